Background: an optimization exercise with open tools, aiming at small area. Do not read the settings as production practice. Only simulation tests tie the RTL to the original design; equivalence was not proved. The runs stand in the order in which they began. Some may have run side by side, so a run need not build on the results above it, and the first need not be the original design. The series may have gaps, and a smaller design here may also do less where the tests do not look.

`run.sh`:
```
#!/bin/bash
# synth_recipe.tcl (not shown) runs the flow's synth.tcl, then flattens the netlist and writes it again
# the make line also repeats each setting of config.mk as NAME=value (left out here)
make -C /OpenROAD-flow-scripts/flow DESIGN_CONFIG=/design/flow/config.mk WORK_HOME=/design/flow/orfs CLKGATE_MAP_FILE= SYNTH_SCRIPT=/design/flow/synth_recipe.tcl finish
```
`constraint.sdc`:
```
create_clock -name core_clock -period 190.0 [get_ports {CLK}]
set_input_delay 38.0000 -clock core_clock [delete_from_list [all_inputs] [get_ports {CLK}]]
set_output_delay 38.0000 -clock core_clock [all_outputs]
set_load 0.01 [all_outputs]
```
`config.mk`:
```
export PLATFORM = sky130hd
export DESIGN_NAME = selevy_core
export DESIGN_NICKNAME = selevy_core
export VERILOG_FILES = /design/flow/design.v
export SDC_FILE = /design/flow/constraint.sdc
export NUM_CORES = 4
export LEC_CHECK = 0
export ABC_AREA = 1
export CAP_MARGIN = 20
export CORE_MARGIN = 2
export CORE_UTILIZATION = 40
export SLEW_MARGIN = 20
```
`design.v`:
```
module sc_mdarr (
    input  wire        dv,    
    input  wire [31:0] a,     
    input  wire [31:0] z,     
    input  wire [31:0] e,     
    input  wire [31:0] hz,    
    output wire [31:0] q,     
    output wire [31:0] r      
);
wire x0_0 = dv & a[31];
wire [0:0] y0 = z[0:0] & {1{e[31]}};
wire [0:0] r0;
wire [0:0] p0;
assign p0[0] = x0_0 ^ y0[0];
wire q0 = ((x0_0 & y0[0]) | (p0[0] & dv)) & hz[1];
wire s0 = q0 | ~dv;
assign r0[0] = s0 ? (p0[0] ^ dv) : x0_0;
assign q[31] = q0;
wire x1_0 = dv & a[30];
wire [1:0] y1 = z[1:0] & {2{e[30]}};
wire [1:0] r1;
wire [1:0] p1;
assign p1[0] = x1_0 ^ y1[0];
assign p1[1] = r0[0] ^ y1[1];
wire c1_g1 = (r0[0] & y1[1]) | (p1[1] & ((x1_0 & y1[0]) | (p1[0] & dv)));
wire q1 = c1_g1 & hz[2];
wire s1 = q1 | ~dv;
assign r1[0] = s1 ? (p1[0] ^ dv) : x1_0;
assign r1[1] = s1 ? (p1[1] ^ ((x1_0 & y1[0]) | (p1[0] & dv))) : r0[0];
assign q[30] = q1;
wire x2_0 = dv & a[29];
wire [2:0] y2 = z[2:0] & {3{e[29]}};
wire [2:0] r2;
wire [2:0] p2;
assign p2[0] = x2_0 ^ y2[0];
assign p2[1] = r1[0] ^ y2[1];
assign p2[2] = r1[1] ^ y2[2];
wire c2_g1 = (r1[0] & y2[1]) | (p2[1] & ((x2_0 & y2[0]) | (p2[0] & dv)));
wire c2_g2 = (r1[1] & y2[2]) | (p2[2] & c2_g1);
wire q2 = c2_g2 & hz[3];
wire s2 = q2 | ~dv;
assign r2[0] = s2 ? (p2[0] ^ dv) : x2_0;
assign r2[1] = s2 ? (p2[1] ^ ((x2_0 & y2[0]) | (p2[0] & dv))) : r1[0];
assign r2[2] = s2 ? (p2[2] ^ c2_g1) : r1[1];
assign q[29] = q2;
wire x3_0 = dv & a[28];
wire [3:0] y3 = z[3:0] & {4{e[28]}};
wire [3:0] r3;
wire [3:0] p3;
assign p3[0] = x3_0 ^ y3[0];
assign p3[1] = r2[0] ^ y3[1];
assign p3[2] = r2[1] ^ y3[2];
assign p3[3] = r2[2] ^ y3[3];
wire c3_g1 = (r2[0] & y3[1]) | (p3[1] & ((x3_0 & y3[0]) | (p3[0] & dv)));
wire c3_g2 = (r2[2] & y3[3]) | (p3[3] & (r2[1] & y3[2]));
wire c3_p3 = p3[3] & p3[2];
wire c3_g4 = (r2[1] & y3[2]) | (p3[2] & c3_g1);
wire c3_g5 = c3_g2 | (c3_p3 & c3_g1);
wire q3 = c3_g5 & hz[4];
wire s3 = q3 | ~dv;
assign r3[0] = s3 ? (p3[0] ^ dv) : x3_0;
assign r3[1] = s3 ? (p3[1] ^ ((x3_0 & y3[0]) | (p3[0] & dv))) : r2[0];
assign r3[2] = s3 ? (p3[2] ^ c3_g1) : r2[1];
assign r3[3] = s3 ? (p3[3] ^ c3_g4) : r2[2];
assign q[28] = q3;
wire x4_0 = dv & a[27];
wire [4:0] y4 = z[4:0] & {5{e[27]}};
wire [4:0] r4;
wire [4:0] p4;
assign p4[0] = x4_0 ^ y4[0];
assign p4[1] = r3[0] ^ y4[1];
assign p4[2] = r3[1] ^ y4[2];
assign p4[3] = r3[2] ^ y4[3];
assign p4[4] = r3[3] ^ y4[4];
wire c4_g1 = (r3[0] & y4[1]) | (p4[1] & ((x4_0 & y4[0]) | (p4[0] & dv)));
wire c4_g2 = (r3[2] & y4[3]) | (p4[3] & (r3[1] & y4[2]));
wire c4_p3 = p4[3] & p4[2];
wire c4_g4 = (r3[1] & y4[2]) | (p4[2] & c4_g1);
wire c4_g5 = c4_g2 | (c4_p3 & c4_g1);
wire c4_g6 = (r3[3] & y4[4]) | (p4[4] & c4_g5);
wire q4 = c4_g6 & hz[5];
wire s4 = q4 | ~dv;
assign r4[0] = s4 ? (p4[0] ^ dv) : x4_0;
assign r4[1] = s4 ? (p4[1] ^ ((x4_0 & y4[0]) | (p4[0] & dv))) : r3[0];
assign r4[2] = s4 ? (p4[2] ^ c4_g1) : r3[1];
assign r4[3] = s4 ? (p4[3] ^ c4_g4) : r3[2];
assign r4[4] = s4 ? (p4[4] ^ c4_g5) : r3[3];
assign q[27] = q4;
wire x5_0 = dv & a[26];
wire [5:0] y5 = z[5:0] & {6{e[26]}};
wire [5:0] r5;
wire [5:0] p5;
assign p5[0] = x5_0 ^ y5[0];
assign p5[1] = r4[0] ^ y5[1];
assign p5[2] = r4[1] ^ y5[2];
assign p5[3] = r4[2] ^ y5[3];
assign p5[4] = r4[3] ^ y5[4];
assign p5[5] = r4[4] ^ y5[5];
wire c5_g1 = (r4[0] & y5[1]) | (p5[1] & ((x5_0 & y5[0]) | (p5[0] & dv)));
wire c5_g2 = (r4[2] & y5[3]) | (p5[3] & (r4[1] & y5[2]));
wire c5_p3 = p5[3] & p5[2];
wire c5_g4 = (r4[4] & y5[5]) | (p5[5] & (r4[3] & y5[4]));
wire c5_p5 = p5[5] & p5[4];
wire c5_g6 = (r4[1] & y5[2]) | (p5[2] & c5_g1);
wire c5_g7 = c5_g2 | (c5_p3 & c5_g1);
wire c5_g8 = (r4[3] & y5[4]) | (p5[4] & c5_g7);
wire c5_g9 = c5_g4 | (c5_p5 & c5_g7);
wire q5 = c5_g9 & hz[6];
wire s5 = q5 | ~dv;
assign r5[0] = s5 ? (p5[0] ^ dv) : x5_0;
assign r5[1] = s5 ? (p5[1] ^ ((x5_0 & y5[0]) | (p5[0] & dv))) : r4[0];
assign r5[2] = s5 ? (p5[2] ^ c5_g1) : r4[1];
assign r5[3] = s5 ? (p5[3] ^ c5_g6) : r4[2];
assign r5[4] = s5 ? (p5[4] ^ c5_g7) : r4[3];
assign r5[5] = s5 ? (p5[5] ^ c5_g8) : r4[4];
assign q[26] = q5;
wire x6_0 = dv & a[25];
wire [6:0] y6 = z[6:0] & {7{e[25]}};
wire [6:0] r6;
wire [6:0] p6;
assign p6[0] = x6_0 ^ y6[0];
assign p6[1] = r5[0] ^ y6[1];
assign p6[2] = r5[1] ^ y6[2];
assign p6[3] = r5[2] ^ y6[3];
assign p6[4] = r5[3] ^ y6[4];
assign p6[5] = r5[4] ^ y6[5];
assign p6[6] = r5[5] ^ y6[6];
wire c6_g1 = (r5[0] & y6[1]) | (p6[1] & ((x6_0 & y6[0]) | (p6[0] & dv)));
wire c6_g2 = (r5[2] & y6[3]) | (p6[3] & (r5[1] & y6[2]));
wire c6_p3 = p6[3] & p6[2];
wire c6_g4 = (r5[4] & y6[5]) | (p6[5] & (r5[3] & y6[4]));
wire c6_p5 = p6[5] & p6[4];
wire c6_g6 = (r5[1] & y6[2]) | (p6[2] & c6_g1);
wire c6_g7 = c6_g2 | (c6_p3 & c6_g1);
wire c6_g8 = (r5[5] & y6[6]) | (p6[6] & c6_g4);
wire c6_p9 = p6[6] & c6_p5;
wire c6_g10 = (r5[3] & y6[4]) | (p6[4] & c6_g7);
wire c6_g11 = c6_g4 | (c6_p5 & c6_g7);
wire c6_g12 = c6_g8 | (c6_p9 & c6_g7);
wire q6 = c6_g12 & hz[7];
wire s6 = q6 | ~dv;
assign r6[0] = s6 ? (p6[0] ^ dv) : x6_0;
assign r6[1] = s6 ? (p6[1] ^ ((x6_0 & y6[0]) | (p6[0] & dv))) : r5[0];
assign r6[2] = s6 ? (p6[2] ^ c6_g1) : r5[1];
assign r6[3] = s6 ? (p6[3] ^ c6_g6) : r5[2];
assign r6[4] = s6 ? (p6[4] ^ c6_g7) : r5[3];
assign r6[5] = s6 ? (p6[5] ^ c6_g10) : r5[4];
assign r6[6] = s6 ? (p6[6] ^ c6_g11) : r5[5];
assign q[25] = q6;
wire x7_0 = dv & a[24];
wire [7:0] y7 = z[7:0] & {8{e[24]}};
wire [7:0] r7;
wire [7:0] p7;
assign p7[0] = x7_0 ^ y7[0];
assign p7[1] = r6[0] ^ y7[1];
assign p7[2] = r6[1] ^ y7[2];
assign p7[3] = r6[2] ^ y7[3];
assign p7[4] = r6[3] ^ y7[4];
assign p7[5] = r6[4] ^ y7[5];
assign p7[6] = r6[5] ^ y7[6];
assign p7[7] = r6[6] ^ y7[7];
wire c7_g1 = (r6[0] & y7[1]) | (p7[1] & ((x7_0 & y7[0]) | (p7[0] & dv)));
wire c7_g2 = (r6[2] & y7[3]) | (p7[3] & (r6[1] & y7[2]));
wire c7_p3 = p7[3] & p7[2];
wire c7_g4 = (r6[4] & y7[5]) | (p7[5] & (r6[3] & y7[4]));
wire c7_p5 = p7[5] & p7[4];
wire c7_g6 = (r6[6] & y7[7]) | (p7[7] & (r6[5] & y7[6]));
wire c7_p7 = p7[7] & p7[6];
wire c7_g8 = (r6[1] & y7[2]) | (p7[2] & c7_g1);
wire c7_g9 = c7_g2 | (c7_p3 & c7_g1);
wire c7_g10 = (r6[5] & y7[6]) | (p7[6] & c7_g4);
wire c7_p11 = p7[6] & c7_p5;
wire c7_g12 = c7_g6 | (c7_p7 & c7_g4);
wire c7_p13 = c7_p7 & c7_p5;
wire c7_g14 = (r6[3] & y7[4]) | (p7[4] & c7_g9);
wire c7_g15 = c7_g4 | (c7_p5 & c7_g9);
wire c7_g16 = c7_g10 | (c7_p11 & c7_g9);
wire c7_g17 = c7_g12 | (c7_p13 & c7_g9);
wire q7 = c7_g17 & hz[8];
wire s7 = q7 | ~dv;
assign r7[0] = s7 ? (p7[0] ^ dv) : x7_0;
assign r7[1] = s7 ? (p7[1] ^ ((x7_0 & y7[0]) | (p7[0] & dv))) : r6[0];
assign r7[2] = s7 ? (p7[2] ^ c7_g1) : r6[1];
assign r7[3] = s7 ? (p7[3] ^ c7_g8) : r6[2];
assign r7[4] = s7 ? (p7[4] ^ c7_g9) : r6[3];
assign r7[5] = s7 ? (p7[5] ^ c7_g14) : r6[4];
assign r7[6] = s7 ? (p7[6] ^ c7_g15) : r6[5];
assign r7[7] = s7 ? (p7[7] ^ c7_g16) : r6[6];
assign q[24] = q7;
wire x8_0 = dv & a[23];
wire [8:0] y8 = z[8:0] & {9{e[23]}};
wire [8:0] r8;
wire [8:0] p8;
assign p8[0] = x8_0 ^ y8[0];
assign p8[1] = r7[0] ^ y8[1];
assign p8[2] = r7[1] ^ y8[2];
assign p8[3] = r7[2] ^ y8[3];
assign p8[4] = r7[3] ^ y8[4];
assign p8[5] = r7[4] ^ y8[5];
assign p8[6] = r7[5] ^ y8[6];
assign p8[7] = r7[6] ^ y8[7];
assign p8[8] = r7[7] ^ y8[8];
wire c8_g1 = (r7[0] & y8[1]) | (p8[1] & ((x8_0 & y8[0]) | (p8[0] & dv)));
wire c8_g2 = (r7[2] & y8[3]) | (p8[3] & (r7[1] & y8[2]));
wire c8_p3 = p8[3] & p8[2];
wire c8_g4 = (r7[4] & y8[5]) | (p8[5] & (r7[3] & y8[4]));
wire c8_p5 = p8[5] & p8[4];
wire c8_g6 = (r7[6] & y8[7]) | (p8[7] & (r7[5] & y8[6]));
wire c8_p7 = p8[7] & p8[6];
wire c8_g8 = (r7[1] & y8[2]) | (p8[2] & c8_g1);
wire c8_g9 = c8_g2 | (c8_p3 & c8_g1);
wire c8_g10 = (r7[5] & y8[6]) | (p8[6] & c8_g4);
wire c8_p11 = p8[6] & c8_p5;
wire c8_g12 = c8_g6 | (c8_p7 & c8_g4);
wire c8_p13 = c8_p7 & c8_p5;
wire c8_g14 = (r7[3] & y8[4]) | (p8[4] & c8_g9);
wire c8_g15 = c8_g4 | (c8_p5 & c8_g9);
wire c8_g16 = c8_g10 | (c8_p11 & c8_g9);
wire c8_g17 = c8_g12 | (c8_p13 & c8_g9);
wire c8_g18 = (r7[7] & y8[8]) | (p8[8] & c8_g17);
wire q8 = c8_g18 & hz[9];
wire s8 = q8 | ~dv;
assign r8[0] = s8 ? (p8[0] ^ dv) : x8_0;
assign r8[1] = s8 ? (p8[1] ^ ((x8_0 & y8[0]) | (p8[0] & dv))) : r7[0];
assign r8[2] = s8 ? (p8[2] ^ c8_g1) : r7[1];
assign r8[3] = s8 ? (p8[3] ^ c8_g8) : r7[2];
assign r8[4] = s8 ? (p8[4] ^ c8_g9) : r7[3];
assign r8[5] = s8 ? (p8[5] ^ c8_g14) : r7[4];
assign r8[6] = s8 ? (p8[6] ^ c8_g15) : r7[5];
assign r8[7] = s8 ? (p8[7] ^ c8_g16) : r7[6];
assign r8[8] = s8 ? (p8[8] ^ c8_g17) : r7[7];
assign q[23] = q8;
wire x9_0 = dv & a[22];
wire [9:0] y9 = z[9:0] & {10{e[22]}};
wire [9:0] r9;
wire [9:0] p9;
assign p9[0] = x9_0 ^ y9[0];
assign p9[1] = r8[0] ^ y9[1];
assign p9[2] = r8[1] ^ y9[2];
assign p9[3] = r8[2] ^ y9[3];
assign p9[4] = r8[3] ^ y9[4];
assign p9[5] = r8[4] ^ y9[5];
assign p9[6] = r8[5] ^ y9[6];
assign p9[7] = r8[6] ^ y9[7];
assign p9[8] = r8[7] ^ y9[8];
assign p9[9] = r8[8] ^ y9[9];
wire c9_g1 = (r8[0] & y9[1]) | (p9[1] & ((x9_0 & y9[0]) | (p9[0] & dv)));
wire c9_g2 = (r8[2] & y9[3]) | (p9[3] & (r8[1] & y9[2]));
wire c9_p3 = p9[3] & p9[2];
wire c9_g4 = (r8[4] & y9[5]) | (p9[5] & (r8[3] & y9[4]));
wire c9_p5 = p9[5] & p9[4];
wire c9_g6 = (r8[6] & y9[7]) | (p9[7] & (r8[5] & y9[6]));
wire c9_p7 = p9[7] & p9[6];
wire c9_g8 = (r8[8] & y9[9]) | (p9[9] & (r8[7] & y9[8]));
wire c9_p9 = p9[9] & p9[8];
wire c9_g10 = (r8[1] & y9[2]) | (p9[2] & c9_g1);
wire c9_g11 = c9_g2 | (c9_p3 & c9_g1);
wire c9_g12 = (r8[5] & y9[6]) | (p9[6] & c9_g4);
wire c9_p13 = p9[6] & c9_p5;
wire c9_g14 = c9_g6 | (c9_p7 & c9_g4);
wire c9_p15 = c9_p7 & c9_p5;
wire c9_g16 = (r8[3] & y9[4]) | (p9[4] & c9_g11);
wire c9_g17 = c9_g4 | (c9_p5 & c9_g11);
wire c9_g18 = c9_g12 | (c9_p13 & c9_g11);
wire c9_g19 = c9_g14 | (c9_p15 & c9_g11);
wire c9_g20 = (r8[7] & y9[8]) | (p9[8] & c9_g19);
wire c9_g21 = c9_g8 | (c9_p9 & c9_g19);
wire q9 = c9_g21 & hz[10];
wire s9 = q9 | ~dv;
assign r9[0] = s9 ? (p9[0] ^ dv) : x9_0;
assign r9[1] = s9 ? (p9[1] ^ ((x9_0 & y9[0]) | (p9[0] & dv))) : r8[0];
assign r9[2] = s9 ? (p9[2] ^ c9_g1) : r8[1];
assign r9[3] = s9 ? (p9[3] ^ c9_g10) : r8[2];
assign r9[4] = s9 ? (p9[4] ^ c9_g11) : r8[3];
assign r9[5] = s9 ? (p9[5] ^ c9_g16) : r8[4];
assign r9[6] = s9 ? (p9[6] ^ c9_g17) : r8[5];
assign r9[7] = s9 ? (p9[7] ^ c9_g18) : r8[6];
assign r9[8] = s9 ? (p9[8] ^ c9_g19) : r8[7];
assign r9[9] = s9 ? (p9[9] ^ c9_g20) : r8[8];
assign q[22] = q9;
wire x10_0 = dv & a[21];
wire [10:0] y10 = z[10:0] & {11{e[21]}};
wire [10:0] r10;
wire [10:0] p10;
assign p10[0] = x10_0 ^ y10[0];
assign p10[1] = r9[0] ^ y10[1];
assign p10[2] = r9[1] ^ y10[2];
assign p10[3] = r9[2] ^ y10[3];
assign p10[4] = r9[3] ^ y10[4];
assign p10[5] = r9[4] ^ y10[5];
assign p10[6] = r9[5] ^ y10[6];
assign p10[7] = r9[6] ^ y10[7];
assign p10[8] = r9[7] ^ y10[8];
assign p10[9] = r9[8] ^ y10[9];
assign p10[10] = r9[9] ^ y10[10];
wire c10_g1 = (r9[0] & y10[1]) | (p10[1] & ((x10_0 & y10[0]) | (p10[0] & dv)));
wire c10_g2 = (r9[2] & y10[3]) | (p10[3] & (r9[1] & y10[2]));
wire c10_p3 = p10[3] & p10[2];
wire c10_g4 = (r9[4] & y10[5]) | (p10[5] & (r9[3] & y10[4]));
wire c10_p5 = p10[5] & p10[4];
wire c10_g6 = (r9[6] & y10[7]) | (p10[7] & (r9[5] & y10[6]));
wire c10_p7 = p10[7] & p10[6];
wire c10_g8 = (r9[8] & y10[9]) | (p10[9] & (r9[7] & y10[8]));
wire c10_p9 = p10[9] & p10[8];
wire c10_g10 = (r9[1] & y10[2]) | (p10[2] & c10_g1);
wire c10_g11 = c10_g2 | (c10_p3 & c10_g1);
wire c10_g12 = (r9[5] & y10[6]) | (p10[6] & c10_g4);
wire c10_p13 = p10[6] & c10_p5;
wire c10_g14 = c10_g6 | (c10_p7 & c10_g4);
wire c10_p15 = c10_p7 & c10_p5;
wire c10_g16 = (r9[9] & y10[10]) | (p10[10] & c10_g8);
wire c10_p17 = p10[10] & c10_p9;
wire c10_g18 = (r9[3] & y10[4]) | (p10[4] & c10_g11);
wire c10_g19 = c10_g4 | (c10_p5 & c10_g11);
wire c10_g20 = c10_g12 | (c10_p13 & c10_g11);
wire c10_g21 = c10_g14 | (c10_p15 & c10_g11);
wire c10_g22 = (r9[7] & y10[8]) | (p10[8] & c10_g21);
wire c10_g23 = c10_g8 | (c10_p9 & c10_g21);
wire c10_g24 = c10_g16 | (c10_p17 & c10_g21);
wire q10 = c10_g24 & hz[11];
wire s10 = q10 | ~dv;
assign r10[0] = s10 ? (p10[0] ^ dv) : x10_0;
assign r10[1] = s10 ? (p10[1] ^ ((x10_0 & y10[0]) | (p10[0] & dv))) : r9[0];
assign r10[2] = s10 ? (p10[2] ^ c10_g1) : r9[1];
assign r10[3] = s10 ? (p10[3] ^ c10_g10) : r9[2];
assign r10[4] = s10 ? (p10[4] ^ c10_g11) : r9[3];
assign r10[5] = s10 ? (p10[5] ^ c10_g18) : r9[4];
assign r10[6] = s10 ? (p10[6] ^ c10_g19) : r9[5];
assign r10[7] = s10 ? (p10[7] ^ c10_g20) : r9[6];
assign r10[8] = s10 ? (p10[8] ^ c10_g21) : r9[7];
assign r10[9] = s10 ? (p10[9] ^ c10_g22) : r9[8];
assign r10[10] = s10 ? (p10[10] ^ c10_g23) : r9[9];
assign q[21] = q10;
wire x11_0 = dv & a[20];
wire [11:0] y11 = z[11:0] & {12{e[20]}};
wire [11:0] r11;
wire [11:0] p11;
assign p11[0] = x11_0 ^ y11[0];
assign p11[1] = r10[0] ^ y11[1];
assign p11[2] = r10[1] ^ y11[2];
assign p11[3] = r10[2] ^ y11[3];
assign p11[4] = r10[3] ^ y11[4];
assign p11[5] = r10[4] ^ y11[5];
assign p11[6] = r10[5] ^ y11[6];
assign p11[7] = r10[6] ^ y11[7];
assign p11[8] = r10[7] ^ y11[8];
assign p11[9] = r10[8] ^ y11[9];
assign p11[10] = r10[9] ^ y11[10];
assign p11[11] = r10[10] ^ y11[11];
wire c11_g1 = (r10[0] & y11[1]) | (p11[1] & ((x11_0 & y11[0]) | (p11[0] & dv)));
wire c11_g2 = (r10[2] & y11[3]) | (p11[3] & (r10[1] & y11[2]));
wire c11_p3 = p11[3] & p11[2];
wire c11_g4 = (r10[4] & y11[5]) | (p11[5] & (r10[3] & y11[4]));
wire c11_p5 = p11[5] & p11[4];
wire c11_g6 = (r10[6] & y11[7]) | (p11[7] & (r10[5] & y11[6]));
wire c11_p7 = p11[7] & p11[6];
wire c11_g8 = (r10[8] & y11[9]) | (p11[9] & (r10[7] & y11[8]));
wire c11_p9 = p11[9] & p11[8];
wire c11_g10 = (r10[10] & y11[11]) | (p11[11] & (r10[9] & y11[10]));
wire c11_p11 = p11[11] & p11[10];
wire c11_g12 = (r10[1] & y11[2]) | (p11[2] & c11_g1);
wire c11_g13 = c11_g2 | (c11_p3 & c11_g1);
wire c11_g14 = (r10[5] & y11[6]) | (p11[6] & c11_g4);
wire c11_p15 = p11[6] & c11_p5;
wire c11_g16 = c11_g6 | (c11_p7 & c11_g4);
wire c11_p17 = c11_p7 & c11_p5;
wire c11_g18 = (r10[9] & y11[10]) | (p11[10] & c11_g8);
wire c11_p19 = p11[10] & c11_p9;
wire c11_g20 = c11_g10 | (c11_p11 & c11_g8);
wire c11_p21 = c11_p11 & c11_p9;
wire c11_g22 = (r10[3] & y11[4]) | (p11[4] & c11_g13);
wire c11_g23 = c11_g4 | (c11_p5 & c11_g13);
wire c11_g24 = c11_g14 | (c11_p15 & c11_g13);
wire c11_g25 = c11_g16 | (c11_p17 & c11_g13);
wire c11_g26 = (r10[7] & y11[8]) | (p11[8] & c11_g25);
wire c11_g27 = c11_g8 | (c11_p9 & c11_g25);
wire c11_g28 = c11_g18 | (c11_p19 & c11_g25);
wire c11_g29 = c11_g20 | (c11_p21 & c11_g25);
wire q11 = c11_g29 & hz[12];
wire s11 = q11 | ~dv;
assign r11[0] = s11 ? (p11[0] ^ dv) : x11_0;
assign r11[1] = s11 ? (p11[1] ^ ((x11_0 & y11[0]) | (p11[0] & dv))) : r10[0];
assign r11[2] = s11 ? (p11[2] ^ c11_g1) : r10[1];
assign r11[3] = s11 ? (p11[3] ^ c11_g12) : r10[2];
assign r11[4] = s11 ? (p11[4] ^ c11_g13) : r10[3];
assign r11[5] = s11 ? (p11[5] ^ c11_g22) : r10[4];
assign r11[6] = s11 ? (p11[6] ^ c11_g23) : r10[5];
assign r11[7] = s11 ? (p11[7] ^ c11_g24) : r10[6];
assign r11[8] = s11 ? (p11[8] ^ c11_g25) : r10[7];
assign r11[9] = s11 ? (p11[9] ^ c11_g26) : r10[8];
assign r11[10] = s11 ? (p11[10] ^ c11_g27) : r10[9];
assign r11[11] = s11 ? (p11[11] ^ c11_g28) : r10[10];
assign q[20] = q11;
wire x12_0 = dv & a[19];
wire [12:0] y12 = z[12:0] & {13{e[19]}};
wire [12:0] r12;
wire [12:0] p12;
assign p12[0] = x12_0 ^ y12[0];
assign p12[1] = r11[0] ^ y12[1];
assign p12[2] = r11[1] ^ y12[2];
assign p12[3] = r11[2] ^ y12[3];
assign p12[4] = r11[3] ^ y12[4];
assign p12[5] = r11[4] ^ y12[5];
assign p12[6] = r11[5] ^ y12[6];
assign p12[7] = r11[6] ^ y12[7];
assign p12[8] = r11[7] ^ y12[8];
assign p12[9] = r11[8] ^ y12[9];
assign p12[10] = r11[9] ^ y12[10];
assign p12[11] = r11[10] ^ y12[11];
assign p12[12] = r11[11] ^ y12[12];
wire c12_g1 = (r11[0] & y12[1]) | (p12[1] & ((x12_0 & y12[0]) | (p12[0] & dv)));
wire c12_g2 = (r11[2] & y12[3]) | (p12[3] & (r11[1] & y12[2]));
wire c12_p3 = p12[3] & p12[2];
wire c12_g4 = (r11[4] & y12[5]) | (p12[5] & (r11[3] & y12[4]));
wire c12_p5 = p12[5] & p12[4];
wire c12_g6 = (r11[6] & y12[7]) | (p12[7] & (r11[5] & y12[6]));
wire c12_p7 = p12[7] & p12[6];
wire c12_g8 = (r11[8] & y12[9]) | (p12[9] & (r11[7] & y12[8]));
wire c12_p9 = p12[9] & p12[8];
wire c12_g10 = (r11[10] & y12[11]) | (p12[11] & (r11[9] & y12[10]));
wire c12_p11 = p12[11] & p12[10];
wire c12_g12 = (r11[1] & y12[2]) | (p12[2] & c12_g1);
wire c12_g13 = c12_g2 | (c12_p3 & c12_g1);
wire c12_g14 = (r11[5] & y12[6]) | (p12[6] & c12_g4);
wire c12_p15 = p12[6] & c12_p5;
wire c12_g16 = c12_g6 | (c12_p7 & c12_g4);
wire c12_p17 = c12_p7 & c12_p5;
wire c12_g18 = (r11[9] & y12[10]) | (p12[10] & c12_g8);
wire c12_p19 = p12[10] & c12_p9;
wire c12_g20 = c12_g10 | (c12_p11 & c12_g8);
wire c12_p21 = c12_p11 & c12_p9;
wire c12_g22 = (r11[3] & y12[4]) | (p12[4] & c12_g13);
wire c12_g23 = c12_g4 | (c12_p5 & c12_g13);
wire c12_g24 = c12_g14 | (c12_p15 & c12_g13);
wire c12_g25 = c12_g16 | (c12_p17 & c12_g13);
wire c12_g26 = (r11[11] & y12[12]) | (p12[12] & c12_g20);
wire c12_p27 = p12[12] & c12_p21;
wire c12_g28 = (r11[7] & y12[8]) | (p12[8] & c12_g25);
wire c12_g29 = c12_g8 | (c12_p9 & c12_g25);
wire c12_g30 = c12_g18 | (c12_p19 & c12_g25);
wire c12_g31 = c12_g20 | (c12_p21 & c12_g25);
wire c12_g32 = c12_g26 | (c12_p27 & c12_g25);
wire q12 = c12_g32 & hz[13];
wire s12 = q12 | ~dv;
assign r12[0] = s12 ? (p12[0] ^ dv) : x12_0;
assign r12[1] = s12 ? (p12[1] ^ ((x12_0 & y12[0]) | (p12[0] & dv))) : r11[0];
assign r12[2] = s12 ? (p12[2] ^ c12_g1) : r11[1];
assign r12[3] = s12 ? (p12[3] ^ c12_g12) : r11[2];
assign r12[4] = s12 ? (p12[4] ^ c12_g13) : r11[3];
assign r12[5] = s12 ? (p12[5] ^ c12_g22) : r11[4];
assign r12[6] = s12 ? (p12[6] ^ c12_g23) : r11[5];
assign r12[7] = s12 ? (p12[7] ^ c12_g24) : r11[6];
assign r12[8] = s12 ? (p12[8] ^ c12_g25) : r11[7];
assign r12[9] = s12 ? (p12[9] ^ c12_g28) : r11[8];
assign r12[10] = s12 ? (p12[10] ^ c12_g29) : r11[9];
assign r12[11] = s12 ? (p12[11] ^ c12_g30) : r11[10];
assign r12[12] = s12 ? (p12[12] ^ c12_g31) : r11[11];
assign q[19] = q12;
wire x13_0 = dv & a[18];
wire [13:0] y13 = z[13:0] & {14{e[18]}};
wire [13:0] r13;
wire [13:0] p13;
assign p13[0] = x13_0 ^ y13[0];
assign p13[1] = r12[0] ^ y13[1];
assign p13[2] = r12[1] ^ y13[2];
assign p13[3] = r12[2] ^ y13[3];
assign p13[4] = r12[3] ^ y13[4];
assign p13[5] = r12[4] ^ y13[5];
assign p13[6] = r12[5] ^ y13[6];
assign p13[7] = r12[6] ^ y13[7];
assign p13[8] = r12[7] ^ y13[8];
assign p13[9] = r12[8] ^ y13[9];
assign p13[10] = r12[9] ^ y13[10];
assign p13[11] = r12[10] ^ y13[11];
assign p13[12] = r12[11] ^ y13[12];
assign p13[13] = r12[12] ^ y13[13];
wire c13_g1 = (r12[0] & y13[1]) | (p13[1] & ((x13_0 & y13[0]) | (p13[0] & dv)));
wire c13_g2 = (r12[2] & y13[3]) | (p13[3] & (r12[1] & y13[2]));
wire c13_p3 = p13[3] & p13[2];
wire c13_g4 = (r12[4] & y13[5]) | (p13[5] & (r12[3] & y13[4]));
wire c13_p5 = p13[5] & p13[4];
wire c13_g6 = (r12[6] & y13[7]) | (p13[7] & (r12[5] & y13[6]));
wire c13_p7 = p13[7] & p13[6];
wire c13_g8 = (r12[8] & y13[9]) | (p13[9] & (r12[7] & y13[8]));
wire c13_p9 = p13[9] & p13[8];
wire c13_g10 = (r12[10] & y13[11]) | (p13[11] & (r12[9] & y13[10]));
wire c13_p11 = p13[11] & p13[10];
wire c13_g12 = (r12[12] & y13[13]) | (p13[13] & (r12[11] & y13[12]));
wire c13_p13 = p13[13] & p13[12];
wire c13_g14 = (r12[1] & y13[2]) | (p13[2] & c13_g1);
wire c13_g15 = c13_g2 | (c13_p3 & c13_g1);
wire c13_g16 = (r12[5] & y13[6]) | (p13[6] & c13_g4);
wire c13_p17 = p13[6] & c13_p5;
wire c13_g18 = c13_g6 | (c13_p7 & c13_g4);
wire c13_p19 = c13_p7 & c13_p5;
wire c13_g20 = (r12[9] & y13[10]) | (p13[10] & c13_g8);
wire c13_p21 = p13[10] & c13_p9;
wire c13_g22 = c13_g10 | (c13_p11 & c13_g8);
wire c13_p23 = c13_p11 & c13_p9;
wire c13_g24 = (r12[3] & y13[4]) | (p13[4] & c13_g15);
wire c13_g25 = c13_g4 | (c13_p5 & c13_g15);
wire c13_g26 = c13_g16 | (c13_p17 & c13_g15);
wire c13_g27 = c13_g18 | (c13_p19 & c13_g15);
wire c13_g28 = (r12[11] & y13[12]) | (p13[12] & c13_g22);
wire c13_p29 = p13[12] & c13_p23;
wire c13_g30 = c13_g12 | (c13_p13 & c13_g22);
wire c13_p31 = c13_p13 & c13_p23;
wire c13_g32 = (r12[7] & y13[8]) | (p13[8] & c13_g27);
wire c13_g33 = c13_g8 | (c13_p9 & c13_g27);
wire c13_g34 = c13_g20 | (c13_p21 & c13_g27);
wire c13_g35 = c13_g22 | (c13_p23 & c13_g27);
wire c13_g36 = c13_g28 | (c13_p29 & c13_g27);
wire c13_g37 = c13_g30 | (c13_p31 & c13_g27);
wire q13 = c13_g37 & hz[14];
wire s13 = q13 | ~dv;
assign r13[0] = s13 ? (p13[0] ^ dv) : x13_0;
assign r13[1] = s13 ? (p13[1] ^ ((x13_0 & y13[0]) | (p13[0] & dv))) : r12[0];
assign r13[2] = s13 ? (p13[2] ^ c13_g1) : r12[1];
assign r13[3] = s13 ? (p13[3] ^ c13_g14) : r12[2];
assign r13[4] = s13 ? (p13[4] ^ c13_g15) : r12[3];
assign r13[5] = s13 ? (p13[5] ^ c13_g24) : r12[4];
assign r13[6] = s13 ? (p13[6] ^ c13_g25) : r12[5];
assign r13[7] = s13 ? (p13[7] ^ c13_g26) : r12[6];
assign r13[8] = s13 ? (p13[8] ^ c13_g27) : r12[7];
assign r13[9] = s13 ? (p13[9] ^ c13_g32) : r12[8];
assign r13[10] = s13 ? (p13[10] ^ c13_g33) : r12[9];
assign r13[11] = s13 ? (p13[11] ^ c13_g34) : r12[10];
assign r13[12] = s13 ? (p13[12] ^ c13_g35) : r12[11];
assign r13[13] = s13 ? (p13[13] ^ c13_g36) : r12[12];
assign q[18] = q13;
wire x14_0 = dv & a[17];
wire [14:0] y14 = z[14:0] & {15{e[17]}};
wire [14:0] r14;
wire [14:0] p14;
assign p14[0] = x14_0 ^ y14[0];
assign p14[1] = r13[0] ^ y14[1];
assign p14[2] = r13[1] ^ y14[2];
assign p14[3] = r13[2] ^ y14[3];
assign p14[4] = r13[3] ^ y14[4];
assign p14[5] = r13[4] ^ y14[5];
assign p14[6] = r13[5] ^ y14[6];
assign p14[7] = r13[6] ^ y14[7];
assign p14[8] = r13[7] ^ y14[8];
assign p14[9] = r13[8] ^ y14[9];
assign p14[10] = r13[9] ^ y14[10];
assign p14[11] = r13[10] ^ y14[11];
assign p14[12] = r13[11] ^ y14[12];
assign p14[13] = r13[12] ^ y14[13];
assign p14[14] = r13[13] ^ y14[14];
wire c14_g1 = (r13[0] & y14[1]) | (p14[1] & ((x14_0 & y14[0]) | (p14[0] & dv)));
wire c14_g2 = (r13[2] & y14[3]) | (p14[3] & (r13[1] & y14[2]));
wire c14_p3 = p14[3] & p14[2];
wire c14_g4 = (r13[4] & y14[5]) | (p14[5] & (r13[3] & y14[4]));
wire c14_p5 = p14[5] & p14[4];
wire c14_g6 = (r13[6] & y14[7]) | (p14[7] & (r13[5] & y14[6]));
wire c14_p7 = p14[7] & p14[6];
wire c14_g8 = (r13[8] & y14[9]) | (p14[9] & (r13[7] & y14[8]));
wire c14_p9 = p14[9] & p14[8];
wire c14_g10 = (r13[10] & y14[11]) | (p14[11] & (r13[9] & y14[10]));
wire c14_p11 = p14[11] & p14[10];
wire c14_g12 = (r13[12] & y14[13]) | (p14[13] & (r13[11] & y14[12]));
wire c14_p13 = p14[13] & p14[12];
wire c14_g14 = (r13[1] & y14[2]) | (p14[2] & c14_g1);
wire c14_g15 = c14_g2 | (c14_p3 & c14_g1);
wire c14_g16 = (r13[5] & y14[6]) | (p14[6] & c14_g4);
wire c14_p17 = p14[6] & c14_p5;
wire c14_g18 = c14_g6 | (c14_p7 & c14_g4);
wire c14_p19 = c14_p7 & c14_p5;
wire c14_g20 = (r13[9] & y14[10]) | (p14[10] & c14_g8);
wire c14_p21 = p14[10] & c14_p9;
wire c14_g22 = c14_g10 | (c14_p11 & c14_g8);
wire c14_p23 = c14_p11 & c14_p9;
wire c14_g24 = (r13[13] & y14[14]) | (p14[14] & c14_g12);
wire c14_p25 = p14[14] & c14_p13;
wire c14_g26 = (r13[3] & y14[4]) | (p14[4] & c14_g15);
wire c14_g27 = c14_g4 | (c14_p5 & c14_g15);
wire c14_g28 = c14_g16 | (c14_p17 & c14_g15);
wire c14_g29 = c14_g18 | (c14_p19 & c14_g15);
wire c14_g30 = (r13[11] & y14[12]) | (p14[12] & c14_g22);
wire c14_p31 = p14[12] & c14_p23;
wire c14_g32 = c14_g12 | (c14_p13 & c14_g22);
wire c14_p33 = c14_p13 & c14_p23;
wire c14_g34 = c14_g24 | (c14_p25 & c14_g22);
wire c14_p35 = c14_p25 & c14_p23;
wire c14_g36 = (r13[7] & y14[8]) | (p14[8] & c14_g29);
wire c14_g37 = c14_g8 | (c14_p9 & c14_g29);
wire c14_g38 = c14_g20 | (c14_p21 & c14_g29);
wire c14_g39 = c14_g22 | (c14_p23 & c14_g29);
wire c14_g40 = c14_g30 | (c14_p31 & c14_g29);
wire c14_g41 = c14_g32 | (c14_p33 & c14_g29);
wire c14_g42 = c14_g34 | (c14_p35 & c14_g29);
wire q14 = c14_g42 & hz[15];
wire s14 = q14 | ~dv;
assign r14[0] = s14 ? (p14[0] ^ dv) : x14_0;
assign r14[1] = s14 ? (p14[1] ^ ((x14_0 & y14[0]) | (p14[0] & dv))) : r13[0];
assign r14[2] = s14 ? (p14[2] ^ c14_g1) : r13[1];
assign r14[3] = s14 ? (p14[3] ^ c14_g14) : r13[2];
assign r14[4] = s14 ? (p14[4] ^ c14_g15) : r13[3];
assign r14[5] = s14 ? (p14[5] ^ c14_g26) : r13[4];
assign r14[6] = s14 ? (p14[6] ^ c14_g27) : r13[5];
assign r14[7] = s14 ? (p14[7] ^ c14_g28) : r13[6];
assign r14[8] = s14 ? (p14[8] ^ c14_g29) : r13[7];
assign r14[9] = s14 ? (p14[9] ^ c14_g36) : r13[8];
assign r14[10] = s14 ? (p14[10] ^ c14_g37) : r13[9];
assign r14[11] = s14 ? (p14[11] ^ c14_g38) : r13[10];
assign r14[12] = s14 ? (p14[12] ^ c14_g39) : r13[11];
assign r14[13] = s14 ? (p14[13] ^ c14_g40) : r13[12];
assign r14[14] = s14 ? (p14[14] ^ c14_g41) : r13[13];
assign q[17] = q14;
wire x15_0 = dv & a[16];
wire [15:0] y15 = z[15:0] & {16{e[16]}};
wire [15:0] r15;
wire [15:0] p15;
assign p15[0] = x15_0 ^ y15[0];
assign p15[1] = r14[0] ^ y15[1];
assign p15[2] = r14[1] ^ y15[2];
assign p15[3] = r14[2] ^ y15[3];
assign p15[4] = r14[3] ^ y15[4];
assign p15[5] = r14[4] ^ y15[5];
assign p15[6] = r14[5] ^ y15[6];
assign p15[7] = r14[6] ^ y15[7];
assign p15[8] = r14[7] ^ y15[8];
assign p15[9] = r14[8] ^ y15[9];
assign p15[10] = r14[9] ^ y15[10];
assign p15[11] = r14[10] ^ y15[11];
assign p15[12] = r14[11] ^ y15[12];
assign p15[13] = r14[12] ^ y15[13];
assign p15[14] = r14[13] ^ y15[14];
assign p15[15] = r14[14] ^ y15[15];
wire c15_g1 = (r14[0] & y15[1]) | (p15[1] & ((x15_0 & y15[0]) | (p15[0] & dv)));
wire c15_g2 = (r14[2] & y15[3]) | (p15[3] & (r14[1] & y15[2]));
wire c15_p3 = p15[3] & p15[2];
wire c15_g4 = (r14[4] & y15[5]) | (p15[5] & (r14[3] & y15[4]));
wire c15_p5 = p15[5] & p15[4];
wire c15_g6 = (r14[6] & y15[7]) | (p15[7] & (r14[5] & y15[6]));
wire c15_p7 = p15[7] & p15[6];
wire c15_g8 = (r14[8] & y15[9]) | (p15[9] & (r14[7] & y15[8]));
wire c15_p9 = p15[9] & p15[8];
wire c15_g10 = (r14[10] & y15[11]) | (p15[11] & (r14[9] & y15[10]));
wire c15_p11 = p15[11] & p15[10];
wire c15_g12 = (r14[12] & y15[13]) | (p15[13] & (r14[11] & y15[12]));
wire c15_p13 = p15[13] & p15[12];
wire c15_g14 = (r14[14] & y15[15]) | (p15[15] & (r14[13] & y15[14]));
wire c15_p15 = p15[15] & p15[14];
wire c15_g16 = (r14[1] & y15[2]) | (p15[2] & c15_g1);
wire c15_g17 = c15_g2 | (c15_p3 & c15_g1);
wire c15_g18 = (r14[5] & y15[6]) | (p15[6] & c15_g4);
wire c15_p19 = p15[6] & c15_p5;
wire c15_g20 = c15_g6 | (c15_p7 & c15_g4);
wire c15_p21 = c15_p7 & c15_p5;
wire c15_g22 = (r14[9] & y15[10]) | (p15[10] & c15_g8);
wire c15_p23 = p15[10] & c15_p9;
wire c15_g24 = c15_g10 | (c15_p11 & c15_g8);
wire c15_p25 = c15_p11 & c15_p9;
wire c15_g26 = (r14[13] & y15[14]) | (p15[14] & c15_g12);
wire c15_p27 = p15[14] & c15_p13;
wire c15_g28 = c15_g14 | (c15_p15 & c15_g12);
wire c15_p29 = c15_p15 & c15_p13;
wire c15_g30 = (r14[3] & y15[4]) | (p15[4] & c15_g17);
wire c15_g31 = c15_g4 | (c15_p5 & c15_g17);
wire c15_g32 = c15_g18 | (c15_p19 & c15_g17);
wire c15_g33 = c15_g20 | (c15_p21 & c15_g17);
wire c15_g34 = (r14[11] & y15[12]) | (p15[12] & c15_g24);
wire c15_p35 = p15[12] & c15_p25;
wire c15_g36 = c15_g12 | (c15_p13 & c15_g24);
wire c15_p37 = c15_p13 & c15_p25;
wire c15_g38 = c15_g26 | (c15_p27 & c15_g24);
wire c15_p39 = c15_p27 & c15_p25;
wire c15_g40 = c15_g28 | (c15_p29 & c15_g24);
wire c15_p41 = c15_p29 & c15_p25;
wire c15_g42 = (r14[7] & y15[8]) | (p15[8] & c15_g33);
wire c15_g43 = c15_g8 | (c15_p9 & c15_g33);
wire c15_g44 = c15_g22 | (c15_p23 & c15_g33);
wire c15_g45 = c15_g24 | (c15_p25 & c15_g33);
wire c15_g46 = c15_g34 | (c15_p35 & c15_g33);
wire c15_g47 = c15_g36 | (c15_p37 & c15_g33);
wire c15_g48 = c15_g38 | (c15_p39 & c15_g33);
wire c15_g49 = c15_g40 | (c15_p41 & c15_g33);
wire q15 = c15_g49 & hz[16];
wire s15 = q15 | ~dv;
assign r15[0] = s15 ? (p15[0] ^ dv) : x15_0;
assign r15[1] = s15 ? (p15[1] ^ ((x15_0 & y15[0]) | (p15[0] & dv))) : r14[0];
assign r15[2] = s15 ? (p15[2] ^ c15_g1) : r14[1];
assign r15[3] = s15 ? (p15[3] ^ c15_g16) : r14[2];
assign r15[4] = s15 ? (p15[4] ^ c15_g17) : r14[3];
assign r15[5] = s15 ? (p15[5] ^ c15_g30) : r14[4];
assign r15[6] = s15 ? (p15[6] ^ c15_g31) : r14[5];
assign r15[7] = s15 ? (p15[7] ^ c15_g32) : r14[6];
assign r15[8] = s15 ? (p15[8] ^ c15_g33) : r14[7];
assign r15[9] = s15 ? (p15[9] ^ c15_g42) : r14[8];
assign r15[10] = s15 ? (p15[10] ^ c15_g43) : r14[9];
assign r15[11] = s15 ? (p15[11] ^ c15_g44) : r14[10];
assign r15[12] = s15 ? (p15[12] ^ c15_g45) : r14[11];
assign r15[13] = s15 ? (p15[13] ^ c15_g46) : r14[12];
assign r15[14] = s15 ? (p15[14] ^ c15_g47) : r14[13];
assign r15[15] = s15 ? (p15[15] ^ c15_g48) : r14[14];
assign q[16] = q15;
wire x16_0 = dv & a[15];
wire [16:0] y16 = z[16:0] & {17{e[15]}};
wire [16:0] r16;
wire [16:0] p16;
assign p16[0] = x16_0 ^ y16[0];
assign p16[1] = r15[0] ^ y16[1];
assign p16[2] = r15[1] ^ y16[2];
assign p16[3] = r15[2] ^ y16[3];
assign p16[4] = r15[3] ^ y16[4];
assign p16[5] = r15[4] ^ y16[5];
assign p16[6] = r15[5] ^ y16[6];
assign p16[7] = r15[6] ^ y16[7];
assign p16[8] = r15[7] ^ y16[8];
assign p16[9] = r15[8] ^ y16[9];
assign p16[10] = r15[9] ^ y16[10];
assign p16[11] = r15[10] ^ y16[11];
assign p16[12] = r15[11] ^ y16[12];
assign p16[13] = r15[12] ^ y16[13];
assign p16[14] = r15[13] ^ y16[14];
assign p16[15] = r15[14] ^ y16[15];
assign p16[16] = r15[15] ^ y16[16];
wire c16_g1 = (r15[0] & y16[1]) | (p16[1] & ((x16_0 & y16[0]) | (p16[0] & dv)));
wire c16_g2 = (r15[2] & y16[3]) | (p16[3] & (r15[1] & y16[2]));
wire c16_p3 = p16[3] & p16[2];
wire c16_g4 = (r15[4] & y16[5]) | (p16[5] & (r15[3] & y16[4]));
wire c16_p5 = p16[5] & p16[4];
wire c16_g6 = (r15[6] & y16[7]) | (p16[7] & (r15[5] & y16[6]));
wire c16_p7 = p16[7] & p16[6];
wire c16_g8 = (r15[8] & y16[9]) | (p16[9] & (r15[7] & y16[8]));
wire c16_p9 = p16[9] & p16[8];
wire c16_g10 = (r15[10] & y16[11]) | (p16[11] & (r15[9] & y16[10]));
wire c16_p11 = p16[11] & p16[10];
wire c16_g12 = (r15[12] & y16[13]) | (p16[13] & (r15[11] & y16[12]));
wire c16_p13 = p16[13] & p16[12];
wire c16_g14 = (r15[14] & y16[15]) | (p16[15] & (r15[13] & y16[14]));
wire c16_p15 = p16[15] & p16[14];
wire c16_g16 = (r15[1] & y16[2]) | (p16[2] & c16_g1);
wire c16_g17 = c16_g2 | (c16_p3 & c16_g1);
wire c16_g18 = (r15[5] & y16[6]) | (p16[6] & c16_g4);
wire c16_p19 = p16[6] & c16_p5;
wire c16_g20 = c16_g6 | (c16_p7 & c16_g4);
wire c16_p21 = c16_p7 & c16_p5;
wire c16_g22 = (r15[9] & y16[10]) | (p16[10] & c16_g8);
wire c16_p23 = p16[10] & c16_p9;
wire c16_g24 = c16_g10 | (c16_p11 & c16_g8);
wire c16_p25 = c16_p11 & c16_p9;
wire c16_g26 = (r15[13] & y16[14]) | (p16[14] & c16_g12);
wire c16_p27 = p16[14] & c16_p13;
wire c16_g28 = c16_g14 | (c16_p15 & c16_g12);
wire c16_p29 = c16_p15 & c16_p13;
wire c16_g30 = (r15[3] & y16[4]) | (p16[4] & c16_g17);
wire c16_g31 = c16_g4 | (c16_p5 & c16_g17);
wire c16_g32 = c16_g18 | (c16_p19 & c16_g17);
wire c16_g33 = c16_g20 | (c16_p21 & c16_g17);
wire c16_g34 = (r15[11] & y16[12]) | (p16[12] & c16_g24);
wire c16_p35 = p16[12] & c16_p25;
wire c16_g36 = c16_g12 | (c16_p13 & c16_g24);
wire c16_p37 = c16_p13 & c16_p25;
wire c16_g38 = c16_g26 | (c16_p27 & c16_g24);
wire c16_p39 = c16_p27 & c16_p25;
wire c16_g40 = c16_g28 | (c16_p29 & c16_g24);
wire c16_p41 = c16_p29 & c16_p25;
wire c16_g42 = (r15[7] & y16[8]) | (p16[8] & c16_g33);
wire c16_g43 = c16_g8 | (c16_p9 & c16_g33);
wire c16_g44 = c16_g22 | (c16_p23 & c16_g33);
wire c16_g45 = c16_g24 | (c16_p25 & c16_g33);
wire c16_g46 = c16_g34 | (c16_p35 & c16_g33);
wire c16_g47 = c16_g36 | (c16_p37 & c16_g33);
wire c16_g48 = c16_g38 | (c16_p39 & c16_g33);
wire c16_g49 = c16_g40 | (c16_p41 & c16_g33);
wire c16_g50 = (r15[15] & y16[16]) | (p16[16] & c16_g49);
wire q16 = c16_g50 & hz[17];
wire s16 = q16 | ~dv;
assign r16[0] = s16 ? (p16[0] ^ dv) : x16_0;
assign r16[1] = s16 ? (p16[1] ^ ((x16_0 & y16[0]) | (p16[0] & dv))) : r15[0];
assign r16[2] = s16 ? (p16[2] ^ c16_g1) : r15[1];
assign r16[3] = s16 ? (p16[3] ^ c16_g16) : r15[2];
assign r16[4] = s16 ? (p16[4] ^ c16_g17) : r15[3];
assign r16[5] = s16 ? (p16[5] ^ c16_g30) : r15[4];
assign r16[6] = s16 ? (p16[6] ^ c16_g31) : r15[5];
assign r16[7] = s16 ? (p16[7] ^ c16_g32) : r15[6];
assign r16[8] = s16 ? (p16[8] ^ c16_g33) : r15[7];
assign r16[9] = s16 ? (p16[9] ^ c16_g42) : r15[8];
assign r16[10] = s16 ? (p16[10] ^ c16_g43) : r15[9];
assign r16[11] = s16 ? (p16[11] ^ c16_g44) : r15[10];
assign r16[12] = s16 ? (p16[12] ^ c16_g45) : r15[11];
assign r16[13] = s16 ? (p16[13] ^ c16_g46) : r15[12];
assign r16[14] = s16 ? (p16[14] ^ c16_g47) : r15[13];
assign r16[15] = s16 ? (p16[15] ^ c16_g48) : r15[14];
assign r16[16] = s16 ? (p16[16] ^ c16_g49) : r15[15];
assign q[15] = q16;
wire x17_0 = dv & a[14];
wire [17:0] y17 = z[17:0] & {18{e[14]}};
wire [17:0] r17;
wire [17:0] p17;
assign p17[0] = x17_0 ^ y17[0];
assign p17[1] = r16[0] ^ y17[1];
assign p17[2] = r16[1] ^ y17[2];
assign p17[3] = r16[2] ^ y17[3];
assign p17[4] = r16[3] ^ y17[4];
assign p17[5] = r16[4] ^ y17[5];
assign p17[6] = r16[5] ^ y17[6];
assign p17[7] = r16[6] ^ y17[7];
assign p17[8] = r16[7] ^ y17[8];
assign p17[9] = r16[8] ^ y17[9];
assign p17[10] = r16[9] ^ y17[10];
assign p17[11] = r16[10] ^ y17[11];
assign p17[12] = r16[11] ^ y17[12];
assign p17[13] = r16[12] ^ y17[13];
assign p17[14] = r16[13] ^ y17[14];
assign p17[15] = r16[14] ^ y17[15];
assign p17[16] = r16[15] ^ y17[16];
assign p17[17] = r16[16] ^ y17[17];
wire c17_g1 = (r16[0] & y17[1]) | (p17[1] & ((x17_0 & y17[0]) | (p17[0] & dv)));
wire c17_g2 = (r16[2] & y17[3]) | (p17[3] & (r16[1] & y17[2]));
wire c17_p3 = p17[3] & p17[2];
wire c17_g4 = (r16[4] & y17[5]) | (p17[5] & (r16[3] & y17[4]));
wire c17_p5 = p17[5] & p17[4];
wire c17_g6 = (r16[6] & y17[7]) | (p17[7] & (r16[5] & y17[6]));
wire c17_p7 = p17[7] & p17[6];
wire c17_g8 = (r16[8] & y17[9]) | (p17[9] & (r16[7] & y17[8]));
wire c17_p9 = p17[9] & p17[8];
wire c17_g10 = (r16[10] & y17[11]) | (p17[11] & (r16[9] & y17[10]));
wire c17_p11 = p17[11] & p17[10];
wire c17_g12 = (r16[12] & y17[13]) | (p17[13] & (r16[11] & y17[12]));
wire c17_p13 = p17[13] & p17[12];
wire c17_g14 = (r16[14] & y17[15]) | (p17[15] & (r16[13] & y17[14]));
wire c17_p15 = p17[15] & p17[14];
wire c17_g16 = (r16[16] & y17[17]) | (p17[17] & (r16[15] & y17[16]));
wire c17_p17 = p17[17] & p17[16];
wire c17_g18 = (r16[1] & y17[2]) | (p17[2] & c17_g1);
wire c17_g19 = c17_g2 | (c17_p3 & c17_g1);
wire c17_g20 = (r16[5] & y17[6]) | (p17[6] & c17_g4);
wire c17_p21 = p17[6] & c17_p5;
wire c17_g22 = c17_g6 | (c17_p7 & c17_g4);
wire c17_p23 = c17_p7 & c17_p5;
wire c17_g24 = (r16[9] & y17[10]) | (p17[10] & c17_g8);
wire c17_p25 = p17[10] & c17_p9;
wire c17_g26 = c17_g10 | (c17_p11 & c17_g8);
wire c17_p27 = c17_p11 & c17_p9;
wire c17_g28 = (r16[13] & y17[14]) | (p17[14] & c17_g12);
wire c17_p29 = p17[14] & c17_p13;
wire c17_g30 = c17_g14 | (c17_p15 & c17_g12);
wire c17_p31 = c17_p15 & c17_p13;
wire c17_g32 = (r16[3] & y17[4]) | (p17[4] & c17_g19);
wire c17_g33 = c17_g4 | (c17_p5 & c17_g19);
wire c17_g34 = c17_g20 | (c17_p21 & c17_g19);
wire c17_g35 = c17_g22 | (c17_p23 & c17_g19);
wire c17_g36 = (r16[11] & y17[12]) | (p17[12] & c17_g26);
wire c17_p37 = p17[12] & c17_p27;
wire c17_g38 = c17_g12 | (c17_p13 & c17_g26);
wire c17_p39 = c17_p13 & c17_p27;
wire c17_g40 = c17_g28 | (c17_p29 & c17_g26);
wire c17_p41 = c17_p29 & c17_p27;
wire c17_g42 = c17_g30 | (c17_p31 & c17_g26);
wire c17_p43 = c17_p31 & c17_p27;
wire c17_g44 = (r16[7] & y17[8]) | (p17[8] & c17_g35);
wire c17_g45 = c17_g8 | (c17_p9 & c17_g35);
wire c17_g46 = c17_g24 | (c17_p25 & c17_g35);
wire c17_g47 = c17_g26 | (c17_p27 & c17_g35);
wire c17_g48 = c17_g36 | (c17_p37 & c17_g35);
wire c17_g49 = c17_g38 | (c17_p39 & c17_g35);
wire c17_g50 = c17_g40 | (c17_p41 & c17_g35);
wire c17_g51 = c17_g42 | (c17_p43 & c17_g35);
wire c17_g52 = (r16[15] & y17[16]) | (p17[16] & c17_g51);
wire c17_g53 = c17_g16 | (c17_p17 & c17_g51);
wire q17 = c17_g53 & hz[18];
wire s17 = q17 | ~dv;
assign r17[0] = s17 ? (p17[0] ^ dv) : x17_0;
assign r17[1] = s17 ? (p17[1] ^ ((x17_0 & y17[0]) | (p17[0] & dv))) : r16[0];
assign r17[2] = s17 ? (p17[2] ^ c17_g1) : r16[1];
assign r17[3] = s17 ? (p17[3] ^ c17_g18) : r16[2];
assign r17[4] = s17 ? (p17[4] ^ c17_g19) : r16[3];
assign r17[5] = s17 ? (p17[5] ^ c17_g32) : r16[4];
assign r17[6] = s17 ? (p17[6] ^ c17_g33) : r16[5];
assign r17[7] = s17 ? (p17[7] ^ c17_g34) : r16[6];
assign r17[8] = s17 ? (p17[8] ^ c17_g35) : r16[7];
assign r17[9] = s17 ? (p17[9] ^ c17_g44) : r16[8];
assign r17[10] = s17 ? (p17[10] ^ c17_g45) : r16[9];
assign r17[11] = s17 ? (p17[11] ^ c17_g46) : r16[10];
assign r17[12] = s17 ? (p17[12] ^ c17_g47) : r16[11];
assign r17[13] = s17 ? (p17[13] ^ c17_g48) : r16[12];
assign r17[14] = s17 ? (p17[14] ^ c17_g49) : r16[13];
assign r17[15] = s17 ? (p17[15] ^ c17_g50) : r16[14];
assign r17[16] = s17 ? (p17[16] ^ c17_g51) : r16[15];
assign r17[17] = s17 ? (p17[17] ^ c17_g52) : r16[16];
assign q[14] = q17;
wire x18_0 = dv & a[13];
wire [18:0] y18 = z[18:0] & {19{e[13]}};
wire [18:0] r18;
wire [18:0] p18;
assign p18[0] = x18_0 ^ y18[0];
assign p18[1] = r17[0] ^ y18[1];
assign p18[2] = r17[1] ^ y18[2];
assign p18[3] = r17[2] ^ y18[3];
assign p18[4] = r17[3] ^ y18[4];
assign p18[5] = r17[4] ^ y18[5];
assign p18[6] = r17[5] ^ y18[6];
assign p18[7] = r17[6] ^ y18[7];
assign p18[8] = r17[7] ^ y18[8];
assign p18[9] = r17[8] ^ y18[9];
assign p18[10] = r17[9] ^ y18[10];
assign p18[11] = r17[10] ^ y18[11];
assign p18[12] = r17[11] ^ y18[12];
assign p18[13] = r17[12] ^ y18[13];
assign p18[14] = r17[13] ^ y18[14];
assign p18[15] = r17[14] ^ y18[15];
assign p18[16] = r17[15] ^ y18[16];
assign p18[17] = r17[16] ^ y18[17];
assign p18[18] = r17[17] ^ y18[18];
wire c18_g1 = (r17[0] & y18[1]) | (p18[1] & ((x18_0 & y18[0]) | (p18[0] & dv)));
wire c18_g2 = (r17[2] & y18[3]) | (p18[3] & (r17[1] & y18[2]));
wire c18_p3 = p18[3] & p18[2];
wire c18_g4 = (r17[4] & y18[5]) | (p18[5] & (r17[3] & y18[4]));
wire c18_p5 = p18[5] & p18[4];
wire c18_g6 = (r17[6] & y18[7]) | (p18[7] & (r17[5] & y18[6]));
wire c18_p7 = p18[7] & p18[6];
wire c18_g8 = (r17[8] & y18[9]) | (p18[9] & (r17[7] & y18[8]));
wire c18_p9 = p18[9] & p18[8];
wire c18_g10 = (r17[10] & y18[11]) | (p18[11] & (r17[9] & y18[10]));
wire c18_p11 = p18[11] & p18[10];
wire c18_g12 = (r17[12] & y18[13]) | (p18[13] & (r17[11] & y18[12]));
wire c18_p13 = p18[13] & p18[12];
wire c18_g14 = (r17[14] & y18[15]) | (p18[15] & (r17[13] & y18[14]));
wire c18_p15 = p18[15] & p18[14];
wire c18_g16 = (r17[16] & y18[17]) | (p18[17] & (r17[15] & y18[16]));
wire c18_p17 = p18[17] & p18[16];
wire c18_g18 = (r17[1] & y18[2]) | (p18[2] & c18_g1);
wire c18_g19 = c18_g2 | (c18_p3 & c18_g1);
wire c18_g20 = (r17[5] & y18[6]) | (p18[6] & c18_g4);
wire c18_p21 = p18[6] & c18_p5;
wire c18_g22 = c18_g6 | (c18_p7 & c18_g4);
wire c18_p23 = c18_p7 & c18_p5;
wire c18_g24 = (r17[9] & y18[10]) | (p18[10] & c18_g8);
wire c18_p25 = p18[10] & c18_p9;
wire c18_g26 = c18_g10 | (c18_p11 & c18_g8);
wire c18_p27 = c18_p11 & c18_p9;
wire c18_g28 = (r17[13] & y18[14]) | (p18[14] & c18_g12);
wire c18_p29 = p18[14] & c18_p13;
wire c18_g30 = c18_g14 | (c18_p15 & c18_g12);
wire c18_p31 = c18_p15 & c18_p13;
wire c18_g32 = (r17[17] & y18[18]) | (p18[18] & c18_g16);
wire c18_p33 = p18[18] & c18_p17;
wire c18_g34 = (r17[3] & y18[4]) | (p18[4] & c18_g19);
wire c18_g35 = c18_g4 | (c18_p5 & c18_g19);
wire c18_g36 = c18_g20 | (c18_p21 & c18_g19);
wire c18_g37 = c18_g22 | (c18_p23 & c18_g19);
wire c18_g38 = (r17[11] & y18[12]) | (p18[12] & c18_g26);
wire c18_p39 = p18[12] & c18_p27;
wire c18_g40 = c18_g12 | (c18_p13 & c18_g26);
wire c18_p41 = c18_p13 & c18_p27;
wire c18_g42 = c18_g28 | (c18_p29 & c18_g26);
wire c18_p43 = c18_p29 & c18_p27;
wire c18_g44 = c18_g30 | (c18_p31 & c18_g26);
wire c18_p45 = c18_p31 & c18_p27;
wire c18_g46 = (r17[7] & y18[8]) | (p18[8] & c18_g37);
wire c18_g47 = c18_g8 | (c18_p9 & c18_g37);
wire c18_g48 = c18_g24 | (c18_p25 & c18_g37);
wire c18_g49 = c18_g26 | (c18_p27 & c18_g37);
wire c18_g50 = c18_g38 | (c18_p39 & c18_g37);
wire c18_g51 = c18_g40 | (c18_p41 & c18_g37);
wire c18_g52 = c18_g42 | (c18_p43 & c18_g37);
wire c18_g53 = c18_g44 | (c18_p45 & c18_g37);
wire c18_g54 = (r17[15] & y18[16]) | (p18[16] & c18_g53);
wire c18_g55 = c18_g16 | (c18_p17 & c18_g53);
wire c18_g56 = c18_g32 | (c18_p33 & c18_g53);
wire q18 = c18_g56 & hz[19];
wire s18 = q18 | ~dv;
assign r18[0] = s18 ? (p18[0] ^ dv) : x18_0;
assign r18[1] = s18 ? (p18[1] ^ ((x18_0 & y18[0]) | (p18[0] & dv))) : r17[0];
assign r18[2] = s18 ? (p18[2] ^ c18_g1) : r17[1];
assign r18[3] = s18 ? (p18[3] ^ c18_g18) : r17[2];
assign r18[4] = s18 ? (p18[4] ^ c18_g19) : r17[3];
assign r18[5] = s18 ? (p18[5] ^ c18_g34) : r17[4];
assign r18[6] = s18 ? (p18[6] ^ c18_g35) : r17[5];
assign r18[7] = s18 ? (p18[7] ^ c18_g36) : r17[6];
assign r18[8] = s18 ? (p18[8] ^ c18_g37) : r17[7];
assign r18[9] = s18 ? (p18[9] ^ c18_g46) : r17[8];
assign r18[10] = s18 ? (p18[10] ^ c18_g47) : r17[9];
assign r18[11] = s18 ? (p18[11] ^ c18_g48) : r17[10];
assign r18[12] = s18 ? (p18[12] ^ c18_g49) : r17[11];
assign r18[13] = s18 ? (p18[13] ^ c18_g50) : r17[12];
assign r18[14] = s18 ? (p18[14] ^ c18_g51) : r17[13];
assign r18[15] = s18 ? (p18[15] ^ c18_g52) : r17[14];
assign r18[16] = s18 ? (p18[16] ^ c18_g53) : r17[15];
assign r18[17] = s18 ? (p18[17] ^ c18_g54) : r17[16];
assign r18[18] = s18 ? (p18[18] ^ c18_g55) : r17[17];
assign q[13] = q18;
wire x19_0 = dv & a[12];
wire [19:0] y19 = z[19:0] & {20{e[12]}};
wire [19:0] r19;
wire [19:0] p19;
assign p19[0] = x19_0 ^ y19[0];
assign p19[1] = r18[0] ^ y19[1];
assign p19[2] = r18[1] ^ y19[2];
assign p19[3] = r18[2] ^ y19[3];
assign p19[4] = r18[3] ^ y19[4];
assign p19[5] = r18[4] ^ y19[5];
assign p19[6] = r18[5] ^ y19[6];
assign p19[7] = r18[6] ^ y19[7];
assign p19[8] = r18[7] ^ y19[8];
assign p19[9] = r18[8] ^ y19[9];
assign p19[10] = r18[9] ^ y19[10];
assign p19[11] = r18[10] ^ y19[11];
assign p19[12] = r18[11] ^ y19[12];
assign p19[13] = r18[12] ^ y19[13];
assign p19[14] = r18[13] ^ y19[14];
assign p19[15] = r18[14] ^ y19[15];
assign p19[16] = r18[15] ^ y19[16];
assign p19[17] = r18[16] ^ y19[17];
assign p19[18] = r18[17] ^ y19[18];
assign p19[19] = r18[18] ^ y19[19];
wire c19_g1 = (r18[0] & y19[1]) | (p19[1] & ((x19_0 & y19[0]) | (p19[0] & dv)));
wire c19_g2 = (r18[2] & y19[3]) | (p19[3] & (r18[1] & y19[2]));
wire c19_p3 = p19[3] & p19[2];
wire c19_g4 = (r18[4] & y19[5]) | (p19[5] & (r18[3] & y19[4]));
wire c19_p5 = p19[5] & p19[4];
wire c19_g6 = (r18[6] & y19[7]) | (p19[7] & (r18[5] & y19[6]));
wire c19_p7 = p19[7] & p19[6];
wire c19_g8 = (r18[8] & y19[9]) | (p19[9] & (r18[7] & y19[8]));
wire c19_p9 = p19[9] & p19[8];
wire c19_g10 = (r18[10] & y19[11]) | (p19[11] & (r18[9] & y19[10]));
wire c19_p11 = p19[11] & p19[10];
wire c19_g12 = (r18[12] & y19[13]) | (p19[13] & (r18[11] & y19[12]));
wire c19_p13 = p19[13] & p19[12];
wire c19_g14 = (r18[14] & y19[15]) | (p19[15] & (r18[13] & y19[14]));
wire c19_p15 = p19[15] & p19[14];
wire c19_g16 = (r18[16] & y19[17]) | (p19[17] & (r18[15] & y19[16]));
wire c19_p17 = p19[17] & p19[16];
wire c19_g18 = (r18[18] & y19[19]) | (p19[19] & (r18[17] & y19[18]));
wire c19_p19 = p19[19] & p19[18];
wire c19_g20 = (r18[1] & y19[2]) | (p19[2] & c19_g1);
wire c19_g21 = c19_g2 | (c19_p3 & c19_g1);
wire c19_g22 = (r18[5] & y19[6]) | (p19[6] & c19_g4);
wire c19_p23 = p19[6] & c19_p5;
wire c19_g24 = c19_g6 | (c19_p7 & c19_g4);
wire c19_p25 = c19_p7 & c19_p5;
wire c19_g26 = (r18[9] & y19[10]) | (p19[10] & c19_g8);
wire c19_p27 = p19[10] & c19_p9;
wire c19_g28 = c19_g10 | (c19_p11 & c19_g8);
wire c19_p29 = c19_p11 & c19_p9;
wire c19_g30 = (r18[13] & y19[14]) | (p19[14] & c19_g12);
wire c19_p31 = p19[14] & c19_p13;
wire c19_g32 = c19_g14 | (c19_p15 & c19_g12);
wire c19_p33 = c19_p15 & c19_p13;
wire c19_g34 = (r18[17] & y19[18]) | (p19[18] & c19_g16);
wire c19_p35 = p19[18] & c19_p17;
wire c19_g36 = c19_g18 | (c19_p19 & c19_g16);
wire c19_p37 = c19_p19 & c19_p17;
wire c19_g38 = (r18[3] & y19[4]) | (p19[4] & c19_g21);
wire c19_g39 = c19_g4 | (c19_p5 & c19_g21);
wire c19_g40 = c19_g22 | (c19_p23 & c19_g21);
wire c19_g41 = c19_g24 | (c19_p25 & c19_g21);
wire c19_g42 = (r18[11] & y19[12]) | (p19[12] & c19_g28);
wire c19_p43 = p19[12] & c19_p29;
wire c19_g44 = c19_g12 | (c19_p13 & c19_g28);
wire c19_p45 = c19_p13 & c19_p29;
wire c19_g46 = c19_g30 | (c19_p31 & c19_g28);
wire c19_p47 = c19_p31 & c19_p29;
wire c19_g48 = c19_g32 | (c19_p33 & c19_g28);
wire c19_p49 = c19_p33 & c19_p29;
wire c19_g50 = (r18[7] & y19[8]) | (p19[8] & c19_g41);
wire c19_g51 = c19_g8 | (c19_p9 & c19_g41);
wire c19_g52 = c19_g26 | (c19_p27 & c19_g41);
wire c19_g53 = c19_g28 | (c19_p29 & c19_g41);
wire c19_g54 = c19_g42 | (c19_p43 & c19_g41);
wire c19_g55 = c19_g44 | (c19_p45 & c19_g41);
wire c19_g56 = c19_g46 | (c19_p47 & c19_g41);
wire c19_g57 = c19_g48 | (c19_p49 & c19_g41);
wire c19_g58 = (r18[15] & y19[16]) | (p19[16] & c19_g57);
wire c19_g59 = c19_g16 | (c19_p17 & c19_g57);
wire c19_g60 = c19_g34 | (c19_p35 & c19_g57);
wire c19_g61 = c19_g36 | (c19_p37 & c19_g57);
wire q19 = c19_g61 & hz[20];
wire s19 = q19 | ~dv;
assign r19[0] = s19 ? (p19[0] ^ dv) : x19_0;
assign r19[1] = s19 ? (p19[1] ^ ((x19_0 & y19[0]) | (p19[0] & dv))) : r18[0];
assign r19[2] = s19 ? (p19[2] ^ c19_g1) : r18[1];
assign r19[3] = s19 ? (p19[3] ^ c19_g20) : r18[2];
assign r19[4] = s19 ? (p19[4] ^ c19_g21) : r18[3];
assign r19[5] = s19 ? (p19[5] ^ c19_g38) : r18[4];
assign r19[6] = s19 ? (p19[6] ^ c19_g39) : r18[5];
assign r19[7] = s19 ? (p19[7] ^ c19_g40) : r18[6];
assign r19[8] = s19 ? (p19[8] ^ c19_g41) : r18[7];
assign r19[9] = s19 ? (p19[9] ^ c19_g50) : r18[8];
assign r19[10] = s19 ? (p19[10] ^ c19_g51) : r18[9];
assign r19[11] = s19 ? (p19[11] ^ c19_g52) : r18[10];
assign r19[12] = s19 ? (p19[12] ^ c19_g53) : r18[11];
assign r19[13] = s19 ? (p19[13] ^ c19_g54) : r18[12];
assign r19[14] = s19 ? (p19[14] ^ c19_g55) : r18[13];
assign r19[15] = s19 ? (p19[15] ^ c19_g56) : r18[14];
assign r19[16] = s19 ? (p19[16] ^ c19_g57) : r18[15];
assign r19[17] = s19 ? (p19[17] ^ c19_g58) : r18[16];
assign r19[18] = s19 ? (p19[18] ^ c19_g59) : r18[17];
assign r19[19] = s19 ? (p19[19] ^ c19_g60) : r18[18];
assign q[12] = q19;
wire x20_0 = dv & a[11];
wire [20:0] y20 = z[20:0] & {21{e[11]}};
wire [20:0] r20;
wire [20:0] p20;
assign p20[0] = x20_0 ^ y20[0];
assign p20[1] = r19[0] ^ y20[1];
assign p20[2] = r19[1] ^ y20[2];
assign p20[3] = r19[2] ^ y20[3];
assign p20[4] = r19[3] ^ y20[4];
assign p20[5] = r19[4] ^ y20[5];
assign p20[6] = r19[5] ^ y20[6];
assign p20[7] = r19[6] ^ y20[7];
assign p20[8] = r19[7] ^ y20[8];
assign p20[9] = r19[8] ^ y20[9];
assign p20[10] = r19[9] ^ y20[10];
assign p20[11] = r19[10] ^ y20[11];
assign p20[12] = r19[11] ^ y20[12];
assign p20[13] = r19[12] ^ y20[13];
assign p20[14] = r19[13] ^ y20[14];
assign p20[15] = r19[14] ^ y20[15];
assign p20[16] = r19[15] ^ y20[16];
assign p20[17] = r19[16] ^ y20[17];
assign p20[18] = r19[17] ^ y20[18];
assign p20[19] = r19[18] ^ y20[19];
assign p20[20] = r19[19] ^ y20[20];
wire c20_g1 = (r19[0] & y20[1]) | (p20[1] & ((x20_0 & y20[0]) | (p20[0] & dv)));
wire c20_g2 = (r19[2] & y20[3]) | (p20[3] & (r19[1] & y20[2]));
wire c20_p3 = p20[3] & p20[2];
wire c20_g4 = (r19[4] & y20[5]) | (p20[5] & (r19[3] & y20[4]));
wire c20_p5 = p20[5] & p20[4];
wire c20_g6 = (r19[6] & y20[7]) | (p20[7] & (r19[5] & y20[6]));
wire c20_p7 = p20[7] & p20[6];
wire c20_g8 = (r19[8] & y20[9]) | (p20[9] & (r19[7] & y20[8]));
wire c20_p9 = p20[9] & p20[8];
wire c20_g10 = (r19[10] & y20[11]) | (p20[11] & (r19[9] & y20[10]));
wire c20_p11 = p20[11] & p20[10];
wire c20_g12 = (r19[12] & y20[13]) | (p20[13] & (r19[11] & y20[12]));
wire c20_p13 = p20[13] & p20[12];
wire c20_g14 = (r19[14] & y20[15]) | (p20[15] & (r19[13] & y20[14]));
wire c20_p15 = p20[15] & p20[14];
wire c20_g16 = (r19[16] & y20[17]) | (p20[17] & (r19[15] & y20[16]));
wire c20_p17 = p20[17] & p20[16];
wire c20_g18 = (r19[18] & y20[19]) | (p20[19] & (r19[17] & y20[18]));
wire c20_p19 = p20[19] & p20[18];
wire c20_g20 = (r19[1] & y20[2]) | (p20[2] & c20_g1);
wire c20_g21 = c20_g2 | (c20_p3 & c20_g1);
wire c20_g22 = (r19[5] & y20[6]) | (p20[6] & c20_g4);
wire c20_p23 = p20[6] & c20_p5;
wire c20_g24 = c20_g6 | (c20_p7 & c20_g4);
wire c20_p25 = c20_p7 & c20_p5;
wire c20_g26 = (r19[9] & y20[10]) | (p20[10] & c20_g8);
wire c20_p27 = p20[10] & c20_p9;
wire c20_g28 = c20_g10 | (c20_p11 & c20_g8);
wire c20_p29 = c20_p11 & c20_p9;
wire c20_g30 = (r19[13] & y20[14]) | (p20[14] & c20_g12);
wire c20_p31 = p20[14] & c20_p13;
wire c20_g32 = c20_g14 | (c20_p15 & c20_g12);
wire c20_p33 = c20_p15 & c20_p13;
wire c20_g34 = (r19[17] & y20[18]) | (p20[18] & c20_g16);
wire c20_p35 = p20[18] & c20_p17;
wire c20_g36 = c20_g18 | (c20_p19 & c20_g16);
wire c20_p37 = c20_p19 & c20_p17;
wire c20_g38 = (r19[3] & y20[4]) | (p20[4] & c20_g21);
wire c20_g39 = c20_g4 | (c20_p5 & c20_g21);
wire c20_g40 = c20_g22 | (c20_p23 & c20_g21);
wire c20_g41 = c20_g24 | (c20_p25 & c20_g21);
wire c20_g42 = (r19[11] & y20[12]) | (p20[12] & c20_g28);
wire c20_p43 = p20[12] & c20_p29;
wire c20_g44 = c20_g12 | (c20_p13 & c20_g28);
wire c20_p45 = c20_p13 & c20_p29;
wire c20_g46 = c20_g30 | (c20_p31 & c20_g28);
wire c20_p47 = c20_p31 & c20_p29;
wire c20_g48 = c20_g32 | (c20_p33 & c20_g28);
wire c20_p49 = c20_p33 & c20_p29;
wire c20_g50 = (r19[19] & y20[20]) | (p20[20] & c20_g36);
wire c20_p51 = p20[20] & c20_p37;
wire c20_g52 = (r19[7] & y20[8]) | (p20[8] & c20_g41);
wire c20_g53 = c20_g8 | (c20_p9 & c20_g41);
wire c20_g54 = c20_g26 | (c20_p27 & c20_g41);
wire c20_g55 = c20_g28 | (c20_p29 & c20_g41);
wire c20_g56 = c20_g42 | (c20_p43 & c20_g41);
wire c20_g57 = c20_g44 | (c20_p45 & c20_g41);
wire c20_g58 = c20_g46 | (c20_p47 & c20_g41);
wire c20_g59 = c20_g48 | (c20_p49 & c20_g41);
wire c20_g60 = (r19[15] & y20[16]) | (p20[16] & c20_g59);
wire c20_g61 = c20_g16 | (c20_p17 & c20_g59);
wire c20_g62 = c20_g34 | (c20_p35 & c20_g59);
wire c20_g63 = c20_g36 | (c20_p37 & c20_g59);
wire c20_g64 = c20_g50 | (c20_p51 & c20_g59);
wire q20 = c20_g64 & hz[21];
wire s20 = q20 | ~dv;
assign r20[0] = s20 ? (p20[0] ^ dv) : x20_0;
assign r20[1] = s20 ? (p20[1] ^ ((x20_0 & y20[0]) | (p20[0] & dv))) : r19[0];
assign r20[2] = s20 ? (p20[2] ^ c20_g1) : r19[1];
assign r20[3] = s20 ? (p20[3] ^ c20_g20) : r19[2];
assign r20[4] = s20 ? (p20[4] ^ c20_g21) : r19[3];
assign r20[5] = s20 ? (p20[5] ^ c20_g38) : r19[4];
assign r20[6] = s20 ? (p20[6] ^ c20_g39) : r19[5];
assign r20[7] = s20 ? (p20[7] ^ c20_g40) : r19[6];
assign r20[8] = s20 ? (p20[8] ^ c20_g41) : r19[7];
assign r20[9] = s20 ? (p20[9] ^ c20_g52) : r19[8];
assign r20[10] = s20 ? (p20[10] ^ c20_g53) : r19[9];
assign r20[11] = s20 ? (p20[11] ^ c20_g54) : r19[10];
assign r20[12] = s20 ? (p20[12] ^ c20_g55) : r19[11];
assign r20[13] = s20 ? (p20[13] ^ c20_g56) : r19[12];
assign r20[14] = s20 ? (p20[14] ^ c20_g57) : r19[13];
assign r20[15] = s20 ? (p20[15] ^ c20_g58) : r19[14];
assign r20[16] = s20 ? (p20[16] ^ c20_g59) : r19[15];
assign r20[17] = s20 ? (p20[17] ^ c20_g60) : r19[16];
assign r20[18] = s20 ? (p20[18] ^ c20_g61) : r19[17];
assign r20[19] = s20 ? (p20[19] ^ c20_g62) : r19[18];
assign r20[20] = s20 ? (p20[20] ^ c20_g63) : r19[19];
assign q[11] = q20;
wire x21_0 = dv & a[10];
wire [21:0] y21 = z[21:0] & {22{e[10]}};
wire [21:0] r21;
wire [21:0] p21;
assign p21[0] = x21_0 ^ y21[0];
assign p21[1] = r20[0] ^ y21[1];
assign p21[2] = r20[1] ^ y21[2];
assign p21[3] = r20[2] ^ y21[3];
assign p21[4] = r20[3] ^ y21[4];
assign p21[5] = r20[4] ^ y21[5];
assign p21[6] = r20[5] ^ y21[6];
assign p21[7] = r20[6] ^ y21[7];
assign p21[8] = r20[7] ^ y21[8];
assign p21[9] = r20[8] ^ y21[9];
assign p21[10] = r20[9] ^ y21[10];
assign p21[11] = r20[10] ^ y21[11];
assign p21[12] = r20[11] ^ y21[12];
assign p21[13] = r20[12] ^ y21[13];
assign p21[14] = r20[13] ^ y21[14];
assign p21[15] = r20[14] ^ y21[15];
assign p21[16] = r20[15] ^ y21[16];
assign p21[17] = r20[16] ^ y21[17];
assign p21[18] = r20[17] ^ y21[18];
assign p21[19] = r20[18] ^ y21[19];
assign p21[20] = r20[19] ^ y21[20];
assign p21[21] = r20[20] ^ y21[21];
wire c21_g1 = (r20[0] & y21[1]) | (p21[1] & ((x21_0 & y21[0]) | (p21[0] & dv)));
wire c21_g2 = (r20[2] & y21[3]) | (p21[3] & (r20[1] & y21[2]));
wire c21_p3 = p21[3] & p21[2];
wire c21_g4 = (r20[4] & y21[5]) | (p21[5] & (r20[3] & y21[4]));
wire c21_p5 = p21[5] & p21[4];
wire c21_g6 = (r20[6] & y21[7]) | (p21[7] & (r20[5] & y21[6]));
wire c21_p7 = p21[7] & p21[6];
wire c21_g8 = (r20[8] & y21[9]) | (p21[9] & (r20[7] & y21[8]));
wire c21_p9 = p21[9] & p21[8];
wire c21_g10 = (r20[10] & y21[11]) | (p21[11] & (r20[9] & y21[10]));
wire c21_p11 = p21[11] & p21[10];
wire c21_g12 = (r20[12] & y21[13]) | (p21[13] & (r20[11] & y21[12]));
wire c21_p13 = p21[13] & p21[12];
wire c21_g14 = (r20[14] & y21[15]) | (p21[15] & (r20[13] & y21[14]));
wire c21_p15 = p21[15] & p21[14];
wire c21_g16 = (r20[16] & y21[17]) | (p21[17] & (r20[15] & y21[16]));
wire c21_p17 = p21[17] & p21[16];
wire c21_g18 = (r20[18] & y21[19]) | (p21[19] & (r20[17] & y21[18]));
wire c21_p19 = p21[19] & p21[18];
wire c21_g20 = (r20[20] & y21[21]) | (p21[21] & (r20[19] & y21[20]));
wire c21_p21 = p21[21] & p21[20];
wire c21_g22 = (r20[1] & y21[2]) | (p21[2] & c21_g1);
wire c21_g23 = c21_g2 | (c21_p3 & c21_g1);
wire c21_g24 = (r20[5] & y21[6]) | (p21[6] & c21_g4);
wire c21_p25 = p21[6] & c21_p5;
wire c21_g26 = c21_g6 | (c21_p7 & c21_g4);
wire c21_p27 = c21_p7 & c21_p5;
wire c21_g28 = (r20[9] & y21[10]) | (p21[10] & c21_g8);
wire c21_p29 = p21[10] & c21_p9;
wire c21_g30 = c21_g10 | (c21_p11 & c21_g8);
wire c21_p31 = c21_p11 & c21_p9;
wire c21_g32 = (r20[13] & y21[14]) | (p21[14] & c21_g12);
wire c21_p33 = p21[14] & c21_p13;
wire c21_g34 = c21_g14 | (c21_p15 & c21_g12);
wire c21_p35 = c21_p15 & c21_p13;
wire c21_g36 = (r20[17] & y21[18]) | (p21[18] & c21_g16);
wire c21_p37 = p21[18] & c21_p17;
wire c21_g38 = c21_g18 | (c21_p19 & c21_g16);
wire c21_p39 = c21_p19 & c21_p17;
wire c21_g40 = (r20[3] & y21[4]) | (p21[4] & c21_g23);
wire c21_g41 = c21_g4 | (c21_p5 & c21_g23);
wire c21_g42 = c21_g24 | (c21_p25 & c21_g23);
wire c21_g43 = c21_g26 | (c21_p27 & c21_g23);
wire c21_g44 = (r20[11] & y21[12]) | (p21[12] & c21_g30);
wire c21_p45 = p21[12] & c21_p31;
wire c21_g46 = c21_g12 | (c21_p13 & c21_g30);
wire c21_p47 = c21_p13 & c21_p31;
wire c21_g48 = c21_g32 | (c21_p33 & c21_g30);
wire c21_p49 = c21_p33 & c21_p31;
wire c21_g50 = c21_g34 | (c21_p35 & c21_g30);
wire c21_p51 = c21_p35 & c21_p31;
wire c21_g52 = (r20[19] & y21[20]) | (p21[20] & c21_g38);
wire c21_p53 = p21[20] & c21_p39;
wire c21_g54 = c21_g20 | (c21_p21 & c21_g38);
wire c21_p55 = c21_p21 & c21_p39;
wire c21_g56 = (r20[7] & y21[8]) | (p21[8] & c21_g43);
wire c21_g57 = c21_g8 | (c21_p9 & c21_g43);
wire c21_g58 = c21_g28 | (c21_p29 & c21_g43);
wire c21_g59 = c21_g30 | (c21_p31 & c21_g43);
wire c21_g60 = c21_g44 | (c21_p45 & c21_g43);
wire c21_g61 = c21_g46 | (c21_p47 & c21_g43);
wire c21_g62 = c21_g48 | (c21_p49 & c21_g43);
wire c21_g63 = c21_g50 | (c21_p51 & c21_g43);
wire c21_g64 = (r20[15] & y21[16]) | (p21[16] & c21_g63);
wire c21_g65 = c21_g16 | (c21_p17 & c21_g63);
wire c21_g66 = c21_g36 | (c21_p37 & c21_g63);
wire c21_g67 = c21_g38 | (c21_p39 & c21_g63);
wire c21_g68 = c21_g52 | (c21_p53 & c21_g63);
wire c21_g69 = c21_g54 | (c21_p55 & c21_g63);
wire q21 = c21_g69 & hz[22];
wire s21 = q21 | ~dv;
assign r21[0] = s21 ? (p21[0] ^ dv) : x21_0;
assign r21[1] = s21 ? (p21[1] ^ ((x21_0 & y21[0]) | (p21[0] & dv))) : r20[0];
assign r21[2] = s21 ? (p21[2] ^ c21_g1) : r20[1];
assign r21[3] = s21 ? (p21[3] ^ c21_g22) : r20[2];
assign r21[4] = s21 ? (p21[4] ^ c21_g23) : r20[3];
assign r21[5] = s21 ? (p21[5] ^ c21_g40) : r20[4];
assign r21[6] = s21 ? (p21[6] ^ c21_g41) : r20[5];
assign r21[7] = s21 ? (p21[7] ^ c21_g42) : r20[6];
assign r21[8] = s21 ? (p21[8] ^ c21_g43) : r20[7];
assign r21[9] = s21 ? (p21[9] ^ c21_g56) : r20[8];
assign r21[10] = s21 ? (p21[10] ^ c21_g57) : r20[9];
assign r21[11] = s21 ? (p21[11] ^ c21_g58) : r20[10];
assign r21[12] = s21 ? (p21[12] ^ c21_g59) : r20[11];
assign r21[13] = s21 ? (p21[13] ^ c21_g60) : r20[12];
assign r21[14] = s21 ? (p21[14] ^ c21_g61) : r20[13];
assign r21[15] = s21 ? (p21[15] ^ c21_g62) : r20[14];
assign r21[16] = s21 ? (p21[16] ^ c21_g63) : r20[15];
assign r21[17] = s21 ? (p21[17] ^ c21_g64) : r20[16];
assign r21[18] = s21 ? (p21[18] ^ c21_g65) : r20[17];
assign r21[19] = s21 ? (p21[19] ^ c21_g66) : r20[18];
assign r21[20] = s21 ? (p21[20] ^ c21_g67) : r20[19];
assign r21[21] = s21 ? (p21[21] ^ c21_g68) : r20[20];
assign q[10] = q21;
wire x22_0 = dv & a[9];
wire [22:0] y22 = z[22:0] & {23{e[9]}};
wire [22:0] r22;
wire [22:0] p22;
assign p22[0] = x22_0 ^ y22[0];
assign p22[1] = r21[0] ^ y22[1];
assign p22[2] = r21[1] ^ y22[2];
assign p22[3] = r21[2] ^ y22[3];
assign p22[4] = r21[3] ^ y22[4];
assign p22[5] = r21[4] ^ y22[5];
assign p22[6] = r21[5] ^ y22[6];
assign p22[7] = r21[6] ^ y22[7];
assign p22[8] = r21[7] ^ y22[8];
assign p22[9] = r21[8] ^ y22[9];
assign p22[10] = r21[9] ^ y22[10];
assign p22[11] = r21[10] ^ y22[11];
assign p22[12] = r21[11] ^ y22[12];
assign p22[13] = r21[12] ^ y22[13];
assign p22[14] = r21[13] ^ y22[14];
assign p22[15] = r21[14] ^ y22[15];
assign p22[16] = r21[15] ^ y22[16];
assign p22[17] = r21[16] ^ y22[17];
assign p22[18] = r21[17] ^ y22[18];
assign p22[19] = r21[18] ^ y22[19];
assign p22[20] = r21[19] ^ y22[20];
assign p22[21] = r21[20] ^ y22[21];
assign p22[22] = r21[21] ^ y22[22];
wire c22_g1 = (r21[0] & y22[1]) | (p22[1] & ((x22_0 & y22[0]) | (p22[0] & dv)));
wire c22_g2 = (r21[2] & y22[3]) | (p22[3] & (r21[1] & y22[2]));
wire c22_p3 = p22[3] & p22[2];
wire c22_g4 = (r21[4] & y22[5]) | (p22[5] & (r21[3] & y22[4]));
wire c22_p5 = p22[5] & p22[4];
wire c22_g6 = (r21[6] & y22[7]) | (p22[7] & (r21[5] & y22[6]));
wire c22_p7 = p22[7] & p22[6];
wire c22_g8 = (r21[8] & y22[9]) | (p22[9] & (r21[7] & y22[8]));
wire c22_p9 = p22[9] & p22[8];
wire c22_g10 = (r21[10] & y22[11]) | (p22[11] & (r21[9] & y22[10]));
wire c22_p11 = p22[11] & p22[10];
wire c22_g12 = (r21[12] & y22[13]) | (p22[13] & (r21[11] & y22[12]));
wire c22_p13 = p22[13] & p22[12];
wire c22_g14 = (r21[14] & y22[15]) | (p22[15] & (r21[13] & y22[14]));
wire c22_p15 = p22[15] & p22[14];
wire c22_g16 = (r21[16] & y22[17]) | (p22[17] & (r21[15] & y22[16]));
wire c22_p17 = p22[17] & p22[16];
wire c22_g18 = (r21[18] & y22[19]) | (p22[19] & (r21[17] & y22[18]));
wire c22_p19 = p22[19] & p22[18];
wire c22_g20 = (r21[20] & y22[21]) | (p22[21] & (r21[19] & y22[20]));
wire c22_p21 = p22[21] & p22[20];
wire c22_g22 = (r21[1] & y22[2]) | (p22[2] & c22_g1);
wire c22_g23 = c22_g2 | (c22_p3 & c22_g1);
wire c22_g24 = (r21[5] & y22[6]) | (p22[6] & c22_g4);
wire c22_p25 = p22[6] & c22_p5;
wire c22_g26 = c22_g6 | (c22_p7 & c22_g4);
wire c22_p27 = c22_p7 & c22_p5;
wire c22_g28 = (r21[9] & y22[10]) | (p22[10] & c22_g8);
wire c22_p29 = p22[10] & c22_p9;
wire c22_g30 = c22_g10 | (c22_p11 & c22_g8);
wire c22_p31 = c22_p11 & c22_p9;
wire c22_g32 = (r21[13] & y22[14]) | (p22[14] & c22_g12);
wire c22_p33 = p22[14] & c22_p13;
wire c22_g34 = c22_g14 | (c22_p15 & c22_g12);
wire c22_p35 = c22_p15 & c22_p13;
wire c22_g36 = (r21[17] & y22[18]) | (p22[18] & c22_g16);
wire c22_p37 = p22[18] & c22_p17;
wire c22_g38 = c22_g18 | (c22_p19 & c22_g16);
wire c22_p39 = c22_p19 & c22_p17;
wire c22_g40 = (r21[21] & y22[22]) | (p22[22] & c22_g20);
wire c22_p41 = p22[22] & c22_p21;
wire c22_g42 = (r21[3] & y22[4]) | (p22[4] & c22_g23);
wire c22_g43 = c22_g4 | (c22_p5 & c22_g23);
wire c22_g44 = c22_g24 | (c22_p25 & c22_g23);
wire c22_g45 = c22_g26 | (c22_p27 & c22_g23);
wire c22_g46 = (r21[11] & y22[12]) | (p22[12] & c22_g30);
wire c22_p47 = p22[12] & c22_p31;
wire c22_g48 = c22_g12 | (c22_p13 & c22_g30);
wire c22_p49 = c22_p13 & c22_p31;
wire c22_g50 = c22_g32 | (c22_p33 & c22_g30);
wire c22_p51 = c22_p33 & c22_p31;
wire c22_g52 = c22_g34 | (c22_p35 & c22_g30);
wire c22_p53 = c22_p35 & c22_p31;
wire c22_g54 = (r21[19] & y22[20]) | (p22[20] & c22_g38);
wire c22_p55 = p22[20] & c22_p39;
wire c22_g56 = c22_g20 | (c22_p21 & c22_g38);
wire c22_p57 = c22_p21 & c22_p39;
wire c22_g58 = c22_g40 | (c22_p41 & c22_g38);
wire c22_p59 = c22_p41 & c22_p39;
wire c22_g60 = (r21[7] & y22[8]) | (p22[8] & c22_g45);
wire c22_g61 = c22_g8 | (c22_p9 & c22_g45);
wire c22_g62 = c22_g28 | (c22_p29 & c22_g45);
wire c22_g63 = c22_g30 | (c22_p31 & c22_g45);
wire c22_g64 = c22_g46 | (c22_p47 & c22_g45);
wire c22_g65 = c22_g48 | (c22_p49 & c22_g45);
wire c22_g66 = c22_g50 | (c22_p51 & c22_g45);
wire c22_g67 = c22_g52 | (c22_p53 & c22_g45);
wire c22_g68 = (r21[15] & y22[16]) | (p22[16] & c22_g67);
wire c22_g69 = c22_g16 | (c22_p17 & c22_g67);
wire c22_g70 = c22_g36 | (c22_p37 & c22_g67);
wire c22_g71 = c22_g38 | (c22_p39 & c22_g67);
wire c22_g72 = c22_g54 | (c22_p55 & c22_g67);
wire c22_g73 = c22_g56 | (c22_p57 & c22_g67);
wire c22_g74 = c22_g58 | (c22_p59 & c22_g67);
wire q22 = c22_g74 & hz[23];
wire s22 = q22 | ~dv;
assign r22[0] = s22 ? (p22[0] ^ dv) : x22_0;
assign r22[1] = s22 ? (p22[1] ^ ((x22_0 & y22[0]) | (p22[0] & dv))) : r21[0];
assign r22[2] = s22 ? (p22[2] ^ c22_g1) : r21[1];
assign r22[3] = s22 ? (p22[3] ^ c22_g22) : r21[2];
assign r22[4] = s22 ? (p22[4] ^ c22_g23) : r21[3];
assign r22[5] = s22 ? (p22[5] ^ c22_g42) : r21[4];
assign r22[6] = s22 ? (p22[6] ^ c22_g43) : r21[5];
assign r22[7] = s22 ? (p22[7] ^ c22_g44) : r21[6];
assign r22[8] = s22 ? (p22[8] ^ c22_g45) : r21[7];
assign r22[9] = s22 ? (p22[9] ^ c22_g60) : r21[8];
assign r22[10] = s22 ? (p22[10] ^ c22_g61) : r21[9];
assign r22[11] = s22 ? (p22[11] ^ c22_g62) : r21[10];
assign r22[12] = s22 ? (p22[12] ^ c22_g63) : r21[11];
assign r22[13] = s22 ? (p22[13] ^ c22_g64) : r21[12];
assign r22[14] = s22 ? (p22[14] ^ c22_g65) : r21[13];
assign r22[15] = s22 ? (p22[15] ^ c22_g66) : r21[14];
assign r22[16] = s22 ? (p22[16] ^ c22_g67) : r21[15];
assign r22[17] = s22 ? (p22[17] ^ c22_g68) : r21[16];
assign r22[18] = s22 ? (p22[18] ^ c22_g69) : r21[17];
assign r22[19] = s22 ? (p22[19] ^ c22_g70) : r21[18];
assign r22[20] = s22 ? (p22[20] ^ c22_g71) : r21[19];
assign r22[21] = s22 ? (p22[21] ^ c22_g72) : r21[20];
assign r22[22] = s22 ? (p22[22] ^ c22_g73) : r21[21];
assign q[9] = q22;
wire x23_0 = dv & a[8];
wire [23:0] y23 = z[23:0] & {24{e[8]}};
wire [23:0] r23;
wire [23:0] p23;
assign p23[0] = x23_0 ^ y23[0];
assign p23[1] = r22[0] ^ y23[1];
assign p23[2] = r22[1] ^ y23[2];
assign p23[3] = r22[2] ^ y23[3];
assign p23[4] = r22[3] ^ y23[4];
assign p23[5] = r22[4] ^ y23[5];
assign p23[6] = r22[5] ^ y23[6];
assign p23[7] = r22[6] ^ y23[7];
assign p23[8] = r22[7] ^ y23[8];
assign p23[9] = r22[8] ^ y23[9];
assign p23[10] = r22[9] ^ y23[10];
assign p23[11] = r22[10] ^ y23[11];
assign p23[12] = r22[11] ^ y23[12];
assign p23[13] = r22[12] ^ y23[13];
assign p23[14] = r22[13] ^ y23[14];
assign p23[15] = r22[14] ^ y23[15];
assign p23[16] = r22[15] ^ y23[16];
assign p23[17] = r22[16] ^ y23[17];
assign p23[18] = r22[17] ^ y23[18];
assign p23[19] = r22[18] ^ y23[19];
assign p23[20] = r22[19] ^ y23[20];
assign p23[21] = r22[20] ^ y23[21];
assign p23[22] = r22[21] ^ y23[22];
assign p23[23] = r22[22] ^ y23[23];
wire c23_g1 = (r22[0] & y23[1]) | (p23[1] & ((x23_0 & y23[0]) | (p23[0] & dv)));
wire c23_g2 = (r22[2] & y23[3]) | (p23[3] & (r22[1] & y23[2]));
wire c23_p3 = p23[3] & p23[2];
wire c23_g4 = (r22[4] & y23[5]) | (p23[5] & (r22[3] & y23[4]));
wire c23_p5 = p23[5] & p23[4];
wire c23_g6 = (r22[6] & y23[7]) | (p23[7] & (r22[5] & y23[6]));
wire c23_p7 = p23[7] & p23[6];
wire c23_g8 = (r22[8] & y23[9]) | (p23[9] & (r22[7] & y23[8]));
wire c23_p9 = p23[9] & p23[8];
wire c23_g10 = (r22[10] & y23[11]) | (p23[11] & (r22[9] & y23[10]));
wire c23_p11 = p23[11] & p23[10];
wire c23_g12 = (r22[12] & y23[13]) | (p23[13] & (r22[11] & y23[12]));
wire c23_p13 = p23[13] & p23[12];
wire c23_g14 = (r22[14] & y23[15]) | (p23[15] & (r22[13] & y23[14]));
wire c23_p15 = p23[15] & p23[14];
wire c23_g16 = (r22[16] & y23[17]) | (p23[17] & (r22[15] & y23[16]));
wire c23_p17 = p23[17] & p23[16];
wire c23_g18 = (r22[18] & y23[19]) | (p23[19] & (r22[17] & y23[18]));
wire c23_p19 = p23[19] & p23[18];
wire c23_g20 = (r22[20] & y23[21]) | (p23[21] & (r22[19] & y23[20]));
wire c23_p21 = p23[21] & p23[20];
wire c23_g22 = (r22[22] & y23[23]) | (p23[23] & (r22[21] & y23[22]));
wire c23_p23 = p23[23] & p23[22];
wire c23_g24 = (r22[1] & y23[2]) | (p23[2] & c23_g1);
wire c23_g25 = c23_g2 | (c23_p3 & c23_g1);
wire c23_g26 = (r22[5] & y23[6]) | (p23[6] & c23_g4);
wire c23_p27 = p23[6] & c23_p5;
wire c23_g28 = c23_g6 | (c23_p7 & c23_g4);
wire c23_p29 = c23_p7 & c23_p5;
wire c23_g30 = (r22[9] & y23[10]) | (p23[10] & c23_g8);
wire c23_p31 = p23[10] & c23_p9;
wire c23_g32 = c23_g10 | (c23_p11 & c23_g8);
wire c23_p33 = c23_p11 & c23_p9;
wire c23_g34 = (r22[13] & y23[14]) | (p23[14] & c23_g12);
wire c23_p35 = p23[14] & c23_p13;
wire c23_g36 = c23_g14 | (c23_p15 & c23_g12);
wire c23_p37 = c23_p15 & c23_p13;
wire c23_g38 = (r22[17] & y23[18]) | (p23[18] & c23_g16);
wire c23_p39 = p23[18] & c23_p17;
wire c23_g40 = c23_g18 | (c23_p19 & c23_g16);
wire c23_p41 = c23_p19 & c23_p17;
wire c23_g42 = (r22[21] & y23[22]) | (p23[22] & c23_g20);
wire c23_p43 = p23[22] & c23_p21;
wire c23_g44 = c23_g22 | (c23_p23 & c23_g20);
wire c23_p45 = c23_p23 & c23_p21;
wire c23_g46 = (r22[3] & y23[4]) | (p23[4] & c23_g25);
wire c23_g47 = c23_g4 | (c23_p5 & c23_g25);
wire c23_g48 = c23_g26 | (c23_p27 & c23_g25);
wire c23_g49 = c23_g28 | (c23_p29 & c23_g25);
wire c23_g50 = (r22[11] & y23[12]) | (p23[12] & c23_g32);
wire c23_p51 = p23[12] & c23_p33;
wire c23_g52 = c23_g12 | (c23_p13 & c23_g32);
wire c23_p53 = c23_p13 & c23_p33;
wire c23_g54 = c23_g34 | (c23_p35 & c23_g32);
wire c23_p55 = c23_p35 & c23_p33;
wire c23_g56 = c23_g36 | (c23_p37 & c23_g32);
wire c23_p57 = c23_p37 & c23_p33;
wire c23_g58 = (r22[19] & y23[20]) | (p23[20] & c23_g40);
wire c23_p59 = p23[20] & c23_p41;
wire c23_g60 = c23_g20 | (c23_p21 & c23_g40);
wire c23_p61 = c23_p21 & c23_p41;
wire c23_g62 = c23_g42 | (c23_p43 & c23_g40);
wire c23_p63 = c23_p43 & c23_p41;
wire c23_g64 = c23_g44 | (c23_p45 & c23_g40);
wire c23_p65 = c23_p45 & c23_p41;
wire c23_g66 = (r22[7] & y23[8]) | (p23[8] & c23_g49);
wire c23_g67 = c23_g8 | (c23_p9 & c23_g49);
wire c23_g68 = c23_g30 | (c23_p31 & c23_g49);
wire c23_g69 = c23_g32 | (c23_p33 & c23_g49);
wire c23_g70 = c23_g50 | (c23_p51 & c23_g49);
wire c23_g71 = c23_g52 | (c23_p53 & c23_g49);
wire c23_g72 = c23_g54 | (c23_p55 & c23_g49);
wire c23_g73 = c23_g56 | (c23_p57 & c23_g49);
wire c23_g74 = (r22[15] & y23[16]) | (p23[16] & c23_g73);
wire c23_g75 = c23_g16 | (c23_p17 & c23_g73);
wire c23_g76 = c23_g38 | (c23_p39 & c23_g73);
wire c23_g77 = c23_g40 | (c23_p41 & c23_g73);
wire c23_g78 = c23_g58 | (c23_p59 & c23_g73);
wire c23_g79 = c23_g60 | (c23_p61 & c23_g73);
wire c23_g80 = c23_g62 | (c23_p63 & c23_g73);
wire c23_g81 = c23_g64 | (c23_p65 & c23_g73);
wire q23 = c23_g81 & hz[24];
wire s23 = q23 | ~dv;
assign r23[0] = s23 ? (p23[0] ^ dv) : x23_0;
assign r23[1] = s23 ? (p23[1] ^ ((x23_0 & y23[0]) | (p23[0] & dv))) : r22[0];
assign r23[2] = s23 ? (p23[2] ^ c23_g1) : r22[1];
assign r23[3] = s23 ? (p23[3] ^ c23_g24) : r22[2];
assign r23[4] = s23 ? (p23[4] ^ c23_g25) : r22[3];
assign r23[5] = s23 ? (p23[5] ^ c23_g46) : r22[4];
assign r23[6] = s23 ? (p23[6] ^ c23_g47) : r22[5];
assign r23[7] = s23 ? (p23[7] ^ c23_g48) : r22[6];
assign r23[8] = s23 ? (p23[8] ^ c23_g49) : r22[7];
assign r23[9] = s23 ? (p23[9] ^ c23_g66) : r22[8];
assign r23[10] = s23 ? (p23[10] ^ c23_g67) : r22[9];
assign r23[11] = s23 ? (p23[11] ^ c23_g68) : r22[10];
assign r23[12] = s23 ? (p23[12] ^ c23_g69) : r22[11];
assign r23[13] = s23 ? (p23[13] ^ c23_g70) : r22[12];
assign r23[14] = s23 ? (p23[14] ^ c23_g71) : r22[13];
assign r23[15] = s23 ? (p23[15] ^ c23_g72) : r22[14];
assign r23[16] = s23 ? (p23[16] ^ c23_g73) : r22[15];
assign r23[17] = s23 ? (p23[17] ^ c23_g74) : r22[16];
assign r23[18] = s23 ? (p23[18] ^ c23_g75) : r22[17];
assign r23[19] = s23 ? (p23[19] ^ c23_g76) : r22[18];
assign r23[20] = s23 ? (p23[20] ^ c23_g77) : r22[19];
assign r23[21] = s23 ? (p23[21] ^ c23_g78) : r22[20];
assign r23[22] = s23 ? (p23[22] ^ c23_g79) : r22[21];
assign r23[23] = s23 ? (p23[23] ^ c23_g80) : r22[22];
assign q[8] = q23;
wire x24_0 = dv & a[7];
wire [24:0] y24 = z[24:0] & {25{e[7]}};
wire [24:0] r24;
wire [24:0] p24;
assign p24[0] = x24_0 ^ y24[0];
assign p24[1] = r23[0] ^ y24[1];
assign p24[2] = r23[1] ^ y24[2];
assign p24[3] = r23[2] ^ y24[3];
assign p24[4] = r23[3] ^ y24[4];
assign p24[5] = r23[4] ^ y24[5];
assign p24[6] = r23[5] ^ y24[6];
assign p24[7] = r23[6] ^ y24[7];
assign p24[8] = r23[7] ^ y24[8];
assign p24[9] = r23[8] ^ y24[9];
assign p24[10] = r23[9] ^ y24[10];
assign p24[11] = r23[10] ^ y24[11];
assign p24[12] = r23[11] ^ y24[12];
assign p24[13] = r23[12] ^ y24[13];
assign p24[14] = r23[13] ^ y24[14];
assign p24[15] = r23[14] ^ y24[15];
assign p24[16] = r23[15] ^ y24[16];
assign p24[17] = r23[16] ^ y24[17];
assign p24[18] = r23[17] ^ y24[18];
assign p24[19] = r23[18] ^ y24[19];
assign p24[20] = r23[19] ^ y24[20];
assign p24[21] = r23[20] ^ y24[21];
assign p24[22] = r23[21] ^ y24[22];
assign p24[23] = r23[22] ^ y24[23];
assign p24[24] = r23[23] ^ y24[24];
wire c24_g1 = (r23[0] & y24[1]) | (p24[1] & ((x24_0 & y24[0]) | (p24[0] & dv)));
wire c24_g2 = (r23[2] & y24[3]) | (p24[3] & (r23[1] & y24[2]));
wire c24_p3 = p24[3] & p24[2];
wire c24_g4 = (r23[4] & y24[5]) | (p24[5] & (r23[3] & y24[4]));
wire c24_p5 = p24[5] & p24[4];
wire c24_g6 = (r23[6] & y24[7]) | (p24[7] & (r23[5] & y24[6]));
wire c24_p7 = p24[7] & p24[6];
wire c24_g8 = (r23[8] & y24[9]) | (p24[9] & (r23[7] & y24[8]));
wire c24_p9 = p24[9] & p24[8];
wire c24_g10 = (r23[10] & y24[11]) | (p24[11] & (r23[9] & y24[10]));
wire c24_p11 = p24[11] & p24[10];
wire c24_g12 = (r23[12] & y24[13]) | (p24[13] & (r23[11] & y24[12]));
wire c24_p13 = p24[13] & p24[12];
wire c24_g14 = (r23[14] & y24[15]) | (p24[15] & (r23[13] & y24[14]));
wire c24_p15 = p24[15] & p24[14];
wire c24_g16 = (r23[16] & y24[17]) | (p24[17] & (r23[15] & y24[16]));
wire c24_p17 = p24[17] & p24[16];
wire c24_g18 = (r23[18] & y24[19]) | (p24[19] & (r23[17] & y24[18]));
wire c24_p19 = p24[19] & p24[18];
wire c24_g20 = (r23[20] & y24[21]) | (p24[21] & (r23[19] & y24[20]));
wire c24_p21 = p24[21] & p24[20];
wire c24_g22 = (r23[22] & y24[23]) | (p24[23] & (r23[21] & y24[22]));
wire c24_p23 = p24[23] & p24[22];
wire c24_g24 = (r23[1] & y24[2]) | (p24[2] & c24_g1);
wire c24_g25 = c24_g2 | (c24_p3 & c24_g1);
wire c24_g26 = (r23[5] & y24[6]) | (p24[6] & c24_g4);
wire c24_p27 = p24[6] & c24_p5;
wire c24_g28 = c24_g6 | (c24_p7 & c24_g4);
wire c24_p29 = c24_p7 & c24_p5;
wire c24_g30 = (r23[9] & y24[10]) | (p24[10] & c24_g8);
wire c24_p31 = p24[10] & c24_p9;
wire c24_g32 = c24_g10 | (c24_p11 & c24_g8);
wire c24_p33 = c24_p11 & c24_p9;
wire c24_g34 = (r23[13] & y24[14]) | (p24[14] & c24_g12);
wire c24_p35 = p24[14] & c24_p13;
wire c24_g36 = c24_g14 | (c24_p15 & c24_g12);
wire c24_p37 = c24_p15 & c24_p13;
wire c24_g38 = (r23[17] & y24[18]) | (p24[18] & c24_g16);
wire c24_p39 = p24[18] & c24_p17;
wire c24_g40 = c24_g18 | (c24_p19 & c24_g16);
wire c24_p41 = c24_p19 & c24_p17;
wire c24_g42 = (r23[21] & y24[22]) | (p24[22] & c24_g20);
wire c24_p43 = p24[22] & c24_p21;
wire c24_g44 = c24_g22 | (c24_p23 & c24_g20);
wire c24_p45 = c24_p23 & c24_p21;
wire c24_g46 = (r23[3] & y24[4]) | (p24[4] & c24_g25);
wire c24_g47 = c24_g4 | (c24_p5 & c24_g25);
wire c24_g48 = c24_g26 | (c24_p27 & c24_g25);
wire c24_g49 = c24_g28 | (c24_p29 & c24_g25);
wire c24_g50 = (r23[11] & y24[12]) | (p24[12] & c24_g32);
wire c24_p51 = p24[12] & c24_p33;
wire c24_g52 = c24_g12 | (c24_p13 & c24_g32);
wire c24_p53 = c24_p13 & c24_p33;
wire c24_g54 = c24_g34 | (c24_p35 & c24_g32);
wire c24_p55 = c24_p35 & c24_p33;
wire c24_g56 = c24_g36 | (c24_p37 & c24_g32);
wire c24_p57 = c24_p37 & c24_p33;
wire c24_g58 = (r23[19] & y24[20]) | (p24[20] & c24_g40);
wire c24_p59 = p24[20] & c24_p41;
wire c24_g60 = c24_g20 | (c24_p21 & c24_g40);
wire c24_p61 = c24_p21 & c24_p41;
wire c24_g62 = c24_g42 | (c24_p43 & c24_g40);
wire c24_p63 = c24_p43 & c24_p41;
wire c24_g64 = c24_g44 | (c24_p45 & c24_g40);
wire c24_p65 = c24_p45 & c24_p41;
wire c24_g66 = (r23[7] & y24[8]) | (p24[8] & c24_g49);
wire c24_g67 = c24_g8 | (c24_p9 & c24_g49);
wire c24_g68 = c24_g30 | (c24_p31 & c24_g49);
wire c24_g69 = c24_g32 | (c24_p33 & c24_g49);
wire c24_g70 = c24_g50 | (c24_p51 & c24_g49);
wire c24_g71 = c24_g52 | (c24_p53 & c24_g49);
wire c24_g72 = c24_g54 | (c24_p55 & c24_g49);
wire c24_g73 = c24_g56 | (c24_p57 & c24_g49);
wire c24_g74 = (r23[23] & y24[24]) | (p24[24] & c24_g64);
wire c24_p75 = p24[24] & c24_p65;
wire c24_g76 = (r23[15] & y24[16]) | (p24[16] & c24_g73);
wire c24_g77 = c24_g16 | (c24_p17 & c24_g73);
wire c24_g78 = c24_g38 | (c24_p39 & c24_g73);
wire c24_g79 = c24_g40 | (c24_p41 & c24_g73);
wire c24_g80 = c24_g58 | (c24_p59 & c24_g73);
wire c24_g81 = c24_g60 | (c24_p61 & c24_g73);
wire c24_g82 = c24_g62 | (c24_p63 & c24_g73);
wire c24_g83 = c24_g64 | (c24_p65 & c24_g73);
wire c24_g84 = c24_g74 | (c24_p75 & c24_g73);
wire q24 = c24_g84 & hz[25];
wire s24 = q24 | ~dv;
assign r24[0] = s24 ? (p24[0] ^ dv) : x24_0;
assign r24[1] = s24 ? (p24[1] ^ ((x24_0 & y24[0]) | (p24[0] & dv))) : r23[0];
assign r24[2] = s24 ? (p24[2] ^ c24_g1) : r23[1];
assign r24[3] = s24 ? (p24[3] ^ c24_g24) : r23[2];
assign r24[4] = s24 ? (p24[4] ^ c24_g25) : r23[3];
assign r24[5] = s24 ? (p24[5] ^ c24_g46) : r23[4];
assign r24[6] = s24 ? (p24[6] ^ c24_g47) : r23[5];
assign r24[7] = s24 ? (p24[7] ^ c24_g48) : r23[6];
assign r24[8] = s24 ? (p24[8] ^ c24_g49) : r23[7];
assign r24[9] = s24 ? (p24[9] ^ c24_g66) : r23[8];
assign r24[10] = s24 ? (p24[10] ^ c24_g67) : r23[9];
assign r24[11] = s24 ? (p24[11] ^ c24_g68) : r23[10];
assign r24[12] = s24 ? (p24[12] ^ c24_g69) : r23[11];
assign r24[13] = s24 ? (p24[13] ^ c24_g70) : r23[12];
assign r24[14] = s24 ? (p24[14] ^ c24_g71) : r23[13];
assign r24[15] = s24 ? (p24[15] ^ c24_g72) : r23[14];
assign r24[16] = s24 ? (p24[16] ^ c24_g73) : r23[15];
assign r24[17] = s24 ? (p24[17] ^ c24_g76) : r23[16];
assign r24[18] = s24 ? (p24[18] ^ c24_g77) : r23[17];
assign r24[19] = s24 ? (p24[19] ^ c24_g78) : r23[18];
assign r24[20] = s24 ? (p24[20] ^ c24_g79) : r23[19];
assign r24[21] = s24 ? (p24[21] ^ c24_g80) : r23[20];
assign r24[22] = s24 ? (p24[22] ^ c24_g81) : r23[21];
assign r24[23] = s24 ? (p24[23] ^ c24_g82) : r23[22];
assign r24[24] = s24 ? (p24[24] ^ c24_g83) : r23[23];
assign q[7] = q24;
wire x25_0 = dv & a[6];
wire [25:0] y25 = z[25:0] & {26{e[6]}};
wire [25:0] r25;
wire [25:0] p25;
assign p25[0] = x25_0 ^ y25[0];
assign p25[1] = r24[0] ^ y25[1];
assign p25[2] = r24[1] ^ y25[2];
assign p25[3] = r24[2] ^ y25[3];
assign p25[4] = r24[3] ^ y25[4];
assign p25[5] = r24[4] ^ y25[5];
assign p25[6] = r24[5] ^ y25[6];
assign p25[7] = r24[6] ^ y25[7];
assign p25[8] = r24[7] ^ y25[8];
assign p25[9] = r24[8] ^ y25[9];
assign p25[10] = r24[9] ^ y25[10];
assign p25[11] = r24[10] ^ y25[11];
assign p25[12] = r24[11] ^ y25[12];
assign p25[13] = r24[12] ^ y25[13];
assign p25[14] = r24[13] ^ y25[14];
assign p25[15] = r24[14] ^ y25[15];
assign p25[16] = r24[15] ^ y25[16];
assign p25[17] = r24[16] ^ y25[17];
assign p25[18] = r24[17] ^ y25[18];
assign p25[19] = r24[18] ^ y25[19];
assign p25[20] = r24[19] ^ y25[20];
assign p25[21] = r24[20] ^ y25[21];
assign p25[22] = r24[21] ^ y25[22];
assign p25[23] = r24[22] ^ y25[23];
assign p25[24] = r24[23] ^ y25[24];
assign p25[25] = r24[24] ^ y25[25];
wire c25_g1 = (r24[0] & y25[1]) | (p25[1] & ((x25_0 & y25[0]) | (p25[0] & dv)));
wire c25_g2 = (r24[2] & y25[3]) | (p25[3] & (r24[1] & y25[2]));
wire c25_p3 = p25[3] & p25[2];
wire c25_g4 = (r24[4] & y25[5]) | (p25[5] & (r24[3] & y25[4]));
wire c25_p5 = p25[5] & p25[4];
wire c25_g6 = (r24[6] & y25[7]) | (p25[7] & (r24[5] & y25[6]));
wire c25_p7 = p25[7] & p25[6];
wire c25_g8 = (r24[8] & y25[9]) | (p25[9] & (r24[7] & y25[8]));
wire c25_p9 = p25[9] & p25[8];
wire c25_g10 = (r24[10] & y25[11]) | (p25[11] & (r24[9] & y25[10]));
wire c25_p11 = p25[11] & p25[10];
wire c25_g12 = (r24[12] & y25[13]) | (p25[13] & (r24[11] & y25[12]));
wire c25_p13 = p25[13] & p25[12];
wire c25_g14 = (r24[14] & y25[15]) | (p25[15] & (r24[13] & y25[14]));
wire c25_p15 = p25[15] & p25[14];
wire c25_g16 = (r24[16] & y25[17]) | (p25[17] & (r24[15] & y25[16]));
wire c25_p17 = p25[17] & p25[16];
wire c25_g18 = (r24[18] & y25[19]) | (p25[19] & (r24[17] & y25[18]));
wire c25_p19 = p25[19] & p25[18];
wire c25_g20 = (r24[20] & y25[21]) | (p25[21] & (r24[19] & y25[20]));
wire c25_p21 = p25[21] & p25[20];
wire c25_g22 = (r24[22] & y25[23]) | (p25[23] & (r24[21] & y25[22]));
wire c25_p23 = p25[23] & p25[22];
wire c25_g24 = (r24[24] & y25[25]) | (p25[25] & (r24[23] & y25[24]));
wire c25_p25 = p25[25] & p25[24];
wire c25_g26 = (r24[1] & y25[2]) | (p25[2] & c25_g1);
wire c25_g27 = c25_g2 | (c25_p3 & c25_g1);
wire c25_g28 = (r24[5] & y25[6]) | (p25[6] & c25_g4);
wire c25_p29 = p25[6] & c25_p5;
wire c25_g30 = c25_g6 | (c25_p7 & c25_g4);
wire c25_p31 = c25_p7 & c25_p5;
wire c25_g32 = (r24[9] & y25[10]) | (p25[10] & c25_g8);
wire c25_p33 = p25[10] & c25_p9;
wire c25_g34 = c25_g10 | (c25_p11 & c25_g8);
wire c25_p35 = c25_p11 & c25_p9;
wire c25_g36 = (r24[13] & y25[14]) | (p25[14] & c25_g12);
wire c25_p37 = p25[14] & c25_p13;
wire c25_g38 = c25_g14 | (c25_p15 & c25_g12);
wire c25_p39 = c25_p15 & c25_p13;
wire c25_g40 = (r24[17] & y25[18]) | (p25[18] & c25_g16);
wire c25_p41 = p25[18] & c25_p17;
wire c25_g42 = c25_g18 | (c25_p19 & c25_g16);
wire c25_p43 = c25_p19 & c25_p17;
wire c25_g44 = (r24[21] & y25[22]) | (p25[22] & c25_g20);
wire c25_p45 = p25[22] & c25_p21;
wire c25_g46 = c25_g22 | (c25_p23 & c25_g20);
wire c25_p47 = c25_p23 & c25_p21;
wire c25_g48 = (r24[3] & y25[4]) | (p25[4] & c25_g27);
wire c25_g49 = c25_g4 | (c25_p5 & c25_g27);
wire c25_g50 = c25_g28 | (c25_p29 & c25_g27);
wire c25_g51 = c25_g30 | (c25_p31 & c25_g27);
wire c25_g52 = (r24[11] & y25[12]) | (p25[12] & c25_g34);
wire c25_p53 = p25[12] & c25_p35;
wire c25_g54 = c25_g12 | (c25_p13 & c25_g34);
wire c25_p55 = c25_p13 & c25_p35;
wire c25_g56 = c25_g36 | (c25_p37 & c25_g34);
wire c25_p57 = c25_p37 & c25_p35;
wire c25_g58 = c25_g38 | (c25_p39 & c25_g34);
wire c25_p59 = c25_p39 & c25_p35;
wire c25_g60 = (r24[19] & y25[20]) | (p25[20] & c25_g42);
wire c25_p61 = p25[20] & c25_p43;
wire c25_g62 = c25_g20 | (c25_p21 & c25_g42);
wire c25_p63 = c25_p21 & c25_p43;
wire c25_g64 = c25_g44 | (c25_p45 & c25_g42);
wire c25_p65 = c25_p45 & c25_p43;
wire c25_g66 = c25_g46 | (c25_p47 & c25_g42);
wire c25_p67 = c25_p47 & c25_p43;
wire c25_g68 = (r24[7] & y25[8]) | (p25[8] & c25_g51);
wire c25_g69 = c25_g8 | (c25_p9 & c25_g51);
wire c25_g70 = c25_g32 | (c25_p33 & c25_g51);
wire c25_g71 = c25_g34 | (c25_p35 & c25_g51);
wire c25_g72 = c25_g52 | (c25_p53 & c25_g51);
wire c25_g73 = c25_g54 | (c25_p55 & c25_g51);
wire c25_g74 = c25_g56 | (c25_p57 & c25_g51);
wire c25_g75 = c25_g58 | (c25_p59 & c25_g51);
wire c25_g76 = (r24[23] & y25[24]) | (p25[24] & c25_g66);
wire c25_p77 = p25[24] & c25_p67;
wire c25_g78 = c25_g24 | (c25_p25 & c25_g66);
wire c25_p79 = c25_p25 & c25_p67;
wire c25_g80 = (r24[15] & y25[16]) | (p25[16] & c25_g75);
wire c25_g81 = c25_g16 | (c25_p17 & c25_g75);
wire c25_g82 = c25_g40 | (c25_p41 & c25_g75);
wire c25_g83 = c25_g42 | (c25_p43 & c25_g75);
wire c25_g84 = c25_g60 | (c25_p61 & c25_g75);
wire c25_g85 = c25_g62 | (c25_p63 & c25_g75);
wire c25_g86 = c25_g64 | (c25_p65 & c25_g75);
wire c25_g87 = c25_g66 | (c25_p67 & c25_g75);
wire c25_g88 = c25_g76 | (c25_p77 & c25_g75);
wire c25_g89 = c25_g78 | (c25_p79 & c25_g75);
wire q25 = c25_g89 & hz[26];
wire s25 = q25 | ~dv;
assign r25[0] = s25 ? (p25[0] ^ dv) : x25_0;
assign r25[1] = s25 ? (p25[1] ^ ((x25_0 & y25[0]) | (p25[0] & dv))) : r24[0];
assign r25[2] = s25 ? (p25[2] ^ c25_g1) : r24[1];
assign r25[3] = s25 ? (p25[3] ^ c25_g26) : r24[2];
assign r25[4] = s25 ? (p25[4] ^ c25_g27) : r24[3];
assign r25[5] = s25 ? (p25[5] ^ c25_g48) : r24[4];
assign r25[6] = s25 ? (p25[6] ^ c25_g49) : r24[5];
assign r25[7] = s25 ? (p25[7] ^ c25_g50) : r24[6];
assign r25[8] = s25 ? (p25[8] ^ c25_g51) : r24[7];
assign r25[9] = s25 ? (p25[9] ^ c25_g68) : r24[8];
assign r25[10] = s25 ? (p25[10] ^ c25_g69) : r24[9];
assign r25[11] = s25 ? (p25[11] ^ c25_g70) : r24[10];
assign r25[12] = s25 ? (p25[12] ^ c25_g71) : r24[11];
assign r25[13] = s25 ? (p25[13] ^ c25_g72) : r24[12];
assign r25[14] = s25 ? (p25[14] ^ c25_g73) : r24[13];
assign r25[15] = s25 ? (p25[15] ^ c25_g74) : r24[14];
assign r25[16] = s25 ? (p25[16] ^ c25_g75) : r24[15];
assign r25[17] = s25 ? (p25[17] ^ c25_g80) : r24[16];
assign r25[18] = s25 ? (p25[18] ^ c25_g81) : r24[17];
assign r25[19] = s25 ? (p25[19] ^ c25_g82) : r24[18];
assign r25[20] = s25 ? (p25[20] ^ c25_g83) : r24[19];
assign r25[21] = s25 ? (p25[21] ^ c25_g84) : r24[20];
assign r25[22] = s25 ? (p25[22] ^ c25_g85) : r24[21];
assign r25[23] = s25 ? (p25[23] ^ c25_g86) : r24[22];
assign r25[24] = s25 ? (p25[24] ^ c25_g87) : r24[23];
assign r25[25] = s25 ? (p25[25] ^ c25_g88) : r24[24];
assign q[6] = q25;
wire x26_0 = dv & a[5];
wire [26:0] y26 = z[26:0] & {27{e[5]}};
wire [26:0] r26;
wire [26:0] p26;
assign p26[0] = x26_0 ^ y26[0];
assign p26[1] = r25[0] ^ y26[1];
assign p26[2] = r25[1] ^ y26[2];
assign p26[3] = r25[2] ^ y26[3];
assign p26[4] = r25[3] ^ y26[4];
assign p26[5] = r25[4] ^ y26[5];
assign p26[6] = r25[5] ^ y26[6];
assign p26[7] = r25[6] ^ y26[7];
assign p26[8] = r25[7] ^ y26[8];
assign p26[9] = r25[8] ^ y26[9];
assign p26[10] = r25[9] ^ y26[10];
assign p26[11] = r25[10] ^ y26[11];
assign p26[12] = r25[11] ^ y26[12];
assign p26[13] = r25[12] ^ y26[13];
assign p26[14] = r25[13] ^ y26[14];
assign p26[15] = r25[14] ^ y26[15];
assign p26[16] = r25[15] ^ y26[16];
assign p26[17] = r25[16] ^ y26[17];
assign p26[18] = r25[17] ^ y26[18];
assign p26[19] = r25[18] ^ y26[19];
assign p26[20] = r25[19] ^ y26[20];
assign p26[21] = r25[20] ^ y26[21];
assign p26[22] = r25[21] ^ y26[22];
assign p26[23] = r25[22] ^ y26[23];
assign p26[24] = r25[23] ^ y26[24];
assign p26[25] = r25[24] ^ y26[25];
assign p26[26] = r25[25] ^ y26[26];
wire c26_g1 = (r25[0] & y26[1]) | (p26[1] & ((x26_0 & y26[0]) | (p26[0] & dv)));
wire c26_g2 = (r25[2] & y26[3]) | (p26[3] & (r25[1] & y26[2]));
wire c26_p3 = p26[3] & p26[2];
wire c26_g4 = (r25[4] & y26[5]) | (p26[5] & (r25[3] & y26[4]));
wire c26_p5 = p26[5] & p26[4];
wire c26_g6 = (r25[6] & y26[7]) | (p26[7] & (r25[5] & y26[6]));
wire c26_p7 = p26[7] & p26[6];
wire c26_g8 = (r25[8] & y26[9]) | (p26[9] & (r25[7] & y26[8]));
wire c26_p9 = p26[9] & p26[8];
wire c26_g10 = (r25[10] & y26[11]) | (p26[11] & (r25[9] & y26[10]));
wire c26_p11 = p26[11] & p26[10];
wire c26_g12 = (r25[12] & y26[13]) | (p26[13] & (r25[11] & y26[12]));
wire c26_p13 = p26[13] & p26[12];
wire c26_g14 = (r25[14] & y26[15]) | (p26[15] & (r25[13] & y26[14]));
wire c26_p15 = p26[15] & p26[14];
wire c26_g16 = (r25[16] & y26[17]) | (p26[17] & (r25[15] & y26[16]));
wire c26_p17 = p26[17] & p26[16];
wire c26_g18 = (r25[18] & y26[19]) | (p26[19] & (r25[17] & y26[18]));
wire c26_p19 = p26[19] & p26[18];
wire c26_g20 = (r25[20] & y26[21]) | (p26[21] & (r25[19] & y26[20]));
wire c26_p21 = p26[21] & p26[20];
wire c26_g22 = (r25[22] & y26[23]) | (p26[23] & (r25[21] & y26[22]));
wire c26_p23 = p26[23] & p26[22];
wire c26_g24 = (r25[24] & y26[25]) | (p26[25] & (r25[23] & y26[24]));
wire c26_p25 = p26[25] & p26[24];
wire c26_g26 = (r25[1] & y26[2]) | (p26[2] & c26_g1);
wire c26_g27 = c26_g2 | (c26_p3 & c26_g1);
wire c26_g28 = (r25[5] & y26[6]) | (p26[6] & c26_g4);
wire c26_p29 = p26[6] & c26_p5;
wire c26_g30 = c26_g6 | (c26_p7 & c26_g4);
wire c26_p31 = c26_p7 & c26_p5;
wire c26_g32 = (r25[9] & y26[10]) | (p26[10] & c26_g8);
wire c26_p33 = p26[10] & c26_p9;
wire c26_g34 = c26_g10 | (c26_p11 & c26_g8);
wire c26_p35 = c26_p11 & c26_p9;
wire c26_g36 = (r25[13] & y26[14]) | (p26[14] & c26_g12);
wire c26_p37 = p26[14] & c26_p13;
wire c26_g38 = c26_g14 | (c26_p15 & c26_g12);
wire c26_p39 = c26_p15 & c26_p13;
wire c26_g40 = (r25[17] & y26[18]) | (p26[18] & c26_g16);
wire c26_p41 = p26[18] & c26_p17;
wire c26_g42 = c26_g18 | (c26_p19 & c26_g16);
wire c26_p43 = c26_p19 & c26_p17;
wire c26_g44 = (r25[21] & y26[22]) | (p26[22] & c26_g20);
wire c26_p45 = p26[22] & c26_p21;
wire c26_g46 = c26_g22 | (c26_p23 & c26_g20);
wire c26_p47 = c26_p23 & c26_p21;
wire c26_g48 = (r25[25] & y26[26]) | (p26[26] & c26_g24);
wire c26_p49 = p26[26] & c26_p25;
wire c26_g50 = (r25[3] & y26[4]) | (p26[4] & c26_g27);
wire c26_g51 = c26_g4 | (c26_p5 & c26_g27);
wire c26_g52 = c26_g28 | (c26_p29 & c26_g27);
wire c26_g53 = c26_g30 | (c26_p31 & c26_g27);
wire c26_g54 = (r25[11] & y26[12]) | (p26[12] & c26_g34);
wire c26_p55 = p26[12] & c26_p35;
wire c26_g56 = c26_g12 | (c26_p13 & c26_g34);
wire c26_p57 = c26_p13 & c26_p35;
wire c26_g58 = c26_g36 | (c26_p37 & c26_g34);
wire c26_p59 = c26_p37 & c26_p35;
wire c26_g60 = c26_g38 | (c26_p39 & c26_g34);
wire c26_p61 = c26_p39 & c26_p35;
wire c26_g62 = (r25[19] & y26[20]) | (p26[20] & c26_g42);
wire c26_p63 = p26[20] & c26_p43;
wire c26_g64 = c26_g20 | (c26_p21 & c26_g42);
wire c26_p65 = c26_p21 & c26_p43;
wire c26_g66 = c26_g44 | (c26_p45 & c26_g42);
wire c26_p67 = c26_p45 & c26_p43;
wire c26_g68 = c26_g46 | (c26_p47 & c26_g42);
wire c26_p69 = c26_p47 & c26_p43;
wire c26_g70 = (r25[7] & y26[8]) | (p26[8] & c26_g53);
wire c26_g71 = c26_g8 | (c26_p9 & c26_g53);
wire c26_g72 = c26_g32 | (c26_p33 & c26_g53);
wire c26_g73 = c26_g34 | (c26_p35 & c26_g53);
wire c26_g74 = c26_g54 | (c26_p55 & c26_g53);
wire c26_g75 = c26_g56 | (c26_p57 & c26_g53);
wire c26_g76 = c26_g58 | (c26_p59 & c26_g53);
wire c26_g77 = c26_g60 | (c26_p61 & c26_g53);
wire c26_g78 = (r25[23] & y26[24]) | (p26[24] & c26_g68);
wire c26_p79 = p26[24] & c26_p69;
wire c26_g80 = c26_g24 | (c26_p25 & c26_g68);
wire c26_p81 = c26_p25 & c26_p69;
wire c26_g82 = c26_g48 | (c26_p49 & c26_g68);
wire c26_p83 = c26_p49 & c26_p69;
wire c26_g84 = (r25[15] & y26[16]) | (p26[16] & c26_g77);
wire c26_g85 = c26_g16 | (c26_p17 & c26_g77);
wire c26_g86 = c26_g40 | (c26_p41 & c26_g77);
wire c26_g87 = c26_g42 | (c26_p43 & c26_g77);
wire c26_g88 = c26_g62 | (c26_p63 & c26_g77);
wire c26_g89 = c26_g64 | (c26_p65 & c26_g77);
wire c26_g90 = c26_g66 | (c26_p67 & c26_g77);
wire c26_g91 = c26_g68 | (c26_p69 & c26_g77);
wire c26_g92 = c26_g78 | (c26_p79 & c26_g77);
wire c26_g93 = c26_g80 | (c26_p81 & c26_g77);
wire c26_g94 = c26_g82 | (c26_p83 & c26_g77);
wire q26 = c26_g94 & hz[27];
wire s26 = q26 | ~dv;
assign r26[0] = s26 ? (p26[0] ^ dv) : x26_0;
assign r26[1] = s26 ? (p26[1] ^ ((x26_0 & y26[0]) | (p26[0] & dv))) : r25[0];
assign r26[2] = s26 ? (p26[2] ^ c26_g1) : r25[1];
assign r26[3] = s26 ? (p26[3] ^ c26_g26) : r25[2];
assign r26[4] = s26 ? (p26[4] ^ c26_g27) : r25[3];
assign r26[5] = s26 ? (p26[5] ^ c26_g50) : r25[4];
assign r26[6] = s26 ? (p26[6] ^ c26_g51) : r25[5];
assign r26[7] = s26 ? (p26[7] ^ c26_g52) : r25[6];
assign r26[8] = s26 ? (p26[8] ^ c26_g53) : r25[7];
assign r26[9] = s26 ? (p26[9] ^ c26_g70) : r25[8];
assign r26[10] = s26 ? (p26[10] ^ c26_g71) : r25[9];
assign r26[11] = s26 ? (p26[11] ^ c26_g72) : r25[10];
assign r26[12] = s26 ? (p26[12] ^ c26_g73) : r25[11];
assign r26[13] = s26 ? (p26[13] ^ c26_g74) : r25[12];
assign r26[14] = s26 ? (p26[14] ^ c26_g75) : r25[13];
assign r26[15] = s26 ? (p26[15] ^ c26_g76) : r25[14];
assign r26[16] = s26 ? (p26[16] ^ c26_g77) : r25[15];
assign r26[17] = s26 ? (p26[17] ^ c26_g84) : r25[16];
assign r26[18] = s26 ? (p26[18] ^ c26_g85) : r25[17];
assign r26[19] = s26 ? (p26[19] ^ c26_g86) : r25[18];
assign r26[20] = s26 ? (p26[20] ^ c26_g87) : r25[19];
assign r26[21] = s26 ? (p26[21] ^ c26_g88) : r25[20];
assign r26[22] = s26 ? (p26[22] ^ c26_g89) : r25[21];
assign r26[23] = s26 ? (p26[23] ^ c26_g90) : r25[22];
assign r26[24] = s26 ? (p26[24] ^ c26_g91) : r25[23];
assign r26[25] = s26 ? (p26[25] ^ c26_g92) : r25[24];
assign r26[26] = s26 ? (p26[26] ^ c26_g93) : r25[25];
assign q[5] = q26;
wire x27_0 = dv & a[4];
wire [27:0] y27 = z[27:0] & {28{e[4]}};
wire [27:0] r27;
wire [27:0] p27;
assign p27[0] = x27_0 ^ y27[0];
assign p27[1] = r26[0] ^ y27[1];
assign p27[2] = r26[1] ^ y27[2];
assign p27[3] = r26[2] ^ y27[3];
assign p27[4] = r26[3] ^ y27[4];
assign p27[5] = r26[4] ^ y27[5];
assign p27[6] = r26[5] ^ y27[6];
assign p27[7] = r26[6] ^ y27[7];
assign p27[8] = r26[7] ^ y27[8];
assign p27[9] = r26[8] ^ y27[9];
assign p27[10] = r26[9] ^ y27[10];
assign p27[11] = r26[10] ^ y27[11];
assign p27[12] = r26[11] ^ y27[12];
assign p27[13] = r26[12] ^ y27[13];
assign p27[14] = r26[13] ^ y27[14];
assign p27[15] = r26[14] ^ y27[15];
assign p27[16] = r26[15] ^ y27[16];
assign p27[17] = r26[16] ^ y27[17];
assign p27[18] = r26[17] ^ y27[18];
assign p27[19] = r26[18] ^ y27[19];
assign p27[20] = r26[19] ^ y27[20];
assign p27[21] = r26[20] ^ y27[21];
assign p27[22] = r26[21] ^ y27[22];
assign p27[23] = r26[22] ^ y27[23];
assign p27[24] = r26[23] ^ y27[24];
assign p27[25] = r26[24] ^ y27[25];
assign p27[26] = r26[25] ^ y27[26];
assign p27[27] = r26[26] ^ y27[27];
wire c27_g1 = (r26[0] & y27[1]) | (p27[1] & ((x27_0 & y27[0]) | (p27[0] & dv)));
wire c27_g2 = (r26[2] & y27[3]) | (p27[3] & (r26[1] & y27[2]));
wire c27_p3 = p27[3] & p27[2];
wire c27_g4 = (r26[4] & y27[5]) | (p27[5] & (r26[3] & y27[4]));
wire c27_p5 = p27[5] & p27[4];
wire c27_g6 = (r26[6] & y27[7]) | (p27[7] & (r26[5] & y27[6]));
wire c27_p7 = p27[7] & p27[6];
wire c27_g8 = (r26[8] & y27[9]) | (p27[9] & (r26[7] & y27[8]));
wire c27_p9 = p27[9] & p27[8];
wire c27_g10 = (r26[10] & y27[11]) | (p27[11] & (r26[9] & y27[10]));
wire c27_p11 = p27[11] & p27[10];
wire c27_g12 = (r26[12] & y27[13]) | (p27[13] & (r26[11] & y27[12]));
wire c27_p13 = p27[13] & p27[12];
wire c27_g14 = (r26[14] & y27[15]) | (p27[15] & (r26[13] & y27[14]));
wire c27_p15 = p27[15] & p27[14];
wire c27_g16 = (r26[16] & y27[17]) | (p27[17] & (r26[15] & y27[16]));
wire c27_p17 = p27[17] & p27[16];
wire c27_g18 = (r26[18] & y27[19]) | (p27[19] & (r26[17] & y27[18]));
wire c27_p19 = p27[19] & p27[18];
wire c27_g20 = (r26[20] & y27[21]) | (p27[21] & (r26[19] & y27[20]));
wire c27_p21 = p27[21] & p27[20];
wire c27_g22 = (r26[22] & y27[23]) | (p27[23] & (r26[21] & y27[22]));
wire c27_p23 = p27[23] & p27[22];
wire c27_g24 = (r26[24] & y27[25]) | (p27[25] & (r26[23] & y27[24]));
wire c27_p25 = p27[25] & p27[24];
wire c27_g26 = (r26[26] & y27[27]) | (p27[27] & (r26[25] & y27[26]));
wire c27_p27 = p27[27] & p27[26];
wire c27_g28 = (r26[1] & y27[2]) | (p27[2] & c27_g1);
wire c27_g29 = c27_g2 | (c27_p3 & c27_g1);
wire c27_g30 = (r26[5] & y27[6]) | (p27[6] & c27_g4);
wire c27_p31 = p27[6] & c27_p5;
wire c27_g32 = c27_g6 | (c27_p7 & c27_g4);
wire c27_p33 = c27_p7 & c27_p5;
wire c27_g34 = (r26[9] & y27[10]) | (p27[10] & c27_g8);
wire c27_p35 = p27[10] & c27_p9;
wire c27_g36 = c27_g10 | (c27_p11 & c27_g8);
wire c27_p37 = c27_p11 & c27_p9;
wire c27_g38 = (r26[13] & y27[14]) | (p27[14] & c27_g12);
wire c27_p39 = p27[14] & c27_p13;
wire c27_g40 = c27_g14 | (c27_p15 & c27_g12);
wire c27_p41 = c27_p15 & c27_p13;
wire c27_g42 = (r26[17] & y27[18]) | (p27[18] & c27_g16);
wire c27_p43 = p27[18] & c27_p17;
wire c27_g44 = c27_g18 | (c27_p19 & c27_g16);
wire c27_p45 = c27_p19 & c27_p17;
wire c27_g46 = (r26[21] & y27[22]) | (p27[22] & c27_g20);
wire c27_p47 = p27[22] & c27_p21;
wire c27_g48 = c27_g22 | (c27_p23 & c27_g20);
wire c27_p49 = c27_p23 & c27_p21;
wire c27_g50 = (r26[25] & y27[26]) | (p27[26] & c27_g24);
wire c27_p51 = p27[26] & c27_p25;
wire c27_g52 = c27_g26 | (c27_p27 & c27_g24);
wire c27_p53 = c27_p27 & c27_p25;
wire c27_g54 = (r26[3] & y27[4]) | (p27[4] & c27_g29);
wire c27_g55 = c27_g4 | (c27_p5 & c27_g29);
wire c27_g56 = c27_g30 | (c27_p31 & c27_g29);
wire c27_g57 = c27_g32 | (c27_p33 & c27_g29);
wire c27_g58 = (r26[11] & y27[12]) | (p27[12] & c27_g36);
wire c27_p59 = p27[12] & c27_p37;
wire c27_g60 = c27_g12 | (c27_p13 & c27_g36);
wire c27_p61 = c27_p13 & c27_p37;
wire c27_g62 = c27_g38 | (c27_p39 & c27_g36);
wire c27_p63 = c27_p39 & c27_p37;
wire c27_g64 = c27_g40 | (c27_p41 & c27_g36);
wire c27_p65 = c27_p41 & c27_p37;
wire c27_g66 = (r26[19] & y27[20]) | (p27[20] & c27_g44);
wire c27_p67 = p27[20] & c27_p45;
wire c27_g68 = c27_g20 | (c27_p21 & c27_g44);
wire c27_p69 = c27_p21 & c27_p45;
wire c27_g70 = c27_g46 | (c27_p47 & c27_g44);
wire c27_p71 = c27_p47 & c27_p45;
wire c27_g72 = c27_g48 | (c27_p49 & c27_g44);
wire c27_p73 = c27_p49 & c27_p45;
wire c27_g74 = (r26[7] & y27[8]) | (p27[8] & c27_g57);
wire c27_g75 = c27_g8 | (c27_p9 & c27_g57);
wire c27_g76 = c27_g34 | (c27_p35 & c27_g57);
wire c27_g77 = c27_g36 | (c27_p37 & c27_g57);
wire c27_g78 = c27_g58 | (c27_p59 & c27_g57);
wire c27_g79 = c27_g60 | (c27_p61 & c27_g57);
wire c27_g80 = c27_g62 | (c27_p63 & c27_g57);
wire c27_g81 = c27_g64 | (c27_p65 & c27_g57);
wire c27_g82 = (r26[23] & y27[24]) | (p27[24] & c27_g72);
wire c27_p83 = p27[24] & c27_p73;
wire c27_g84 = c27_g24 | (c27_p25 & c27_g72);
wire c27_p85 = c27_p25 & c27_p73;
wire c27_g86 = c27_g50 | (c27_p51 & c27_g72);
wire c27_p87 = c27_p51 & c27_p73;
wire c27_g88 = c27_g52 | (c27_p53 & c27_g72);
wire c27_p89 = c27_p53 & c27_p73;
wire c27_g90 = (r26[15] & y27[16]) | (p27[16] & c27_g81);
wire c27_g91 = c27_g16 | (c27_p17 & c27_g81);
wire c27_g92 = c27_g42 | (c27_p43 & c27_g81);
wire c27_g93 = c27_g44 | (c27_p45 & c27_g81);
wire c27_g94 = c27_g66 | (c27_p67 & c27_g81);
wire c27_g95 = c27_g68 | (c27_p69 & c27_g81);
wire c27_g96 = c27_g70 | (c27_p71 & c27_g81);
wire c27_g97 = c27_g72 | (c27_p73 & c27_g81);
wire c27_g98 = c27_g82 | (c27_p83 & c27_g81);
wire c27_g99 = c27_g84 | (c27_p85 & c27_g81);
wire c27_g100 = c27_g86 | (c27_p87 & c27_g81);
wire c27_g101 = c27_g88 | (c27_p89 & c27_g81);
wire q27 = c27_g101 & hz[28];
wire s27 = q27 | ~dv;
assign r27[0] = s27 ? (p27[0] ^ dv) : x27_0;
assign r27[1] = s27 ? (p27[1] ^ ((x27_0 & y27[0]) | (p27[0] & dv))) : r26[0];
assign r27[2] = s27 ? (p27[2] ^ c27_g1) : r26[1];
assign r27[3] = s27 ? (p27[3] ^ c27_g28) : r26[2];
assign r27[4] = s27 ? (p27[4] ^ c27_g29) : r26[3];
assign r27[5] = s27 ? (p27[5] ^ c27_g54) : r26[4];
assign r27[6] = s27 ? (p27[6] ^ c27_g55) : r26[5];
assign r27[7] = s27 ? (p27[7] ^ c27_g56) : r26[6];
assign r27[8] = s27 ? (p27[8] ^ c27_g57) : r26[7];
assign r27[9] = s27 ? (p27[9] ^ c27_g74) : r26[8];
assign r27[10] = s27 ? (p27[10] ^ c27_g75) : r26[9];
assign r27[11] = s27 ? (p27[11] ^ c27_g76) : r26[10];
assign r27[12] = s27 ? (p27[12] ^ c27_g77) : r26[11];
assign r27[13] = s27 ? (p27[13] ^ c27_g78) : r26[12];
assign r27[14] = s27 ? (p27[14] ^ c27_g79) : r26[13];
assign r27[15] = s27 ? (p27[15] ^ c27_g80) : r26[14];
assign r27[16] = s27 ? (p27[16] ^ c27_g81) : r26[15];
assign r27[17] = s27 ? (p27[17] ^ c27_g90) : r26[16];
assign r27[18] = s27 ? (p27[18] ^ c27_g91) : r26[17];
assign r27[19] = s27 ? (p27[19] ^ c27_g92) : r26[18];
assign r27[20] = s27 ? (p27[20] ^ c27_g93) : r26[19];
assign r27[21] = s27 ? (p27[21] ^ c27_g94) : r26[20];
assign r27[22] = s27 ? (p27[22] ^ c27_g95) : r26[21];
assign r27[23] = s27 ? (p27[23] ^ c27_g96) : r26[22];
assign r27[24] = s27 ? (p27[24] ^ c27_g97) : r26[23];
assign r27[25] = s27 ? (p27[25] ^ c27_g98) : r26[24];
assign r27[26] = s27 ? (p27[26] ^ c27_g99) : r26[25];
assign r27[27] = s27 ? (p27[27] ^ c27_g100) : r26[26];
assign q[4] = q27;
wire x28_0 = dv & a[3];
wire [28:0] y28 = z[28:0] & {29{e[3]}};
wire [28:0] r28;
wire [28:0] p28;
assign p28[0] = x28_0 ^ y28[0];
assign p28[1] = r27[0] ^ y28[1];
assign p28[2] = r27[1] ^ y28[2];
assign p28[3] = r27[2] ^ y28[3];
assign p28[4] = r27[3] ^ y28[4];
assign p28[5] = r27[4] ^ y28[5];
assign p28[6] = r27[5] ^ y28[6];
assign p28[7] = r27[6] ^ y28[7];
assign p28[8] = r27[7] ^ y28[8];
assign p28[9] = r27[8] ^ y28[9];
assign p28[10] = r27[9] ^ y28[10];
assign p28[11] = r27[10] ^ y28[11];
assign p28[12] = r27[11] ^ y28[12];
assign p28[13] = r27[12] ^ y28[13];
assign p28[14] = r27[13] ^ y28[14];
assign p28[15] = r27[14] ^ y28[15];
assign p28[16] = r27[15] ^ y28[16];
assign p28[17] = r27[16] ^ y28[17];
assign p28[18] = r27[17] ^ y28[18];
assign p28[19] = r27[18] ^ y28[19];
assign p28[20] = r27[19] ^ y28[20];
assign p28[21] = r27[20] ^ y28[21];
assign p28[22] = r27[21] ^ y28[22];
assign p28[23] = r27[22] ^ y28[23];
assign p28[24] = r27[23] ^ y28[24];
assign p28[25] = r27[24] ^ y28[25];
assign p28[26] = r27[25] ^ y28[26];
assign p28[27] = r27[26] ^ y28[27];
assign p28[28] = r27[27] ^ y28[28];
wire c28_g1 = (r27[0] & y28[1]) | (p28[1] & ((x28_0 & y28[0]) | (p28[0] & dv)));
wire c28_g2 = (r27[2] & y28[3]) | (p28[3] & (r27[1] & y28[2]));
wire c28_p3 = p28[3] & p28[2];
wire c28_g4 = (r27[4] & y28[5]) | (p28[5] & (r27[3] & y28[4]));
wire c28_p5 = p28[5] & p28[4];
wire c28_g6 = (r27[6] & y28[7]) | (p28[7] & (r27[5] & y28[6]));
wire c28_p7 = p28[7] & p28[6];
wire c28_g8 = (r27[8] & y28[9]) | (p28[9] & (r27[7] & y28[8]));
wire c28_p9 = p28[9] & p28[8];
wire c28_g10 = (r27[10] & y28[11]) | (p28[11] & (r27[9] & y28[10]));
wire c28_p11 = p28[11] & p28[10];
wire c28_g12 = (r27[12] & y28[13]) | (p28[13] & (r27[11] & y28[12]));
wire c28_p13 = p28[13] & p28[12];
wire c28_g14 = (r27[14] & y28[15]) | (p28[15] & (r27[13] & y28[14]));
wire c28_p15 = p28[15] & p28[14];
wire c28_g16 = (r27[16] & y28[17]) | (p28[17] & (r27[15] & y28[16]));
wire c28_p17 = p28[17] & p28[16];
wire c28_g18 = (r27[18] & y28[19]) | (p28[19] & (r27[17] & y28[18]));
wire c28_p19 = p28[19] & p28[18];
wire c28_g20 = (r27[20] & y28[21]) | (p28[21] & (r27[19] & y28[20]));
wire c28_p21 = p28[21] & p28[20];
wire c28_g22 = (r27[22] & y28[23]) | (p28[23] & (r27[21] & y28[22]));
wire c28_p23 = p28[23] & p28[22];
wire c28_g24 = (r27[24] & y28[25]) | (p28[25] & (r27[23] & y28[24]));
wire c28_p25 = p28[25] & p28[24];
wire c28_g26 = (r27[26] & y28[27]) | (p28[27] & (r27[25] & y28[26]));
wire c28_p27 = p28[27] & p28[26];
wire c28_g28 = (r27[1] & y28[2]) | (p28[2] & c28_g1);
wire c28_g29 = c28_g2 | (c28_p3 & c28_g1);
wire c28_g30 = (r27[5] & y28[6]) | (p28[6] & c28_g4);
wire c28_p31 = p28[6] & c28_p5;
wire c28_g32 = c28_g6 | (c28_p7 & c28_g4);
wire c28_p33 = c28_p7 & c28_p5;
wire c28_g34 = (r27[9] & y28[10]) | (p28[10] & c28_g8);
wire c28_p35 = p28[10] & c28_p9;
wire c28_g36 = c28_g10 | (c28_p11 & c28_g8);
wire c28_p37 = c28_p11 & c28_p9;
wire c28_g38 = (r27[13] & y28[14]) | (p28[14] & c28_g12);
wire c28_p39 = p28[14] & c28_p13;
wire c28_g40 = c28_g14 | (c28_p15 & c28_g12);
wire c28_p41 = c28_p15 & c28_p13;
wire c28_g42 = (r27[17] & y28[18]) | (p28[18] & c28_g16);
wire c28_p43 = p28[18] & c28_p17;
wire c28_g44 = c28_g18 | (c28_p19 & c28_g16);
wire c28_p45 = c28_p19 & c28_p17;
wire c28_g46 = (r27[21] & y28[22]) | (p28[22] & c28_g20);
wire c28_p47 = p28[22] & c28_p21;
wire c28_g48 = c28_g22 | (c28_p23 & c28_g20);
wire c28_p49 = c28_p23 & c28_p21;
wire c28_g50 = (r27[25] & y28[26]) | (p28[26] & c28_g24);
wire c28_p51 = p28[26] & c28_p25;
wire c28_g52 = c28_g26 | (c28_p27 & c28_g24);
wire c28_p53 = c28_p27 & c28_p25;
wire c28_g54 = (r27[3] & y28[4]) | (p28[4] & c28_g29);
wire c28_g55 = c28_g4 | (c28_p5 & c28_g29);
wire c28_g56 = c28_g30 | (c28_p31 & c28_g29);
wire c28_g57 = c28_g32 | (c28_p33 & c28_g29);
wire c28_g58 = (r27[11] & y28[12]) | (p28[12] & c28_g36);
wire c28_p59 = p28[12] & c28_p37;
wire c28_g60 = c28_g12 | (c28_p13 & c28_g36);
wire c28_p61 = c28_p13 & c28_p37;
wire c28_g62 = c28_g38 | (c28_p39 & c28_g36);
wire c28_p63 = c28_p39 & c28_p37;
wire c28_g64 = c28_g40 | (c28_p41 & c28_g36);
wire c28_p65 = c28_p41 & c28_p37;
wire c28_g66 = (r27[19] & y28[20]) | (p28[20] & c28_g44);
wire c28_p67 = p28[20] & c28_p45;
wire c28_g68 = c28_g20 | (c28_p21 & c28_g44);
wire c28_p69 = c28_p21 & c28_p45;
wire c28_g70 = c28_g46 | (c28_p47 & c28_g44);
wire c28_p71 = c28_p47 & c28_p45;
wire c28_g72 = c28_g48 | (c28_p49 & c28_g44);
wire c28_p73 = c28_p49 & c28_p45;
wire c28_g74 = (r27[27] & y28[28]) | (p28[28] & c28_g52);
wire c28_p75 = p28[28] & c28_p53;
wire c28_g76 = (r27[7] & y28[8]) | (p28[8] & c28_g57);
wire c28_g77 = c28_g8 | (c28_p9 & c28_g57);
wire c28_g78 = c28_g34 | (c28_p35 & c28_g57);
wire c28_g79 = c28_g36 | (c28_p37 & c28_g57);
wire c28_g80 = c28_g58 | (c28_p59 & c28_g57);
wire c28_g81 = c28_g60 | (c28_p61 & c28_g57);
wire c28_g82 = c28_g62 | (c28_p63 & c28_g57);
wire c28_g83 = c28_g64 | (c28_p65 & c28_g57);
wire c28_g84 = (r27[23] & y28[24]) | (p28[24] & c28_g72);
wire c28_p85 = p28[24] & c28_p73;
wire c28_g86 = c28_g24 | (c28_p25 & c28_g72);
wire c28_p87 = c28_p25 & c28_p73;
wire c28_g88 = c28_g50 | (c28_p51 & c28_g72);
wire c28_p89 = c28_p51 & c28_p73;
wire c28_g90 = c28_g52 | (c28_p53 & c28_g72);
wire c28_p91 = c28_p53 & c28_p73;
wire c28_g92 = c28_g74 | (c28_p75 & c28_g72);
wire c28_p93 = c28_p75 & c28_p73;
wire c28_g94 = (r27[15] & y28[16]) | (p28[16] & c28_g83);
wire c28_g95 = c28_g16 | (c28_p17 & c28_g83);
wire c28_g96 = c28_g42 | (c28_p43 & c28_g83);
wire c28_g97 = c28_g44 | (c28_p45 & c28_g83);
wire c28_g98 = c28_g66 | (c28_p67 & c28_g83);
wire c28_g99 = c28_g68 | (c28_p69 & c28_g83);
wire c28_g100 = c28_g70 | (c28_p71 & c28_g83);
wire c28_g101 = c28_g72 | (c28_p73 & c28_g83);
wire c28_g102 = c28_g84 | (c28_p85 & c28_g83);
wire c28_g103 = c28_g86 | (c28_p87 & c28_g83);
wire c28_g104 = c28_g88 | (c28_p89 & c28_g83);
wire c28_g105 = c28_g90 | (c28_p91 & c28_g83);
wire c28_g106 = c28_g92 | (c28_p93 & c28_g83);
wire q28 = c28_g106 & hz[29];
wire s28 = q28 | ~dv;
assign r28[0] = s28 ? (p28[0] ^ dv) : x28_0;
assign r28[1] = s28 ? (p28[1] ^ ((x28_0 & y28[0]) | (p28[0] & dv))) : r27[0];
assign r28[2] = s28 ? (p28[2] ^ c28_g1) : r27[1];
assign r28[3] = s28 ? (p28[3] ^ c28_g28) : r27[2];
assign r28[4] = s28 ? (p28[4] ^ c28_g29) : r27[3];
assign r28[5] = s28 ? (p28[5] ^ c28_g54) : r27[4];
assign r28[6] = s28 ? (p28[6] ^ c28_g55) : r27[5];
assign r28[7] = s28 ? (p28[7] ^ c28_g56) : r27[6];
assign r28[8] = s28 ? (p28[8] ^ c28_g57) : r27[7];
assign r28[9] = s28 ? (p28[9] ^ c28_g76) : r27[8];
assign r28[10] = s28 ? (p28[10] ^ c28_g77) : r27[9];
assign r28[11] = s28 ? (p28[11] ^ c28_g78) : r27[10];
assign r28[12] = s28 ? (p28[12] ^ c28_g79) : r27[11];
assign r28[13] = s28 ? (p28[13] ^ c28_g80) : r27[12];
assign r28[14] = s28 ? (p28[14] ^ c28_g81) : r27[13];
assign r28[15] = s28 ? (p28[15] ^ c28_g82) : r27[14];
assign r28[16] = s28 ? (p28[16] ^ c28_g83) : r27[15];
assign r28[17] = s28 ? (p28[17] ^ c28_g94) : r27[16];
assign r28[18] = s28 ? (p28[18] ^ c28_g95) : r27[17];
assign r28[19] = s28 ? (p28[19] ^ c28_g96) : r27[18];
assign r28[20] = s28 ? (p28[20] ^ c28_g97) : r27[19];
assign r28[21] = s28 ? (p28[21] ^ c28_g98) : r27[20];
assign r28[22] = s28 ? (p28[22] ^ c28_g99) : r27[21];
assign r28[23] = s28 ? (p28[23] ^ c28_g100) : r27[22];
assign r28[24] = s28 ? (p28[24] ^ c28_g101) : r27[23];
assign r28[25] = s28 ? (p28[25] ^ c28_g102) : r27[24];
assign r28[26] = s28 ? (p28[26] ^ c28_g103) : r27[25];
assign r28[27] = s28 ? (p28[27] ^ c28_g104) : r27[26];
assign r28[28] = s28 ? (p28[28] ^ c28_g105) : r27[27];
assign q[3] = q28;
wire x29_0 = dv & a[2];
wire [29:0] y29 = z[29:0] & {30{e[2]}};
wire [29:0] r29;
wire [29:0] p29;
assign p29[0] = x29_0 ^ y29[0];
assign p29[1] = r28[0] ^ y29[1];
assign p29[2] = r28[1] ^ y29[2];
assign p29[3] = r28[2] ^ y29[3];
assign p29[4] = r28[3] ^ y29[4];
assign p29[5] = r28[4] ^ y29[5];
assign p29[6] = r28[5] ^ y29[6];
assign p29[7] = r28[6] ^ y29[7];
assign p29[8] = r28[7] ^ y29[8];
assign p29[9] = r28[8] ^ y29[9];
assign p29[10] = r28[9] ^ y29[10];
assign p29[11] = r28[10] ^ y29[11];
assign p29[12] = r28[11] ^ y29[12];
assign p29[13] = r28[12] ^ y29[13];
assign p29[14] = r28[13] ^ y29[14];
assign p29[15] = r28[14] ^ y29[15];
assign p29[16] = r28[15] ^ y29[16];
assign p29[17] = r28[16] ^ y29[17];
assign p29[18] = r28[17] ^ y29[18];
assign p29[19] = r28[18] ^ y29[19];
assign p29[20] = r28[19] ^ y29[20];
assign p29[21] = r28[20] ^ y29[21];
assign p29[22] = r28[21] ^ y29[22];
assign p29[23] = r28[22] ^ y29[23];
assign p29[24] = r28[23] ^ y29[24];
assign p29[25] = r28[24] ^ y29[25];
assign p29[26] = r28[25] ^ y29[26];
assign p29[27] = r28[26] ^ y29[27];
assign p29[28] = r28[27] ^ y29[28];
assign p29[29] = r28[28] ^ y29[29];
wire c29_g1 = (r28[0] & y29[1]) | (p29[1] & ((x29_0 & y29[0]) | (p29[0] & dv)));
wire c29_g2 = (r28[2] & y29[3]) | (p29[3] & (r28[1] & y29[2]));
wire c29_p3 = p29[3] & p29[2];
wire c29_g4 = (r28[4] & y29[5]) | (p29[5] & (r28[3] & y29[4]));
wire c29_p5 = p29[5] & p29[4];
wire c29_g6 = (r28[6] & y29[7]) | (p29[7] & (r28[5] & y29[6]));
wire c29_p7 = p29[7] & p29[6];
wire c29_g8 = (r28[8] & y29[9]) | (p29[9] & (r28[7] & y29[8]));
wire c29_p9 = p29[9] & p29[8];
wire c29_g10 = (r28[10] & y29[11]) | (p29[11] & (r28[9] & y29[10]));
wire c29_p11 = p29[11] & p29[10];
wire c29_g12 = (r28[12] & y29[13]) | (p29[13] & (r28[11] & y29[12]));
wire c29_p13 = p29[13] & p29[12];
wire c29_g14 = (r28[14] & y29[15]) | (p29[15] & (r28[13] & y29[14]));
wire c29_p15 = p29[15] & p29[14];
wire c29_g16 = (r28[16] & y29[17]) | (p29[17] & (r28[15] & y29[16]));
wire c29_p17 = p29[17] & p29[16];
wire c29_g18 = (r28[18] & y29[19]) | (p29[19] & (r28[17] & y29[18]));
wire c29_p19 = p29[19] & p29[18];
wire c29_g20 = (r28[20] & y29[21]) | (p29[21] & (r28[19] & y29[20]));
wire c29_p21 = p29[21] & p29[20];
wire c29_g22 = (r28[22] & y29[23]) | (p29[23] & (r28[21] & y29[22]));
wire c29_p23 = p29[23] & p29[22];
wire c29_g24 = (r28[24] & y29[25]) | (p29[25] & (r28[23] & y29[24]));
wire c29_p25 = p29[25] & p29[24];
wire c29_g26 = (r28[26] & y29[27]) | (p29[27] & (r28[25] & y29[26]));
wire c29_p27 = p29[27] & p29[26];
wire c29_g28 = (r28[28] & y29[29]) | (p29[29] & (r28[27] & y29[28]));
wire c29_p29 = p29[29] & p29[28];
wire c29_g30 = (r28[1] & y29[2]) | (p29[2] & c29_g1);
wire c29_g31 = c29_g2 | (c29_p3 & c29_g1);
wire c29_g32 = (r28[5] & y29[6]) | (p29[6] & c29_g4);
wire c29_p33 = p29[6] & c29_p5;
wire c29_g34 = c29_g6 | (c29_p7 & c29_g4);
wire c29_p35 = c29_p7 & c29_p5;
wire c29_g36 = (r28[9] & y29[10]) | (p29[10] & c29_g8);
wire c29_p37 = p29[10] & c29_p9;
wire c29_g38 = c29_g10 | (c29_p11 & c29_g8);
wire c29_p39 = c29_p11 & c29_p9;
wire c29_g40 = (r28[13] & y29[14]) | (p29[14] & c29_g12);
wire c29_p41 = p29[14] & c29_p13;
wire c29_g42 = c29_g14 | (c29_p15 & c29_g12);
wire c29_p43 = c29_p15 & c29_p13;
wire c29_g44 = (r28[17] & y29[18]) | (p29[18] & c29_g16);
wire c29_p45 = p29[18] & c29_p17;
wire c29_g46 = c29_g18 | (c29_p19 & c29_g16);
wire c29_p47 = c29_p19 & c29_p17;
wire c29_g48 = (r28[21] & y29[22]) | (p29[22] & c29_g20);
wire c29_p49 = p29[22] & c29_p21;
wire c29_g50 = c29_g22 | (c29_p23 & c29_g20);
wire c29_p51 = c29_p23 & c29_p21;
wire c29_g52 = (r28[25] & y29[26]) | (p29[26] & c29_g24);
wire c29_p53 = p29[26] & c29_p25;
wire c29_g54 = c29_g26 | (c29_p27 & c29_g24);
wire c29_p55 = c29_p27 & c29_p25;
wire c29_g56 = (r28[3] & y29[4]) | (p29[4] & c29_g31);
wire c29_g57 = c29_g4 | (c29_p5 & c29_g31);
wire c29_g58 = c29_g32 | (c29_p33 & c29_g31);
wire c29_g59 = c29_g34 | (c29_p35 & c29_g31);
wire c29_g60 = (r28[11] & y29[12]) | (p29[12] & c29_g38);
wire c29_p61 = p29[12] & c29_p39;
wire c29_g62 = c29_g12 | (c29_p13 & c29_g38);
wire c29_p63 = c29_p13 & c29_p39;
wire c29_g64 = c29_g40 | (c29_p41 & c29_g38);
wire c29_p65 = c29_p41 & c29_p39;
wire c29_g66 = c29_g42 | (c29_p43 & c29_g38);
wire c29_p67 = c29_p43 & c29_p39;
wire c29_g68 = (r28[19] & y29[20]) | (p29[20] & c29_g46);
wire c29_p69 = p29[20] & c29_p47;
wire c29_g70 = c29_g20 | (c29_p21 & c29_g46);
wire c29_p71 = c29_p21 & c29_p47;
wire c29_g72 = c29_g48 | (c29_p49 & c29_g46);
wire c29_p73 = c29_p49 & c29_p47;
wire c29_g74 = c29_g50 | (c29_p51 & c29_g46);
wire c29_p75 = c29_p51 & c29_p47;
wire c29_g76 = (r28[27] & y29[28]) | (p29[28] & c29_g54);
wire c29_p77 = p29[28] & c29_p55;
wire c29_g78 = c29_g28 | (c29_p29 & c29_g54);
wire c29_p79 = c29_p29 & c29_p55;
wire c29_g80 = (r28[7] & y29[8]) | (p29[8] & c29_g59);
wire c29_g81 = c29_g8 | (c29_p9 & c29_g59);
wire c29_g82 = c29_g36 | (c29_p37 & c29_g59);
wire c29_g83 = c29_g38 | (c29_p39 & c29_g59);
wire c29_g84 = c29_g60 | (c29_p61 & c29_g59);
wire c29_g85 = c29_g62 | (c29_p63 & c29_g59);
wire c29_g86 = c29_g64 | (c29_p65 & c29_g59);
wire c29_g87 = c29_g66 | (c29_p67 & c29_g59);
wire c29_g88 = (r28[23] & y29[24]) | (p29[24] & c29_g74);
wire c29_p89 = p29[24] & c29_p75;
wire c29_g90 = c29_g24 | (c29_p25 & c29_g74);
wire c29_p91 = c29_p25 & c29_p75;
wire c29_g92 = c29_g52 | (c29_p53 & c29_g74);
wire c29_p93 = c29_p53 & c29_p75;
wire c29_g94 = c29_g54 | (c29_p55 & c29_g74);
wire c29_p95 = c29_p55 & c29_p75;
wire c29_g96 = c29_g76 | (c29_p77 & c29_g74);
wire c29_p97 = c29_p77 & c29_p75;
wire c29_g98 = c29_g78 | (c29_p79 & c29_g74);
wire c29_p99 = c29_p79 & c29_p75;
wire c29_g100 = (r28[15] & y29[16]) | (p29[16] & c29_g87);
wire c29_g101 = c29_g16 | (c29_p17 & c29_g87);
wire c29_g102 = c29_g44 | (c29_p45 & c29_g87);
wire c29_g103 = c29_g46 | (c29_p47 & c29_g87);
wire c29_g104 = c29_g68 | (c29_p69 & c29_g87);
wire c29_g105 = c29_g70 | (c29_p71 & c29_g87);
wire c29_g106 = c29_g72 | (c29_p73 & c29_g87);
wire c29_g107 = c29_g74 | (c29_p75 & c29_g87);
wire c29_g108 = c29_g88 | (c29_p89 & c29_g87);
wire c29_g109 = c29_g90 | (c29_p91 & c29_g87);
wire c29_g110 = c29_g92 | (c29_p93 & c29_g87);
wire c29_g111 = c29_g94 | (c29_p95 & c29_g87);
wire c29_g112 = c29_g96 | (c29_p97 & c29_g87);
wire c29_g113 = c29_g98 | (c29_p99 & c29_g87);
wire q29 = c29_g113 & hz[30];
wire s29 = q29 | ~dv;
assign r29[0] = s29 ? (p29[0] ^ dv) : x29_0;
assign r29[1] = s29 ? (p29[1] ^ ((x29_0 & y29[0]) | (p29[0] & dv))) : r28[0];
assign r29[2] = s29 ? (p29[2] ^ c29_g1) : r28[1];
assign r29[3] = s29 ? (p29[3] ^ c29_g30) : r28[2];
assign r29[4] = s29 ? (p29[4] ^ c29_g31) : r28[3];
assign r29[5] = s29 ? (p29[5] ^ c29_g56) : r28[4];
assign r29[6] = s29 ? (p29[6] ^ c29_g57) : r28[5];
assign r29[7] = s29 ? (p29[7] ^ c29_g58) : r28[6];
assign r29[8] = s29 ? (p29[8] ^ c29_g59) : r28[7];
assign r29[9] = s29 ? (p29[9] ^ c29_g80) : r28[8];
assign r29[10] = s29 ? (p29[10] ^ c29_g81) : r28[9];
assign r29[11] = s29 ? (p29[11] ^ c29_g82) : r28[10];
assign r29[12] = s29 ? (p29[12] ^ c29_g83) : r28[11];
assign r29[13] = s29 ? (p29[13] ^ c29_g84) : r28[12];
assign r29[14] = s29 ? (p29[14] ^ c29_g85) : r28[13];
assign r29[15] = s29 ? (p29[15] ^ c29_g86) : r28[14];
assign r29[16] = s29 ? (p29[16] ^ c29_g87) : r28[15];
assign r29[17] = s29 ? (p29[17] ^ c29_g100) : r28[16];
assign r29[18] = s29 ? (p29[18] ^ c29_g101) : r28[17];
assign r29[19] = s29 ? (p29[19] ^ c29_g102) : r28[18];
assign r29[20] = s29 ? (p29[20] ^ c29_g103) : r28[19];
assign r29[21] = s29 ? (p29[21] ^ c29_g104) : r28[20];
assign r29[22] = s29 ? (p29[22] ^ c29_g105) : r28[21];
assign r29[23] = s29 ? (p29[23] ^ c29_g106) : r28[22];
assign r29[24] = s29 ? (p29[24] ^ c29_g107) : r28[23];
assign r29[25] = s29 ? (p29[25] ^ c29_g108) : r28[24];
assign r29[26] = s29 ? (p29[26] ^ c29_g109) : r28[25];
assign r29[27] = s29 ? (p29[27] ^ c29_g110) : r28[26];
assign r29[28] = s29 ? (p29[28] ^ c29_g111) : r28[27];
assign r29[29] = s29 ? (p29[29] ^ c29_g112) : r28[28];
assign q[2] = q29;
wire x30_0 = dv & a[1];
wire [30:0] y30 = z[30:0] & {31{e[1]}};
wire [30:0] r30;
wire [30:0] p30;
assign p30[0] = x30_0 ^ y30[0];
assign p30[1] = r29[0] ^ y30[1];
assign p30[2] = r29[1] ^ y30[2];
assign p30[3] = r29[2] ^ y30[3];
assign p30[4] = r29[3] ^ y30[4];
assign p30[5] = r29[4] ^ y30[5];
assign p30[6] = r29[5] ^ y30[6];
assign p30[7] = r29[6] ^ y30[7];
assign p30[8] = r29[7] ^ y30[8];
assign p30[9] = r29[8] ^ y30[9];
assign p30[10] = r29[9] ^ y30[10];
assign p30[11] = r29[10] ^ y30[11];
assign p30[12] = r29[11] ^ y30[12];
assign p30[13] = r29[12] ^ y30[13];
assign p30[14] = r29[13] ^ y30[14];
assign p30[15] = r29[14] ^ y30[15];
assign p30[16] = r29[15] ^ y30[16];
assign p30[17] = r29[16] ^ y30[17];
assign p30[18] = r29[17] ^ y30[18];
assign p30[19] = r29[18] ^ y30[19];
assign p30[20] = r29[19] ^ y30[20];
assign p30[21] = r29[20] ^ y30[21];
assign p30[22] = r29[21] ^ y30[22];
assign p30[23] = r29[22] ^ y30[23];
assign p30[24] = r29[23] ^ y30[24];
assign p30[25] = r29[24] ^ y30[25];
assign p30[26] = r29[25] ^ y30[26];
assign p30[27] = r29[26] ^ y30[27];
assign p30[28] = r29[27] ^ y30[28];
assign p30[29] = r29[28] ^ y30[29];
assign p30[30] = r29[29] ^ y30[30];
wire c30_g1 = (r29[0] & y30[1]) | (p30[1] & ((x30_0 & y30[0]) | (p30[0] & dv)));
wire c30_g2 = (r29[2] & y30[3]) | (p30[3] & (r29[1] & y30[2]));
wire c30_p3 = p30[3] & p30[2];
wire c30_g4 = (r29[4] & y30[5]) | (p30[5] & (r29[3] & y30[4]));
wire c30_p5 = p30[5] & p30[4];
wire c30_g6 = (r29[6] & y30[7]) | (p30[7] & (r29[5] & y30[6]));
wire c30_p7 = p30[7] & p30[6];
wire c30_g8 = (r29[8] & y30[9]) | (p30[9] & (r29[7] & y30[8]));
wire c30_p9 = p30[9] & p30[8];
wire c30_g10 = (r29[10] & y30[11]) | (p30[11] & (r29[9] & y30[10]));
wire c30_p11 = p30[11] & p30[10];
wire c30_g12 = (r29[12] & y30[13]) | (p30[13] & (r29[11] & y30[12]));
wire c30_p13 = p30[13] & p30[12];
wire c30_g14 = (r29[14] & y30[15]) | (p30[15] & (r29[13] & y30[14]));
wire c30_p15 = p30[15] & p30[14];
wire c30_g16 = (r29[16] & y30[17]) | (p30[17] & (r29[15] & y30[16]));
wire c30_p17 = p30[17] & p30[16];
wire c30_g18 = (r29[18] & y30[19]) | (p30[19] & (r29[17] & y30[18]));
wire c30_p19 = p30[19] & p30[18];
wire c30_g20 = (r29[20] & y30[21]) | (p30[21] & (r29[19] & y30[20]));
wire c30_p21 = p30[21] & p30[20];
wire c30_g22 = (r29[22] & y30[23]) | (p30[23] & (r29[21] & y30[22]));
wire c30_p23 = p30[23] & p30[22];
wire c30_g24 = (r29[24] & y30[25]) | (p30[25] & (r29[23] & y30[24]));
wire c30_p25 = p30[25] & p30[24];
wire c30_g26 = (r29[26] & y30[27]) | (p30[27] & (r29[25] & y30[26]));
wire c30_p27 = p30[27] & p30[26];
wire c30_g28 = (r29[28] & y30[29]) | (p30[29] & (r29[27] & y30[28]));
wire c30_p29 = p30[29] & p30[28];
wire c30_g30 = (r29[1] & y30[2]) | (p30[2] & c30_g1);
wire c30_g31 = c30_g2 | (c30_p3 & c30_g1);
wire c30_g32 = (r29[5] & y30[6]) | (p30[6] & c30_g4);
wire c30_p33 = p30[6] & c30_p5;
wire c30_g34 = c30_g6 | (c30_p7 & c30_g4);
wire c30_p35 = c30_p7 & c30_p5;
wire c30_g36 = (r29[9] & y30[10]) | (p30[10] & c30_g8);
wire c30_p37 = p30[10] & c30_p9;
wire c30_g38 = c30_g10 | (c30_p11 & c30_g8);
wire c30_p39 = c30_p11 & c30_p9;
wire c30_g40 = (r29[13] & y30[14]) | (p30[14] & c30_g12);
wire c30_p41 = p30[14] & c30_p13;
wire c30_g42 = c30_g14 | (c30_p15 & c30_g12);
wire c30_p43 = c30_p15 & c30_p13;
wire c30_g44 = (r29[17] & y30[18]) | (p30[18] & c30_g16);
wire c30_p45 = p30[18] & c30_p17;
wire c30_g46 = c30_g18 | (c30_p19 & c30_g16);
wire c30_p47 = c30_p19 & c30_p17;
wire c30_g48 = (r29[21] & y30[22]) | (p30[22] & c30_g20);
wire c30_p49 = p30[22] & c30_p21;
wire c30_g50 = c30_g22 | (c30_p23 & c30_g20);
wire c30_p51 = c30_p23 & c30_p21;
wire c30_g52 = (r29[25] & y30[26]) | (p30[26] & c30_g24);
wire c30_p53 = p30[26] & c30_p25;
wire c30_g54 = c30_g26 | (c30_p27 & c30_g24);
wire c30_p55 = c30_p27 & c30_p25;
wire c30_g56 = (r29[29] & y30[30]) | (p30[30] & c30_g28);
wire c30_p57 = p30[30] & c30_p29;
wire c30_g58 = (r29[3] & y30[4]) | (p30[4] & c30_g31);
wire c30_g59 = c30_g4 | (c30_p5 & c30_g31);
wire c30_g60 = c30_g32 | (c30_p33 & c30_g31);
wire c30_g61 = c30_g34 | (c30_p35 & c30_g31);
wire c30_g62 = (r29[11] & y30[12]) | (p30[12] & c30_g38);
wire c30_p63 = p30[12] & c30_p39;
wire c30_g64 = c30_g12 | (c30_p13 & c30_g38);
wire c30_p65 = c30_p13 & c30_p39;
wire c30_g66 = c30_g40 | (c30_p41 & c30_g38);
wire c30_p67 = c30_p41 & c30_p39;
wire c30_g68 = c30_g42 | (c30_p43 & c30_g38);
wire c30_p69 = c30_p43 & c30_p39;
wire c30_g70 = (r29[19] & y30[20]) | (p30[20] & c30_g46);
wire c30_p71 = p30[20] & c30_p47;
wire c30_g72 = c30_g20 | (c30_p21 & c30_g46);
wire c30_p73 = c30_p21 & c30_p47;
wire c30_g74 = c30_g48 | (c30_p49 & c30_g46);
wire c30_p75 = c30_p49 & c30_p47;
wire c30_g76 = c30_g50 | (c30_p51 & c30_g46);
wire c30_p77 = c30_p51 & c30_p47;
wire c30_g78 = (r29[27] & y30[28]) | (p30[28] & c30_g54);
wire c30_p79 = p30[28] & c30_p55;
wire c30_g80 = c30_g28 | (c30_p29 & c30_g54);
wire c30_p81 = c30_p29 & c30_p55;
wire c30_g82 = c30_g56 | (c30_p57 & c30_g54);
wire c30_p83 = c30_p57 & c30_p55;
wire c30_g84 = (r29[7] & y30[8]) | (p30[8] & c30_g61);
wire c30_g85 = c30_g8 | (c30_p9 & c30_g61);
wire c30_g86 = c30_g36 | (c30_p37 & c30_g61);
wire c30_g87 = c30_g38 | (c30_p39 & c30_g61);
wire c30_g88 = c30_g62 | (c30_p63 & c30_g61);
wire c30_g89 = c30_g64 | (c30_p65 & c30_g61);
wire c30_g90 = c30_g66 | (c30_p67 & c30_g61);
wire c30_g91 = c30_g68 | (c30_p69 & c30_g61);
wire c30_g92 = (r29[23] & y30[24]) | (p30[24] & c30_g76);
wire c30_p93 = p30[24] & c30_p77;
wire c30_g94 = c30_g24 | (c30_p25 & c30_g76);
wire c30_p95 = c30_p25 & c30_p77;
wire c30_g96 = c30_g52 | (c30_p53 & c30_g76);
wire c30_p97 = c30_p53 & c30_p77;
wire c30_g98 = c30_g54 | (c30_p55 & c30_g76);
wire c30_p99 = c30_p55 & c30_p77;
wire c30_g100 = c30_g78 | (c30_p79 & c30_g76);
wire c30_p101 = c30_p79 & c30_p77;
wire c30_g102 = c30_g80 | (c30_p81 & c30_g76);
wire c30_p103 = c30_p81 & c30_p77;
wire c30_g104 = c30_g82 | (c30_p83 & c30_g76);
wire c30_p105 = c30_p83 & c30_p77;
wire c30_g106 = (r29[15] & y30[16]) | (p30[16] & c30_g91);
wire c30_g107 = c30_g16 | (c30_p17 & c30_g91);
wire c30_g108 = c30_g44 | (c30_p45 & c30_g91);
wire c30_g109 = c30_g46 | (c30_p47 & c30_g91);
wire c30_g110 = c30_g70 | (c30_p71 & c30_g91);
wire c30_g111 = c30_g72 | (c30_p73 & c30_g91);
wire c30_g112 = c30_g74 | (c30_p75 & c30_g91);
wire c30_g113 = c30_g76 | (c30_p77 & c30_g91);
wire c30_g114 = c30_g92 | (c30_p93 & c30_g91);
wire c30_g115 = c30_g94 | (c30_p95 & c30_g91);
wire c30_g116 = c30_g96 | (c30_p97 & c30_g91);
wire c30_g117 = c30_g98 | (c30_p99 & c30_g91);
wire c30_g118 = c30_g100 | (c30_p101 & c30_g91);
wire c30_g119 = c30_g102 | (c30_p103 & c30_g91);
wire c30_g120 = c30_g104 | (c30_p105 & c30_g91);
wire q30 = c30_g120 & hz[31];
wire s30 = q30 | ~dv;
assign r30[0] = s30 ? (p30[0] ^ dv) : x30_0;
assign r30[1] = s30 ? (p30[1] ^ ((x30_0 & y30[0]) | (p30[0] & dv))) : r29[0];
assign r30[2] = s30 ? (p30[2] ^ c30_g1) : r29[1];
assign r30[3] = s30 ? (p30[3] ^ c30_g30) : r29[2];
assign r30[4] = s30 ? (p30[4] ^ c30_g31) : r29[3];
assign r30[5] = s30 ? (p30[5] ^ c30_g58) : r29[4];
assign r30[6] = s30 ? (p30[6] ^ c30_g59) : r29[5];
assign r30[7] = s30 ? (p30[7] ^ c30_g60) : r29[6];
assign r30[8] = s30 ? (p30[8] ^ c30_g61) : r29[7];
assign r30[9] = s30 ? (p30[9] ^ c30_g84) : r29[8];
assign r30[10] = s30 ? (p30[10] ^ c30_g85) : r29[9];
assign r30[11] = s30 ? (p30[11] ^ c30_g86) : r29[10];
assign r30[12] = s30 ? (p30[12] ^ c30_g87) : r29[11];
assign r30[13] = s30 ? (p30[13] ^ c30_g88) : r29[12];
assign r30[14] = s30 ? (p30[14] ^ c30_g89) : r29[13];
assign r30[15] = s30 ? (p30[15] ^ c30_g90) : r29[14];
assign r30[16] = s30 ? (p30[16] ^ c30_g91) : r29[15];
assign r30[17] = s30 ? (p30[17] ^ c30_g106) : r29[16];
assign r30[18] = s30 ? (p30[18] ^ c30_g107) : r29[17];
assign r30[19] = s30 ? (p30[19] ^ c30_g108) : r29[18];
assign r30[20] = s30 ? (p30[20] ^ c30_g109) : r29[19];
assign r30[21] = s30 ? (p30[21] ^ c30_g110) : r29[20];
assign r30[22] = s30 ? (p30[22] ^ c30_g111) : r29[21];
assign r30[23] = s30 ? (p30[23] ^ c30_g112) : r29[22];
assign r30[24] = s30 ? (p30[24] ^ c30_g113) : r29[23];
assign r30[25] = s30 ? (p30[25] ^ c30_g114) : r29[24];
assign r30[26] = s30 ? (p30[26] ^ c30_g115) : r29[25];
assign r30[27] = s30 ? (p30[27] ^ c30_g116) : r29[26];
assign r30[28] = s30 ? (p30[28] ^ c30_g117) : r29[27];
assign r30[29] = s30 ? (p30[29] ^ c30_g118) : r29[28];
assign r30[30] = s30 ? (p30[30] ^ c30_g119) : r29[29];
assign q[1] = q30;
wire x31_0 = dv & a[0];
wire [31:0] y31 = z[31:0] & {32{e[0]}};
wire [31:0] r31;
wire [31:0] p31;
assign p31[0] = x31_0 ^ y31[0];
assign p31[1] = r30[0] ^ y31[1];
assign p31[2] = r30[1] ^ y31[2];
assign p31[3] = r30[2] ^ y31[3];
assign p31[4] = r30[3] ^ y31[4];
assign p31[5] = r30[4] ^ y31[5];
assign p31[6] = r30[5] ^ y31[6];
assign p31[7] = r30[6] ^ y31[7];
assign p31[8] = r30[7] ^ y31[8];
assign p31[9] = r30[8] ^ y31[9];
assign p31[10] = r30[9] ^ y31[10];
assign p31[11] = r30[10] ^ y31[11];
assign p31[12] = r30[11] ^ y31[12];
assign p31[13] = r30[12] ^ y31[13];
assign p31[14] = r30[13] ^ y31[14];
assign p31[15] = r30[14] ^ y31[15];
assign p31[16] = r30[15] ^ y31[16];
assign p31[17] = r30[16] ^ y31[17];
assign p31[18] = r30[17] ^ y31[18];
assign p31[19] = r30[18] ^ y31[19];
assign p31[20] = r30[19] ^ y31[20];
assign p31[21] = r30[20] ^ y31[21];
assign p31[22] = r30[21] ^ y31[22];
assign p31[23] = r30[22] ^ y31[23];
assign p31[24] = r30[23] ^ y31[24];
assign p31[25] = r30[24] ^ y31[25];
assign p31[26] = r30[25] ^ y31[26];
assign p31[27] = r30[26] ^ y31[27];
assign p31[28] = r30[27] ^ y31[28];
assign p31[29] = r30[28] ^ y31[29];
assign p31[30] = r30[29] ^ y31[30];
assign p31[31] = r30[30] ^ y31[31];
wire c31_g1 = (r30[0] & y31[1]) | (p31[1] & ((x31_0 & y31[0]) | (p31[0] & dv)));
wire c31_g2 = (r30[2] & y31[3]) | (p31[3] & (r30[1] & y31[2]));
wire c31_p3 = p31[3] & p31[2];
wire c31_g4 = (r30[4] & y31[5]) | (p31[5] & (r30[3] & y31[4]));
wire c31_p5 = p31[5] & p31[4];
wire c31_g6 = (r30[6] & y31[7]) | (p31[7] & (r30[5] & y31[6]));
wire c31_p7 = p31[7] & p31[6];
wire c31_g8 = (r30[8] & y31[9]) | (p31[9] & (r30[7] & y31[8]));
wire c31_p9 = p31[9] & p31[8];
wire c31_g10 = (r30[10] & y31[11]) | (p31[11] & (r30[9] & y31[10]));
wire c31_p11 = p31[11] & p31[10];
wire c31_g12 = (r30[12] & y31[13]) | (p31[13] & (r30[11] & y31[12]));
wire c31_p13 = p31[13] & p31[12];
wire c31_g14 = (r30[14] & y31[15]) | (p31[15] & (r30[13] & y31[14]));
wire c31_p15 = p31[15] & p31[14];
wire c31_g16 = (r30[16] & y31[17]) | (p31[17] & (r30[15] & y31[16]));
wire c31_p17 = p31[17] & p31[16];
wire c31_g18 = (r30[18] & y31[19]) | (p31[19] & (r30[17] & y31[18]));
wire c31_p19 = p31[19] & p31[18];
wire c31_g20 = (r30[20] & y31[21]) | (p31[21] & (r30[19] & y31[20]));
wire c31_p21 = p31[21] & p31[20];
wire c31_g22 = (r30[22] & y31[23]) | (p31[23] & (r30[21] & y31[22]));
wire c31_p23 = p31[23] & p31[22];
wire c31_g24 = (r30[24] & y31[25]) | (p31[25] & (r30[23] & y31[24]));
wire c31_p25 = p31[25] & p31[24];
wire c31_g26 = (r30[26] & y31[27]) | (p31[27] & (r30[25] & y31[26]));
wire c31_p27 = p31[27] & p31[26];
wire c31_g28 = (r30[28] & y31[29]) | (p31[29] & (r30[27] & y31[28]));
wire c31_p29 = p31[29] & p31[28];
wire c31_g30 = (r30[30] & y31[31]) | (p31[31] & (r30[29] & y31[30]));
wire c31_p31 = p31[31] & p31[30];
wire c31_g32 = (r30[1] & y31[2]) | (p31[2] & c31_g1);
wire c31_g33 = c31_g2 | (c31_p3 & c31_g1);
wire c31_g34 = (r30[5] & y31[6]) | (p31[6] & c31_g4);
wire c31_p35 = p31[6] & c31_p5;
wire c31_g36 = c31_g6 | (c31_p7 & c31_g4);
wire c31_p37 = c31_p7 & c31_p5;
wire c31_g38 = (r30[9] & y31[10]) | (p31[10] & c31_g8);
wire c31_p39 = p31[10] & c31_p9;
wire c31_g40 = c31_g10 | (c31_p11 & c31_g8);
wire c31_p41 = c31_p11 & c31_p9;
wire c31_g42 = (r30[13] & y31[14]) | (p31[14] & c31_g12);
wire c31_p43 = p31[14] & c31_p13;
wire c31_g44 = c31_g14 | (c31_p15 & c31_g12);
wire c31_p45 = c31_p15 & c31_p13;
wire c31_g46 = (r30[17] & y31[18]) | (p31[18] & c31_g16);
wire c31_p47 = p31[18] & c31_p17;
wire c31_g48 = c31_g18 | (c31_p19 & c31_g16);
wire c31_p49 = c31_p19 & c31_p17;
wire c31_g50 = (r30[21] & y31[22]) | (p31[22] & c31_g20);
wire c31_p51 = p31[22] & c31_p21;
wire c31_g52 = c31_g22 | (c31_p23 & c31_g20);
wire c31_p53 = c31_p23 & c31_p21;
wire c31_g54 = (r30[25] & y31[26]) | (p31[26] & c31_g24);
wire c31_p55 = p31[26] & c31_p25;
wire c31_g56 = c31_g26 | (c31_p27 & c31_g24);
wire c31_p57 = c31_p27 & c31_p25;
wire c31_g58 = (r30[29] & y31[30]) | (p31[30] & c31_g28);
wire c31_p59 = p31[30] & c31_p29;
wire c31_g60 = c31_g30 | (c31_p31 & c31_g28);
wire c31_p61 = c31_p31 & c31_p29;
wire c31_g62 = (r30[3] & y31[4]) | (p31[4] & c31_g33);
wire c31_g63 = c31_g4 | (c31_p5 & c31_g33);
wire c31_g64 = c31_g34 | (c31_p35 & c31_g33);
wire c31_g65 = c31_g36 | (c31_p37 & c31_g33);
wire c31_g66 = (r30[11] & y31[12]) | (p31[12] & c31_g40);
wire c31_p67 = p31[12] & c31_p41;
wire c31_g68 = c31_g12 | (c31_p13 & c31_g40);
wire c31_p69 = c31_p13 & c31_p41;
wire c31_g70 = c31_g42 | (c31_p43 & c31_g40);
wire c31_p71 = c31_p43 & c31_p41;
wire c31_g72 = c31_g44 | (c31_p45 & c31_g40);
wire c31_p73 = c31_p45 & c31_p41;
wire c31_g74 = (r30[19] & y31[20]) | (p31[20] & c31_g48);
wire c31_p75 = p31[20] & c31_p49;
wire c31_g76 = c31_g20 | (c31_p21 & c31_g48);
wire c31_p77 = c31_p21 & c31_p49;
wire c31_g78 = c31_g50 | (c31_p51 & c31_g48);
wire c31_p79 = c31_p51 & c31_p49;
wire c31_g80 = c31_g52 | (c31_p53 & c31_g48);
wire c31_p81 = c31_p53 & c31_p49;
wire c31_g82 = (r30[27] & y31[28]) | (p31[28] & c31_g56);
wire c31_p83 = p31[28] & c31_p57;
wire c31_g84 = c31_g28 | (c31_p29 & c31_g56);
wire c31_p85 = c31_p29 & c31_p57;
wire c31_g86 = c31_g58 | (c31_p59 & c31_g56);
wire c31_p87 = c31_p59 & c31_p57;
wire c31_g88 = c31_g60 | (c31_p61 & c31_g56);
wire c31_p89 = c31_p61 & c31_p57;
wire c31_g90 = (r30[7] & y31[8]) | (p31[8] & c31_g65);
wire c31_g91 = c31_g8 | (c31_p9 & c31_g65);
wire c31_g92 = c31_g38 | (c31_p39 & c31_g65);
wire c31_g93 = c31_g40 | (c31_p41 & c31_g65);
wire c31_g94 = c31_g66 | (c31_p67 & c31_g65);
wire c31_g95 = c31_g68 | (c31_p69 & c31_g65);
wire c31_g96 = c31_g70 | (c31_p71 & c31_g65);
wire c31_g97 = c31_g72 | (c31_p73 & c31_g65);
wire c31_g98 = (r30[23] & y31[24]) | (p31[24] & c31_g80);
wire c31_p99 = p31[24] & c31_p81;
wire c31_g100 = c31_g24 | (c31_p25 & c31_g80);
wire c31_p101 = c31_p25 & c31_p81;
wire c31_g102 = c31_g54 | (c31_p55 & c31_g80);
wire c31_p103 = c31_p55 & c31_p81;
wire c31_g104 = c31_g56 | (c31_p57 & c31_g80);
wire c31_p105 = c31_p57 & c31_p81;
wire c31_g106 = c31_g82 | (c31_p83 & c31_g80);
wire c31_p107 = c31_p83 & c31_p81;
wire c31_g108 = c31_g84 | (c31_p85 & c31_g80);
wire c31_p109 = c31_p85 & c31_p81;
wire c31_g110 = c31_g86 | (c31_p87 & c31_g80);
wire c31_p111 = c31_p87 & c31_p81;
wire c31_g112 = c31_g88 | (c31_p89 & c31_g80);
wire c31_p113 = c31_p89 & c31_p81;
wire c31_g114 = (r30[15] & y31[16]) | (p31[16] & c31_g97);
wire c31_g115 = c31_g16 | (c31_p17 & c31_g97);
wire c31_g116 = c31_g46 | (c31_p47 & c31_g97);
wire c31_g117 = c31_g48 | (c31_p49 & c31_g97);
wire c31_g118 = c31_g74 | (c31_p75 & c31_g97);
wire c31_g119 = c31_g76 | (c31_p77 & c31_g97);
wire c31_g120 = c31_g78 | (c31_p79 & c31_g97);
wire c31_g121 = c31_g80 | (c31_p81 & c31_g97);
wire c31_g122 = c31_g98 | (c31_p99 & c31_g97);
wire c31_g123 = c31_g100 | (c31_p101 & c31_g97);
wire c31_g124 = c31_g102 | (c31_p103 & c31_g97);
wire c31_g125 = c31_g104 | (c31_p105 & c31_g97);
wire c31_g126 = c31_g106 | (c31_p107 & c31_g97);
wire c31_g127 = c31_g108 | (c31_p109 & c31_g97);
wire c31_g128 = c31_g110 | (c31_p111 & c31_g97);
wire c31_g129 = c31_g112 | (c31_p113 & c31_g97);
wire q31 = c31_g129 & 1;
wire s31 = q31 | ~dv;
assign r31[0] = s31 ? (p31[0] ^ dv) : x31_0;
assign r31[1] = s31 ? (p31[1] ^ ((x31_0 & y31[0]) | (p31[0] & dv))) : r30[0];
assign r31[2] = s31 ? (p31[2] ^ c31_g1) : r30[1];
assign r31[3] = s31 ? (p31[3] ^ c31_g32) : r30[2];
assign r31[4] = s31 ? (p31[4] ^ c31_g33) : r30[3];
assign r31[5] = s31 ? (p31[5] ^ c31_g62) : r30[4];
assign r31[6] = s31 ? (p31[6] ^ c31_g63) : r30[5];
assign r31[7] = s31 ? (p31[7] ^ c31_g64) : r30[6];
assign r31[8] = s31 ? (p31[8] ^ c31_g65) : r30[7];
assign r31[9] = s31 ? (p31[9] ^ c31_g90) : r30[8];
assign r31[10] = s31 ? (p31[10] ^ c31_g91) : r30[9];
assign r31[11] = s31 ? (p31[11] ^ c31_g92) : r30[10];
assign r31[12] = s31 ? (p31[12] ^ c31_g93) : r30[11];
assign r31[13] = s31 ? (p31[13] ^ c31_g94) : r30[12];
assign r31[14] = s31 ? (p31[14] ^ c31_g95) : r30[13];
assign r31[15] = s31 ? (p31[15] ^ c31_g96) : r30[14];
assign r31[16] = s31 ? (p31[16] ^ c31_g97) : r30[15];
assign r31[17] = s31 ? (p31[17] ^ c31_g114) : r30[16];
assign r31[18] = s31 ? (p31[18] ^ c31_g115) : r30[17];
assign r31[19] = s31 ? (p31[19] ^ c31_g116) : r30[18];
assign r31[20] = s31 ? (p31[20] ^ c31_g117) : r30[19];
assign r31[21] = s31 ? (p31[21] ^ c31_g118) : r30[20];
assign r31[22] = s31 ? (p31[22] ^ c31_g119) : r30[21];
assign r31[23] = s31 ? (p31[23] ^ c31_g120) : r30[22];
assign r31[24] = s31 ? (p31[24] ^ c31_g121) : r30[23];
assign r31[25] = s31 ? (p31[25] ^ c31_g122) : r30[24];
assign r31[26] = s31 ? (p31[26] ^ c31_g123) : r30[25];
assign r31[27] = s31 ? (p31[27] ^ c31_g124) : r30[26];
assign r31[28] = s31 ? (p31[28] ^ c31_g125) : r30[27];
assign r31[29] = s31 ? (p31[29] ^ c31_g126) : r30[28];
assign r31[30] = s31 ? (p31[30] ^ c31_g127) : r30[29];
assign r31[31] = s31 ? (p31[31] ^ c31_g128) : r30[30];
assign q[0] = q31;
assign r = r31;
endmodule
module sc_md (
    input  wire [31:0] r1,
    input  wire [31:0] r2,
    input  wire [ 2:0] f3,
    output wire [31:0] res
);
wire        dv  = f3[2];
wire        dsg = ~f3[0];
wire        na  = dsg & r1[31];
wire        nd  = dsg & r2[31];
wire [31:0] ua  = na ? -r1 : r1;
wire [31:0] ud  = nd ? -r2 : r2;
wire [32:0] hz;
assign hz[32] = 1'b1;
genvar k;
generate
for (k = 31; k >= 0; k = k - 1) begin : g_hz
    assign hz[k] = hz[k+1] & ~ud[k];
end
endgenerate
wire [31:0] z = dv ? ~ud : r1;
wire [31:0] e = dv ? 32'hFFFFFFFF : r2;
wire [31:0] q, r;
sc_mdarr arr (.dv(dv), .a(ua), .z(z), .e(e), .hz(hz[31:0]), .q(q), .r(r));
wire        isrem = f3[1];
wire [31:0] dsel = isrem ? r : q;
wire        dneg = isrem ? na : ((na ^ nd) & ~hz[0]);
wire [31:0] dres = dneg ? -dsel : dsel;
assign res = ~dv ? ((f3[1] | f3[0]) ? {r[31:16], 16'd0} : r) : dres;
endmodule
module selevy_core
(
    input  wire        CLK,
    input  wire        RST,
    output wire [31:0] imem_addr,
    input  wire [31:0] imem_rdata,
    output wire [31:0] dmem_addr,
    output wire        dmem_re,
    input  wire [31:0] dmem_rdata,
    output wire [ 3:0] dmem_we,
    output wire [31:0] dmem_wdata,
    output wire [ 3:0] out_ja1
);
wire [31:0] ins = imem_rdata;
wire [ 6:0] opc = ins[6:0];
wire [ 2:0] f3  = ins[14:12];
wire [ 4:0] a1  = ins[19:15];
wire [ 4:0] a2  = ins[24:20];
wire [ 4:0] ad  = ins[11:7];
wire opL = (opc == 7'b0000011);
wire opI = (opc == 7'b0010011);
wire opS = (opc == 7'b0100011);
wire opR = (opc == 7'b0110011);
wire opB = (opc == 7'b1100011);
wire opY = (opc == 7'b1110011);
wire opX = ~(opL | opI | opS | opR | opB | opY);
wire mx    = ins[25];                  
wire base  = opI | (opR & ~mx);        
wire md    = opR & mx;
wire csr   = opY & (f3[1] | f3[0]);    
wire csrw  = opY & ~f3[1] & f3[0];     
wire legL  = ~f3[1] | (~f3[2] & ~f3[0]);
wire legS  = ~f3[2] & ~(f3[1] & f3[0]);
wire legB  = ~(f3[2] & f3[1]);
wire ecall = (ins[31:7] == 25'd0);
wire mret  = (ins[31:20] == 12'h302);
wire sys0  = opY & (f3 == 3'd0);
wire ill   = opX | (opL & ~legL) | (opS & ~legS) | (opB & ~legB)
           | (opY & (f3 == 3'd4)) | (sys0 & ~ecall & ~mret);
wire ecm   = sys0 & (ecall | mret);
reg  [31:0] rf [1:31];
reg  [31:0] r1, r2;
integer i;
always @(*) begin
    r1 = 32'd0;
    r2 = 32'd0;
    for (i = 1; i < 32; i = i + 1) begin
        r1 = r1 | ({32{a1 == i}} & rf[i]);
        r2 = r2 | ({32{a2 == i}} & rf[i]);
    end
end
reg  [31:2] pc;
reg  [31:2] mepc_r;
reg  [31:0] mtval_r;
reg         ca, cb;        
reg         mpp;           
wire isR  = ~ca &  cb;
wire is2  =  ca & ~cb;
wire is0  = ~ca & ~cb;
wire is11 =  ca &  cb;
wire [11:0] caddr = ins[31:20];
reg  [31:0] cval;
always @(*) begin
    case (caddr)
        12'h300: cval = {19'd0, mpp, mpp, 11'd0};
        12'h301: cval = 32'h7C001000;
        12'h341: cval = isR ? 32'd0 : {mepc_r, 2'b00};
        12'h342: cval = {isR, 27'd0, is11, 1'b0, ca, is11};
        12'h343: cval = is2 ? mtval_r : is0 ? {mepc_r, 2'b00} : 32'd0;
        default: cval = 32'd0;
    endcase
end
wire [31:0] immI = {ins[31], 20'd0, ins[30:20]};
wire [31:0] immS = {ins[31], 20'd0, ins[30:25], ins[11:7]};
wire [31:0] b    = (opI | opL) ? immI : opS ? immS : csr ? cval : r2;
wire sub = opB | (opR & ~mx & (f3 == 3'd0) & ins[30]) | (base & (f3[2:1] == 2'b01));
wire [32:0] sum = {1'b0, r1} + {1'b0, b ^ {32{sub}}} + {32'd0, sub};
wire sltu = ~sum[32];
wire slt  = (r1[31] ^ b[31]) ? r1[31] : sum[31];
wire [ 4:0] sh  = b[4:0];
wire [31:0] sll = r1 << sh;
wire [31:0] srx = $signed({ins[30] & r1[31], r1}) >>> sh;
reg [31:0] bres;
always @(*) begin
    case (f3)
        3'd0: bres = sum[31:0];
        3'd1: bres = sll;
        3'd2: bres = {31'd0, slt};
        3'd3: bres = {31'd0, sltu};
        3'd4: bres = r1 ^ b;
        3'd5: bres = srx;
        3'd6: bres = r1 | b;
        default: bres = r1 & b;
    endcase
end
wire [31:0] mres;
sc_md mdu (.r1(r1), .r2(r2), .f3(f3), .res(mres));
wire [31:0] ares = (opL | opS | opB) ? sum[31:0]
                 : base ? bres
                 : md   ? mres
                 : (csrw | opX) ? b
                 : r1 & b;
wire [31:0] md_ = dmem_rdata;
wire [31:0] ld = f3[1] ? md_
               : f3[0] ? {{16{~f3[2] & md_[15]}}, md_[15:0]}
               :         {{24{~f3[2] & md_[7]}},  md_[7:0]};
assign dmem_addr  = sum[31:0];
assign dmem_re    = opL & legL;
assign dmem_we    = ~opS ? 4'b0000
                  : (f3 == 3'd0) ? 4'b0001
                  : (f3 == 3'd1) ? 4'b0011
                  : (f3 == 3'd2) ? 4'b1111 : 4'b0000;
assign dmem_wdata = {r2[7:0], r2[15:8],
                     f3[1] ? r2[23:16] : r2[7:0],
                     f3[1] ? r2[31:24] : f3[0] ? r2[15:8] : r2[7:0]};
assign out_ja1    = ares[3:0];
wire [31:0] wdat  = opL ? ld : ares;
wire        rf_we = ((opL & legL) | opI | opR | csr) & (ad != 5'd0);
always @(posedge CLK) begin
    if (rf_we) rf[ad] <= wdat;
end
wire eq = (sum[31:0] == 32'd0);
reg  tk;
always @(*) begin
    case (f3)
        3'd0: tk = eq;
        3'd1: tk = ~eq;
        3'd3, 3'd5: tk = 1'b1;
        default: tk = 1'b0;
    endcase
end
wire brt = opB & tk;
wire mis = brt & ins[8];
wire exc = ill | mis | ecm;
wire [31:2] immB = {ins[31], 19'd0, ins[7], ins[30:25], ins[11:9]};
wire [31:2] pinc = pc + (brt ? immB : 30'd1);
always @(posedge CLK) begin
    if (RST | exc) pc <= 30'd0;
    else           pc <= pinc;
    if (exc)        mepc_r  <= pc;
    if (exc & ill)  mtval_r <= ins;
    if (RST) begin
        ca  <= 1'b0;
        cb  <= 1'b1;
        mpp <= 1'b0;
    end else if (exc) begin
        ca  <= ill | ~mis;
        cb  <= ~ill & ~mis;
        mpp <= 1'b1;
    end
end
assign imem_addr = {pc, 2'b00};
endmodule
```
==> results of run 1 <==
logic make-up (layout without fill, tap and decap cells):
kind of cell	count (synthesis)	in the layout
XOR/XNOR	369	369
multiplexers	5	5
AND/OR/NAND/NOR	6672	6676
flip-flops	1087	1087
AO/OA/AOI/OAI	1533	1533
adder cells (fa/ha/maj)	733	733
buffers and inverters	1349	1633
other	1	24
cell usage after synthesis, drive strengths merged, types with 233 or more instances:
master	number
edfxtp	1054
nor2	1378
inv	757
nand3	970
a21oi	334
clkbuf	341
ha	570
nand2	3680
buf	233
nand4	281
xnor2	267
o21ai	545
cell type report:
class	count	share of cell area, %
diodes	22	0.0540
repair buffers	637	5.57
repair inverters	8	0.0478
inverters	775	3.01
multi-input cells	9318	52.1
well taps	2975	3.65
clock inverters	77	0.999
clock buffers	136	2.94
flip-flops and latches	1087	31.7
what timing repair did:
action                     4_1_cts  5_1_grt
cloned                           0       14
setup buffers                    0       92
pin swaps                        0       23
setup endpoints to repair        4        4
resized for setup                2      186
per-stage QoR:
step                instances  area (um2)  utilization [%]  hold WS, ns
floorplan               11800       89400                -        0.447
global placement        14700       96100             43.2        0.494
CTS                     14900      100000             45.1        0.518
finish                  15000      102000             45.9        0.522
detailed placement      14700       96200             43.3        0.502
global route            15000      102000             45.9        0.540
metal layers:
layer	GRT usage [%]	share of wire [%]
met2	62.9	41
met5	0.273	0.028
met3	13.2	13
met1	51.1	36
met4	34.6	10
registers in the layout (all words and copies together) (netlist names):
name,count
mtval_r,32
pc,30
cb,1
mpp,1
rf,992
mepc_r,30
ca,1
cell usage in the layout (no fill, tap or decap), types with 160 or more instances in the layout:
cell type,n
sky130_fd_sc_hd__a21oi_1,323
sky130_fd_sc_hd__buf_4,425
sky130_fd_sc_hd__clkdlybuf4s50_1,160
sky130_fd_sc_hd__edfxtp_1,1054
sky130_fd_sc_hd__fa_1,163
sky130_fd_sc_hd__ha_1,570
sky130_fd_sc_hd__inv_1,690
sky130_fd_sc_hd__nand2_1,3619
sky130_fd_sc_hd__nand3_1,951
sky130_fd_sc_hd__nand4_1,277
sky130_fd_sc_hd__nor2_1,1252
sky130_fd_sc_hd__o21ai_0,386
sky130_fd_sc_hd__xnor2_1,266
==> run_results.csv, run 1 <==
group,metric,value,unit
die,io_pins,171,
critical_path,setup.worst_path.start,"imem_rdata[21]",
drt,detail_routed_net_length_per_standard_cell,33.6,um
synth,netlist-cell-type-count,74,
place,preCtsSetupSlack,-0.529,ns
grt,grt_max_degree,109,
sta,fin_crit_sh,94.7,%
critical_path,type_of_element_launching_the_critical_path,"input port",
die,dieArea,0.227,mm2
place,place_hpwl,352000,um
critical_path,slowest_stage,"sky130_fd_sc_hd__nor2_4",
clocking,cts.sink_count,1087,
synth,syn_avg_cell_area,7.61,um2
hold_path,worst_hold_startpoint,"mpp",
layout,ff_latch_area,0.0323,mm2
sta,maxSlewHeadroom,14.2,%
die,die-height,477,um
clocking,clock_insertion_delay_worst_skew,0.81,ns
synth,synth_top_area_cell,"sky130_fd_sc_hd__edfxtp_1",
sta,tightest_slew,1.29,ns
critical_path,path_buf_inv,54,
critical_path,cp-endpoint,"out_ja1[2]",
clocking,clock-root-buffer,"sky130_fd_sc_hd__clkbuf_16",
sta,fmax,5.56,MHz
grt,antenna_found_initial,28,
die,start_util,40.2,%
critical_path,type_of_the_worst_setup_path,"input port to primary output",
sta,finalHoldViolCount,0,
clocking,cts_tree,"yes",
clocking,clock_tree.buffer_depth,3,
drt,routed_wl,506000,um
sta,skew,0.0925,ns
hold_path,timing.hold.worst_path_depth,2,
die,core,0.222,mm2
clocking,post_cts_hold_buffer_count,0,
critical_path,critical_path_cell_count,933,
grt,first_global_vias,87900,
layout,final_nets,12700,
synth,synthMuxAreaShare,0.0560,%
synth,async_flop_share,0,%
layout,multi_input_gate_area_in_the_final_layout,0.0531,mm2
drt,antenna_violating_nets_post_route,0,
grt,globalRouteOverflowTotal,0,
critical_path,critical-path-max-stage-delay,0.63,ns
die,fp-row-count,173,
clocking,tritoncts.num_buffers,116,
clocking,clk_pin_slew_worst_paths,0.06,ns
synth,postSynthRegisterBits,1087,
outcome,result_of_the_run,"complete, no violations",
flow_run,max_cap_viol_count,0,
drt,drc_errors,0,
die,die_w,477,um
hold_path,worstHoldPathType,"flop to flop",
hold_path,worstHoldEndpoint,"mpp",
sta,sum_of_negative_setup_slack,0,ns
sta,finalSetupViolations,0,
grt,grt_first_pass_wirelength,688000,um
synth,ys.warnings.count,1,
critical_path,timing.critical_path.arrival,141.97,ns
synth,mappedNetlistArea,0.0894,mm2
clocking,htreeDepth,3,
layout,syn2layout_area_growth,14.1,%
drt,num_vias,94500,
sta,setup_ws,10.03,ns
critical_path,timing.critical_path.max_delay_family,"simple AND/OR/NAND/NOR gates",
critical_path,timing.reg2reg.setup_slack,83.97,ns
place,placement.io_buffers,168,
drt,route.detailed.vias_per_inst,6.29,
drt,drt_pre_antenna_iters,7,
grt,groute.usage.overall,42.7,%
synth,synth.top_cells.by_area,"sky130_fd_sc_hd__edfxtp_1 (35%), sky130_fd_sc_hd__nand2_1 (15%), sky130_fd_sc_hd__ha_1 (8.0%)",
synth,post_synth_fa_ha_maj_area_fraction,11.6,%
synth,post_synthesis_cells,11700,
layout,fillerInstances,22200,
synth,yosys_most_used_dff,"sky130_fd_sc_hd__edfxtp_1",
synth,post_synthesis_sequential_area_ratio,36.1,%
place,globalplace.congestion,1.05,
synth,post_synth_simple_gate_area,31.7,%
sta,slew_violations,0,
critical_path,critical_path_required,152.00,ns
critical_path,r2r_end,"rf[28][29]",
drt,drtIter0Drc,15500,
synth,synth-xor-area-share,3.61,%
critical_path,critPathCaptureType,"primary output",
sta,min_period,179.97,ns
critical_path,timing.critical_path.fanout_max,44,
synth,netlist.area_leader.share,35.4,%
synth,synth_top_family_by_area,"simple AND/OR/NAND/NOR gates",
critical_path,worst-r2r-cell-count,806,
critical_path,r2r_startpoint,"rf[18][11]",
critical_path,path_common_cell,"sky130_fd_sc_hd__nand2_1",
synth,synth_edf_count,1054,
synth,synth_compound_area_share,10.8,%
layout,final_layout_size_suffix_gt1_share,9.93,%
Power of run 1 is not shown: the default activity estimate is doubtful for this run.
==> run 2, diff against run 1 <==
--- a/design.v
+++ b/design.v
@@ -52,16 +52,14 @@
 assign p3[2] = r2[1] ^ y3[2];
 assign p3[3] = r2[2] ^ y3[3];
 wire c3_g1 = (r2[0] & y3[1]) | (p3[1] & ((x3_0 & y3[0]) | (p3[0] & dv)));
-wire c3_g2 = (r2[2] & y3[3]) | (p3[3] & (r2[1] & y3[2]));
-wire c3_p3 = p3[3] & p3[2];
-wire c3_g4 = (r2[1] & y3[2]) | (p3[2] & c3_g1);
-wire c3_g5 = c3_g2 | (c3_p3 & c3_g1);
-wire q3 = c3_g5 & hz[4];
+wire c3_g2 = (r2[1] & y3[2]) | (p3[2] & c3_g1);
+wire c3_g3 = (r2[2] & y3[3]) | (p3[3] & c3_g2);
+wire q3 = c3_g3 & hz[4];
 wire s3 = q3 | ~dv;
 assign r3[0] = s3 ? (p3[0] ^ dv) : x3_0;
 assign r3[1] = s3 ? (p3[1] ^ ((x3_0 & y3[0]) | (p3[0] & dv))) : r2[0];
 assign r3[2] = s3 ? (p3[2] ^ c3_g1) : r2[1];
-assign r3[3] = s3 ? (p3[3] ^ c3_g4) : r2[2];
+assign r3[3] = s3 ? (p3[3] ^ c3_g2) : r2[2];
 assign q[28] = q3;
 wire x4_0 = dv & a[27];
 wire [4:0] y4 = z[4:0] & {5{e[27]}};
@@ -73,18 +71,16 @@
 assign p4[3] = r3[2] ^ y4[3];
 assign p4[4] = r3[3] ^ y4[4];
 wire c4_g1 = (r3[0] & y4[1]) | (p4[1] & ((x4_0 & y4[0]) | (p4[0] & dv)));
-wire c4_g2 = (r3[2] & y4[3]) | (p4[3] & (r3[1] & y4[2]));
-wire c4_p3 = p4[3] & p4[2];
-wire c4_g4 = (r3[1] & y4[2]) | (p4[2] & c4_g1);
-wire c4_g5 = c4_g2 | (c4_p3 & c4_g1);
-wire c4_g6 = (r3[3] & y4[4]) | (p4[4] & c4_g5);
-wire q4 = c4_g6 & hz[5];
+wire c4_g2 = (r3[1] & y4[2]) | (p4[2] & c4_g1);
+wire c4_g3 = (r3[2] & y4[3]) | (p4[3] & c4_g2);
+wire c4_g4 = (r3[3] & y4[4]) | (p4[4] & c4_g3);
+wire q4 = c4_g4 & hz[5];
 wire s4 = q4 | ~dv;
 assign r4[0] = s4 ? (p4[0] ^ dv) : x4_0;
 assign r4[1] = s4 ? (p4[1] ^ ((x4_0 & y4[0]) | (p4[0] & dv))) : r3[0];
 assign r4[2] = s4 ? (p4[2] ^ c4_g1) : r3[1];
-assign r4[3] = s4 ? (p4[3] ^ c4_g4) : r3[2];
-assign r4[4] = s4 ? (p4[4] ^ c4_g5) : r3[3];
+assign r4[3] = s4 ? (p4[3] ^ c4_g2) : r3[2];
+assign r4[4] = s4 ? (p4[4] ^ c4_g3) : r3[3];
 assign q[27] = q4;
 wire x5_0 = dv & a[26];
 wire [5:0] y5 = z[5:0] & {6{e[26]}};
@@ -97,22 +93,18 @@
 assign p5[4] = r4[3] ^ y5[4];
 assign p5[5] = r4[4] ^ y5[5];
 wire c5_g1 = (r4[0] & y5[1]) | (p5[1] & ((x5_0 & y5[0]) | (p5[0] & dv)));
-wire c5_g2 = (r4[2] & y5[3]) | (p5[3] & (r4[1] & y5[2]));
-wire c5_p3 = p5[3] & p5[2];
-wire c5_g4 = (r4[4] & y5[5]) | (p5[5] & (r4[3] & y5[4]));
-wire c5_p5 = p5[5] & p5[4];
-wire c5_g6 = (r4[1] & y5[2]) | (p5[2] & c5_g1);
-wire c5_g7 = c5_g2 | (c5_p3 & c5_g1);
-wire c5_g8 = (r4[3] & y5[4]) | (p5[4] & c5_g7);
-wire c5_g9 = c5_g4 | (c5_p5 & c5_g7);
-wire q5 = c5_g9 & hz[6];
+wire c5_g2 = (r4[1] & y5[2]) | (p5[2] & c5_g1);
+wire c5_g3 = (r4[2] & y5[3]) | (p5[3] & c5_g2);
+wire c5_g4 = (r4[3] & y5[4]) | (p5[4] & c5_g3);
+wire c5_g5 = (r4[4] & y5[5]) | (p5[5] & c5_g4);
+wire q5 = c5_g5 & hz[6];
 wire s5 = q5 | ~dv;
 assign r5[0] = s5 ? (p5[0] ^ dv) : x5_0;
 assign r5[1] = s5 ? (p5[1] ^ ((x5_0 & y5[0]) | (p5[0] & dv))) : r4[0];
 assign r5[2] = s5 ? (p5[2] ^ c5_g1) : r4[1];
-assign r5[3] = s5 ? (p5[3] ^ c5_g6) : r4[2];
-assign r5[4] = s5 ? (p5[4] ^ c5_g7) : r4[3];
-assign r5[5] = s5 ? (p5[5] ^ c5_g8) : r4[4];
+assign r5[3] = s5 ? (p5[3] ^ c5_g2) : r4[2];
+assign r5[4] = s5 ? (p5[4] ^ c5_g3) : r4[3];
+assign r5[5] = s5 ? (p5[5] ^ c5_g4) : r4[4];
 assign q[26] = q5;
 wire x6_0 = dv & a[25];
 wire [6:0] y6 = z[6:0] & {7{e[25]}};
@@ -126,26 +118,20 @@
 assign p6[5] = r5[4] ^ y6[5];
 assign p6[6] = r5[5] ^ y6[6];
 wire c6_g1 = (r5[0] & y6[1]) | (p6[1] & ((x6_0 & y6[0]) | (p6[0] & dv)));
-wire c6_g2 = (r5[2] & y6[3]) | (p6[3] & (r5[1] & y6[2]));
-wire c6_p3 = p6[3] & p6[2];
-wire c6_g4 = (r5[4] & y6[5]) | (p6[5] & (r5[3] & y6[4]));
-wire c6_p5 = p6[5] & p6[4];
-wire c6_g6 = (r5[1] & y6[2]) | (p6[2] & c6_g1);
-wire c6_g7 = c6_g2 | (c6_p3 & c6_g1);
-wire c6_g8 = (r5[5] & y6[6]) | (p6[6] & c6_g4);
-wire c6_p9 = p6[6] & c6_p5;
-wire c6_g10 = (r5[3] & y6[4]) | (p6[4] & c6_g7);
-wire c6_g11 = c6_g4 | (c6_p5 & c6_g7);
-wire c6_g12 = c6_g8 | (c6_p9 & c6_g7);
-wire q6 = c6_g12 & hz[7];
+wire c6_g2 = (r5[1] & y6[2]) | (p6[2] & c6_g1);
+wire c6_g3 = (r5[2] & y6[3]) | (p6[3] & c6_g2);
+wire c6_g4 = (r5[3] & y6[4]) | (p6[4] & c6_g3);
+wire c6_g5 = (r5[4] & y6[5]) | (p6[5] & c6_g4);
+wire c6_g6 = (r5[5] & y6[6]) | (p6[6] & c6_g5);
+wire q6 = c6_g6 & hz[7];
 wire s6 = q6 | ~dv;
 assign r6[0] = s6 ? (p6[0] ^ dv) : x6_0;
 assign r6[1] = s6 ? (p6[1] ^ ((x6_0 & y6[0]) | (p6[0] & dv))) : r5[0];
 assign r6[2] = s6 ? (p6[2] ^ c6_g1) : r5[1];
-assign r6[3] = s6 ? (p6[3] ^ c6_g6) : r5[2];
-assign r6[4] = s6 ? (p6[4] ^ c6_g7) : r5[3];
-assign r6[5] = s6 ? (p6[5] ^ c6_g10) : r5[4];
-assign r6[6] = s6 ? (p6[6] ^ c6_g11) : r5[5];
+assign r6[3] = s6 ? (p6[3] ^ c6_g2) : r5[2];
+assign r6[4] = s6 ? (p6[4] ^ c6_g3) : r5[3];
+assign r6[5] = s6 ? (p6[5] ^ c6_g4) : r5[4];
+assign r6[6] = s6 ? (p6[6] ^ c6_g5) : r5[5];
 assign q[25] = q6;
 wire x7_0 = dv & a[24];
 wire [7:0] y7 = z[7:0] & {8{e[24]}};
@@ -160,32 +146,22 @@
 assign p7[6] = r6[5] ^ y7[6];
 assign p7[7] = r6[6] ^ y7[7];
 wire c7_g1 = (r6[0] & y7[1]) | (p7[1] & ((x7_0 & y7[0]) | (p7[0] & dv)));
-wire c7_g2 = (r6[2] & y7[3]) | (p7[3] & (r6[1] & y7[2]));
-wire c7_p3 = p7[3] & p7[2];
-wire c7_g4 = (r6[4] & y7[5]) | (p7[5] & (r6[3] & y7[4]));
-wire c7_p5 = p7[5] & p7[4];
-wire c7_g6 = (r6[6] & y7[7]) | (p7[7] & (r6[5] & y7[6]));
-wire c7_p7 = p7[7] & p7[6];
-wire c7_g8 = (r6[1] & y7[2]) | (p7[2] & c7_g1);
-wire c7_g9 = c7_g2 | (c7_p3 & c7_g1);
-wire c7_g10 = (r6[5] & y7[6]) | (p7[6] & c7_g4);
-wire c7_p11 = p7[6] & c7_p5;
-wire c7_g12 = c7_g6 | (c7_p7 & c7_g4);
-wire c7_p13 = c7_p7 & c7_p5;
-wire c7_g14 = (r6[3] & y7[4]) | (p7[4] & c7_g9);
-wire c7_g15 = c7_g4 | (c7_p5 & c7_g9);
-wire c7_g16 = c7_g10 | (c7_p11 & c7_g9);
-wire c7_g17 = c7_g12 | (c7_p13 & c7_g9);
-wire q7 = c7_g17 & hz[8];
+wire c7_g2 = (r6[1] & y7[2]) | (p7[2] & c7_g1);
+wire c7_g3 = (r6[2] & y7[3]) | (p7[3] & c7_g2);
+wire c7_g4 = (r6[3] & y7[4]) | (p7[4] & c7_g3);
+wire c7_g5 = (r6[4] & y7[5]) | (p7[5] & c7_g4);
+wire c7_g6 = (r6[5] & y7[6]) | (p7[6] & c7_g5);
+wire c7_g7 = (r6[6] & y7[7]) | (p7[7] & c7_g6);
+wire q7 = c7_g7 & hz[8];
 wire s7 = q7 | ~dv;
 assign r7[0] = s7 ? (p7[0] ^ dv) : x7_0;
 assign r7[1] = s7 ? (p7[1] ^ ((x7_0 & y7[0]) | (p7[0] & dv))) : r6[0];
 assign r7[2] = s7 ? (p7[2] ^ c7_g1) : r6[1];
-assign r7[3] = s7 ? (p7[3] ^ c7_g8) : r6[2];
-assign r7[4] = s7 ? (p7[4] ^ c7_g9) : r6[3];
-assign r7[5] = s7 ? (p7[5] ^ c7_g14) : r6[4];
-assign r7[6] = s7 ? (p7[6] ^ c7_g15) : r6[5];
-assign r7[7] = s7 ? (p7[7] ^ c7_g16) : r6[6];
+assign r7[3] = s7 ? (p7[3] ^ c7_g2) : r6[2];
+assign r7[4] = s7 ? (p7[4] ^ c7_g3) : r6[3];
+assign r7[5] = s7 ? (p7[5] ^ c7_g4) : r6[4];
+assign r7[6] = s7 ? (p7[6] ^ c7_g5) : r6[5];
+assign r7[7] = s7 ? (p7[7] ^ c7_g6) : r6[6];
 assign q[24] = q7;
 wire x8_0 = dv & a[23];
 wire [8:0] y8 = z[8:0] & {9{e[23]}};
@@ -2937,35 +2913,113 @@
 assign q[0] = q31;
 assign r = r31;
 endmodule
-module sc_md (
+module sc_dec (
+    input  wire [ 4:0] a,
+    output wire [31:0] s
+);
+genvar i;
+generate
+for (i = 0; i < 32; i = i + 1) begin : g
+    assign s[i] = (a == i);
+end
+endgenerate
+endmodule
+module sc_rdm (
+    input  wire [  31:1] s,
+    input  wire [32*31-1:0] d,
+    output reg  [  31:0] o
+);
+integer i;
+always @(*) begin
+    o = 32'd0;
+    for (i = 1; i < 32; i = i + 1)
+        o = o | ({32{s[i]}} & d[32*(i-1) +: 32]);
+end
+endmodule
+module sc_neg #(parameter FAST = 0) (
+    input  wire [31:0] x,
+    input  wire        n,
+    output wire [31:0] y
+);
+wire [31:0] o;           
+assign o[0] = 1'b0;
+genvar i, l;
+generate
+if (FAST) begin : g_fast
+    wire [30:0] lv [0:5];
+    assign lv[0] = x[30:0];
+    for (l = 0; l < 5; l = l + 1) begin : g_l
+        for (i = 0; i < 31; i = i + 1) begin : g_i
+            if (((i >> l) & 1) == 1) begin : g_m
+                assign lv[l+1][i] = lv[l][i] | lv[l][((i >> l) << l) - 1];
+            end else begin : g_k
+                assign lv[l+1][i] = lv[l][i];
+            end
+        end
+    end
+    assign o[31:1] = lv[5];
+end else begin : g_slow
+    for (i = 1; i < 32; i = i + 1) begin : g_i
+        assign o[i] = o[i-1] | x[i-1];
+    end
+end
+endgenerate
+assign y = x ^ ({32{n}} & o);
+endmodule
+module sc_mds (
     input  wire [31:0] r1,
     input  wire [31:0] r2,
+    input  wire [ 4:0] shamt,
     input  wire [ 2:0] f3,
+    input  wire        dv,
+    input  wire        sh,
+    input  wire        shr,
+    input  wire        sra,
     output wire [31:0] res
 );
-wire        dv  = f3[2];
 wire        dsg = ~f3[0];
-wire        na  = dsg & r1[31];
-wire        nd  = dsg & r2[31];
-wire [31:0] ua  = na ? -r1 : r1;
-wire [31:0] ud  = nd ? -r2 : r2;
+wire        na  = dv & dsg & r1[31];
+wire        nd  = dv & dsg & r2[31];
+wire [31:0] ua, ud;
+sc_neg #(.FAST(1)) nega (.x(r1), .n(na), .y(ua));
+sc_neg #(.FAST(1)) negd (.x(r2), .n(nd), .y(ud));
 wire [32:0] hz;
 assign hz[32] = 1'b1;
+wire [31:0] h;           
+wire [31:0] r1r;         
+wire [31:0] mask;        
+assign mask[0] = 1'b0;
 genvar k;
 generate
 for (k = 31; k >= 0; k = k - 1) begin : g_hz
     assign hz[k] = hz[k+1] & ~ud[k];
 end
+for (k = 0; k < 32; k = k + 1) begin : g_h
+    assign h[k]   = (shamt == k);
+    assign r1r[k] = r1[31-k];
+end
+for (k = 1; k < 32; k = k + 1) begin : g_m
+    assign mask[k] = mask[k-1] | h[32-k];
+end
 endgenerate
-wire [31:0] z = dv ? ~ud : r1;
-wire [31:0] e = dv ? 32'hFFFFFFFF : r2;
+wire [31:0] zm = shr ? r1r : r1;
+wire [31:0] z  = dv ? ~ud : zm;
+wire [31:0] e  = dv ? 32'hFFFFFFFF : sh ? h : r2;
 wire [31:0] q, r;
 sc_mdarr arr (.dv(dv), .a(ua), .z(z), .e(e), .hz(hz[31:0]), .q(q), .r(r));
+wire [31:0] rr;
+generate
+for (k = 0; k < 32; k = k + 1) begin : g_rr
+    assign rr[k] = r[31-k];
+end
+endgenerate
+wire [31:0] sres = shr ? (rr | ({32{sra & r1[31]}} & mask)) : r;
 wire        isrem = f3[1];
 wire [31:0] dsel = isrem ? r : q;
 wire        dneg = isrem ? na : ((na ^ nd) & ~hz[0]);
-wire [31:0] dres = dneg ? -dsel : dsel;
-assign res = ~dv ? ((f3[1] | f3[0]) ? {r[31:16], 16'd0} : r) : dres;
+wire [31:0] dres;
+sc_neg #(.FAST(0)) nego (.x(dsel), .n(dneg), .y(dres));
+assign res = dv ? dres : sh ? sres : (f3[1] | f3[0]) ? {r[31:16], 16'd0} : r;
 endmodule
 module selevy_core
 (
@@ -3008,16 +3062,18 @@
            | (opY & (f3 == 3'd4)) | (sys0 & ~ecall & ~mret);
 wire ecm   = sys0 & (ecall | mret);
 reg  [31:0] rf [1:31];
-reg  [31:0] r1, r2;
-integer i;
-always @(*) begin
-    r1 = 32'd0;
-    r2 = 32'd0;
-    for (i = 1; i < 32; i = i + 1) begin
-        r1 = r1 | ({32{a1 == i}} & rf[i]);
-        r2 = r2 | ({32{a2 == i}} & rf[i]);
-    end
+wire [32*31-1:0] rfl;
+genvar gi;
+generate
+for (gi = 1; gi < 32; gi = gi + 1) begin : g_rfl
+    assign rfl[32*(gi-1) +: 32] = rf[gi];
 end
+endgenerate
+wire [31:0] s1, s2, r1, r2;
+sc_dec  dec1 (.a(a1), .s(s1));
+sc_dec  dec2 (.a(a2), .s(s2));
+sc_rdm  rdm1 (.s(s1[31:1]), .d(rfl), .o(r1));
+sc_rdm  rdm2 (.s(s2[31:1]), .d(rfl), .o(r2));
 reg  [31:2] pc;
 reg  [31:2] mepc_r;
 reg  [31:0] mtval_r;
@@ -3043,37 +3099,45 @@
 wire [31:0] immS = {ins[31], 20'd0, ins[30:25], ins[11:7]};
 wire [31:0] b    = (opI | opL) ? immI : opS ? immS : csr ? cval : r2;
 wire sub = opB | (opR & ~mx & (f3 == 3'd0) & ins[30]) | (base & (f3[2:1] == 2'b01));
-wire [32:0] sum = {1'b0, r1} + {1'b0, b ^ {32{sub}}} + {32'd0, sub};
-wire sltu = ~sum[32];
+wire [31:0] bb = b ^ {32{sub}};
+wire [32:0] cy;
+wire [31:0] sum;
+assign cy[0] = sub;
+genvar ai;
+generate
+for (ai = 0; ai < 32; ai = ai + 1) begin : g_add
+    assign sum[ai]  = r1[ai] ^ bb[ai] ^ cy[ai];
+    assign cy[ai+1] = (r1[ai] & bb[ai]) | (cy[ai] & (r1[ai] ^ bb[ai]));
+end
+endgenerate
+wire sltu = ~cy[32];
 wire slt  = (r1[31] ^ b[31]) ? r1[31] : sum[31];
-wire [ 4:0] sh  = b[4:0];
-wire [31:0] sll = r1 << sh;
-wire [31:0] srx = $signed({ins[30] & r1[31], r1}) >>> sh;
+wire        shf   = base & (f3[1:0] == 2'b01);     
+wire [ 4:0] shamt = opI ? ins[24:20] : r2[4:0];
+wire [31:0] mres;
+sc_mds mdu (.r1(r1), .r2(r2), .shamt(shamt), .f3(f3), .dv(md & f3[2]), .sh(shf),
+            .shr(f3[2]), .sra(ins[30]), .res(mres));
 reg [31:0] bres;
 always @(*) begin
     case (f3)
-        3'd0: bres = sum[31:0];
-        3'd1: bres = sll;
+        3'd0: bres = sum;
         3'd2: bres = {31'd0, slt};
         3'd3: bres = {31'd0, sltu};
         3'd4: bres = r1 ^ b;
-        3'd5: bres = srx;
         3'd6: bres = r1 | b;
         default: bres = r1 & b;
     endcase
 end
-wire [31:0] mres;
-sc_md mdu (.r1(r1), .r2(r2), .f3(f3), .res(mres));
-wire [31:0] ares = (opL | opS | opB) ? sum[31:0]
+wire [31:0] ares = (opL | opS | opB) ? sum
+                 : (md | shf) ? mres
                  : base ? bres
-                 : md   ? mres
                  : (csrw | opX) ? b
                  : r1 & b;
 wire [31:0] md_ = dmem_rdata;
 wire [31:0] ld = f3[1] ? md_
                : f3[0] ? {{16{~f3[2] & md_[15]}}, md_[15:0]}
                :         {{24{~f3[2] & md_[7]}},  md_[7:0]};
-assign dmem_addr  = sum[31:0];
+assign dmem_addr  = sum;
 assign dmem_re    = opL & legL;
 assign dmem_we    = ~opS ? 4'b0000
                   : (f3 == 3'd0) ? 4'b0001
@@ -3088,7 +3152,7 @@
 always @(posedge CLK) begin
     if (rf_we) rf[ad] <= wdat;
 end
-wire eq = (sum[31:0] == 32'd0);
+wire eq = (sum == 32'd0);
 reg  tk;
 always @(*) begin
     case (f3)
@@ -3102,7 +3166,20 @@
 wire mis = brt & ins[8];
 wire exc = ill | mis | ecm;
 wire [31:2] immB = {ins[31], 19'd0, ins[7], ins[30:25], ins[11:9]};
-wire [31:2] pinc = pc + (brt ? immB : 30'd1);
+wire [31:2] pad = brt ? immB : 30'd1;
+wire [31:2] pinc;
+wire [31:2] pcy;
+generate
+for (ai = 2; ai < 32; ai = ai + 1) begin : g_pc
+    if (ai == 2) begin : g_0
+        assign pinc[ai] = pc[ai] ^ pad[ai];
+        assign pcy[ai]  = pc[ai] & pad[ai];
+    end else begin : g_n
+        assign pinc[ai] = pc[ai] ^ pad[ai] ^ pcy[ai-1];
+        assign pcy[ai]  = (pc[ai] & pad[ai]) | (pcy[ai-1] & (pc[ai] ^ pad[ai]));
+    end
+end
+endgenerate
 always @(posedge CLK) begin
     if (RST | exc) pc <= 30'd0;
     else           pc <= pinc;
--- a/config.mk
+++ b/config.mk
@@ -8,5 +8,5 @@
 export ABC_AREA = 1
 export CAP_MARGIN = 20
 export CORE_MARGIN = 2
-export CORE_UTILIZATION = 40
+export CORE_UTILIZATION = 55
 export SLEW_MARGIN = 20
==> run 2 against run 1 <==
Net effect: sequential share of layout area is 1.8 points higher; first-iteration DRC count is 9.9% higher; worst setup slack worse by 0.73 ns; cell area is 5.5% lower; synthesized cell count is 5.5% lower; via count is 3.4% lower; non-clock buffer count is 180 lower; critical endpoint unchanged; register-to-register slack worse by 0.57 ns; global-route usage is 9.3 points higher.
==> run_results.csv, run 2 <==
group,metric,value,unit
drt,route.detailed.vias_per_inst,6.86,
layout,syn2layout_area_growth,9.79,%
layout,final_layout_size_suffix_gt1_share,9.38,%
place,placement.io_buffers,168,
layout,final_nets,11900,
synth,synth.most_common_cell,"sky130_fd_sc_hd__nand2_1",
sta,fin_worst_hold_slack,0.465,ns
sta,tightest_slew,1.28,ns
critical_path,critPathCaptureType,"primary output",
critical_path,timing.reg2reg.setup_slack,83.40,ns
die,start_util,55.4,%
synth,post_synthesis_cells,11100,
synth,ys.warnings.count,3,
critical_path,timing.critical_path.fanout_max,41,
sta,skew,0.0505,ns
sta,finalHoldViolCount,0,
clocking,cts_tree,"yes",
critical_path,r2r_end,"rf[17][31]",
synth,synth_compound_area_share,10.1,%
clocking,post_cts_hold_buffer_count,0,
clocking,clock_insertion_delay_worst_skew,0.78,ns
grt,globalRouteOverflowTotal,0,
clocking,clock-root-buffer,"sky130_fd_sc_hd__clkbuf_16",
clocking,clk_pin_slew_worst_paths,0.07,ns
sta,slew_violations,0,
flow_run,max_cap_viol_count,0,
drt,drc_errors,0,
hold_path,worst_hold_startpoint,"pc[18]",
grt,groute.usage.overall,52.0,%
critical_path,worst-r2r-cell-count,726,
sta,finalSetupViolations,0,
critical_path,path_common_cell,"sky130_fd_sc_hd__nand2_1",
critical_path,slowest_stage,"sky130_fd_sc_hd__buf_4",
die,core,0.159,mm2
critical_path,type_of_element_launching_the_critical_path,"input port",
layout,final_common_cell,"sky130_fd_sc_hd__nand2_1",
critical_path,path_buf_inv,50,
synth,synth_edf_count,1054,
grt,grt_max_degree,135,
synth,synth.top_cells.by_area,"sky130_fd_sc_hd__edfxtp_1 (36%), sky130_fd_sc_hd__nand2_1 (13%), sky130_fd_sc_hd__ha_1 (7.5%)",
sta,fmax,5.53,MHz
drt,routed_wl,436000,um
clocking,htreeDepth,3,
synth,postSynthRegisterBits,1087,
place,globalplace.congestion,1.08,
synth,netlist-cell-type-count,77,
critical_path,critical_path_required,152.00,ns
die,io_pins,171,
synth,mappedNetlistArea,0.0878,mm2
drt,antenna_violating_nets_post_route,0,
die,die_w,404,um
die,fp-row-count,146,
synth,synth-xor-area-share,3.04,%
layout,layout_common_cells,"sky130_fd_sc_hd__nand2_1 (3110), sky130_fd_sc_hd__nor2_1 (1175), sky130_fd_sc_hd__edfxtp_1 (1054)",
clocking,tritoncts.num_buffers,102,
place,place_hpwl,289000,um
grt,first_global_vias,85100,
sta,min_period,180.71,ns
clocking,cts.sink_count,1087,
critical_path,timing.critical_path.arrival,142.71,ns
grt,grt_first_pass_wirelength,605000,um
synth,async_flop_share,0,%
drt,num_vias,91300,
layout,biggestRegsByFlops,"rf: 992 flops, mtval_r: 32 flops",
die,die-height,404,um
layout,fillerInstances,14000,
synth,netlist.area_leader.share,36.0,%
hold_path,worstHoldEndpoint,"mepc_r[18]",
layout,largest_register_by_flop_count,"rf",
critical_path,critical_path_cell_count,703,
critical_path,type_of_the_worst_setup_path,"input port to primary output",
outcome,result_of_the_run,"complete, no violations",
critical_path,timing.critical_path.max_delay_family,"simple AND/OR/NAND/NOR gates",
sta,fin_crit_sh,95.1,%
hold_path,timing.hold.worst_path_depth,0,
drt,drt_pre_antenna_iters,13,
critical_path,r2r_startpoint,"rf[29][4]",
synth,synthMuxAreaShare,0.0342,%
synth,most_instantiated_cells_after_synthesis,"sky130_fd_sc_hd__nand2_1 (3130), sky130_fd_sc_hd__nor2_1 (1231), sky130_fd_sc_hd__edfxtp_1 (1054), sky130_fd_sc_hd__nand3_1 (991), sky130_fd_sc_hd__inv_1 (775)",
synth,post_synth_fa_ha_maj_area_fraction,12.3,%
drt,drtIter0Drc,17000,
sta,maxSlewHeadroom,13.9,%
synth,synth_top_family_by_area,"simple AND/OR/NAND/NOR gates",
synth,post_synth_simple_gate_area,30.9,%
synth,yosys_most_used_dff,"sky130_fd_sc_hd__edfxtp_1",
synth,synth_top_area_cell,"sky130_fd_sc_hd__edfxtp_1",
layout,largest_register_ffs,992,
hold_path,worstHoldPathType,"flop to flop",
die,dieArea,0.163,mm2
synth,syn_avg_cell_area,7.91,um2
critical_path,critical-path-max-stage-delay,0.85,ns
grt,antenna_found_initial,28,
critical_path,setup.worst_path.start,"imem_rdata[23]",
clocking,clock_tree.buffer_depth,3,
critical_path,cp-endpoint,"out_ja1[2]",
drt,detail_routed_net_length_per_standard_cell,32.8,um
synth,post_synthesis_sequential_area_ratio,36.8,%
run 2: cell count changes after synthesis, moves of 49 or more:
cell                       previous run  this run
sky130_fd_sc_hd__nand2_1           3636      3130
sky130_fd_sc_hd__inv_1              710       775
sky130_fd_sc_hd__nor2_1            1334      1231
sky130_fd_sc_hd__clkbuf_1           341       277
sky130_fd_sc_hd__xnor2_1            267       181
sky130_fd_sc_hd__o221ai_1            22        73
sky130_fd_sc_hd__fa_1               163       212
sky130_fd_sc_hd__o21ai_1            117        46
sky130_fd_sc_hd__o21ai_0            410       326
run 2: metrics by stage:
step | cells | TNS, ns | area, um2 | utilization, % | setup WS, ns
after floorplan | 11100 | 0 | 87800 | - | 28.08
after global placement | 13000 | 0 | 92100 | 58.1 | 5.09
after detailed placement | 13000 | 0 | 92200 | 58.1 | 2.11
after CTS | 13200 | 0 | 95600 | 60.3 | 1.84
after global routing | 13300 | -0.270 | 96400 | 60.8 | -0.168
final | 13300 | 0 | 96400 | 60.8 | 9.29
run 2: cells by family (layout without fill, tap and decap cells):
kind of cell	Yosys count	count (layout)
buffers and inverters	1392	1493
flip-flops	1087	1087
AND/OR/NAND/NOR	6231	6231
multiplexers	3	3
adder cells (fa/ha/maj)	738	738
other	1	37
XOR/XNOR	305	305
AO/OA/AOI/OAI	1346	1347
run 2: cell type report:
cell class              count  area (um2)  area share, %
diodes                     35        87.6         0.0908
clock buffers             118        2640           2.74
clock inverters            73         831          0.862
inverters                 837        3230           3.35
multi-input cells        8626       50700           52.6
flip-flops and latches   1087       32300           33.5
well taps                2072        2590           2.69
repair buffers            457        3980           4.13
repair inverters            8        40.0         0.0415
run 2: layer usage:
layer	vias to the layer above	share of wire (%)	GRT usage, %
met5	-	0.20	3.93
met1	41900	32	59.5
met4	26	12	46.6
met3	2891	16	20.7
li1	37900	-	-
met2	8599	40	74.5
run 2: timing repair:
action | in CTS | in global routing
endpoints found under the setup margin | 0 | 4
hold endpoints to repair | 0 | 0
gates resized for setup | 0 | 83
buffers inserted | 0 | 31
Power of run 2 is not shown: the default activity estimate is doubtful for this run.

-- afterwards: timing with drivers on the ports --
In the flow no input, the clock included, has a driving cell. The finished layouts below were timed again as built, in two steps. Step 1 (the two cells are an assumption about what drives the block):
set clk [get_ports {CLK}]
set_driving_cell -lib_cell sky130_fd_sc_hd__clkbuf_16 $clk
set_driving_cell -lib_cell sky130_fd_sc_hd__buf_2 [delete_from_list [all_inputs] $clk]
Step 2, shift: input delay + t, output delay - t, t = (earliest + latest rising clock arrival at the registers) / 2. This alone moves slack from input paths to output paths. Slacks: ideal / step 1 / step 2; pairs: ideal / step 1.
run | t, ns | setup slack, ns | slew at the worst register clock pin (ns) | pins driven straight from the clock port
run 1 | 0.839 | 10.026 / 9.975 / 9.975 | 0.07 / 0.07 | 1
run 2 | 0.833 | 9.295 / 9.233 / 9.233 | 0.08 / 0.08 | 1
After both steps every run listed still meets setup and hold. The setup slack of run 2, which loses most, moves by -0.062 ns with the drivers and by -0.062 ns with both steps.
